This is an optimization exercise on Yosys and OpenROAD, whose aim is small area, not a production implementation.
RTL that was checked went through simulation tests only; none was proved equivalent to the original.
Order is by start time. A run may have started before the one above it ended, and the first run may already hold edits.
Not every run is shown, and edits may drop behaviour that the tests do not exercise.
Only the layout flow was run in run 1; the RTL was not checked for function there.

<file path="run.sh">
#!/bin/bash
# synth_recipe.tcl (not shown) runs the flow's synth.tcl, then flattens the netlist and writes it again
# the make line also repeats each setting of config.mk as NAME=value (left out here)
make -C /OpenROAD-flow-scripts/flow DESIGN_CONFIG=/design/flow/config.mk WORK_HOME=/design/flow/orfs CLKGATE_MAP_FILE= SYNTH_SCRIPT=/design/flow/synth_recipe.tcl finish
</file>
<file path="config.mk">
export PLATFORM = sky130hd
export DESIGN_NAME = wrapper
export DESIGN_NICKNAME = wrapper
export VERILOG_FILES = /design/flow/design.v
export SDC_FILE = /design/flow/constraint.sdc
export NUM_CORES = 4
export LEC_CHECK = 0
export CAP_MARGIN = 20
export CORE_MARGIN = 2
export CORE_UTILIZATION = 40
export SLEW_MARGIN = 20
</file>
<file path="constraint.sdc">
create_clock -name core_clock -period 5.0 [get_ports {sck}]
set_input_delay 1.0000 -clock core_clock [delete_from_list [all_inputs] [get_ports {sck}]]
set_output_delay 1.0000 -clock core_clock [all_outputs]
set_load 0.01 [all_outputs]
</file>
<file path="design.v">
`timescale 1ns / 1ps
module adc(
    input  sck,  
    input  ws,   
    input  sd,
    input  rst,
    input  start,
    input  flag_in,
    output reg        flag_out,
    output reg [31:0] data
);
    reg [31:0] buffer;
    reg  [4:0] bit_count;
    reg  [1:0] delay;
    reg        state;
    reg        ws_d;  
    always @(posedge sck or posedge rst)begin
        if(rst)begin
            state     <=  1'b0;
            delay     <=  1'b0;
            flag_out  <=  1'b0;
            bit_count <=  5'd0;
            buffer    <= 32'b0;
            data      <= 32'b0;
            ws_d      <=  1'b0;
        end else begin
            ws_d <= ws;
            case(state)
                1'b0: begin
                    state <= start ? 1'b1 : state;
                end
                1'b1: begin
                    if(flag_out && flag_in) begin
                        flag_out  <= 1'b0;
                        bit_count <= 5'd0;
                        delay     <= 1'b0;
                    end
                    else if(!flag_out) begin
                        if(!ws) begin
                            if(!delay) begin
                                delay  <= 1'b1;
                                buffer <= 32'b0;
                            end else begin
                                if(bit_count < 5'd24) begin
                                    buffer[5'd31 - bit_count] <= sd;
                                    bit_count                 <= bit_count + 5'b1;
                                end else begin
                                    bit_count <= 5'd24;
                                end
                            end
                        end else begin
                            bit_count <= 5'd0;
                            delay     <= 1'b0;
                        end
                        if(ws && !ws_d && (bit_count >= 5'd24)) begin
                            data     <= buffer;
                            flag_out <= 1'b1;
                        end
                    end
                end
            endcase
        end
    end
endmodule
`timescale 1ns / 1ps
module mux(
    input clk,
    input rst,
    input start,
    input S_AXIS_tready,
    input [31:0] data1,
    input [31:0] data2,
    input [31:0] data3,
    input [31:0] data4,
    input [31:0] data5,
    input [31:0] data6,
    input [31:0] data7,
    input [31:0] data8,
    input flag1_in,
    input flag2_in,
    input flag3_in,
    input flag4_in,
    input flag5_in,
    input flag6_in,
    input flag7_in,
    input flag8_in,
    output reg [127:0] S_AXIS_tdata,
    output reg S_AXIS_tvalid,
    output reg S_AXIS_tlast,
    output reg flag1_out,
    output reg flag2_out,
    output reg flag3_out,
    output reg flag4_out,
    output reg flag5_out,
    output reg flag6_out,
    output reg flag7_out,
    output reg flag8_out
);
    reg [2:0] state;
    localparam S_IDLE   = 3'd0;
    localparam S_CHECK  = 3'd1;
    localparam S_TRANS1 = 3'd2;
    localparam S_TRANS2 = 3'd3;
    always @(posedge clk or posedge rst)begin
        if(rst)begin
            state <= S_IDLE;
        end else begin
            case(state)
                S_IDLE: begin
                    state <= start ? S_CHECK : S_IDLE;
                end
                S_CHECK: begin
                    state <= (S_AXIS_tready && {flag1_in, flag2_in, flag3_in, flag4_in} == 4'hf) ? S_TRANS1 : S_CHECK;
                end
                S_TRANS1: begin
                    state <= (S_AXIS_tready && {flag5_in, flag6_in, flag7_in, flag8_in} == 4'hf) ? S_TRANS2 : S_TRANS1;
                end
                S_TRANS2: begin
                    state <= S_IDLE;
                end
                default: begin
                    state <= S_IDLE;
                end
            endcase
        end
    end
    always @(posedge clk or posedge rst)begin
        if(rst)begin
            S_AXIS_tvalid <=   1'b0;
            S_AXIS_tlast  <=   1'b0;
            S_AXIS_tdata  <= 128'd0;
            {flag1_out, flag2_out, flag3_out, flag4_out, flag5_out, flag6_out, flag7_out, flag8_out} <= 8'h00;
        end else begin
            case(state)
                S_IDLE: begin
                    S_AXIS_tvalid <=   1'b0;
                    S_AXIS_tlast  <=   1'b0;
                end
                S_CHECK: begin
                    S_AXIS_tvalid <= 1'b0;
                    S_AXIS_tlast  <= 1'b0;
                    {flag1_out, flag2_out, flag3_out, flag4_out, flag5_out, flag6_out, flag7_out, flag8_out} <= 8'hff;
                end
                S_TRANS1: begin
                    S_AXIS_tdata  <= {data4, data3, data2, data1};
                    S_AXIS_tvalid <= 1'b1;
                    S_AXIS_tlast  <= 1'b0;
                    {flag1_out, flag2_out, flag3_out, flag4_out} <= 4'h0;
                end
                S_TRANS2: begin
                    S_AXIS_tdata  <= {data8, data7, data6, data5};
                    S_AXIS_tvalid <= 1'b1;
                    S_AXIS_tlast  <= 1'b1;
                    {flag5_out, flag6_out, flag7_out, flag8_out} <= 4'h0;
                end
                default: begin
                    S_AXIS_tvalid <=   1'b0;
                    S_AXIS_tlast  <=   1'b0;
                    S_AXIS_tdata  <= 128'd0;
                    {flag1_out, flag2_out, flag3_out, flag4_out, flag5_out, flag6_out, flag7_out, flag8_out} <= 8'h00;
                end
            endcase
        end
    end
endmodule
module wrapper(
  input sck,
  input ws,
  input rst,
  input start,
  input S_AXIS_tready,
  input [7:0]sd,
  output   [7:0] flag_mux_to_adc_debug,
  output   [7:0] flag_adc_to_mux_debug,
  output [127:0] S_AXIS_tdata,
  output         S_AXIS_tvalid,
  output         S_AXIS_tlast,
  output [255:0] data_debug
);
  wire [31:0] data [0:7];
  wire  [7:0] flag_adc_to_mux;
  wire  [7:0] flag_mux_to_adc;
  assign flag_mux_to_adc_debug = flag_mux_to_adc;
  assign flag_adc_to_mux_debug = flag_adc_to_mux;
  assign data_debug = {data[7], data[6], data[5], data[4], data[3], data[2], data[1], data[0]};
  genvar i;
  generate
    for (i=0; i<8; i=i+1) begin : adc_inst
      adc u_adc (
        .sck(sck),
        .ws(ws),
        .sd(sd[i]),
        .rst(rst),
        .start(start),
        .data(data[i]),
        .flag_in(flag_mux_to_adc[i]),
        .flag_out(flag_adc_to_mux[i])
      );
    end
  endgenerate
  mux m0(
    .clk(sck),
    .rst(rst),
    .start(start),
    .data1(data[0]),
    .data2(data[1]),
    .data3(data[2]),
    .data4(data[3]),
    .data5(data[4]),
    .data6(data[5]),
    .data7(data[6]),
    .data8(data[7]),
    .flag1_in(flag_adc_to_mux[0]),
    .flag2_in(flag_adc_to_mux[1]),
    .flag3_in(flag_adc_to_mux[2]),
    .flag4_in(flag_adc_to_mux[3]),
    .flag5_in(flag_adc_to_mux[4]),
    .flag6_in(flag_adc_to_mux[5]),
    .flag7_in(flag_adc_to_mux[6]),
    .flag8_in(flag_adc_to_mux[7]),
    .S_AXIS_tdata(S_AXIS_tdata),
    .S_AXIS_tvalid(S_AXIS_tvalid),
    .S_AXIS_tlast(S_AXIS_tlast),
    .S_AXIS_tready(S_AXIS_tready),
    .flag1_out(flag_mux_to_adc[0]),
    .flag2_out(flag_mux_to_adc[1]),
    .flag3_out(flag_mux_to_adc[2]),
    .flag4_out(flag_mux_to_adc[3]),
    .flag5_out(flag_mux_to_adc[4]),
    .flag6_out(flag_mux_to_adc[5]),
    .flag7_out(flag_mux_to_adc[6]),
    .flag8_out(flag_mux_to_adc[7])
);
endmodule
</file>
==> results of run 1 <==
[layer usage]
metal  global-route usage  up-vias  share of wire
li1                     -    11219              -
met2                0.391      738           0.49
met5                    0        -        0.00011
met3               0.0356      124          0.048
met4               0.0533        2          0.019
met1                0.325    12538           0.44
[sequential cells by signal, indices dropped and copies added (netlist names)]
signal	cells
adc_inst.u_adc.delay	8
m0.state	2
m0.S_AXIS_tvalid	1
m0.S_AXIS_tlast	1
adc_inst.u_adc.ws_d	1
adc_inst.u_adc.data	256
adc_inst.u_adc.state	8
adc_inst.u_adc.flag_out	8
m0.S_AXIS_tdata	128
m0.flag4_out	1
adc_inst.u_adc.bit_count	40
adc_inst.u_adc.buffer	256
m0.flag8_out	1
[how the worst max path moves through the flow]
stage            startpoint                              to  slack [ns]  cells past startpoint
6_report       m0.flag8_out        flag_mux_to_adc_debug[7]        1.84                      1
5_1_grt        m0.flag8_out        flag_mux_to_adc_debug[4]        1.66                      1
4_1_cts        m0.flag8_out        flag_mux_to_adc_debug[7]        1.70                      1
3_5_place_dp             ws       adc_inst[2].u_adc.data[9]        1.26                      5
3_3_place_gp             ws      adc_inst[4].u_adc.data[22]        1.38                      5
2_1_floorplan           rst  adc_inst[0].u_adc.bit_count[0]       -5.74                      1
[final cells by class]
cell class / count / share of cell area
Timing Repair Buffer: 451 / 0.115
Sequential cell: 711 / 0.450
Inverter: 75 / 0.00722
Clock buffer: 116 / 0.0605
Tap cell: 1050 / 0.0332
Multi-Input combinational cell: 1883 / 0.327
Clock inverter: 27 / 0.00700
[through the flow]
stage	setup slack (ns)	hold slack, ns
after floorplan	-5.74	0.447
after global placement	1.38	0.460
after detailed placement	1.26	0.469
after CTS	1.70	0.481
after global routing	1.66	0.500
final	1.84	0.474
[cells by family after synthesis]
kind of cell             count (synthesis)  synth area share
AO/OA/AOI/OAI                          895             0.184
flip-flops                             711             0.559
XOR/XNOR                                35            0.0102
multiplexers                           265            0.0934
AND/OR/NAND/NOR                        655             0.103
adder cells (fa/ha/maj)                 33            0.0130
buffers and inverters                  279            0.0377
[cells in the final DEF (no fill, tap or decap), drive strengths merged, types with 24 or more instances in the layout]
cell | synthesis | layout
clkdlybuf4s50 | 0 | 413
xnor2 | 30 | 30
o211ai | 175 | 175
nor3 | 36 | 36
clkbuf | 128 | 116
dfrtp | 711 | 711
inv | 71 | 73
a21oi | 48 | 48
o21ai | 346 | 346
nand4 | 39 | 39
nand2 | 298 | 298
buf | 76 | 38
nor2 | 53 | 53
o22ai | 32 | 32
nand3 | 74 | 74
a31oi | 24 | 24
a22oi | 129 | 129
mux2 | 259 | 259
ha | 33 | 33
==> flow_summary_export.csv, run 1 <==
group,metric,value,unit
layout,multi_input_area,12900,sq um
synth,synth_top_cell_by_area,"dfrtp_1",
synth,synth_area_leaders,"dfrtp_1 56%, mux2_2 9.0%, o21ai_0 5.4%",
route,finalWirelength,97.3,mm
setup_path,reg2reg_depth,6,
timing,period_minus_slack,3.16,ns
synth,synth.most_common_cell,"dfrtp_1",
hold_path,hp-start,"m0.S_AXIS_tdata[127]",
setup_path,r2r-start,"adc_inst[5].u_adc.bit_count[0]",
timing,slew_headroom,0.276,
cts,cts_hold_buf,0,
die,io_pins,415,
layout,fin_util,0.501,
setup_path,crit_type,"reg2out",
setup_path,path_buf_inv,1,
synth,postSynthCellCount,2873,
timing,setup_viol,0,
hold_path,worstHoldPathType,"reg2reg",
grt,grt-ovfl-total,0,
grt,antenna_found_initial,2,
timing,fmax,316,MHz
synth,synthFlopType,"dfrtp_1",
synth,synth_commonest_cells,"711 x dfrtp_1, 342 x o21ai_0, 296 x nand2_1, 256 x mux2_2, 175 x o211ai_1",
place,portBuffers,414,
grt,grt_max_degree,112,
cts,worst_skew_pair.late_latency,0.62,ns
cts,clkSinkCount,711,
layout,area_growth,24.0,%
setup_path,crit_path_start_kind,"flop",
cts,cts.path.max_buffers,3,
layout,regArea,17800,sq um
place,hpwl,70.2,mm
cts,cts_inserted_buffers,80,
setup_path,ff2ff_setup_slack,2.35,ns
timing,period_share,0.632,
synth,synth-edff-count,0,
cts,cts-resized-gates,0,
place,gp_congestion,0.895,
layout,layoutNonFillerInstCount,4313,
route,antenna_left,0,
job,maxCapViolCount,0,
timing,rsz0062_at_grt,"false",
route,wl_per_cell,22.6,um
timing,tns,0,ns
die,start_util,0.404,
die,core,78900,sq um
synth,ys_ff_latch,711,
timing,tightest_slew,1.08,ns
setup_path,cp_top_family,"flip-flops",
grt,grt_usage,0.235,
setup_path,crit_path_max_incr_delay,0.87,ns
setup_path,crit_fanout,17,
place,postPlaceCellArea,36800,sq um
synth,synth.distinct_cells,83,
layout,nNetsFinal,3248,
synth,synth-warning-count,3,
timing,fin_skew,0.0205,ns
setup_path,cp-end-kind,"output pin",
synth,netlist_area,31900,sq um
cts,cts_tree,"done",
die,die_h,286,um
route,drcViolationCount,0,
run_status,outcome,"timing/DRC/antenna clean",
synth,synth_top_cell_area_share,0.559,
route,vias_per_cell,5.71,
timing,hold_violations,0,
route,vias,24621,
place,post-place-cells,4170,
setup_path,crit_required,4.00,ns
grt,grt_pass1_vias,24593,
cts,post_cts_buffers,0,
grt,grt_pass1_wl,152,mm
cts,htreeDepth,3,
synth,synth_async_sr_flop_share,1.00,
setup_path,crit_slowest_cell,"dfrtp_1",
synth,yosysSeqAreaShare,0.559,
layout,drive_above_1_share,0.149,
setup_path,crit_chain,"clkdlybuf4s50_1",
hold_path,whs_endpoint,"m0.S_AXIS_tdata[127]",
layout,fill_cells,7030,
layout,diodes,0,
route,drt-initial-drc-count,2154,
layout,stdcell_area,39500,sq um
setup_path,r2r-end,"adc_inst[5].u_adc.buffer[24]",
die,std_cell_rows,103,
synth,avgSynthCellArea,11.1,sq um
timing,maxSlewViolCount,0,
hold_path,hold_depth,2,
die,fp.dieW,286,um
setup_path,crit_arrival,2.16,ns
cts,clk_pin_slew,0.06,ns
die,die_area,81900,sq um
route,drt-pass1-iter-count,6,
cts,cts-root-buf,"clkbuf_16",
Power of run 1 is not shown: the default activity estimate is doubtful for this run.
==> inputs of run 2 (changes only) <==
==> design.v (replaced) <==
module adc(
    input              sck,
    input              rst,
    input              ws,
    input              run,       
    input        [3:0] sd,
    input              flag_in,
    output reg         flag_out,
    output reg  [95:0] data       
);
    reg  [4:0] cnt;
    reg [95:0] sreg;
    wire full = (cnt == 5'd25);
    wire load = ws & full;
    always @(posedge sck or posedge rst) begin
        if (rst) begin
            cnt      <= 5'd0;
            flag_out <= 1'b0;
            data     <= 96'd0;
        end else begin
            if (!ws && run && !flag_out)
                cnt <= full ? cnt : cnt + 5'd1;
            else
                cnt <= 5'd0;
            flag_out <= flag_out ? !flag_in : load;
            if (load)
                data <= sreg;
        end
    end
    integer i;
    always @(posedge sck) begin
        if (!full)
            for (i = 0; i < 4; i = i + 1)
                sreg[24*i +: 24] <= {sreg[24*i +: 23], sd[i]};
    end
endmodule
module mux(
    input               clk,
    input               rst,
    input               start,
    input               S_AXIS_tready,
    input        [95:0] data_a,      
    input        [95:0] data_b,      
    input               flag_a_in,
    input               flag_b_in,
    output reg   [95:0] tdata,
    output reg          S_AXIS_tvalid,
    output reg          S_AXIS_tlast,
    output reg          flag_a_out,
    output reg          flag_b_out
);
    localparam S_IDLE   = 2'd0;
    localparam S_CHECK  = 2'd1;
    localparam S_TRANS1 = 2'd2;
    localparam S_TRANS2 = 2'd3;
    reg [1:0] state;
    always @(posedge clk or posedge rst) begin
        if (rst) begin
            state         <= S_IDLE;
            S_AXIS_tvalid <= 1'b0;
            S_AXIS_tlast  <= 1'b0;
            tdata         <= 96'd0;
            flag_a_out    <= 1'b0;
            flag_b_out    <= 1'b0;
        end else begin
            case (state)
                S_IDLE: begin
                    state         <= start ? S_CHECK : S_IDLE;
                    S_AXIS_tvalid <= 1'b0;
                    S_AXIS_tlast  <= 1'b0;
                end
                S_CHECK: begin
                    state         <= (S_AXIS_tready && flag_a_in) ? S_TRANS1 : S_CHECK;
                    S_AXIS_tvalid <= 1'b0;
                    S_AXIS_tlast  <= 1'b0;
                    flag_a_out    <= 1'b1;
                    flag_b_out    <= 1'b1;
                end
                S_TRANS1: begin
                    state         <= (S_AXIS_tready && flag_b_in) ? S_TRANS2 : S_TRANS1;
                    tdata         <= data_a;
                    S_AXIS_tvalid <= 1'b1;
                    S_AXIS_tlast  <= 1'b0;
                    flag_a_out    <= 1'b0;
                end
                S_TRANS2: begin
                    state         <= S_IDLE;
                    tdata         <= data_b;
                    S_AXIS_tvalid <= 1'b1;
                    S_AXIS_tlast  <= 1'b1;
                    flag_b_out    <= 1'b0;
                end
            endcase
        end
    end
endmodule
module wrapper(
  input sck,
  input ws,
  input rst,
  input start,
  input S_AXIS_tready,
  input [7:0]sd,
  output   [7:0] flag_mux_to_adc_debug,
  output   [7:0] flag_adc_to_mux_debug,
  output [127:0] S_AXIS_tdata,
  output         S_AXIS_tvalid,
  output         S_AXIS_tlast,
  output [255:0] data_debug
);
  reg run;
  always @(posedge sck or posedge rst)
    if (rst) run <= 1'b0;
    else if (start) run <= 1'b1;
  wire [95:0] data_a, data_b, tdata;
  wire        valid_a, valid_b, ready_a, ready_b;
  adc u_adc_a (
    .sck(sck), .rst(rst), .ws(ws), .run(run), .sd(sd[3:0]),
    .flag_in(ready_a), .flag_out(valid_a), .data(data_a)
  );
  adc u_adc_b (
    .sck(sck), .rst(rst), .ws(ws), .run(run), .sd(sd[7:4]),
    .flag_in(ready_b), .flag_out(valid_b), .data(data_b)
  );
  mux m0 (
    .clk(sck), .rst(rst), .start(start), .S_AXIS_tready(S_AXIS_tready),
    .data_a(data_a), .data_b(data_b),
    .flag_a_in(valid_a), .flag_b_in(valid_b),
    .tdata(tdata), .S_AXIS_tvalid(S_AXIS_tvalid), .S_AXIS_tlast(S_AXIS_tlast),
    .flag_a_out(ready_a), .flag_b_out(ready_b)
  );
  assign flag_mux_to_adc_debug = {{4{ready_b}}, {4{ready_a}}};
  assign flag_adc_to_mux_debug = {{4{valid_b}}, {4{valid_a}}};
  genvar i;
  generate
    for (i = 0; i < 4; i = i + 1) begin : g_out
      assign data_debug[32*i +: 32]      = {data_a[24*i +: 24], 8'h00};
      assign data_debug[32*(i+4) +: 32]  = {data_b[24*i +: 24], 8'h00};
      assign S_AXIS_tdata[32*i +: 32]    = {tdata[24*i +: 24], 8'h00};
    end
  endgenerate
endmodule
==> flow_summary_export.csv, run 2 <==
group,metric,value,unit
route,drt-initial-drc-count,586,
synth,synth_async_sr_flop_share,0.615,
route,drcViolationCount,0,
route,drt-pass1-iter-count,4,
timing,setup_viol,0,
layout,nNetsFinal,1545,
place,portBuffers,318,
synth,synthFlopType,"dfrtp_1",
layout,layout_common_cells,"318 x clkdlybuf4s50_1, 307 x dfrtp_1, 192 x edfxtp_1",
grt,antenna_found_initial,0,
timing,maxSlewViolCount,0,
place,hpwl,26.2,mm
setup_path,r2r-end,"u_adc_a.data[0]",
cts,cts_inserted_buffers,52,
setup_path,crit_path_max_incr_delay,0.73,ns
die,io_pins,415,
layout,final_common_cell,"clkdlybuf4s50_1",
setup_path,cp-end-kind,"flop",
cts,cts.path.max_buffers,3,
synth,ys_ff_latch,499,
setup_path,r2r-start,"u_adc_a.cnt[1]",
timing,period_share,0.588,
cts,post_cts_buffers,0,
synth,netlist_area,19100,sq um
route,wl_per_cell,18.8,um
setup_path,ff2ff_setup_slack,2.06,ns
setup_path,crit_chain,"inv_1 > ha_1 > nand4b_4 > or2_4 > buf_12 > mux2_4",
die,die_area,49400,sq um
setup_path,crit_fanout,51,
synth,synth_top_cell_by_area,"dfrtp_1",
route,vias,10295,
setup_path,crit_slowest_cell,"or2_4",
synth,synth-warning-count,3,
synth,avgSynthCellArea,15.8,sq um
cts,worst_skew_pair.late_latency,0.59,ns
place,preCtsSetupSlack,1.78,ns
grt,grt_pass1_vias,10349,
grt,grt_max_degree,107,
timing,hold_violations,0,
synth,synth-edff-count,192,
setup_path,cp_top_family,"simple AND/OR/NAND/NOR gates",
hold_path,whs_endpoint,"u_adc_b.sreg[54]",
cts,htreeDepth,2,
cts,clk_pin_slew,0.06,ns
timing,slew_headroom,0.329,
die,start_util,0.408,
setup_path,crit_type,"reg2reg",
route,vias_per_cell,4.73,
place,postPlaceCellArea,22500,sq um
cts,clkSinkCount,499,
timing,tns,0,ns
synth,postSynthCellCount,1205,
layout,area_growth,26.9,%
grt,grt_pass1_wl,63.9,mm
die,die_h,222,um
die,std_cell_rows,79,
setup_path,path_buf_inv,2,
cts,cts_hold_buf,0,
setup_path,crit_required,5.46,ns
layout,drive_above_1_share,0.186,
setup_path,reg2reg_depth,6,
setup_path,crit_arrival,3.39,ns
place,gp_congestion,0.752,
timing,worst_slack,2.06,ns
die,core,46800,sq um
route,antenna_left,0,
synth,yosysSeqAreaShare,0.706,
timing,fin_skew,0.0225,ns
job,maxCapViolCount,0,
cts,cts_tree,"done",
hold_path,hp-start,"u_adc_b.sreg[53]",
hold_path,worstHoldPathType,"reg2reg",
die,fp.dieW,222,um
timing,rsz0062_at_grt,"false",
synth,synth_area_leaders,"dfrtp_1 40%, edfxtp_1 30%, mux2_2 9.7%",
timing,fmax,340,MHz
grt,grt_usage,0.165,
synth,synth_commonest_cells,"307 x dfrtp_1, 192 x edfxtp_1, 164 x mux2_2, 115 x buf_4, 100 x nand2_1",
hold_path,hold_depth,0,
synth,synth.distinct_cells,28,
timing,period_minus_slack,2.94,ns
synth,synth_top_cell_area_share,0.403,
route,finalWirelength,41.0,mm
cts,cts-resized-gates,0,
grt,grt-ovfl-total,0,
layout,stdcell_area,24200,sq um
setup_path,crit_path_start_kind,"flop",
synth,synth.most_common_cell,"dfrtp_1",
timing,tightest_slew,1.01,ns
cts,cts-root-buf,"clkbuf_16",
run_status,outcome,"timing/DRC/antenna clean",
==> run 2: changes by cell type in the layout (fill, tap and decap cells not counted), moves of 95 or more <==
cell	delta
edfxtp_1	+192
nand2_1	-197
a22oi_1	-129
clkdlybuf4s50_1	-95
conb_1	+96
o211ai_1	-175
dfrtp_1	-404
o21ai_0	-246
==> run 2: how the worst max path moves through the flow <==
stage / to / slack [ns] / start / depth (start not counted)
floorplan: async pin / -0.08 / rst / 1
global placement: u_adc_a.data[80] / 1.81 / ws / 5
detailed placement: u_adc_a.data[93] / 1.78 / ws / 5
CTS: u_adc_a.data[0] / 2.03 / u_adc_a.cnt[1] / 6
global route: u_adc_a.data[0] / 1.84 / u_adc_a.cnt[1] / 6
finish: u_adc_a.data[0] / 2.06 / u_adc_a.cnt[1] / 6
==> run 2: cell families (layout without fill, tap and decap cells) <==
family          count (synthesis)  in the layout  synth area share
buf+inv                       174            442            0.0601
other cells                     1             97          0.000197
xor+xnor                        8              8           0.00368
compound gates                100            100            0.0269
flops                         499            499             0.706
mux                           292            292             0.172
simple gates                  123            123            0.0266
fa+ha+maj                       8              8           0.00525
==> run 2: layout make-up <==
cell class                 count  area (sq um)
clock buffer                  77          1490
inverter                       9          40.0
clock inverter                21           179
sequential                   499         13400
multi-input combinational    627          4860
antenna                        1          2.50
tap                          607           759
timing repair buffer         335          3410
fill                        3987         22600
==> run 2: routing by layer <==
layer	vias up	global-route usage	wire (um)
li1	4708	-	-
met1	5257	0.230	18500
met2	277	0.259	19400
met3	53	0.0424	2320
met4	0	0.0429	714
met5	-	0	0
==> run 2: metrics by stage <==
step                      instances  hold slack, ns  utilization
final                          2176           0.435        0.517
after global routing           2175           0.450        0.517
after CTS                      2173           0.436        0.516
after detailed placement       2075           0.430        0.480
after global placement         2075           0.424        0.480
after floorplan                1300           0.422            -
Power of run 2 is not shown: the default activity estimate is doubtful for this run.
==> inputs of run 3 (changes only) <==
--- a/config.mk
+++ b/config.mk
@@ -7,2 +7,3 @@
 export LEC_CHECK = 0
+export ABC_AREA = 1
 export CAP_MARGIN = 20
==> flow_summary_export.csv, run 3 <==
group,metric,value,unit
job,maxCapViolCount,0,
run_status,outcome,"timing/DRC/antenna clean",
die,start_util,0.403,
cts,cts_inserted_buffers,53,
synth,synth.most_common_cell,"nand2_1",
timing,period_minus_slack,2.68,ns
timing,tns,0,ns
synth,synth-warning-count,3,
cts,clkSinkCount,499,
timing,hold_violations,0,
place,portBuffers,318,
place,hpwl,31.0,mm
timing,fmax,373,MHz
grt,antenna_found_initial,2,
place,post-place-cells,2811,
layout,fill_cells,4569,
cts,cts-resized-gates,0,
layout,area_growth,23.7,%
setup_path,crit_required,4.00,ns
synth,synth-edff-count,192,
hold_path,worstHoldPathType,"reg2reg",
cts,htreeDepth,2,
die,die_area,52200,sq um
cts,cts_tree,"done",
synth,synthFlopType,"dfrtp_1",
setup_path,crit_type,"reg2out",
route,vias,13719,
layout,diodes,0,
timing,rsz0062_at_grt,"false",
layout,drive_above_1_share,0.0509,
synth,synth_commonest_cells,"696 x nand2_1, 307 x dfrtp_1, 206 x nand3_1, 192 x edfxtp_1, 131 x buf_4",
cts,cts_hold_buf,0,
cts,worst_skew_pair.late_latency,0.59,ns
place,gp_congestion,0.770,
grt,grt_max_degree,120,
synth,synth_top_cell_area_share,0.381,
place,preCtsSetupSlack,2.13,ns
synth,synth_top_cell_by_area,"dfrtp_1",
setup_path,crit_fanout,6,
timing,tightest_slew,1.00,ns
route,drcViolationCount,0,
setup_path,crit_arrival,1.68,ns
synth,ys_ff_latch,499,
die,core,50000,sq um
setup_path,crit_slowest_cell,"clkdlybuf4s50_1",
route,drt-pass1-iter-count,5,
layout,layout_common_cells,"696 x nand2_1, 317 x clkdlybuf4s50_1, 307 x dfrtp_1",
layout,nNetsFinal,2215,
route,finalWirelength,49.0,mm
route,wl_per_cell,16.8,um
setup_path,crit_path_start_kind,"flop",
timing,slew_headroom,0.333,
die,std_cell_rows,82,
synth,netlist_area,20100,sq um
synth,postSynthCellCount,1928,
route,antenna_left,0,
setup_path,cp_top_family,"buffers and inverters",
timing,maxSlewViolCount,0,
synth,synth_async_sr_flop_share,0.615,
setup_path,cp-end-kind,"output pin",
synth,synth_area_leaders,"dfrtp_1 38%, edfxtp_1 29%, nand2_1 13%",
grt,grt_pass1_vias,13324,
grt,grt_usage,0.187,
synth,yosysSeqAreaShare,0.667,
die,die_h,228,um
route,vias_per_cell,4.71,
synth,avgSynthCellArea,10.4,sq um
setup_path,path_buf_inv,1,
cts,post_cts_buffers,0,
die,io_pins,415,
timing,fin_skew,0.0179,ns
setup_path,crit_path_max_incr_delay,0.60,ns
grt,grt_pass1_wl,77.7,mm
layout,layoutNonFillerInstCount,2911,
die,fp.dieW,228,um
timing,period_share,0.537,
cts,cts-root-buf,"clkbuf_16",
setup_path,crit_chain,"clkdlybuf4s50_1",
layout,final_common_cell,"nand2_1",
timing,worst_slack,2.32,ns
cts,clk_pin_slew,0.06,ns
route,drt-initial-drc-count,852,
cts,cts.path.max_buffers,3,
grt,grt-ovfl-total,0,
synth,synth.distinct_cells,26,
timing,setup_viol,0,
run 3: worst paths after layout:
check                                       from                       end  slack, ns  cells past startpoint
worst max-delay path            u_adc_b.flag_out  flag_adc_to_mux_debug[7]       2.32                      1
worst min-delay path            u_adc_b.sreg[24]          u_adc_b.sreg[25]       0.45                      0
min in group asynchronous                    rst          u_adc_a.data[39]       0.98                      2
max in group asynchronous                    rst          u_adc_b.data[56]       3.01                      3
worst max register to register       m0.state[0]              m0.tdata[64]       2.35                      7
worst min register to register  u_adc_b.sreg[24]          u_adc_b.sreg[25]       0.45                      0
run 3: cell families after synthesis:
family	after synthesis	share of synthesized area
other	1	0.000186
XOR/XNOR	2	0.000870
flip-flops	499	0.667
adder cells (fa/ha/maj)	8	0.00497
buffers and inverters	336	0.0971
AO/OA/AOI/OAI	100	0.0304
AND/OR/NAND/NOR	982	0.199
run 3: final cells by class:
class,instances,area [sq um],share of cell area
sequential,499,13400,0.540
multi-input combinational,1188,5130,0.206
timing repair buffer,334,3380,0.136
clock buffer,73,1450,0.0582
tap,672,841,0.0337
inverter,118,452,0.0181
clock inverter,27,219,0.00879
run 3: metrics by stage:
step	utilization	area (sq um)	hold slack [ns]
final	0.499	24900	0.446
after global placement	0.464	23200	0.429
after floorplan	-	20500	0.427
after global routing	0.499	24900	0.456
after detailed placement	0.465	23200	0.433
after CTS	0.498	24900	0.434
run 3: routing by layer:
layer  global-route usage  vias up  part of all wire
met5                    0        -           0.00051
met4               0.0596        4             0.026
met3               0.0371       77             0.050
met2                0.308      357              0.48
met1                0.249     6744              0.44
li1                     -     6537                 -
Power of run 3 is not shown: the default activity estimate is doubtful for this run.
==> inputs of run 4 (changes only) <==
==> flow/run.sh (new file) <==
#!/bin/bash
# Standard layout with two changes: ports get the smallest buffer
# (buf_1) instead of the resizer's default pick, and clock tree synthesis
# inserts no dummy loads. Each tool's output goes to a log of its own here.
set -euo pipefail
export BUFFER_PORTS_ARGS="-buffer_cell sky130_fd_sc_hd__buf_1"
export CTS_ARGS="-sink_clustering_enable -repair_clock_nets -dont_use_dummy_load -buf_list {sky130_fd_sc_hd__clkbuf_4 sky130_fd_sc_hd__clkbuf_8}"
bash standard.sh > standard.log 2>&1
==> standard.sh (new file) <==
#!/bin/bash
# synth_recipe.tcl (not shown) runs the flow's synth.tcl, then flattens the netlist and writes it again
# the make line also repeats each setting of config.mk as NAME=value (left out here)
make -C /OpenROAD-flow-scripts/flow DESIGN_CONFIG=/design/flow/config.mk WORK_HOME=/design/flow/orfs CLKGATE_MAP_FILE= SYNTH_SCRIPT=/design/flow/synth_recipe.tcl "${@:-finish}"
--- a/config.mk
+++ b/config.mk
@@ -11,2 +11,3 @@
 export CORE_UTILIZATION = 40
+export CTS_BUF_LIST = sky130_fd_sc_hd__clkbuf_4 sky130_fd_sc_hd__clkbuf_8
 export SLEW_MARGIN = 20
removed: run.sh
==> flow_summary_export.csv, run 4 <==
group,metric,value,unit
cts,cts-resized-gates,0,
layout,final_common_cell,"nand2_1",
route,vias,13847,
synth,synth.distinct_cells,26,
synth,synth_top_cell_area_share,0.381,
route,antenna_left,0,
timing,period_share,0.520,
place,gp_congestion,0.789,
synth,synth_commonest_cells,"696 x nand2_1, 307 x dfrtp_1, 206 x nand3_1, 192 x edfxtp_1, 131 x buf_4",
route,finalWirelength,46.7,mm
timing,hold_violations,0,
cts,cts_tree,"done",
cts,htreeDepth,3,
timing,setup_viol,0,
layout,stdcell_area,22400,sq um
timing,rsz0062_at_grt,"false",
layout,drive_above_1_share,0.0522,
job,maxCapViolCount,0,
place,hpwl,29.2,mm
cts,cts_hold_buf,0,
synth,netlist_area,20100,sq um
synth,yosysSeqAreaShare,0.667,
die,die_area,52200,sq um
cts,clkSinkCount,499,
timing,fin_skew,0.0573,ns
setup_path,crit_path_start_kind,"flop",
setup_path,ff2ff_setup_slack,2.40,ns
synth,synth_top_cell_by_area,"dfrtp_1",
die,std_cell_rows,82,
hold_path,worstHoldPathType,"in2async",
grt,grt_pass1_wl,75.5,mm
grt,grt-ovfl-total,0,
setup_path,crit_arrival,2.87,ns
setup_path,cp-end-kind,"flop",
layout,layout_common_cells,"696 x nand2_1, 317 x buf_1, 307 x dfrtp_1",
route,vias_per_cell,4.78,
synth,synth-warning-count,3,
synth,ys_ff_latch,499,
layout,nNetsFinal,2246,
setup_path,r2r-start,"u_adc_b.cnt[1]",
setup_path,crit_fanout,63,
setup_path,reg2reg_depth,7,
synth,synth.most_common_cell,"nand2_1",
route,wl_per_cell,16.1,um
setup_path,critical_path.endpoint,"u_adc_b.sreg[74]",
die,start_util,0.403,
timing,maxSlewViolCount,0,
grt,grt_usage,0.182,
layout,fill_cells,4785,
timing,slew_headroom,0.314,
cts,cts.path.max_buffers,3,
cts,cts-root-buf,"clkbuf_8",
run_status,outcome,"timing/DRC/antenna clean",
die,die_h,228,um
cts,cts_inserted_buffers,85,
setup_path,crit_type,"reg2reg",
setup_path,crit_start,"u_adc_b.cnt[1]",
cts,clk_pin_slew,0.05,ns
cts,post_cts_buffers,0,
synth,synth_async_sr_flop_share,0.615,
route,drt-pass1-iter-count,5,
grt,grt_max_degree,112,
timing,period_minus_slack,2.60,ns
cts,worst_skew_pair.late_latency,0.63,ns
layout,diodes,0,
grt,antenna_found_initial,2,
timing,fmax,384,MHz
die,core,50000,sq um
setup_path,crit_required,5.27,ns
die,fp.dieW,228,um
route,drt-initial-drc-count,849,
place,portBuffers,318,
synth,synth_area_leaders,"dfrtp_1 38%, edfxtp_1 29%, nand2_1 13%",
die,io_pins,415,
timing,tightest_slew,1.03,ns
place,postPlaceCellArea,21200,sq um
grt,grt_pass1_vias,13399,
synth,avgSynthCellArea,10.4,sq um
synth,synth-edff-count,192,
layout,area_growth,11.2,%
synth,postSynthCellCount,1928,
synth,synthFlopType,"dfrtp_1",
setup_path,r2r-end,"u_adc_b.sreg[74]",
route,drcViolationCount,0,
run 4: final cells by class:
cell class	instances	area, sq um	share of cell area
timing repair buffer	333	1360	0.0609
inverter	118	454	0.0203
sequential	499	13400	0.600
multi-input combinational	1188	5130	0.229
clock buffer	85	1170	0.0522
tap	672	841	0.0375
run 4: routing by layer:
layer	track usage	routed length, um
met5	0	28
met1	0.242	20600
met3	0.0392	2780
met4	0.0741	1300
met2	0.291	22100
run 4: cells by family after synthesis:
group / count (synthesis) / share of synthesized area
AND/OR/NAND/NOR: 982 / 0.199
XOR/XNOR: 2 / 0.000870
other: 1 / 0.000186
adder cells (fa/ha/maj): 8 / 0.00497
buffers and inverters: 336 / 0.0971
flip-flops: 499 / 0.667
AO/OA/AOI/OAI: 100 / 0.0304
run 4: critical path, stage by stage (launching register included):
cell	delay, ns
dfrtp_1	0.37
inv_1	0.07
ha_1	0.18
nand2_1	0.12
nor2_4	0.05
buf_4	0.28
inv_4	0.61
buf_4	0.51
run 4: worst min path at each step:
stage	to	depth (start not counted)	from
3_5_place_dp	u_adc_a.sreg[17]	0	u_adc_a.sreg[16]
6_report	u_adc_a.data[39]	2	rst
2_1_floorplan	u_adc_a.sreg[53]	0	u_adc_a.sreg[52]
5_1_grt	u_adc_a.data[39]	2	rst
3_3_place_gp	u_adc_a.sreg[29]	0	u_adc_a.sreg[28]
4_1_cts	u_adc_a.data[39]	2	rst
run 4: through the flow:
| stage | setup slack [ns] | cells | util | hold slack, ns | setup TNS (ns) |
|---|---|---|---|---|---|
| 2_1_floorplan | -0.0850 | 2023 | - | 0.427 | -26.08 |
| 3_3_place_gp | 2.34 | 2810 | 0.425 | 0.431 | 0 |
| 3_5_place_dp | 2.26 | 2810 | 0.425 | 0.434 | 0 |
| 4_1_cts | 2.25 | 2895 | 0.448 | 0.244 | 0 |
| 5_1_grt | 2.13 | 2895 | 0.448 | 0.267 | 0 |
| 6_report | 2.40 | 2895 | 0.448 | 0.312 | 0 |
Power of run 4 is not shown: the default activity estimate is doubtful for this run.
==> inputs of run 5 (changes only) <==
==> flow/run.sh (replaced) <==
#!/bin/bash
# Standard layout with these changes: ports get the smallest buffer
# (buf_1), clock tree synthesis uses larger sink clusters and no dummy
# loads and no dummy loads.
# Each tool's output goes to a log of its own here.
set -euo pipefail
export BUFFER_PORTS_ARGS="-buffer_cell sky130_fd_sc_hd__buf_1"
export CTS_ARGS="-sink_clustering_enable -repair_clock_nets -dont_use_dummy_load -sink_clustering_size 20 -sink_clustering_max_diameter 60 -buf_list {sky130_fd_sc_hd__clkbuf_4 sky130_fd_sc_hd__clkbuf_8}"
bash standard.sh > standard.log 2>&1
--- a/config.mk
+++ b/config.mk
@@ -7,3 +7,2 @@
 export LEC_CHECK = 0
-export ABC_AREA = 1
 export CAP_MARGIN = 20
@@ -11,3 +10,2 @@
 export CORE_UTILIZATION = 40
-export CTS_BUF_LIST = sky130_fd_sc_hd__clkbuf_4 sky130_fd_sc_hd__clkbuf_8
 export SLEW_MARGIN = 20
==> flow_summary_export.csv, run 5 <==
group,metric,value,unit
cts,cts_inserted_buffers,38,
timing,fin_skew,0.0791,ns
setup_path,ff2ff_setup_slack,2.21,ns
synth,avgSynthCellArea,15.8,sq um
cts,htreeDepth,2,
run_status,outcome,"timing/DRC/antenna clean",
synth,synth_top_cell_area_share,0.403,
cts,post_cts_buffers,0,
synth,synth-warning-count,3,
setup_path,crit_slowest_cell,"or2_4",
setup_path,r2r-start,"u_adc_a.cnt[0]",
timing,period_minus_slack,2.79,ns
grt,grt_pass1_wl,60.2,mm
synth,yosysSeqAreaShare,0.706,
grt,grt_usage,0.156,
grt,antenna_found_initial,0,
setup_path,critical_path.endpoint,"u_adc_a.data[32]",
timing,rsz0062_at_grt,"false",
route,met2_length,18.8,mm
setup_path,r2r-end,"u_adc_a.data[32]",
hold_path,hp-start,"u_adc_b.sreg[53]",
synth,synthSimpleGateAreaFrac,0.0266,
synth,synth_fa_ha_area_frac,0.00525,
cts,cts_tree,"done",
setup_path,crit_chain,"ha_1 > nand4b_4 > or2_4 > buf_12 > mux2_2",
die,die_h,222,um
layout,nNetsFinal,1525,
synth,synth.distinct_cells,28,
timing,period_share,0.558,
timing,tns,0,ns
setup_path,crit_type,"reg2reg",
timing,slew_headroom,0.334,
cts,worst_skew_pair.late_latency,0.63,ns
timing,maxSlewViolCount,0,
route,drt-pass1-iter-count,4,
die,core,46800,sq um
die,std_cell_rows,79,
timing,tightest_slew,0.999,ns
synth,synth_xor_area_frac,0.00368,
layout,drive_above_1_share,0.167,
route,vias,10025,
synth,synth_compound_area_frac,0.0269,
grt,grt_max_degree,142,
layout,area_growth,10.1,%
synth,synth_top_cell_by_area,"dfrtp_1",
synth,synth_mux_area_frac,0.172,
synth,synthFlopType,"dfrtp_1",
layout,layout_common_cells,"318 x buf_1, 307 x dfrtp_1, 192 x edfxtp_1",
route,drt-initial-drc-count,561,
synth,synth_area_leaders,"dfrtp_1 40%, edfxtp_1 30%, mux2_2 9.7%",
synth,netlist_area,19100,sq um
route,antenna_left,0,
layout,final_common_cell,"buf_1",
hold_path,worstHoldPathType,"reg2reg",
cts,cts_hold_buf,0,
synth,synth-edff-count,192,
route,dr.max_layer_used,"met4",
route,finalWirelength,38.9,mm
die,start_util,0.408,
synth,postSynthCellCount,1205,
route,drcViolationCount,0,
cts,clk_pin_slew,0.11,ns
setup_path,crit_required,5.45,ns
grt,grt_pass1_vias,9749,
timing,setup_viol,0,
route,wl_met1,17.6,mm
setup_path,crit_fanout,51,
setup_path,crit_arrival,3.24,ns
setup_path,crit_start,"u_adc_a.cnt[0]",
route,wl_per_cell,18.5,um
timing,hold_violations,0,
grt,grt-ovfl-total,0,
synth,synth.most_common_cell,"dfrtp_1",
setup_path,cp_top_family,"simple AND/OR/NAND/NOR gates",
place,portBuffers,318,
setup_path,worst-path-stages,5,
cts,cts.path.max_buffers,3,
setup_path,crit_path_start_kind,"flop",
setup_path,cp-end-kind,"flop",
setup_path,crit_path_max_incr_delay,0.69,ns
route,wl_met3,1.80,mm
setup_path,path_buf_inv,1,
route,vias_per_cell,4.75,
cts,cts-resized-gates,0,
synth,synth_top_family_by_area,"multiplexers",
die,io_pins,415,
cts,cts-root-buf,"clkbuf_8",
place,hpwl,25.4,mm
setup_path,reg2reg_depth,5,
die,die_area,49400,sq um
layout,diodes,0,
timing,fmax,358,MHz
job,maxCapViolCount,0,
place,gp_congestion,0.762,
synth,ys_ff_latch,499,
die,fp.dieW,222,um
cts,clkSinkCount,499,
synth,synth_async_sr_flop_share,0.615,
synth,synth_commonest_cells,"307 x dfrtp_1, 192 x edfxtp_1, 164 x mux2_2, 115 x buf_4, 100 x nand2_1",
run 5: cell types whose count changed after synthesis, sizes merged, moves of 5 or more:
cell    change
inv       -109
nor2       -58
o21ai      +44
xor2        +5
mux2      +193
nand2     -599
o211ai     -44
mux2i      +99
buf        -67
clkbuf     +14
nand3     -201
run 5: logic make-up (layout without fill, tap and decap cells):
logic type,count (synthesis),count (layout)
DFF,499,499
muxes,292,292
buffers and inverters,174,376
and+or+nand+nor,123,123
AOI/OAI and AO/OA,100,100
adders and majority gates,8,8
xor gates and xnor gates,8,8
other,1,96
run 5: area by class of cell:
type | instances | area, sq um
repair buffers | 329 | 1350
multi-input cells | 627 | 4860
inverters | 9 | 40.0
well taps | 607 | 759
fillers | 4250 | 25800
clock buffers | 38 | 523
flip-flops and latches | 499 | 13400
run 5: through the flow:
step | hold WS (ns) | area, sq um | std cells | setup WS (ns) | utilization
after detailed placement | 0.431 | 20400 | 2070 | 2.03 | 0.437
after global routing | 0.405 | 21000 | 2109 | 2.01 | 0.449
after floorplan | 0.422 | 19400 | 1300 | -0.0850 | -
after CTS | 0.401 | 20900 | 2108 | 2.12 | 0.448
after global placement | 0.424 | 20400 | 2070 | 2.06 | 0.437
final | 0.402 | 21000 | 2109 | 2.21 | 0.449
run 5: how the worst min path moves through the flow:
stage               depth (start not counted)               end  slack (ns)
finish                                      0  u_adc_b.sreg[54]        0.40
global route                                0  u_adc_b.sreg[54]        0.40
CTS                                         2      m0.tdata[65]        0.40
detailed placement                          0  u_adc_b.sreg[49]        0.43
global placement                            0  u_adc_b.sreg[23]        0.42
floorplan                                   0  u_adc_a.sreg[30]        0.42
run 5: routing by layer:
| metal | vias to the layer above | track usage |
|---|---|---|
| met5 | - | 0 |
| met4 | 0 | 0.0469 |
| met3 | 51 | 0.0267 |
| met2 | 257 | 0.245 |
| met1 | 5126 | 0.222 |
| li1 | 4591 | - |
Power of run 5 is not shown: the default activity estimate is doubtful for this run.
==> inputs of run 6 (changes only) <==
==> design.v (replaced) <==
module adc(
    input              sck,
    input              rst,
    input              ws,
    input              run,       
    input        [3:0] sd,
    input              flag_in,
    output             flag_out,
    output reg  [95:0] data       
);
    localparam [4:0] S0      = 5'b00000;
    localparam [4:0] S_FULL  = 5'b01001;    
    localparam [4:0] S_VALID = 5'b10011;    
    reg  [4:0] st;
    reg [95:0] sreg;
    wire full  = (st == S_FULL);
    wire valid = (st == S_VALID);
    wire load  = ws & full;
    wire [4:0] step = {st[3:0], ~(st[4] ^ st[2])};
    assign flag_out = valid;
    always @(posedge sck or posedge rst) begin
        if (rst) begin
            st   <= S0;
            data <= 96'd0;
        end else begin
            if (valid)
                st <= flag_in ? S0 : S_VALID;
            else if (full)
                st <= ws ? S_VALID : S_FULL;
            else
                st <= (ws || !run) ? S0 : step;
            if (load)
                data <= sreg;
        end
    end
    integer i;
    always @(posedge sck) begin
        if (!full)
            for (i = 0; i < 4; i = i + 1)
                sreg[24*i +: 24] <= {sreg[24*i +: 23], sd[i]};
    end
endmodule
module mux(
    input               clk,
    input               rst,
    input               start,
    input               S_AXIS_tready,
    input        [95:0] data_a,      
    input        [95:0] data_b,      
    input               flag_a_in,
    input               flag_b_in,
    output reg   [95:0] tdata,
    output              S_AXIS_tvalid,
    output              S_AXIS_tlast,
    output              flag_a_out,
    output              flag_b_out,
    output              run
);
    localparam [2:0] NEVER   = 3'b000;
    localparam [2:0] IDLE    = 3'b001;
    localparam [2:0] IDLE_L  = 3'b010;
    localparam [2:0] CHECK_0 = 3'b011;
    localparam [2:0] CHECK   = 3'b100;
    localparam [2:0] T1_0    = 3'b101;
    localparam [2:0] T1      = 3'b111;
    localparam [2:0] T2      = 3'b110;
    reg [2:0] state;
    wire in_t1 = (state == T1_0) || (state == T1);
    wire in_t2 = (state == T2);
    assign run           = (state != NEVER);
    assign flag_a_out    = (state == CHECK) || (state == T1_0);
    assign flag_b_out    = state[2];
    assign S_AXIS_tvalid = (state == IDLE_L) || (state == T1) || (state == T2);
    assign S_AXIS_tlast  = (state == IDLE_L);
    always @(posedge clk or posedge rst) begin
        if (rst) begin
            state <= NEVER;
            tdata <= 96'd0;
        end else begin
            case (state)
                NEVER, IDLE, IDLE_L:
                    state <= start ? CHECK_0 : (state == NEVER ? NEVER : IDLE);
                CHECK_0, CHECK:
                    state <= (S_AXIS_tready && flag_a_in) ? T1_0 : CHECK;
                T1_0, T1:
                    state <= (S_AXIS_tready && flag_b_in) ? T2 : T1;
                default:
                    state <= IDLE_L;
            endcase
            if (in_t1)
                tdata <= data_a;
            else if (in_t2)
                tdata <= data_b;
        end
    end
endmodule
module wrapper(
  input sck,
  input ws,
  input rst,
  input start,
  input S_AXIS_tready,
  input [7:0]sd,
  output   [7:0] flag_mux_to_adc_debug,
  output   [7:0] flag_adc_to_mux_debug,
  output [127:0] S_AXIS_tdata,
  output         S_AXIS_tvalid,
  output         S_AXIS_tlast,
  output [255:0] data_debug
);
  wire [95:0] data_a, data_b, tdata;
  wire        valid_a, valid_b, ready_a, ready_b, run;
  adc u_adc_a (
    .sck(sck), .rst(rst), .ws(ws), .run(run), .sd(sd[3:0]),
    .flag_in(ready_a), .flag_out(valid_a), .data(data_a)
  );
  adc u_adc_b (
    .sck(sck), .rst(rst), .ws(ws), .run(run), .sd(sd[7:4]),
    .flag_in(ready_b), .flag_out(valid_b), .data(data_b)
  );
  mux m0 (
    .clk(sck), .rst(rst), .start(start), .S_AXIS_tready(S_AXIS_tready),
    .data_a(data_a), .data_b(data_b),
    .flag_a_in(valid_a), .flag_b_in(valid_b),
    .tdata(tdata), .S_AXIS_tvalid(S_AXIS_tvalid), .S_AXIS_tlast(S_AXIS_tlast),
    .flag_a_out(ready_a), .flag_b_out(ready_b), .run(run)
  );
  assign flag_mux_to_adc_debug = {{4{ready_b}}, {4{ready_a}}};
  assign flag_adc_to_mux_debug = {{4{valid_b}}, {4{valid_a}}};
  genvar i;
  generate
    for (i = 0; i < 4; i = i + 1) begin : g_out
      assign data_debug[32*i +: 32]      = {data_a[24*i +: 24], 8'h00};
      assign data_debug[32*(i+4) +: 32]  = {data_b[24*i +: 24], 8'h00};
      assign S_AXIS_tdata[32*i +: 32]    = {tdata[24*i +: 24], 8'h00};
    end
  endgenerate
endmodule
==> flow/run.sh (replaced) <==
#!/bin/bash
# The standard layout (standard.sh) with these changes:
#  - synthesis maps logic with an area-oriented ABC script (flow/synth.tcl);
#    flip-flops are mapped exactly as in the standard synthesis
#  - every port gets the smallest buffer, buf_1
#  - clock tree synthesis: larger sink clusters, clkbuf_4/clkbuf_8, no
#    dummy loads
#  - constant outputs share one tie cell (no tie fanout repair)
# Each tool's output goes to a log of its own in this folder.
set -euo pipefail
here=$(pwd)
export FLOW_ABC_SCRIPT=$here/flow/abc_area.script
export BUFFER_PORTS_ARGS="-buffer_cell sky130_fd_sc_hd__buf_1"
export CTS_ARGS="-sink_clustering_enable -repair_clock_nets -dont_use_dummy_load -sink_clustering_size 20 -sink_clustering_max_diameter 60 -buf_list {sky130_fd_sc_hd__clkbuf_4 sky130_fd_sc_hd__clkbuf_8}"
export SKIP_REPAIR_TIE_FANOUT=1
sed "s#SYNTH_SCRIPT=[^ ]*#SYNTH_SCRIPT=$here/flow/synth.tcl#" standard.sh > flow_standard.sh
grep -q "SYNTH_SCRIPT=$here/flow/synth.tcl" flow_standard.sh
bash flow_standard.sh > standard.log 2>&1
==> flow/abc_area.script (new file) <==
strash
dch -f
amap -m -F 4 -A 8
topo
strash
dch -f
amap -m -F 4 -A 8
topo
==> flow/synth.tcl (new file) <==
# The standard flow's synthesis script (synth_recipe.tcl) with one change: ABC maps the
# logic with an area-oriented script (flow/abc_area.script) instead of
# ORFS's speed script. Flip-flops are mapped before ABC runs, so the
# registers, their names and cell types are those of the standard synthesis.
proc synth {args} { yosys synth -nofsm -noshare {*}$args }
proc abc {args} {
  set i [lsearch -exact $args -script]
  if { $i >= 0 } {
    lset args [expr {$i + 1}] $::env(FLOW_ABC_SCRIPT)
  }
  yosys abc {*}$args
}
source $::env(SCRIPTS_DIR)/synth.tcl
# left out here: clear keep_hierarchy, flatten, clean up, hide names made inside functions, write 1_2_yosys.v
==> flow_summary_export.csv, run 6 <==
group,metric,value,unit
timing,worst_slack,1.91,ns
timing,period_minus_slack,3.09,ns
place,gp_congestion,0.781,
timing,tns,0,ns
setup_path,crit_chain,"clkinv_1 > nand3_1 > nor3_1 > buf_1",
setup_path,cp_top_family,"simple AND/OR/NAND/NOR gates",
layout,drive_above_1_share,0.0448,
grt,grt_pass1_wl,63.1,mm
place,portBuffers,318,
synth,synth_area_leaders,"dfrtp_1 43%, edfxtp_1 33%, a22o_1 9.6%",
layout,regArea,13300,sq um
timing,fmax,323,MHz
grt,grt_usage,0.180,
layout,fill_cells,3931,
grt,grt_max_degree,176,
setup_path,crit_arrival,2.09,ns
synth,avgSynthCellArea,15.3,sq um
route,vias,10869,
synth,synth_xor_area_frac,0,
layout,final_common_cell,"buf_1",
die,die_area,45600,sq um
place,preCtsSetupSlack,1.91,ns
route,drt-pass1-iter-count,5,
layout,diodes,0,
synth,synth-warning-count,2,
setup_path,crit_path_start_kind,"flop",
setup_path,crit_slowest_cell,"nor3_1",
cts,cts-root-buf,"clkbuf_8",
cts,worst_skew_pair.late_latency,0.60,ns
synth,synthSimpleGateAreaFrac,0.0260,
cts,post_cts_buffers,0,
die,start_util,0.407,
cts,clk_pin_slew,0.11,ns
grt,grt_pass1_vias,10250,
layout,multi_input_area,3380,sq um
route,wl_per_cell,20.8,um
route,antenna_left,0,
timing,tightest_slew,0.973,ns
synth,yosysSeqAreaShare,0.757,
place,hpwl,24.9,mm
grt,grt-ovfl-total,0,
die,core,43200,sq um
timing,fin_hold_ws,0.387,ns
setup_path,crit_path_max_incr_delay,0.75,ns
synth,synth_mux_area_frac,0,
die,io_pins,415,
die,die_h,214,um
layout,area_growth,10.3,%
timing,hold_violations,0,
synth,synth_async_sr_flop_share,0.611,
run_status,outcome,"timing/DRC/antenna clean",
setup_path,crit_fanout,8,
timing,fin_skew,0.0747,ns
synth,ys_ff_latch,493,
job,maxCapViolCount,0,
synth,synth_top_cell_by_area,"dfrtp_1",
cts,cts.path.max_buffers,3,
synth,netlist_area,17600,sq um
synth,synth-edff-count,192,
setup_path,path_buf_inv,2,
timing,slew_headroom,0.347,
die,fp.dieW,214,um
layout,layout_common_cells,"318 x buf_1, 300 x dfrtp_1, 192 x a22o_1, 192 x edfxtp_1, 101 x o22ai_1",
timing,setup_viol,0,
route,finalWirelength,41.4,mm
route,vias_per_cell,5.46,
timing,period_share,0.619,
synth,synth_top_cell_area_share,0.429,
timing,rsz0062_at_grt,"false",
synth,postSynthCellCount,1148,
cts,clkSinkCount,493,
synth,synth_fa_ha_area_frac,0,
route,drcViolationCount,0,
grt,antenna_found_initial,0,
cts,cts_inserted_buffers,38,
synth,synth_top_family_by_area,"compound AO/OA/AOI/OAI gates",
setup_path,crit_type,"reg2out",
route,drt-initial-drc-count,1019,
cts,cts_hold_buf,0,
synth,synth.most_common_cell,"dfrtp_1",
layout,nNetsFinal,1422,
synth,synthFlopType,"dfrtp_1",
synth,synth.distinct_cells,18,
cts,cts_tree,"done",
die,std_cell_rows,76,
hold_path,worstHoldPathType,"reg2reg",
setup_path,crit_required,4.00,ns
synth,synth_compound_area_frac,0.165,
synth,synth_commonest_cells,"301 x dfrtp_1, 192 x a22o_1, 192 x edfxtp_1, 112 x buf_4, 103 x nor2_1",
timing,maxSlewViolCount,0,
cts,htreeDepth,2,
setup_path,cp-end-kind,"output pin",
cts,cts-resized-gates,0,
[run 6: cell count changes in the layout (fill, tap and decap cells not counted), moves of 7 or more]
cell	change
a22o_1	+192
mux2_2	-164
o22ai_1	+100
mux2i_1	-99
a21oi_1	+97
conb_1	-95
nand2_1	-95
o21ai_0	-92
nor2_1	+89
mux2_4	-29
clkinv_1	+15
dfrtp_1	-7
inv_1	-7
[run 6: cell type report]
type | instances | share of cell area
clock buffers | 38 | 0.0270
inverters | 20 | 0.00517
multi-input cells | 523 | 0.174
flip-flops and latches | 493 | 0.687
well taps | 585 | 0.0378
repair buffers | 333 | 0.0689
[run 6: logic make-up (layout without fill, tap and decap cells)]
| family | Yosys count | count (layout) |
|---|---|---|
| AO/OA/AOI/OAI | 404 | 404 |
| buffers and inverters | 132 | 391 |
| flip-flops | 493 | 493 |
| other | 1 | 1 |
| AND/OR/NAND/NOR | 118 | 118 |
[run 6: final timing paths]
check	start	to	slack [ns]	depth (start not counted)
worst min register to register	u_adc_b.sreg[24]	u_adc_b.sreg[25]	0.39	0
max in group asynchronous	rst	u_adc_b.data[55]	3.26	3
worst max register to register	u_adc_a.st[2]	u_adc_a.data[29]	2.01	8
worst min-delay path	u_adc_b.sreg[24]	u_adc_b.sreg[25]	0.39	0
worst max-delay path	u_adc_b.st[3]	flag_adc_to_mux_debug[5]	1.91	4
min in group asynchronous	rst	m0.tdata[24]	0.59	2
[run 6: per-stage QoR]
step           area [sq um]  instances  utilization
3_5_place_dp          18800       1954        0.436
6_report              19400       1992        0.449
3_3_place_gp          18800       1954        0.436
5_1_grt               19400       1992        0.449
4_1_cts               19400       1992        0.449
2_1_floorplan         17600       1148            -
[run 6: worst register-to-register path, cell delays in order (launching register included)]
cell	delay (ns)
dfrtp_1	0.42
clkinv_1	0.09
nand3_1	0.08
nor3_1	0.31
inv_4	0.31
nor2_4	0.25
buf_4	0.49
buf_4	0.68
a22o_1	0.27
[run 6: metal layers]
layer  vias to the layer above  part of all wire  track usage
li1                       4801                 -            -
met1                      5630              0.47        0.274
met2                       384              0.45        0.262
met3                        54             0.070       0.0453
met4                         0             0.015       0.0359
met5                         -                 0            0
Power of run 6 is not shown: the default activity estimate is doubtful for this run.
==> inputs of run 7 (changes only) <==
--- a/flow/run.sh
+++ b/flow/run.sh
@@ -13,3 +13,3 @@
 export BUFFER_PORTS_ARGS="-buffer_cell sky130_fd_sc_hd__buf_1"
-export CTS_ARGS="-sink_clustering_enable -repair_clock_nets -dont_use_dummy_load -sink_clustering_size 20 -sink_clustering_max_diameter 60 -buf_list {sky130_fd_sc_hd__clkbuf_4 sky130_fd_sc_hd__clkbuf_8}"
+export CTS_ARGS="-sink_clustering_enable -repair_clock_nets -dont_use_dummy_load -sink_clustering_size 20 -sink_clustering_max_diameter 40 -buf_list {sky130_fd_sc_hd__clkbuf_4 sky130_fd_sc_hd__clkbuf_8}"
 export SKIP_REPAIR_TIE_FANOUT=1
--- a/config.mk
+++ b/config.mk
@@ -9,3 +9,4 @@
 export CORE_MARGIN = 2
-export CORE_UTILIZATION = 40
+export CORE_UTILIZATION = 65
+export PLACE_DENSITY = 0.75
 export SLEW_MARGIN = 20
==> flow_summary_export.csv, run 7 <==
group,metric,value,unit
run_status,outcome,"timing/DRC/antenna clean",
setup_path,crit_path_start_kind,"flop",
route,drcViolationCount,0,
timing,fin_hold_ws,0.389,ns
grt,grt_pass1_vias,10417,
synth,synth_top_cell_area_share,0.429,
die,io_pins,415,
timing,worst_slack,1.74,ns
place,preCtsSetupSlack,1.84,ns
synth,synthFlopType,"dfrtp_1",
cts,cts_inserted_buffers,46,
route,wl_per_cell,21.8,um
grt,antenna_found_initial,0,
grt,grt_pass1_wl,60.0,mm
timing,slew_headroom,0.334,
cts,htreeDepth,2,
cts,cts_hold_buf,0,
synth,yosysSeqAreaShare,0.757,
die,start_util,0.657,
timing,period_share,0.651,
layout,diodes,0,
cts,clk_pin_slew,0.11,ns
cts,clkSinkCount,493,
layout,drive_above_1_share,0.0488,
cts,cts-resized-gates,0,
die,fp.dieW,168,um
layout,area_growth,9.03,%
timing,fmax,307,MHz
die,die_h,168,um
cts,worst_skew_pair.late_latency,0.59,ns
timing,rsz0062_at_grt,"false",
layout,final_common_cell,"buf_1",
setup_path,crit_arrival,2.26,ns
synth,synth-warning-count,2,
place,hpwl,23.0,mm
route,drt-initial-drc-count,1000,
timing,period_minus_slack,3.26,ns
hold_path,worstHoldPathType,"reg2reg",
layout,stdcell_area,19100,sq um
route,drt-pass1-iter-count,5,
route,finalWirelength,38.2,mm
synth,ys_ff_latch,493,
route,vias,10988,
timing,tns,0,ns
route,antenna_left,0,
die,die_area,28400,sq um
setup_path,crit_fanout,56,
job,maxCapViolCount,0,
route,vias_per_cell,6.26,
synth,synth_top_cell_by_area,"dfrtp_1",
timing,maxSlewViolCount,0,
cts,post_cts_buffers,0,
die,std_cell_rows,60,
layout,layout_common_cells,"318 x buf_1, 300 x dfrtp_1, 192 x a22o_1, 192 x edfxtp_1, 101 x o22ai_1",
layout,nNetsFinal,1428,
synth,netlist_area,17600,sq um
cts,cts_tree,"done",
setup_path,cp-end-kind,"output pin",
grt,grt_max_degree,179,
setup_path,crit_type,"reg2out",
timing,hold_violations,0,
place,portBuffers,318,
synth,synth_area_leaders,"dfrtp_1 43%, edfxtp_1 33%, a22o_1 9.6%",
place,gp_congestion,0.782,
synth,synth.distinct_cells,18,
die,core,26700,sq um
synth,postSynthCellCount,1148,
cts,cts.path.max_buffers,3,
cts,cts-root-buf,"clkbuf_8",
grt,grt-ovfl-total,0,
synth,synth_commonest_cells,"301 x dfrtp_1, 192 x a22o_1, 192 x edfxtp_1, 112 x buf_4, 103 x nor2_1",
synth,synth-edff-count,192,
grt,grt_usage,0.269,
synth,synth_async_sr_flop_share,0.611,
setup_path,crit_required,4.00,ns
timing,setup_viol,0,
timing,fin_skew,0.0601,ns
timing,tightest_slew,0.989,ns
place,postPlaceCellArea,18500,sq um
synth,synth.most_common_cell,"dfrtp_1",
synth,avgSynthCellArea,15.3,sq um
[run 7: per-stage QoR]
step	utilization	cells
floorplan	-	1148
global placement	0.693	1708
detailed placement	0.693	1708
CTS	0.716	1754
global route	0.717	1754
finish	0.717	1754
[run 7: layout make-up]
class	count	area (sq um)
sequential	493	13300
fill	1788	7580
multi-input combinational	523	3380
timing repair buffer	331	1310
clock buffer	46	633
tap	341	427
inverter	20	103
[run 7: path summary, 6_finish.rpt]
kind | start | to | slack (ns) | cells past startpoint
max reg2reg | u_adc_b.st[1] | u_adc_b.data[91] | 1.85 | 7
max in group asynchronous | rst | u_adc_b.data[53] | 3.21 | 3
min in group asynchronous | rst | m0.tdata[35] | 0.64 | 2
min reg2reg | u_adc_b.sreg[9] | u_adc_b.sreg[10] | 0.39 | 0
max | m0.state[0] | S_AXIS_tvalid | 1.74 | 3
min | u_adc_b.sreg[9] | u_adc_b.sreg[10] | 0.39 | 0
[run 7: kinds of logic after synthesis]
kind of cell,synth area share
AOI/OAI and AO/OA,0.165
other,0.000214
and+or+nand+nor,0.0260
buffers and inverters,0.0521
DFF,0.757
[run 7: worst max-delay path, cell delays in order (launching register included)]
cell     delay, ns
dfrtp_4       0.79
buf_4         0.61
o22ai_1       0.17
buf_1         0.15
[run 7: per-layer routing]
| layer | part of all wire | vias up | global-route usage |
|---|---|---|---|
| met5 | 0 | - | 0 |
| met1 | 0.44 | 5621 | 0.412 |
| met4 | 0.020 | 0 | 0.0667 |
| met3 | 0.075 | 59 | 0.0508 |
| met2 | 0.47 | 483 | 0.411 |
| li1 | - | 4825 | - |
Power of run 7 is not shown: the default activity estimate is doubtful for this run.
==> inputs of run 8 (changes only) <==
--- a/flow/run.sh
+++ b/flow/run.sh
@@ -5,3 +5,3 @@
 #  - every port gets the smallest buffer, buf_1
-#  - clock tree synthesis: larger sink clusters, clkbuf_4/clkbuf_8, no
+#  - clock tree synthesis: larger sink clusters, clkbuf_16, no
 #    dummy loads
@@ -13,3 +13,3 @@
 export BUFFER_PORTS_ARGS="-buffer_cell sky130_fd_sc_hd__buf_1"
-export CTS_ARGS="-sink_clustering_enable -repair_clock_nets -dont_use_dummy_load -sink_clustering_size 20 -sink_clustering_max_diameter 40 -buf_list {sky130_fd_sc_hd__clkbuf_4 sky130_fd_sc_hd__clkbuf_8}"
+export CTS_ARGS="-sink_clustering_enable -repair_clock_nets -dont_use_dummy_load -sink_clustering_size 32 -sink_clustering_max_diameter 80 -buf_list {sky130_fd_sc_hd__clkbuf_16}"
 export SKIP_REPAIR_TIE_FANOUT=1
--- a/config.mk
+++ b/config.mk
@@ -9,4 +9,3 @@
 export CORE_MARGIN = 2
-export CORE_UTILIZATION = 65
-export PLACE_DENSITY = 0.75
+export CORE_UTILIZATION = 40
 export SLEW_MARGIN = 20
==> flow_summary_export.csv, run 8 <==
group,metric,value,unit
cts,cts-resized-gates,0,
synth,synth_top_cell_area_share,0.429,
synth,synth_area_leaders,"dfrtp_1 43%, edfxtp_1 33%, a22o_1 9.6%",
timing,period_minus_slack,3.02,ns
timing,maxSlewViolCount,0,
setup_path,crit_arrival,2.02,ns
layout,final_common_cell,"buf_1",
setup_path,crit_fanout,8,
place,portBuffers,318,
layout,diodes,0,
die,start_util,0.407,
synth,synth_async_sr_flop_share,0.611,
synth,synth.most_common_cell,"dfrtp_1",
grt,grt_pass1_wl,62.5,mm
place,hpwl,24.9,mm
cts,cts_tree,"done",
layout,drive_above_1_share,0.0345,
route,drt-pass1-iter-count,6,
die,die_area,45600,sq um
job,maxCapViolCount,0,
hold_path,worstHoldPathType,"reg2reg",
timing,fmax,331,MHz
place,gp_congestion,0.781,
cts,worst_skew_pair.late_latency,0.57,ns
grt,antenna_found_initial,0,
route,vias_per_cell,5.48,
route,wl_per_cell,20.7,um
synth,yosysSeqAreaShare,0.757,
synth,avgSynthCellArea,15.3,sq um
grt,grt_max_degree,176,
cts,clkSinkCount,493,
grt,grt_usage,0.176,
synth,synth-edff-count,192,
cts,cts_inserted_buffers,23,
cts,htreeDepth,1,
cts,cts.path.max_buffers,3,
setup_path,crit_required,4.00,ns
setup_path,crit_path_max_incr_delay,0.77,ns
timing,hold_violations,0,
die,io_pins,415,
route,finalWirelength,41.0,mm
timing,setup_viol,0,
die,std_cell_rows,76,
synth,synth_commonest_cells,"301 x dfrtp_1, 192 x a22o_1, 192 x edfxtp_1, 112 x buf_4, 103 x nor2_1",
grt,grt_pass1_vias,10128,
synth,synth.distinct_cells,18,
timing,period_share,0.604,
timing,tns,0,ns
synth,synth-warning-count,2,
route,drcViolationCount,0,
layout,layout_common_cells,"318 x buf_1, 300 x dfrtp_1, 192 x a22o_1, 192 x edfxtp_1, 101 x o22ai_1",
die,core,43200,sq um
setup_path,crit_type,"reg2out",
setup_path,cp-end-kind,"output pin",
synth,synth_top_cell_by_area,"dfrtp_1",
cts,cts-root-buf,"clkbuf_16",
grt,grt-ovfl-total,0,
timing,rsz0062_at_grt,"false",
layout,nNetsFinal,1407,
cts,cts_hold_buf,0,
setup_path,crit_path_start_kind,"flop",
synth,synthFlopType,"dfrtp_1",
run_status,outcome,"timing/DRC/antenna clean",
cts,clk_pin_slew,0.10,ns
die,die_h,214,um
route,antenna_left,0,
setup_path,crit_chain,"clkinv_1 > nor3_1 > buf_1",
die,fp.dieW,214,um
synth,ys_ff_latch,493,
synth,postSynthCellCount,1148,
timing,fin_skew,0.0549,ns
synth,netlist_area,17600,sq um
layout,area_growth,10.6,%
timing,slew_headroom,0.357,
timing,tightest_slew,0.965,ns
cts,post_cts_buffers,0,
route,drt-initial-drc-count,900,
route,vias,10835,
setup_path,crit_slowest_cell,"nor3_1",
## run 8: final timing paths
kind | from | to | slack [ns] | cells past startpoint
worst max-delay path | u_adc_b.st[4] | flag_adc_to_mux_debug[5] | 1.98 | 3
worst min-delay path | u_adc_b.sreg[62] | u_adc_b.sreg[63] | 0.43 | 0
worst max register to register | u_adc_a.st[2] | u_adc_a.data[32] | 2.02 | 8
worst min register to register | u_adc_b.sreg[62] | u_adc_b.sreg[63] | 0.43 | 0
max in group asynchronous | rst | u_adc_b.data[55] | 3.23 | 3
min in group asynchronous | rst | m0.tdata[24] | 0.65 | 2
## run 8: kinds of logic after synthesis
group	after synthesis	share of synthesized area
flip-flops	493	0.757
AO/OA/AOI/OAI	404	0.165
buffers and inverters	132	0.0521
AND/OR/NAND/NOR	118	0.0260
other	1	0.000214
## run 8: final cells by class
cell class	instances	area (sq um)
flip-flops and latches	493	13300
well taps	585	732
fillers	3913	23700
repair buffers	333	1340
inverters	20	100
multi-input cells	523	3380
clock buffers	23	576
## run 8: layer usage
metal | up-vias | track usage | wire length [um]
li1 | 4786 | - | -
met4 | 0 | 0.0316 | 535
met5 | - | 0 | 0
met1 | 5654 | 0.275 | 19200
met3 | 31 | 0.0274 | 2630
met2 | 364 | 0.263 | 18600
## run 8: through the flow
| step | hold slack [ns] | cells | instance area [sq um] | util | worst slack (ns) |
|---|---|---|---|---|---|
| floorplan | 0.427 | 1148 | 17600 | - | 0.00736 |
| global placement | 0.428 | 1954 | 18800 | 0.436 | 1.99 |
| detailed placement | 0.435 | 1954 | 18800 | 0.436 | 1.91 |
| CTS | 0.424 | 1977 | 19400 | 0.450 | 1.93 |
| global route | 0.423 | 1977 | 19400 | 0.450 | 1.72 |
| finish | 0.426 | 1977 | 19400 | 0.450 | 1.98 |
## run 8: critical path: cells and delay by family (launching register included)
kind	cells	cell delay, ns
DFF	1	0.40
and+or+nand+nor	1	0.77
buffers and inverters	2	0.32
Power of run 8 is not shown: the default activity estimate is doubtful for this run.
==> inputs of run 9 (changes only) <==
--- a/flow/run.sh
+++ b/flow/run.sh
@@ -5,3 +5,3 @@
 #  - every port gets the smallest buffer, buf_1
-#  - clock tree synthesis: larger sink clusters, clkbuf_16, no
+#  - clock tree synthesis: larger sink clusters, clkbuf_4/clkbuf_8, no
 #    dummy loads
@@ -13,3 +13,3 @@
 export BUFFER_PORTS_ARGS="-buffer_cell sky130_fd_sc_hd__buf_1"
-export CTS_ARGS="-sink_clustering_enable -repair_clock_nets -dont_use_dummy_load -sink_clustering_size 32 -sink_clustering_max_diameter 80 -buf_list {sky130_fd_sc_hd__clkbuf_16}"
+export CTS_ARGS="-sink_clustering_enable -repair_clock_nets -dont_use_dummy_load -sink_clustering_size 20 -sink_clustering_max_diameter 60 -buf_list {sky130_fd_sc_hd__clkbuf_4 sky130_fd_sc_hd__clkbuf_8}"
 export SKIP_REPAIR_TIE_FANOUT=1
--- a/config.mk
+++ b/config.mk
@@ -7,5 +7,5 @@
 export LEC_CHECK = 0
-export CAP_MARGIN = 20
+export CAP_MARGIN = 5
 export CORE_MARGIN = 2
 export CORE_UTILIZATION = 40
-export SLEW_MARGIN = 20
+export SLEW_MARGIN = 5
==> flow_summary_export.csv, run 9 <==
group,metric,value,unit
run_status,outcome,"timing/DRC/antenna clean",
setup_path,crit_chain,"clkinv_1 > nand3_1 > nor3_1 > buf_1",
setup_path,crit_type,"reg2out",
setup_path,crit_required,4.00,ns
synth,netlist_area,17600,sq um
timing,fmax,321,MHz
layout,area_growth,10.2,%
cts,cts_inserted_buffers,38,
cts,clkSinkCount,493,
grt,grt_usage,0.180,
setup_path,crit_fanout,8,
setup_path,ff2ff_setup_slack,2.03,ns
synth,synth.distinct_cells,18,
synth,synth-edff-count,192,
grt,grt_pass1_wl,63.1,mm
layout,drive_above_1_share,0.0448,
synth,synth_compound_area_frac,0.165,
synth,synth_fa_ha_area_frac,0,
place,portBuffers,318,
synth,synth_top_family_by_area,"compound AO/OA/AOI/OAI gates",
cts,htreeDepth,2,
cts,clk_pin_slew,0.11,ns
synth,ys_ff_latch,493,
route,drt-pass1-iter-count,6,
timing,slew_headroom,0.236,
timing,period_share,0.623,
timing,fin_hold_ws,0.387,ns
setup_path,critical_path.endpoint,"flag_adc_to_mux_debug[5]",
setup_path,cp_top_family,"simple AND/OR/NAND/NOR gates",
setup_path,crit_start,"u_adc_b.st[3]",
setup_path,cp-end-kind,"output pin",
hold_path,hp-start,"u_adc_b.sreg[24]",
layout,final_common_cell,"buf_1",
place,gp_congestion,0.781,
route,drcViolationCount,0,
layout,diodes,0,
die,core,43200,sq um
synth,postSynthCellCount,1148,
hold_path,worstHoldPathType,"reg2reg",
layout,layoutNonFillerInstCount,1992,
timing,setup_viol,0,
die,die_h,214,um
die,fp.dieW,214,um
timing,tns,0,ns
synth,synthFlopType,"dfrtp_1",
layout,fill_cells,3932,
route,finalWirelength,41.4,mm
grt,grt-ovfl-total,0,
setup_path,crit_slowest_cell,"nor3_1",
setup_path,r2r-start,"u_adc_a.st[2]",
grt,grt_max_degree,176,
synth,synthSimpleGateAreaFrac,0.0260,
route,wl_per_cell,20.8,um
cts,post_cts_buffers,0,
layout,nNetsFinal,1422,
setup_path,worst-path-stages,4,
synth,yosysSeqAreaShare,0.757,
die,io_pins,415,
layout,fin_util,0.449,
die,start_util,0.407,
synth,synth_mux_area_frac,0,
timing,maxSlewViolCount,0,
synth,synth.most_common_cell,"dfrtp_1",
route,vias_per_cell,5.45,
synth,synth_xor_area_frac,0,
synth,synth_area_leaders,"dfrtp_1 43%, edfxtp_1 33%, a22o_1 9.6%",
synth,synth_async_sr_flop_share,0.611,
timing,fin_skew,0.0740,ns
die,die_area,45600,sq um
setup_path,reg2reg_depth,8,
timing,period_minus_slack,3.11,ns
setup_path,crit_path_start_kind,"flop",
layout,layout_common_cells,"318 x buf_1, 300 x dfrtp_1, 192 x a22o_1, 192 x edfxtp_1, 101 x o22ai_1",
synth,synth_top_cell_by_area,"dfrtp_1",
cts,cts_hold_buf,0,
route,vias,10859,
timing,hold_violations,0,
synth,synth_top_cell_area_share,0.429,
grt,antenna_found_initial,0,
cts,cts_tree,"done",
cts,worst_skew_pair.late_latency,0.60,ns
synth,synth-warning-count,2,
cts,cts-resized-gates,0,
setup_path,crit_path_max_incr_delay,0.77,ns
route,drt-initial-drc-count,991,
cts,cts-root-buf,"clkbuf_8",
synth,avgSynthCellArea,15.3,sq um
place,hpwl,24.9,mm
timing,tightest_slew,1.15,ns
setup_path,crit_arrival,2.11,ns
synth,synth_commonest_cells,"301 x dfrtp_1, 192 x a22o_1, 192 x edfxtp_1, 112 x buf_4, 103 x nor2_1",
setup_path,r2r-end,"u_adc_a.data[29]",
timing,rsz0062_at_grt,"false",
setup_path,path_buf_inv,2,
route,antenna_left,0,
place,post-place-cells,1954,
grt,grt_pass1_vias,10250,
die,std_cell_rows,76,
cts,cts.path.max_buffers,3,
job,maxCapViolCount,0,
[run 9: worst reg2reg max path, stage by stage, from the launching register on]
cell,delay [ns]
dfrtp_1,0.42
clkinv_1,0.09
nand3_1,0.08
nor3_1,0.32
inv_4,0.31
nor2_4,0.23
buf_4,0.48
buf_4,0.68
a22o_1,0.27
[run 9: layout make-up]
class | instances | area [sq um] | area share
sequential | 493 | 13300 | 0.687
multi-input combinational | 523 | 3380 | 0.174
timing repair buffer | 333 | 1330 | 0.0688
tap | 585 | 732 | 0.0378
clock buffer | 38 | 523 | 0.0270
inverter | 20 | 97.6 | 0.00504
[run 9: worst min path at each step]
stage | to | slack (ns) | cells past startpoint
after detailed placement | u_adc_b.sreg[30] | 0.44 | 0
after CTS | u_adc_b.sreg[25] | 0.38 | 0
after global routing | u_adc_b.sreg[25] | 0.39 | 0
after floorplan | u_adc_a.sreg[10] | 0.43 | 0
final | u_adc_b.sreg[25] | 0.39 | 0
after global placement | u_adc_a.sreg[81] | 0.43 | 0
[run 9: per-stage QoR]
| step | setup WS (ns) | instance area (sq um) |
|---|---|---|
| final | 1.89 | 19400 |
| after global placement | 1.99 | 18800 |
| after detailed placement | 1.91 | 18800 |
| after CTS | 1.85 | 19400 |
| after floorplan | 0.00736 | 17600 |
| after global routing | 1.73 | 19400 |
[run 9: cell families (layout without fill, tap and decap cells)]
logic type | count (synthesis) | count (layout)
other cells | 1 | 1
compound gates | 404 | 404
buf+inv | 132 | 391
flops | 493 | 493
simple gates | 118 | 118
[run 9: per-layer routing]
layer / wire, um / up-vias / global-route usage
li1: - / 4801 / -
met1: 19400 / 5623 / 0.274
met2: 18600 / 383 / 0.262
met3: 2840 / 52 / 0.0453
met4: 607 / 0 / 0.0359
met5: 0 / - / 0
Power of run 9 is not shown: the default activity estimate is doubtful for this run.
==> inputs of run 10 (changes only) <==
--- a/flow/run.sh
+++ b/flow/run.sh
@@ -13,3 +13,3 @@
 export BUFFER_PORTS_ARGS="-buffer_cell sky130_fd_sc_hd__buf_1"
-export CTS_ARGS="-sink_clustering_enable -repair_clock_nets -dont_use_dummy_load -sink_clustering_size 20 -sink_clustering_max_diameter 60 -buf_list {sky130_fd_sc_hd__clkbuf_4 sky130_fd_sc_hd__clkbuf_8}"
+export CTS_ARGS="-sink_clustering_enable -repair_clock_nets -dont_use_dummy_load -sink_clustering_size 24 -sink_clustering_max_diameter 50 -buf_list {sky130_fd_sc_hd__clkbuf_8 sky130_fd_sc_hd__clkbuf_16}"
 export SKIP_REPAIR_TIE_FANOUT=1
--- a/config.mk
+++ b/config.mk
@@ -7,5 +7,6 @@
 export LEC_CHECK = 0
-export CAP_MARGIN = 5
+export CAP_MARGIN = 20
 export CORE_MARGIN = 2
-export CORE_UTILIZATION = 40
-export SLEW_MARGIN = 5
+export CORE_UTILIZATION = 55
+export PLACE_DENSITY = 0.7
+export SLEW_MARGIN = 20
==> flow_summary_export.csv, run 10 <==
group,metric,value,unit
cts,worst_skew_pair.late_latency,0.52,ns
synth,synth_top_family_by_area,"compound AO/OA/AOI/OAI gates",
job,maxCapViolCount,0,
cts,cts_hold_buf,0,
synth,synth.distinct_cells,18,
cts,post_cts_buffers,0,
setup_path,crit_slowest_cell,"dfrtp_4",
synth,synth_top_cell_by_area,"dfrtp_1",
timing,period_share,0.662,
timing,period_minus_slack,3.31,ns
synth,synth_commonest_cells,"301 x dfrtp_1, 192 x a22o_1, 192 x edfxtp_1, 112 x buf_4, 103 x nor2_1",
place,gp_congestion,0.768,
setup_path,crit_path_max_incr_delay,0.81,ns
cts,cts-root-buf,"clkbuf_16",
synth,netlist_area,17600,sq um
timing,rsz0062_at_grt,"false",
synth,postSynthCellCount,1148,
synth,synthFlopType,"dfrtp_1",
place,hpwl,23.9,mm
die,core,31500,sq um
setup_path,crit_arrival,2.31,ns
die,std_cell_rows,65,
synth,synth.most_common_cell,"dfrtp_1",
setup_path,crit_required,4.00,ns
route,vias,10960,
synth,synth_xor_area_frac,0,
timing,tns,0,ns
synth,avgSynthCellArea,15.3,sq um
route,vias_per_cell,6.06,
synth,synth-warning-count,2,
timing,slew_headroom,0.373,
setup_path,reg2reg_depth,8,
grt,antenna_found_initial,0,
grt,grt_max_degree,155,
route,drt-pass1-iter-count,5,
layout,drive_above_1_share,0.0455,
cts,clk_pin_slew,0.08,ns
setup_path,r2r-end,"u_adc_a.data[82]",
timing,hold_violations,0,
synth,ys_ff_latch,493,
route,drt-initial-drc-count,947,
layout,diodes,0,
hold_path,hold_depth,0,
layout,nNetsFinal,1423,
setup_path,ff2ff_setup_slack,1.99,ns
synth,synth_mux_area_frac,0,
setup_path,crit_chain,"buf_4 > o22ai_1 > buf_1",
timing,fmax,302,MHz
route,wl_per_cell,21.8,um
synth,synth_async_sr_flop_share,0.611,
run_status,outcome,"timing/DRC/antenna clean",
synth,synth_area_leaders,"dfrtp_1 43%, edfxtp_1 33%, a22o_1 9.6%",
cts,cts_tree,"done",
die,die_h,183,um
synth,synth_fa_ha_area_frac,0,
timing,maxSlewViolCount,0,
layout,area_growth,11.4,%
grt,grt_pass1_vias,10525,
die,fp.dieW,183,um
setup_path,crit_path_start_kind,"flop",
timing,fin_skew,0.0407,ns
route,finalWirelength,39.4,mm
layout,fill_cells,2384,
synth,synth_compound_area_frac,0.165,
cts,cts-resized-gates,0,
setup_path,path_buf_inv,2,
timing,setup_viol,0,
die,die_area,33400,sq um
place,portBuffers,318,
setup_path,cp-end-kind,"output pin",
cts,cts.path.max_buffers,3,
setup_path,cp_top_family,"flip-flops",
hold_path,hp-start,"u_adc_b.sreg[60]",
route,antenna_left,0,
hold_path,worstHoldPathType,"reg2reg",
setup_path,crit_fanout,55,
cts,clkSinkCount,493,
hold_path,whs_endpoint,"u_adc_b.sreg[61]",
timing,tightest_slew,0.938,ns
layout,final_common_cell,"buf_1",
synth,synth-edff-count,192,
cts,htreeDepth,2,
grt,grt_usage,0.236,
setup_path,r2r-start,"u_adc_a.st[2]",
grt,grt-ovfl-total,0,
die,io_pins,415,
synth,synthSimpleGateAreaFrac,0.0260,
layout,layout_common_cells,"318 x buf_1, 300 x dfrtp_1, 192 x a22o_1, 192 x edfxtp_1, 101 x o22ai_1",
route,drcViolationCount,0,
synth,synth_top_cell_area_share,0.429,
synth,yosysSeqAreaShare,0.757,
die,start_util,0.558,
grt,grt_pass1_wl,61.9,mm
cts,cts_inserted_buffers,38,
setup_path,crit_type,"reg2out",
## run 10: cell counts after synthesis
No cell type changed its count.
## run 10: cell type report
class                           instances  area [sq um]  share of cell area
Sequential cell                       493         13300               0.680
Multi-Input combinational cell        523          3380               0.173
Timing Repair Buffer                  334          1340              0.0684
Clock buffer                           38           951              0.0486
Tap cell                              402           503              0.0257
Inverter                               20           103             0.00524
## run 10: layer usage
metal	share of wire	routed length (um)	GRT usage
met5	0	0	0
met1	0.44	17400	0.364
met2	0.46	18200	0.353
met4	0.014	549	0.0435
met3	0.082	3230	0.0511
## run 10: cell families after synthesis
group	count (synthesis)
DFF	493
and+or+nand+nor	118
other	1
buffers and inverters	132
AOI/OAI and AO/OA	404
## run 10: how the worst max path moves through the flow
stage                     slack, ns               end  depth (start not counted)     startpoint
after floorplan               0.007   u_adc_b.data[0]                          7  u_adc_b.st[2]
after global placement         2.05  u_adc_a.data[91]                          6             ws
after detailed placement       1.96   u_adc_a.data[3]                          6             ws
after CTS                      1.63     S_AXIS_tvalid                          3    m0.state[0]
after global routing           1.48     S_AXIS_tvalid                          3    m0.state[0]
final                          1.69     S_AXIS_tvalid                          3    m0.state[0]
## run 10: metrics by stage
stage / hold slack [ns] / area, sq um / worst slack (ns) / instances / utilization
finish: 0.424 / 19600 / 1.69 / 1810 / 0.622
global route: 0.432 / 19600 / 1.48 / 1810 / 0.622
CTS: 0.430 / 19600 / 1.63 / 1810 / 0.622
detailed placement: 0.434 / 18600 / 1.96 / 1772 / 0.592
global placement: 0.429 / 18600 / 2.05 / 1772 / 0.592
floorplan: 0.427 / 17600 / 0.00736 / 1148 / -
Power of run 10 is not shown: the default activity estimate is doubtful for this run.
==> inputs of run 11 (changes only) <==
--- a/flow/run.sh
+++ b/flow/run.sh
@@ -13,3 +13,3 @@
 export BUFFER_PORTS_ARGS="-buffer_cell sky130_fd_sc_hd__buf_1"
-export CTS_ARGS="-sink_clustering_enable -repair_clock_nets -dont_use_dummy_load -sink_clustering_size 24 -sink_clustering_max_diameter 50 -buf_list {sky130_fd_sc_hd__clkbuf_8 sky130_fd_sc_hd__clkbuf_16}"
+export CTS_ARGS="-sink_clustering_enable -repair_clock_nets -dont_use_dummy_load -sink_clustering_size 16 -sink_clustering_max_diameter 50 -buf_list {sky130_fd_sc_hd__clkbuf_8}"
 export SKIP_REPAIR_TIE_FANOUT=1
--- a/config.mk
+++ b/config.mk
@@ -9,4 +9,3 @@
 export CORE_MARGIN = 2
-export CORE_UTILIZATION = 55
-export PLACE_DENSITY = 0.7
+export CORE_UTILIZATION = 40
 export SLEW_MARGIN = 20
==> flow_summary_export.csv, run 11 <==
group,metric,value,unit
hold_path,hold_depth,0,
synth,netlist_area,17600,sq um
die,core,43200,sq um
grt,grt_pass1_vias,10337,
synth,synth_top_cell_by_area,"dfrtp_1",
timing,fin_skew,0.0515,ns
timing,rsz0062_at_grt,"false",
die,io_pins,415,
route,finalWirelength,41.7,mm
layout,fill_cells,3928,
cts,cts_inserted_buffers,46,
timing,period_minus_slack,3.13,ns
route,wl_per_cell,20.8,um
setup_path,crit_type,"reg2out",
hold_path,hp-start,"u_adc_b.sreg[14]",
timing,setup_viol,0,
synth,synth-warning-count,2,
run_status,outcome,"timing/DRC/antenna clean",
route,drcViolationCount,0,
route,drt-pass1-iter-count,5,
layout,drive_above_1_share,0.0502,
cts,cts-resized-gates,0,
setup_path,ff2ff_setup_slack,2.00,ns
place,hpwl,24.9,mm
place,gp_congestion,0.781,
timing,maxSlewViolCount,0,
place,portBuffers,318,
job,maxCapViolCount,0,
cts,post_cts_buffers,0,
route,vias,10938,
cts,clk_pin_slew,0.10,ns
route,drt-initial-drc-count,929,
hold_path,worstHoldPathType,"reg2reg",
cts,cts_tree,"done",
cts,worst_skew_pair.late_latency,0.62,ns
die,std_cell_rows,76,
synth,synthFlopType,"dfrtp_1",
layout,diodes,0,
synth,yosysSeqAreaShare,0.757,
route,dr.max_layer_used,"met4",
timing,fmax,319,MHz
setup_path,r2r-start,"u_adc_a.st[2]",
timing,slew_headroom,0.340,
setup_path,reg2reg_depth,8,
grt,antenna_found_initial,0,
synth,avgSynthCellArea,15.3,sq um
cts,cts_hold_buf,0,
setup_path,crit_fanout,8,
timing,period_share,0.626,
timing,tightest_slew,0.982,ns
synth,synth.distinct_cells,18,
cts,cts.path.max_buffers,3,
die,start_util,0.407,
setup_path,crit_path_start_kind,"flop",
grt,grt_usage,0.180,
grt,grt_max_degree,176,
die,die_area,45600,sq um
synth,synth_area_leaders,"dfrtp_1 43%, edfxtp_1 33%, a22o_1 9.6%",
synth,ys_ff_latch,493,
synth,synth.most_common_cell,"dfrtp_1",
setup_path,crit_arrival,2.13,ns
route,wl_met3,2.54,mm
route,antenna_left,0,
route,met2_length,18.5,mm
setup_path,cp-end-kind,"output pin",
route,vias_per_cell,5.47,
cts,clkSinkCount,493,
layout,area_growth,10.9,%
cts,cts-root-buf,"clkbuf_8",
synth,synth_top_cell_area_share,0.429,
synth,synth-edff-count,192,
die,fp.dieW,214,um
die,die_h,214,um
setup_path,r2r-end,"u_adc_a.data[32]",
cts,htreeDepth,2,
grt,grt_pass1_wl,63.0,mm
hold_path,whs_endpoint,"u_adc_b.sreg[15]",
synth,postSynthCellCount,1148,
route,wl_met1,19.7,mm
grt,grt-ovfl-total,0,
layout,nNetsFinal,1430,
synth,synth_async_sr_flop_share,0.611,
setup_path,crit_required,4.00,ns
timing,hold_violations,0,
timing,tns,0,ns
synth,synth_commonest_cells,"301 x dfrtp_1, 192 x a22o_1, 192 x edfxtp_1, 112 x buf_4, 103 x nor2_1",
layout,final_common_cell,"buf_1",
layout,layout_common_cells,"318 x buf_1, 300 x dfrtp_1, 192 x a22o_1, 192 x edfxtp_1, 101 x o22ai_1",
-- run 11: cell types whose count changed in the layout (fill, tap and decap cells not counted) --
cell / previous run / this run
inv_4: 2 / 3
buf_6: 0 / 1
inv_6: 2 / 1
o21ai_1: 0 / 1
buf_4: 14 / 12
clkbuf_16: 38 / 0
o21ai_0: 5 / 4
clkbuf_8: 0 / 46
-- run 11: metrics by stage --
stage / area, sq um / instances / worst slack [ns] / utilization / hold slack [ns]
2_1_floorplan: 17600 / 1148 / 0.00736 / - / 0.427
3_3_place_gp: 18800 / 1954 / 1.99 / 0.436 / 0.428
3_5_place_dp: 18800 / 1954 / 1.91 / 0.436 / 0.435
4_1_cts: 19500 / 2000 / 1.84 / 0.451 / 0.417
5_1_grt: 19500 / 2000 / 1.72 / 0.451 / 0.431
6_report: 19500 / 2000 / 1.87 / 0.451 / 0.413
-- run 11: worst max-delay path by stage --
stage	startpoint	endpoint	cells past startpoint
after global routing	u_adc_a.st[2]	u_adc_a.st[1]	9
after CTS	u_adc_b.st[4]	flag_adc_to_mux_debug[5]	3
after floorplan	u_adc_b.st[2]	u_adc_b.data[0]	7
after detailed placement	ws	u_adc_b.data[81]	6
final	u_adc_b.st[4]	flag_adc_to_mux_debug[5]	3
after global placement	ws	u_adc_a.st[1]	7
-- run 11: logic make-up after synthesis --
group	Yosys count	synth area share
AND/OR/NAND/NOR	118	0.0260
other	1	0.000214
AO/OA/AOI/OAI	404	0.165
buffers and inverters	132	0.0521
flip-flops	493	0.757
-- run 11: layout make-up --
| class | instances | area [sq um] | area share |
|---|---|---|---|
| Multi-Input combinational cell | 523 | 3380 | 0.173 |
| Inverter | 20 | 100 | 0.00514 |
| Timing Repair Buffer | 333 | 1340 | 0.0685 |
| Sequential cell | 493 | 13300 | 0.683 |
| Tap cell | 585 | 732 | 0.0376 |
| Clock buffer | 46 | 633 | 0.0325 |
-- run 11: worst max-delay path, stage by stage (launching register included) --
cell and delay, ns:
dfrtp_1 0.40, clkinv_1 0.10, nor3_1 0.79, buf_1 0.22
-- run 11: per-layer routing --
metal,track usage,vias to the layer above
met3,0.0321,63
met1,0.276,5667
met5,0,-
met2,0.260,386
met4,0.0546,0
li1,-,4822
Power of run 11 is not shown: the default activity estimate is doubtful for this run.
==> inputs of run 12 (changes only) <==
--- a/flow/run.sh
+++ b/flow/run.sh
@@ -13,3 +13,3 @@
 export BUFFER_PORTS_ARGS="-buffer_cell sky130_fd_sc_hd__buf_1"
-export CTS_ARGS="-sink_clustering_enable -repair_clock_nets -dont_use_dummy_load -sink_clustering_size 16 -sink_clustering_max_diameter 50 -buf_list {sky130_fd_sc_hd__clkbuf_8}"
+export CTS_ARGS="-sink_clustering_enable -repair_clock_nets -dont_use_dummy_load -sink_clustering_size 10 -sink_clustering_max_diameter 40 -buf_list {sky130_fd_sc_hd__clkbuf_4}"
 export SKIP_REPAIR_TIE_FANOUT=1
==> flow_summary_export.csv, run 12 <==
group,metric,value,unit
synth,yosysSeqAreaShare,0.757,
setup_path,cp_top_family,"simple AND/OR/NAND/NOR gates",
setup_path,crit_chain,"clkinv_1 > nor3_1 > buf_1",
cts,cts_inserted_buffers,70,
die,fp.dieW,214,um
place,portBuffers,318,
synth,synth-warning-count,2,
synth,synth_commonest_cells,"301 x dfrtp_1, 192 x a22o_1, 192 x edfxtp_1, 112 x buf_4, 103 x nor2_1",
route,drcViolationCount,0,
setup_path,crit_required,4.00,ns
route,antenna_left,0,
die,core,43200,sq um
grt,grt-ovfl-total,0,
timing,rsz0062_at_grt,"false",
layout,area_growth,10.3,%
layout,regArea,13300,sq um
cts,htreeDepth,3,
hold_path,worstHoldPathType,"in2reg",
route,vias_per_cell,5.48,
cts,cts.path.max_buffers,3,
layout,final_common_cell,"buf_1",
synth,synth_async_sr_flop_share,0.611,
setup_path,crit_path_max_incr_delay,0.76,ns
grt,grt_pass1_vias,10513,
setup_path,crit_slowest_cell,"nor3_1",
timing,tns,0,ns
timing,worst_slack,1.76,ns
place,gp_congestion,0.781,
cts,cts-root-buf,"clkbuf_4",
synth,synth.most_common_cell,"dfrtp_1",
setup_path,crit_arrival,2.24,ns
timing,hold_violations,0,
synth,synth_top_cell_area_share,0.429,
grt,grt_max_degree,176,
die,std_cell_rows,76,
cts,clkSinkCount,493,
route,wl_per_cell,20.6,um
route,drt-initial-drc-count,820,
place,hpwl,24.9,mm
timing,fin_skew,0.0879,ns
grt,grt_pass1_wl,63.7,mm
setup_path,crit_path_start_kind,"flop",
cts,cts-resized-gates,0,
die,start_util,0.407,
layout,fill_cells,3960,
cts,post_cts_buffers,0,
synth,netlist_area,17600,sq um
synth,postSynthCellCount,1148,
place,preCtsSetupSlack,1.91,ns
route,vias,11094,
setup_path,crit_fanout,8,
synth,synth_top_cell_by_area,"dfrtp_1",
die,die_area,45600,sq um
timing,slew_headroom,0.355,
synth,synth.distinct_cells,18,
synth,ys_ff_latch,493,
layout,layout_common_cells,"318 x buf_1, 300 x dfrtp_1, 192 x a22o_1, 192 x edfxtp_1, 101 x o22ai_1",
cts,worst_skew_pair.late_latency,0.76,ns
die,io_pins,415,
layout,fin_util,0.449,
setup_path,cp-end-kind,"output pin",
timing,fmax,308,MHz
setup_path,path_buf_inv,2,
synth,synth-edff-count,192,
synth,avgSynthCellArea,15.3,sq um
layout,multi_input_area,3380,sq um
grt,antenna_found_initial,1,
timing,period_minus_slack,3.24,ns
run_status,outcome,"timing/DRC/antenna clean",
timing,period_share,0.649,
setup_path,crit_type,"reg2out",
layout,nNetsFinal,1454,
cts,cts_hold_buf,0,
layout,drive_above_1_share,0.0660,
grt,grt_usage,0.182,
timing,maxSlewViolCount,0,
cts,cts_tree,"done",
job,maxCapViolCount,0,
timing,setup_viol,0,
route,drt-pass1-iter-count,7,
route,finalWirelength,41.8,mm
synth,synth_area_leaders,"dfrtp_1 43%, edfxtp_1 33%, a22o_1 9.6%",
cts,clk_pin_slew,0.12,ns
synth,synthFlopType,"dfrtp_1",
timing,tightest_slew,0.967,ns
die,die_h,214,um
-- run 12: cell counts after synthesis --
Identical to the previous run, type by type.
-- run 12: worst reg2reg max path, stage by stage, from the launching register on --
cell	delay [ns]
dfrtp_1	0.40
clkinv_1	0.08
nand3_1	0.08
nor3_1	0.31
inv_4	0.31
nor2_4	0.25
buf_4	0.50
buf_4	0.68
a22o_1	0.28
-- run 12: metal layers --
layer | vias to the layer above | share of wire | GRT usage
met4 | 0 | 0.018 | 0.0536
met1 | 5700 | 0.46 | 0.273
li1 | 4903 | - | -
met3 | 61 | 0.076 | 0.0472
met5 | - | 0 | 0
met2 | 430 | 0.44 | 0.261
-- run 12: path summary, 6_finish.rpt --
path / startpoint / depth (start not counted) / slack [ns] / endpoint
min: sd[0] / 1 / 0.40 / u_adc_a.sreg[0]
min reg2reg: u_adc_b.sreg[82] / 0 / 0.41 / u_adc_b.sreg[83]
min in group asynchronous: rst / 2 / 0.44 / m0.tdata[2]
max reg2reg: u_adc_a.st[2] / 8 / 2.03 / u_adc_a.data[33]
max: u_adc_b.st[4] / 3 / 1.76 / flag_adc_to_mux_debug[5]
max in group asynchronous: rst / 3 / 3.39 / u_adc_b.data[62]
-- run 12: area by class of cell --
class                      instances  area share
sequential                       493       0.687
antenna                            1    0.000129
multi-input combinational        523       0.174
clock buffer                      70      0.0271
tap                              585      0.0378
timing repair buffer             333      0.0689
inverter                          20     0.00517
-- run 12: kinds of logic (layout without fill, tap and decap cells) --
family,count (synthesis),in the layout,share of synthesized area
AND/OR/NAND/NOR,118,118,0.0260
other,1,2,0.000214
AO/OA/AOI/OAI,404,404,0.165
flip-flops,493,493,0.757
buffers and inverters,132,423,0.0521
-- run 12: metrics by stage --
stage                     hold WS [ns]  instance area [sq um]  instances
after floorplan                  0.427                  17600       1148
after global placement           0.428                  18800       1954
after detailed placement         0.435                  18800       1954
after CTS                        0.306                  19400       2024
after global routing             0.352                  19400       2025
final                            0.397                  19400       2025
Power of run 12 is not shown: the default activity estimate is doubtful for this run.
==> inputs of run 13 (changes only) <==
--- a/flow/run.sh
+++ b/flow/run.sh
@@ -13,3 +13,3 @@
 export BUFFER_PORTS_ARGS="-buffer_cell sky130_fd_sc_hd__buf_1"
-export CTS_ARGS="-sink_clustering_enable -repair_clock_nets -dont_use_dummy_load -sink_clustering_size 10 -sink_clustering_max_diameter 40 -buf_list {sky130_fd_sc_hd__clkbuf_4}"
+export CTS_ARGS="-sink_clustering_enable -repair_clock_nets -dont_use_dummy_load -sink_clustering_size 12 -sink_clustering_max_diameter 35 -buf_list {sky130_fd_sc_hd__clkbuf_4 sky130_fd_sc_hd__clkbuf_8}"
 export SKIP_REPAIR_TIE_FANOUT=1
==> flow_summary_export.csv, run 13 <==
group,metric,value,unit
die,die_area,45600,sq um
cts,cts_tree,"done",
timing,rsz0062_at_grt,"false",
layout,layout_common_cells,"318 x buf_1, 300 x dfrtp_1, 192 x a22o_1, 192 x edfxtp_1, 101 x o22ai_1",
setup_path,crit_type,"reg2out",
hold_path,worstHoldPathType,"reg2reg",
layout,drive_above_1_share,0.0718,
synth,synth-warning-count,2,
layout,regArea,13300,sq um
cts,cts.path.max_buffers,3,
synth,synth_area_leaders,"dfrtp_1 43%, edfxtp_1 33%, a22o_1 9.6%",
grt,grt_usage,0.182,
cts,post_cts_buffers,0,
timing,period_share,0.620,
place,hpwl,24.9,mm
route,wl_per_cell,20.6,um
grt,antenna_found_initial,0,
cts,clk_pin_slew,0.07,ns
timing,period_minus_slack,3.10,ns
layout,final_common_cell,"buf_1",
setup_path,crit_required,4.00,ns
timing,fin_skew,0.0794,ns
cts,cts_inserted_buffers,79,
layout,multi_input_area,3380,sq um
timing,tns,0,ns
cts,cts-resized-gates,0,
synth,postSynthCellCount,1148,
job,maxCapViolCount,0,
synth,synthFlopType,"dfrtp_1",
synth,ys_ff_latch,493,
grt,grt_pass1_vias,10589,
die,die_h,214,um
place,portBuffers,318,
layout,nNetsFinal,1463,
cts,clkSinkCount,493,
cts,cts-root-buf,"clkbuf_8",
layout,area_growth,13.5,%
synth,netlist_area,17600,sq um
die,core,43200,sq um
timing,setup_viol,0,
route,drcViolationCount,0,
synth,synth_top_cell_area_share,0.429,
setup_path,path_buf_inv,2,
timing,maxSlewViolCount,0,
route,drt-initial-drc-count,846,
cts,cts_hold_buf,0,
synth,synth.distinct_cells,18,
timing,hold_violations,0,
route,drt-pass1-iter-count,5,
die,fp.dieW,214,um
cts,worst_skew_pair.late_latency,0.62,ns
setup_path,crit_path_start_kind,"flop",
die,io_pins,415,
setup_path,crit_path_max_incr_delay,0.77,ns
timing,fmax,322,MHz
synth,yosysSeqAreaShare,0.757,
layout,diodes,0,
grt,grt_max_degree,176,
synth,synth_async_sr_flop_share,0.611,
synth,synth.most_common_cell,"dfrtp_1",
route,vias,11090,
layout,fill_cells,3875,
synth,synth_top_cell_by_area,"dfrtp_1",
timing,tightest_slew,1.00,ns
setup_path,cp_top_family,"simple AND/OR/NAND/NOR gates",
cts,htreeDepth,3,
setup_path,crit_fanout,8,
setup_path,crit_chain,"clkinv_1 > nand3_1 > nor3_1 > buf_1",
setup_path,crit_arrival,2.10,ns
synth,avgSynthCellArea,15.3,sq um
route,antenna_left,0,
grt,grt-ovfl-total,0,
synth,synth_commonest_cells,"301 x dfrtp_1, 192 x a22o_1, 192 x edfxtp_1, 112 x buf_4, 103 x nor2_1",
die,start_util,0.407,
timing,slew_headroom,0.326,
route,finalWirelength,41.9,mm
setup_path,crit_slowest_cell,"nor3_1",
die,std_cell_rows,76,
synth,synth-edff-count,192,
run_status,outcome,"timing/DRC/antenna clean",
setup_path,cp-end-kind,"output pin",
place,gp_congestion,0.781,
route,vias_per_cell,5.45,
grt,grt_pass1_wl,64.0,mm
==> run 13: cell counts after synthesis <==
Identical to the previous run, type by type.
==> run 13: final timing paths <==
path                       cells past startpoint            start                  endpoint  slack, ns
hold reg to reg                                0  u_adc_b.sreg[7]           u_adc_b.sreg[8]       0.41
setup / recovery                               4    u_adc_b.st[3]  flag_adc_to_mux_debug[5]       1.90
max in group asynchronous                      3              rst          u_adc_a.data[62]       3.25
min in group asynchronous                      2              rst              m0.tdata[27]       0.63
hold / removal                                 0  u_adc_b.sreg[7]           u_adc_b.sreg[8]       0.41
setup reg to reg                               8    u_adc_a.st[2]           u_adc_a.data[6]       2.01
==> run 13: cell type report <==
type / instances / share of cell area
sequential: 493 / 0.667
multi-input combinational: 523 / 0.169
timing repair buffer: 333 / 0.0670
clock buffer: 79 / 0.0545
tap: 585 / 0.0367
inverter: 20 / 0.00502
==> run 13: kinds of logic after synthesis <==
logic type	Yosys count	synth area share
other cells	1	0.000214
flops	493	0.757
buf+inv	132	0.0521
compound gates	404	0.165
simple gates	118	0.0260
==> run 13: stage by stage <==
step	instances	area (sq um)	util	hold WS (ns)	worst slack [ns]
CTS	2033	19900	0.462	0.416	1.85
floorplan	1148	17600	-	0.427	0.00736
detailed placement	1954	18800	0.436	0.435	1.91
global route	2033	19900	0.462	0.420	1.72
finish	2033	19900	0.462	0.412	1.90
global placement	1954	18800	0.436	0.428	1.99
==> run 13: per-layer routing <==
metal	routed length, um	global-route usage	vias to the layer above
met5	0	0	-
met4	627	0.0527	0
met3	2920	0.0438	53
met2	18700	0.263	417
met1	19700	0.275	5728
li1	-	-	4892
Power of run 13 is not shown: the default activity estimate is doubtful for this run.
==> inputs of run 14 (changes only) <==
--- a/flow/run.sh
+++ b/flow/run.sh
@@ -13,3 +13,3 @@
 export BUFFER_PORTS_ARGS="-buffer_cell sky130_fd_sc_hd__buf_1"
-export CTS_ARGS="-sink_clustering_enable -repair_clock_nets -dont_use_dummy_load -sink_clustering_size 12 -sink_clustering_max_diameter 35 -buf_list {sky130_fd_sc_hd__clkbuf_4 sky130_fd_sc_hd__clkbuf_8}"
+export CTS_ARGS="-sink_clustering_enable -repair_clock_nets -dont_use_dummy_load -sink_clustering_size 36 -sink_clustering_max_diameter 60 -buf_list {sky130_fd_sc_hd__clkbuf_16}"
 export SKIP_REPAIR_TIE_FANOUT=1
==> flow_summary_export.csv, run 14 <==
group,metric,value,unit
run_status,outcome,"timing/DRC/antenna clean",
layout,diodes,0,
timing,tns,0,ns
timing,rsz0062_at_grt,"false",
setup_path,crit_path_start_kind,"flop",
die,start_util,0.407,
cts,cts-root-buf,"clkbuf_16",
layout,final_common_cell,"buf_1",
place,hpwl,24.9,mm
route,antenna_left,0,
timing,tightest_slew,0.979,ns
layout,drive_above_1_share,0.0421,
cts,cts_hold_buf,0,
setup_path,crit_fanout,8,
synth,synth_top_family_by_area,"compound AO/OA/AOI/OAI gates",
route,wl_per_cell,20.9,um
setup_path,crit_arrival,2.03,ns
synth,synth_commonest_cells,"301 x dfrtp_1, 192 x a22o_1, 192 x edfxtp_1, 112 x buf_4, 103 x nor2_1",
grt,grt_pass1_vias,10281,
route,drcViolationCount,0,
setup_path,crit_required,4.00,ns
synth,synth_area_leaders,"dfrtp_1 43%, edfxtp_1 33%, a22o_1 9.6%",
synth,synth_xor_area_frac,0,
timing,slew_headroom,0.343,
synth,synth-warning-count,2,
place,portBuffers,318,
timing,hold_violations,0,
synth,synth_top_cell_area_share,0.429,
setup_path,cp-end-kind,"output pin",
setup_path,ff2ff_setup_slack,2.00,ns
cts,cts-resized-gates,0,
cts,htreeDepth,2,
hold_path,worstHoldPathType,"reg2reg",
layout,stdcell_area,19700,sq um
grt,grt-ovfl-total,0,
die,io_pins,415,
cts,cts.path.max_buffers,3,
synth,synth_mux_area_frac,0,
setup_path,crit_type,"reg2out",
timing,setup_viol,0,
grt,grt_usage,0.180,
synth,synth_compound_area_frac,0.165,
die,die_h,214,um
route,finalWirelength,41.5,mm
timing,period_share,0.605,
synth,synth-edff-count,192,
cts,worst_skew_pair.late_latency,0.56,ns
die,die_area,45600,sq um
synth,synth.distinct_cells,18,
setup_path,r2r-start,"u_adc_a.st[2]",
synth,synth_top_cell_by_area,"dfrtp_1",
hold_path,hp-start,"u_adc_a.sreg[35]",
timing,maxSlewViolCount,0,
layout,area_growth,12.1,%
route,vias_per_cell,5.53,
place,postPlaceCellArea,18800,sq um
synth,ys_ff_latch,493,
cts,cts_tree,"done",
synth,synthSimpleGateAreaFrac,0.0260,
timing,period_minus_slack,3.03,ns
cts,clkSinkCount,493,
job,maxCapViolCount,0,
route,drt-pass1-iter-count,6,
synth,synth_async_sr_flop_share,0.611,
grt,antenna_found_initial,0,
layout,nNetsFinal,1418,
cts,post_cts_buffers,0,
die,core,43200,sq um
grt,grt_max_degree,176,
timing,fin_skew,0.0615,ns
die,std_cell_rows,76,
cts,clk_pin_slew,0.09,ns
die,fp.dieW,214,um
synth,yosysSeqAreaShare,0.757,
synth,synthFlopType,"dfrtp_1",
setup_path,crit_start,"u_adc_b.st[4]",
timing,fin_hold_ws,0.399,ns
synth,netlist_area,17600,sq um
synth,avgSynthCellArea,15.3,sq um
grt,grt_pass1_wl,63.0,mm
layout,layout_common_cells,"318 x buf_1, 300 x dfrtp_1, 192 x a22o_1, 192 x edfxtp_1, 101 x o22ai_1",
route,vias,10989,
synth,synth_fa_ha_area_frac,0,
place,gp_congestion,0.781,
synth,synth.most_common_cell,"dfrtp_1",
synth,postSynthCellCount,1148,
route,drt-initial-drc-count,986,
cts,cts_inserted_buffers,34,
timing,fmax,330,MHz
[run 14: kinds of logic (layout without fill, tap and decap cells)]
| kind of cell | Yosys count | in the layout |
|---|---|---|
| AOI/OAI and AO/OA | 404 | 404 |
| DFF | 493 | 493 |
| other | 1 | 1 |
| buffers and inverters | 132 | 387 |
| and+or+nand+nor | 118 | 118 |
[run 14: path summary, 6_finish.rpt]
path                            cells after the start                        to
worst min register to register                      0          u_adc_a.sreg[36]
worst max-delay path                                3  flag_adc_to_mux_debug[5]
max in group asynchronous                           3              m0.tdata[10]
worst max register to register                      8           u_adc_a.data[6]
min in group asynchronous                           2              m0.tdata[24]
worst min-delay path                                0          u_adc_a.sreg[36]
[run 14: routing by layer]
| metal | track usage | wire (um) |
|---|---|---|
| met1 | 0.275 | 19500 |
| met2 | 0.263 | 18600 |
| met3 | 0.0328 | 2540 |
| met4 | 0.0486 | 767 |
| met5 | 0 | 0 |
[run 14: critical path: stages, from the launching register on]
cell and delay (ns):
dfrtp_1 0.39, clkinv_1 0.10, nor3_1 0.79, buf_1 0.22
[run 14: cell type report]
cell class / instances / area (sq um)
clock buffer: 34 / 851
fill: 3889 / 23500
inverter: 20 / 100
multi-input combinational: 523 / 3380
sequential: 493 / 13300
tap: 585 / 732
timing repair buffer: 333 / 1340
[run 14: stage by stage]
stage | util | cells | setup slack (ns)
after global routing | 0.456 | 1988 | 1.71
after floorplan | - | 1148 | 0.00736
after global placement | 0.436 | 1954 | 1.99
after detailed placement | 0.436 | 1954 | 1.91
after CTS | 0.456 | 1988 | 1.95
final | 0.456 | 1988 | 1.97
Power of run 14 is not shown: the default activity estimate is doubtful for this run.
==> inputs of run 15 (changes only) <==
--- a/design.v
+++ b/design.v
@@ -74,21 +74,26 @@
     assign S_AXIS_tlast  = (state == IDLE_L);
+    reg [2:0] state_nx;
+    always @(*) begin
+        case (state)
+            NEVER, IDLE, IDLE_L:
+                state_nx = start ? CHECK_0 : (state == NEVER ? NEVER : IDLE);
+            CHECK_0, CHECK:
+                state_nx = (S_AXIS_tready && flag_a_in) ? T1_0 : CHECK;
+            T1_0, T1:
+                state_nx = (S_AXIS_tready && flag_b_in) ? T2 : T1;
+            default:
+                state_nx = IDLE_L;
+        endcase
+    end
+    reg keep_t;
     always @(posedge clk or posedge rst) begin
         if (rst) begin
-            state <= NEVER;
-            tdata <= 96'd0;
+            state  <= NEVER;
+            keep_t <= 1'b1;
+            tdata  <= 96'd0;
         end else begin
-            case (state)
-                NEVER, IDLE, IDLE_L:
-                    state <= start ? CHECK_0 : (state == NEVER ? NEVER : IDLE);
-                CHECK_0, CHECK:
-                    state <= (S_AXIS_tready && flag_a_in) ? T1_0 : CHECK;
-                T1_0, T1:
-                    state <= (S_AXIS_tready && flag_b_in) ? T2 : T1;
-                default:
-                    state <= IDLE_L;
-            endcase
-            if (in_t1)
-                tdata <= data_a;
-            else if (in_t2)
-                tdata <= data_b;
+            state  <= state_nx;
+            keep_t <= !(state_nx == T1_0 || state_nx == T1 || state_nx == T2);
+            tdata  <= ({96{in_t1}} & data_a) | ({96{in_t2}} & data_b) |
+                      ({96{keep_t}} & tdata);
         end
--- a/flow/run.sh
+++ b/flow/run.sh
@@ -13,3 +13,3 @@
 export BUFFER_PORTS_ARGS="-buffer_cell sky130_fd_sc_hd__buf_1"
-export CTS_ARGS="-sink_clustering_enable -repair_clock_nets -dont_use_dummy_load -sink_clustering_size 36 -sink_clustering_max_diameter 60 -buf_list {sky130_fd_sc_hd__clkbuf_16}"
+export CTS_ARGS="-sink_clustering_enable -repair_clock_nets -dont_use_dummy_load -sink_clustering_size 11 -sink_clustering_max_diameter 30 -buf_list {sky130_fd_sc_hd__clkbuf_4}"
 export SKIP_REPAIR_TIE_FANOUT=1
==> flow_summary_export.csv, run 15 <==
group,metric,value,unit
synth,synth-warning-count,2,
timing,period_share,0.631,
grt,antenna_found_initial,2,
route,antenna_left,0,
job,maxCapViolCount,0,
timing,worst_slack,1.84,ns
synth,synth_commonest_cells,"301 x dfrtp_1, 192 x a22o_1, 192 x edfxtp_1, 114 x clkinv_1, 112 x buf_4",
timing,setup_viol,0,
hold_path,hold_depth,0,
synth,yosysSeqAreaShare,0.763,
setup_path,crit_path_max_incr_delay,0.67,ns
synth,synth.distinct_cells,19,
setup_path,cp_top_family,"simple AND/OR/NAND/NOR gates",
timing,tightest_slew,1.04,ns
setup_path,crit_fanout,8,
timing,fin_hold_ws,0.373,ns
layout,area_growth,11.6,%
setup_path,ff2ff_setup_slack,1.91,ns
layout,fill_cells,3861,
synth,ys_ff_latch,494,
die,io_pins,415,
cts,cts.path.max_buffers,3,
route,vias_per_cell,5.41,
route,drt-initial-drc-count,1114,
cts,cts_tree,"done",
route,finalWirelength,40.9,mm
die,die_h,213,um
setup_path,crit_path_start_kind,"flop",
timing,tns,0,ns
grt,grt-ovfl-total,0,
cts,worst_skew_pair.late_latency,0.77,ns
hold_path,whs_endpoint,"u_adc_b.sreg[13]",
setup_path,cp-end-kind,"output pin",
cts,post_cts_buffers,0,
timing,slew_headroom,0.309,
layout,layoutNonFillerInstCount,1960,
grt,grt_pass1_vias,10344,
setup_path,crit_slowest_cell,"nor3_1",
cts,cts_hold_buf,0,
setup_path,path_buf_inv,2,
synth,postSynthCellCount,1052,
setup_path,crit_chain,"clkinv_1 > nand3_1 > nor3_1 > buf_1",
cts,clkSinkCount,494,
grt,grt_max_degree,165,
place,post-place-cells,1856,
die,std_cell_rows,76,
die,core,43100,sq um
cts,cts_inserted_buffers,100,
synth,synth.most_common_cell,"dfrtp_1",
run_status,outcome,"timing/DRC/antenna clean",
synth,netlist_area,17500,sq um
layout,layout_common_cells,"318 x buf_1, 301 x dfrtp_1, 192 x a22o_1, 192 x edfxtp_1, 109 x clkinv_1",
setup_path,crit_arrival,2.16,ns
synth,synth_area_leaders,"dfrtp_1 43%, edfxtp_1 33%, a22o_1 9.6%",
setup_path,crit_type,"reg2out",
setup_path,r2r-start,"u_adc_a.st[2]",
timing,hold_violations,0,
timing,fmax,317,MHz
route,wl_per_cell,20.9,um
synth,synth_top_cell_by_area,"dfrtp_1",
place,portBuffers,318,
synth,avgSynthCellArea,16.6,sq um
place,gp_congestion,0.774,
setup_path,crit_required,4.00,ns
grt,grt_usage,0.180,
hold_path,hp-start,"u_adc_b.sreg[12]",
timing,rsz0062_at_grt,"false",
timing,fin_skew,0.0875,ns
place,hpwl,24.5,mm
synth,synth_top_cell_area_share,0.431,
route,vias,10607,
cts,clk_pin_slew,0.09,ns
timing,maxSlewViolCount,0,
synth,synth-edff-count,192,
layout,nNetsFinal,1386,
cts,cts-resized-gates,0,
grt,grt_pass1_wl,62.5,mm
place,preCtsSetupSlack,1.91,ns
hold_path,worstHoldPathType,"reg2reg",
layout,final_common_cell,"buf_1",
synth,synthFlopType,"dfrtp_1",
die,start_util,0.406,
route,drt-pass1-iter-count,5,
timing,period_minus_slack,3.16,ns
setup_path,reg2reg_depth,8,
cts,cts-root-buf,"clkbuf_4",
layout,drive_above_1_share,0.0897,
die,fp.dieW,213,um
route,drcViolationCount,0,
setup_path,r2r-end,"u_adc_a.data[58]",
die,die_area,45400,sq um
cts,htreeDepth,3,
synth,synth_async_sr_flop_share,0.611,
[run 15: changes by cell type in the layout (fill, tap and decap cells not counted), sizes merged, moves of 2 or more]
cell    before  now
nor2       103    6
a222oi       0   96
o22ai      101    6
a21oi       97    3
clkinv      16  110
clkbuf      34  100
diode        0    4
buf        333  331
[run 15: how the worst max path moves through the flow]
stage / start / to / cells after the start
floorplan: u_adc_b.st[2] / u_adc_b.data[0] / 7
finish: u_adc_a.st[3] / flag_adc_to_mux_debug[2] / 4
global route: u_adc_a.st[3] / flag_adc_to_mux_debug[0] / 4
global placement: ws / u_adc_a.data[65] / 6
CTS: u_adc_a.st[3] / flag_adc_to_mux_debug[2] / 4
detailed placement: ws / u_adc_a.data[65] / 6
[run 15: layout make-up]
class                           count  area, sq um  share of cell area
Inverter                          114          453              0.0232
Timing Repair Buffer              331         1310              0.0671
Clock buffer                      100          751              0.0385
Antenna cell                        4         10.0            0.000514
Sequential cell                   494        13300               0.684
Multi-Input combinational cell    332         2910               0.149
Tap cell                          585          732              0.0376
[run 15: through the flow]
stage | area (sq um) | utilization
floorplan | 17500 | -
global placement | 18700 | 0.435
detailed placement | 18700 | 0.435
CTS | 19500 | 0.452
global route | 19500 | 0.452
finish | 19500 | 0.452
[run 15: kinds of logic after synthesis]
family                 count (synthesis)  share of synthesized area
flip-flops                           494                      0.763
AND/OR/NAND/NOR                       21                    0.00537
buffers and inverters                226                     0.0726
other                                  1                   0.000215
AO/OA/AOI/OAI                        310                      0.159
[run 15: metal layers]
metal,up-vias,global-route usage,part of all wire,routed length [um]
met5,-,0,0,0
met2,464,0.256,0.44,17900
met4,0,0.0617,0.022,899
met1,5393,0.266,0.46,18900
met3,74,0.0487,0.077,3140
li1,4676,-,-,-
Power of run 15 is not shown: the default activity estimate is doubtful for this run.
==> inputs of run 16 (changes only) <==
--- a/flow/run.sh
+++ b/flow/run.sh
@@ -13,3 +13,3 @@
 export BUFFER_PORTS_ARGS="-buffer_cell sky130_fd_sc_hd__buf_1"
-export CTS_ARGS="-sink_clustering_enable -repair_clock_nets -dont_use_dummy_load -sink_clustering_size 11 -sink_clustering_max_diameter 30 -buf_list {sky130_fd_sc_hd__clkbuf_4}"
+export CTS_ARGS="-sink_clustering_enable -repair_clock_nets -dont_use_dummy_load -sink_clustering_size 10 -sink_clustering_max_diameter 40 -buf_list {sky130_fd_sc_hd__clkbuf_4}"
 export SKIP_REPAIR_TIE_FANOUT=1
==> flow_summary_export.csv, run 16 <==
group,metric,value,unit
die,fp.dieW,213,um
setup_path,crit_arrival,2.14,ns
timing,rsz0062_at_grt,"false",
timing,hold_violations,0,
hold_path,worstHoldPathType,"reg2reg",
synth,synth_commonest_cells,"301 x dfrtp_1, 192 x a22o_1, 192 x edfxtp_1, 114 x clkinv_1, 112 x buf_4",
cts,post_cts_buffers,0,
grt,grt_pass1_vias,10098,
route,antenna_left,0,
cts,clk_pin_slew,0.10,ns
grt,grt_pass1_wl,62.2,mm
layout,nNetsFinal,1359,
cts,cts_hold_buf,0,
setup_path,crit_type,"reg2out",
synth,synth_area_leaders,"dfrtp_1 43%, edfxtp_1 33%, a22o_1 9.6%",
die,start_util,0.406,
layout,drive_above_1_share,0.0714,
synth,synth_top_cell_area_share,0.431,
timing,fmax,318,MHz
cts,cts.path.max_buffers,3,
synth,synth-warning-count,2,
cts,cts-resized-gates,0,
timing,fin_skew,0.0791,ns
synth,synth-edff-count,192,
place,portBuffers,318,
timing,tns,0,ns
synth,synth_async_sr_flop_share,0.611,
route,vias_per_cell,5.48,
synth,synthFlopType,"dfrtp_1",
route,drt-initial-drc-count,1141,
grt,grt_usage,0.179,
route,drt-pass1-iter-count,8,
die,std_cell_rows,76,
setup_path,cp-end-kind,"output pin",
job,maxCapViolCount,0,
layout,fill_cells,3854,
cts,cts_tree,"done",
cts,htreeDepth,3,
die,die_h,213,um
cts,cts-root-buf,"clkbuf_4",
synth,yosysSeqAreaShare,0.763,
layout,layout_common_cells,"318 x buf_1, 301 x dfrtp_1, 192 x a22o_1, 192 x edfxtp_1, 109 x clkinv_1",
timing,setup_viol,0,
timing,period_share,0.629,
grt,antenna_found_initial,1,
synth,ys_ff_latch,494,
synth,postSynthCellCount,1052,
synth,synth.most_common_cell,"dfrtp_1",
timing,period_minus_slack,3.14,ns
setup_path,crit_required,4.00,ns
die,core,43100,sq um
timing,tightest_slew,1.06,ns
die,die_area,45400,sq um
timing,maxSlewViolCount,0,
place,hpwl,24.5,mm
synth,avgSynthCellArea,16.6,sq um
route,wl_per_cell,21.2,um
layout,final_common_cell,"buf_1",
die,io_pins,415,
cts,cts_inserted_buffers,73,
place,gp_congestion,0.774,
run_status,outcome,"timing/DRC/antenna clean",
setup_path,crit_path_start_kind,"flop",
layout,area_growth,10.4,%
setup_path,crit_fanout,8,
route,finalWirelength,40.9,mm
route,vias,10570,
synth,netlist_area,17500,sq um
cts,worst_skew_pair.late_latency,0.77,ns
synth,synth.distinct_cells,19,
cts,clkSinkCount,494,
route,drcViolationCount,0,
synth,synth_top_cell_by_area,"dfrtp_1",
grt,grt_max_degree,165,
timing,slew_headroom,0.295,
grt,grt-ovfl-total,0,
-- run 16: final cells by class --
type,instances,area (sq um),share of cell area
well taps,585,732,0.0380
repair buffers,331,1310,0.0678
diodes,1,2.50,0.000130
clock buffers,73,548,0.0284
multi-input cells,332,2910,0.151
inverters,114,453,0.0235
flip-flops and latches,494,13300,0.691
-- run 16: layer usage --
layer  routed length, um  vias to the layer above  track usage
li1                    -                     4602            -
met4                 835                        0       0.0569
met2               17900                      444        0.253
met5                   0                        -            0
met1               19000                     5453        0.272
met3                3100                       71       0.0427
-- run 16: cells by family after synthesis --
group                  after synthesis  share of synthesized area
flip-flops                         494                      0.763
AND/OR/NAND/NOR                     21                    0.00537
other                                1                   0.000215
AO/OA/AOI/OAI                      310                      0.159
buffers and inverters              226                     0.0726
-- run 16: worst paths after layout --
kind                             startpoint                  endpoint  slack, ns  cells past startpoint
max                           u_adc_a.st[3]  flag_adc_to_mux_debug[2]       1.86                      4
min in group asynchronous               rst          u_adc_b.data[66]       0.43                      2
max in group asynchronous               rst               m0.tdata[4]       3.43                      3
max reg2reg                   u_adc_a.st[2]          u_adc_a.data[58]       1.88                      8
min reg2reg                u_adc_a.sreg[59]          u_adc_a.data[59]       0.41                      1
min                        u_adc_a.sreg[59]          u_adc_a.data[59]       0.41                      1
-- run 16: worst max-delay path, stage by stage, from the launching register on --
cell and delay [ns]:
dfrtp_1 0.37, clkinv_1 0.06, nand3_1 0.08, nor3_1 0.67, buf_1 0.22
-- run 16: per-stage QoR --
stage	hold WS, ns	instance area [sq um]	util	cells	setup slack (ns)
floorplan	0.427	17500	-	1052	0.00267
global placement	0.428	18700	0.435	1856	2.02
detailed placement	0.434	18700	0.435	1856	1.91
CTS	0.330	19300	0.447	1929	1.72
global route	0.357	19300	0.448	1930	1.61
finish	0.407	19300	0.448	1930	1.86
Power of run 16 is not shown: the default activity estimate is doubtful for this run.
==> inputs of run 17 (changes only) <==
--- a/config.mk
+++ b/config.mk
@@ -9,3 +9,3 @@
 export CORE_MARGIN = 2
-export CORE_UTILIZATION = 40
+export CORE_UTILIZATION = 30
 export SLEW_MARGIN = 20
==> flow_summary_export.csv, run 17 <==
group,metric,value,unit
timing,tns,0,ns
cts,cts-resized-gates,0,
route,drcViolationCount,0,
setup_path,reg2reg_depth,8,
die,io_pins,415,
synth,synth.most_common_cell,"dfrtp_1",
cts,worst_skew_pair.late_latency,0.77,ns
die,fp.dieW,245,um
setup_path,crit_start,"u_adc_a.st[2]",
layout,regArea,13300,sq um
setup_path,crit_fanout,49,
synth,avgSynthCellArea,16.6,sq um
setup_path,r2r-start,"u_adc_a.st[2]",
layout,final_common_cell,"buf_1",
route,vias_per_cell,5.06,
cts,post_cts_buffers,0,
setup_path,ff2ff_setup_slack,1.84,ns
synth,synth-edff-count,192,
die,core,57600,sq um
route,antenna_left,0,
layout,drive_above_1_share,0.0735,
setup_path,crit_arrival,3.77,ns
route,finalWirelength,43.3,mm
job,maxCapViolCount,0,
die,die_area,60200,sq um
place,portBuffers,318,
run_status,outcome,"timing/DRC/antenna clean",
place,hpwl,26.9,mm
synth,synth_async_sr_flop_share,0.611,
setup_path,cp-end-kind,"flop",
cts,cts_inserted_buffers,77,
timing,slew_headroom,0.306,
timing,setup_viol,0,
timing,period_share,0.631,
synth,synth_commonest_cells,"301 x dfrtp_1, 192 x a22o_1, 192 x edfxtp_1, 114 x clkinv_1, 112 x buf_4",
cts,htreeDepth,3,
synth,synth_top_cell_by_area,"dfrtp_1",
grt,grt_max_degree,154,
synth,synth-warning-count,2,
route,dr.max_layer_used,"met4",
cts,cts_tree,"done",
setup_path,crit_required,5.62,ns
layout,nNetsFinal,1362,
timing,maxSlewViolCount,0,
route,vias,10698,
synth,ys_ff_latch,494,
layout,multi_input_area,2910,sq um
route,wl_per_cell,20.5,um
synth,postSynthCellCount,1052,
place,preCtsSetupSlack,1.91,ns
route,wl_met1,20.2,mm
grt,grt_pass1_vias,10463,
timing,worst_slack,1.84,ns
timing,fin_skew,0.0910,ns
cts,clk_pin_slew,0.09,ns
synth,synth_top_cell_area_share,0.431,
synth,synth_area_leaders,"dfrtp_1 43%, edfxtp_1 33%, a22o_1 9.6%",
layout,area_growth,11.9,%
timing,tightest_slew,1.04,ns
hold_path,worstHoldPathType,"in2async",
layout,layout_common_cells,"318 x buf_1, 301 x dfrtp_1, 192 x a22o_1, 192 x edfxtp_1, 109 x clkinv_1",
cts,cts_hold_buf,0,
cts,clkSinkCount,494,
timing,period_minus_slack,3.16,ns
route,wl_met3,4.01,mm
setup_path,crit_type,"reg2reg",
route,met2_length,18.3,mm
synth,netlist_area,17500,sq um
timing,fmax,317,MHz
layout,fin_util,0.339,
die,start_util,0.303,
grt,grt_usage,0.143,
grt,grt-ovfl-total,0,
setup_path,r2r-end,"u_adc_a.data[63]",
cts,cts-root-buf,"clkbuf_4",
setup_path,crit_path_start_kind,"flop",
die,die_h,245,um
cts,cts.path.max_buffers,3,
die,std_cell_rows,88,
synth,synth.distinct_cells,19,
route,drt-initial-drc-count,1217,
grt,antenna_found_initial,1,
timing,hold_violations,0,
synth,yosysSeqAreaShare,0.763,
layout,fill_cells,5632,
timing,rsz0062_at_grt,"false",
grt,grt_pass1_wl,66.1,mm
route,drt-pass1-iter-count,8,
place,gp_congestion,0.803,
synth,synthFlopType,"dfrtp_1",
[run 17: stage by stage]
stage / std cells / hold WS (ns) / instance area [sq um]
floorplan: 1052 / 0.427 / 17500
global placement: 2035 / 0.429 / 19000
detailed placement: 2035 / 0.435 / 19000
CTS: 2112 / 0.236 / 19500
global route: 2113 / 0.287 / 19500
finish: 2113 / 0.331 / 19500
[run 17: per-layer routing]
layer,up-vias,track usage
met3,69,0.0348
li1,4622,-
met5,-,0
met4,0,0.0486
met2,535,0.198
met1,5472,0.215
[run 17: final cells by class]
type                    count  share of cell area
inverters                 114              0.0233
diodes                      1            0.000128
flip-flops and latches    494               0.682
well taps                 765              0.0490
repair buffers            330              0.0673
clock buffers              77              0.0296
multi-input cells         332               0.149
[run 17: worst max-delay path by stage]
stage / to / slack (ns) / depth (start not counted)
after floorplan: u_adc_b.data[0] / 0.003 / 7
after CTS: flag_adc_to_mux_debug[0] / 1.74 / 3
after detailed placement: u_adc_b.data[48] / 1.91 / 6
after global placement: u_adc_b.data[30] / 1.95 / 8
after global routing: u_adc_a.data[63] / 1.59 / 8
final: u_adc_a.data[63] / 1.84 / 8
[run 17: cells by family (layout without fill, tap and decap cells)]
group                  Yosys count  after routing  synth area share
buffers and inverters          226            521            0.0726
flip-flops                     494            494             0.763
AO/OA/AOI/OAI                  310            310             0.159
AND/OR/NAND/NOR                 21             21           0.00537
other                            1              2          0.000215
[run 17: critical path: stages, from the launching register on]
cell and delay, ns:
dfrtp_1 0.42, clkinv_1 0.09, nand3_1 0.08, nor3_1 0.46, inv_6 0.29, nor2_4 0.21, buf_4 0.50, buf_4 0.61
a22o_1 0.24
Power of run 17 is not shown: the default activity estimate is doubtful for this run.
==> inputs of run 18 (changes only) <==
--- a/config.mk
+++ b/config.mk
@@ -9,3 +9,3 @@
 export CORE_MARGIN = 2
-export CORE_UTILIZATION = 30
+export CORE_UTILIZATION = 50
 export SLEW_MARGIN = 20
==> flow_summary_export.csv, run 18 <==
group,metric,value,unit
timing,tns,0,ns
layout,area_growth,9.13,%
setup_path,r2r-start,"u_adc_b.st[1]",
synth,synth.most_common_cell,"dfrtp_1",
grt,grt_pass1_vias,10097,
job,maxCapViolCount,0,
grt,grt_pass1_wl,60.4,mm
setup_path,crit_chain,"nor3_1 > buf_1",
route,vias,10424,
cts,worst_skew_pair.late_latency,0.70,ns
synth,synth_top_cell_by_area,"dfrtp_1",
synth,yosysSeqAreaShare,0.763,
grt,antenna_found_initial,2,
route,wl_per_cell,21.6,um
place,hpwl,23.0,mm
synth,synth_async_sr_flop_share,0.611,
die,die_h,191,um
timing,fmax,330,MHz
synth,synth_area_leaders,"dfrtp_1 43%, edfxtp_1 33%, a22o_1 9.6%",
cts,cts.path.max_buffers,3,
timing,worst_slack,1.97,ns
grt,grt_max_degree,171,
layout,multi_input_area,2910,sq um
route,drt-pass1-iter-count,6,
setup_path,crit_path_start_kind,"flop",
layout,regArea,13300,sq um
setup_path,r2r-end,"u_adc_b.data[37]",
setup_path,crit_type,"reg2out",
setup_path,crit_arrival,2.03,ns
layout,fill_cells,2876,
synth,synthFlopType,"dfrtp_1",
layout,nNetsFinal,1351,
cts,cts_tree,"done",
die,start_util,0.507,
hold_path,hold_depth,0,
setup_path,crit_required,4.00,ns
route,vias_per_cell,5.81,
hold_path,hp-start,"u_adc_a.sreg[60]",
setup_path,ff2ff_setup_slack,2.15,ns
synth,postSynthCellCount,1052,
cts,clk_pin_slew,0.11,ns
place,preCtsSetupSlack,2.04,ns
run_status,outcome,"timing/DRC/antenna clean",
synth,synth.distinct_cells,19,
synth,synth_top_cell_area_share,0.431,
die,std_cell_rows,68,
timing,period_share,0.606,
setup_path,crit_path_max_incr_delay,0.70,ns
grt,grt-ovfl-total,0,
die,core,34500,sq um
setup_path,crit_fanout,8,
place,portBuffers,318,
cts,clkSinkCount,494,
route,drt-initial-drc-count,1129,
cts,post_cts_buffers,0,
timing,fin_skew,0.0888,ns
cts,cts-root-buf,"clkbuf_4",
synth,synth-edff-count,192,
grt,grt_usage,0.213,
layout,final_common_cell,"buf_1",
route,finalWirelength,38.8,mm
setup_path,crit_slowest_cell,"nor3_1",
synth,synth_commonest_cells,"301 x dfrtp_1, 192 x a22o_1, 192 x edfxtp_1, 114 x clkinv_1, 112 x buf_4",
timing,setup_viol,0,
cts,cts_hold_buf,0,
timing,period_minus_slack,3.03,ns
synth,ys_ff_latch,494,
synth,avgSynthCellArea,16.6,sq um
route,drcViolationCount,0,
layout,drive_above_1_share,0.0659,
hold_path,whs_endpoint,"u_adc_a.sreg[61]",
synth,synth-warning-count,2,
setup_path,cp-end-kind,"output pin",
layout,layout_common_cells,"318 x buf_1, 301 x dfrtp_1, 192 x a22o_1, 192 x edfxtp_1, 109 x clkinv_1",
cts,htreeDepth,3,
place,gp_congestion,0.763,
die,fp.dieW,191,um
cts,cts-resized-gates,0,
timing,tightest_slew,1.03,ns
route,antenna_left,0,
hold_path,worstHoldPathType,"reg2reg",
die,die_area,36500,sq um
timing,hold_violations,0,
timing,maxSlewViolCount,0,
setup_path,reg2reg_depth,8,
die,io_pins,415,
synth,netlist_area,17500,sq um
timing,rsz0062_at_grt,"false",
cts,cts_inserted_buffers,66,
timing,fin_hold_ws,0.409,ns
timing,slew_headroom,0.315,
==> run 18: cell type report <==
type | count | share of cell area
Tap cell | 455 | 0.0299
Multi-Input combinational cell | 332 | 0.153
Clock buffer | 66 | 0.0260
Sequential cell | 494 | 0.699
Antenna cell | 2 | 0.000263
Timing Repair Buffer | 330 | 0.0684
Inverter | 114 | 0.0238
==> run 18: critical path: cells and delay by family (launching register included) <==
family        cells  cell delay (ns)
flops             1             0.41
buf+inv           1             0.22
simple gates      1             0.70
==> run 18: layer usage <==
metal | vias up | track usage | part of all wire
met5 | - | 0 | 0
met4 | 0 | 0.0501 | 0.012
met3 | 41 | 0.0540 | 0.084
met2 | 421 | 0.304 | 0.44
met1 | 5373 | 0.330 | 0.46
li1 | 4589 | - | -
==> run 18: stage by stage <==
| step | utilization | cells | area [sq um] |
|---|---|---|---|
| floorplan | - | 1052 | 17500 |
| detailed placement | 0.538 | 1725 | 18600 |
| CTS | 0.553 | 1791 | 19000 |
| finish | 0.553 | 1793 | 19100 |
| global route | 0.553 | 1793 | 19100 |
| global placement | 0.538 | 1725 | 18600 |
==> run 18: worst max path at each step <==
| stage | startpoint | to | slack [ns] | cells after the start |
|---|---|---|---|---|
| floorplan | u_adc_b.st[2] | u_adc_b.data[0] | 0.003 | 7 |
| global placement | ws | u_adc_b.data[4] | 2.06 | 6 |
| detailed placement | ws | u_adc_b.data[30] | 2.04 | 6 |
| CTS | u_adc_a.st[2] | flag_adc_to_mux_debug[2] | 1.89 | 2 |
| global route | u_adc_a.st[2] | flag_adc_to_mux_debug[0] | 1.78 | 2 |
| finish | u_adc_a.st[2] | flag_adc_to_mux_debug[2] | 1.97 | 2 |
==> run 18: kinds of logic after synthesis <==
group                  count (synthesis)  share of synthesized area
and+or+nand+nor                       21                    0.00537
other                                  1                   0.000215
buffers and inverters                226                     0.0726
AOI/OAI and AO/OA                    310                      0.159
DFF                                  494                      0.763
Power of run 18 is not shown: the default activity estimate is doubtful for this run.
==> inputs of run 19 (changes only) <==
--- a/config.mk
+++ b/config.mk
@@ -9,3 +9,3 @@
 export CORE_MARGIN = 2
-export CORE_UTILIZATION = 50
+export CORE_UTILIZATION = 60
 export SLEW_MARGIN = 20
==> flow_summary_export.csv, run 19 <==
group,metric,value,unit
grt,grt_pass1_wl,58.5,mm
cts,worst_skew_pair.late_latency,0.71,ns
timing,tns,0,ns
cts,cts.path.max_buffers,3,
route,drt-pass1-iter-count,6,
setup_path,r2r-end,"u_adc_a.data[37]",
setup_path,crit_arrival,4.13,ns
synth,synth-warning-count,2,
synth,avgSynthCellArea,16.6,sq um
layout,regArea,13300,sq um
grt,grt_usage,0.243,
cts,cts-resized-gates,0,
setup_path,reg2reg_depth,9,
route,drcViolationCount,0,
synth,synth_compound_area_frac,0.159,
die,die_area,30500,sq um
setup_path,ff2ff_setup_slack,1.43,ns
setup_path,crit_fanout,60,
synth,synth_top_family_by_area,"compound AO/OA/AOI/OAI gates",
layout,layout_common_cells,"318 x buf_1, 301 x dfrtp_1, 192 x a22o_1, 192 x edfxtp_1, 109 x clkinv_1",
timing,fmax,280,MHz
die,std_cell_rows,62,
layout,nNetsFinal,1347,
run_status,outcome,"timing/DRC/antenna clean",
job,maxCapViolCount,0,
die,start_util,0.609,
timing,rsz0062_at_grt,"false",
timing,maxSlewViolCount,0,
setup_path,crit_start,"u_adc_a.st[2]",
grt,grt_max_degree,174,
synth,synth_xor_area_frac,0,
place,hpwl,22.6,mm
synth,synth_top_cell_by_area,"dfrtp_1",
synth,synth.distinct_cells,19,
layout,area_growth,8.29,%
synth,synth-edff-count,192,
cts,cts-root-buf,"clkbuf_4",
setup_path,crit_path_start_kind,"flop",
layout,fill_cells,2112,
die,io_pins,415,
setup_path,crit_type,"reg2reg",
synth,synth_top_cell_area_share,0.431,
layout,final_common_cell,"buf_1",
timing,period_share,0.715,
place,post-place-cells,1657,
route,vias_per_cell,6.13,
grt,grt-ovfl-total,0,
place,portBuffers,318,
cts,cts_hold_buf,0,
die,fp.dieW,175,um
setup_path,crit_top_cell,"buf_4",
route,antenna_left,0,
synth,synth.most_common_cell,"dfrtp_1",
setup_path,r2r-start,"u_adc_a.st[2]",
synth,ys_ff_latch,494,
place,gp_congestion,0.755,
layout,layoutNonFillerInstCount,1717,
synth,synth_commonest_cells,"301 x dfrtp_1, 192 x a22o_1, 192 x edfxtp_1, 114 x clkinv_1, 112 x buf_4",
synth,synthSimpleGateAreaFrac,0.00537,
timing,slew_headroom,0.278,
setup_path,crit_slowest_cell,"clkinv_2",
timing,hold_violations,0,
setup_path,critical_path.endpoint,"u_adc_a.data[37]",
die,die_h,175,um
timing,fin_skew,0.0459,ns
route,drt-initial-drc-count,1215,
setup_path,crit_path_max_incr_delay,0.81,ns
cts,clkSinkCount,494,
synth,synth_mux_area_frac,0,
synth,netlist_area,17500,sq um
timing,tightest_slew,1.08,ns
synth,synthFlopType,"dfrtp_1",
route,finalWirelength,37.6,mm
cts,clk_pin_slew,0.10,ns
setup_path,crit_chain,"clkinv_1 > nand3_1 > nor3_1 > inv_4 > nor2_4 > buf_4 > clkinv_2 > buf_4 > a22o_1",
timing,period_minus_slack,3.57,ns
setup_path,crit_required,5.56,ns
grt,antenna_found_initial,1,
route,wl_per_cell,21.9,um
cts,htreeDepth,2,
cts,cts_inserted_buffers,59,
timing,fin_hold_ws,0.421,ns
grt,grt_pass1_vias,9846,
synth,synth_fa_ha_area_frac,0,
synth,postSynthCellCount,1052,
hold_path,worstHoldPathType,"reg2reg",
route,vias,10529,
die,core,28700,sq um
setup_path,cp-end-kind,"flop",
cts,post_cts_buffers,0,
layout,multi_input_area,2910,sq um
layout,drive_above_1_share,0.0631,
synth,yosysSeqAreaShare,0.763,
hold_path,hold_depth,0,
cts,cts_tree,"done",
synth,synth_async_sr_flop_share,0.611,
timing,setup_viol,0,
synth,synth_area_leaders,"dfrtp_1 43%, edfxtp_1 33%, a22o_1 9.6%",
run 19: cell types whose count changed in the layout (fill, tap and decap cells not counted):
cell	change
buf_12	-1
buf_4	+6
buf_6	-2
clkbuf_4	-7
clkinv_2	+2
diode_2	-1
inv_4	-1
inv_6	-1
o21ai_0	-1
o21ai_1	+1
run 19: routing by layer:
layer | part of all wire | GRT usage | up-vias
met5 | 0 | 0 | -
met4 | 0.014 | 0.0597 | 0
met3 | 0.070 | 0.0379 | 50
met2 | 0.46 | 0.354 | 460
met1 | 0.46 | 0.392 | 5431
li1 | - | - | 4588
run 19: critical path: cells and delay by family, from the launching register on:
family / cells / cell delay [ns]
AND/OR/NAND/NOR: 3 / 0.57
buffers and inverters: 5 / 2.14
flip-flops: 1 / 0.42
AO/OA/AOI/OAI: 1 / 0.25
run 19: layout make-up:
class	instances	share of cell area
antenna	1	0.000132
tap	384	0.0254
timing repair buffer	333	0.0690
multi-input combinational	332	0.154
clock buffer	59	0.0234
sequential	494	0.704
inverter	114	0.0237
run 19: worst min-delay path by stage:
stage,to,startpoint
2_1_floorplan,u_adc_a.sreg[10],u_adc_a.sreg[9]
3_3_place_gp,u_adc_a.sreg[1],u_adc_a.sreg[0]
3_5_place_dp,u_adc_b.sreg[84],u_adc_b.sreg[83]
4_1_cts,u_adc_b.sreg[72],sd[7]
5_1_grt,u_adc_b.sreg[72],sd[7]
6_report,u_adc_b.sreg[20],u_adc_b.sreg[19]
run 19: cells by family (layout without fill, tap and decap cells):
logic type	Yosys count	after routing
flops	494	494
compound gates	310	310
buf+inv	226	506
simple gates	21	21
other cells	1	2
run 19: per-stage QoR:
stage | util | setup WS (ns) | instance area (sq um)
after detailed placement | 0.644 | 1.31 | 18500
after CTS | 0.659 | 1.37 | 18900
after floorplan | - | 0.00267 | 17500
final | 0.659 | 1.43 | 18900
after global routing | 0.659 | 1.14 | 18900
after global placement | 0.644 | 1.38 | 18500
Power of run 19 is not shown: the default activity estimate is doubtful for this run.
==> inputs of run 20 (changes only) <==
--- a/config.mk
+++ b/config.mk
@@ -9,3 +9,3 @@
 export CORE_MARGIN = 2
-export CORE_UTILIZATION = 60
+export CORE_UTILIZATION = 80
 export SLEW_MARGIN = 20
==> flow_summary_export.csv, run 20 <==
group,metric,value,unit
grt,grt_pass1_vias,10626,
synth,synth-edff-count,192,
synth,synth_commonest_cells,"301 x dfrtp_1, 192 x a22o_1, 192 x edfxtp_1, 114 x clkinv_1, 112 x buf_4",
timing,tns,0,ns
die,std_cell_rows,54,
cts,cts-resized-gates,0,
setup_path,r2r-start,"u_adc_a.st[2]",
synth,synthFlopType,"dfrtp_1",
die,die_area,23000,sq um
setup_path,r2r-end,"u_adc_a.data[67]",
synth,synth.distinct_cells,19,
synth,synth_area_leaders,"dfrtp_1 43%, edfxtp_1 33%, a22o_1 9.6%",
layout,layout_common_cells,"318 x buf_1, 301 x dfrtp_1, 192 x a22o_1, 192 x edfxtp_1, 109 x clkinv_1",
grt,grt-ovfl-total,0,
setup_path,cp-end-kind,"output pin",
setup_path,reg2reg_depth,8,
layout,fin_util,0.868,
timing,hold_violations,0,
synth,netlist_area,17500,sq um
synth,synth_async_sr_flop_share,0.611,
timing,fin_skew,0.0303,ns
grt,antenna_found_initial,1,
timing,fmax,324,MHz
cts,cts-root-buf,"clkbuf_4",
setup_path,ff2ff_setup_slack,1.96,ns
hold_path,worstHoldPathType,"in2async",
route,drt-initial-drc-count,1402,
timing,maxSlewViolCount,0,
setup_path,crit_slowest_cell,"nor3_1",
setup_path,crit_required,4.00,ns
cts,cts_inserted_buffers,56,
route,wl_per_cell,25.0,um
route,antenna_left,0,
cts,clkSinkCount,494,
run_status,outcome,"timing/DRC/antenna clean",
grt,grt_usage,0.348,
synth,synth_top_cell_area_share,0.431,
setup_path,crit_arrival,2.08,ns
grt,grt_max_degree,168,
layout,drive_above_1_share,0.0588,
die,io_pins,415,
job,maxCapViolCount,0,
synth,postSynthCellCount,1052,
synth,synth-warning-count,2,
place,preCtsSetupSlack,1.97,ns
synth,ys_ff_latch,494,
timing,slew_headroom,0.271,
route,vias_per_cell,6.85,
setup_path,crit_type,"reg2out",
cts,cts_tree,"done",
grt,grt_pass1_wl,60.3,mm
place,gp_congestion,0.824,
cts,cts.path.max_buffers,3,
cts,post_cts_buffers,0,
die,start_util,0.808,
synth,synth_top_cell_by_area,"dfrtp_1",
layout,nNetsFinal,1341,
setup_path,critical_path.endpoint,"flag_adc_to_mux_debug[1]",
timing,worst_slack,1.92,ns
cts,worst_skew_pair.late_latency,0.70,ns
route,finalWirelength,40.2,mm
synth,yosysSeqAreaShare,0.763,
setup_path,crit_path_start_kind,"flop",
timing,tightest_slew,1.09,ns
timing,rsz0062_at_grt,"false",
synth,avgSynthCellArea,16.6,sq um
place,portBuffers,318,
timing,period_minus_slack,3.08,ns
synth,synth.most_common_cell,"dfrtp_1",
die,die_h,152,um
cts,htreeDepth,2,
route,vias,11014,
die,core,21600,sq um
route,drt-pass1-iter-count,9,
cts,cts_hold_buf,0,
setup_path,crit_chain,"clkinv_1 > nand3_1 > nor3_1 > buf_1",
place,hpwl,24.7,mm
timing,setup_viol,0,
layout,final_common_cell,"buf_1",
cts,clk_pin_slew,0.10,ns
timing,period_share,0.617,
setup_path,crit_path_max_incr_delay,0.65,ns
route,drcViolationCount,0,
layout,area_growth,7.48,%
die,fp.dieW,152,um
setup_path,crit_fanout,8,
setup_path,crit_start,"u_adc_a.st[3]",
run 20: cell count changes in the layout (fill, tap and decap cells not counted):
cell and change:
buf_6 +2, clkbuf_4 -3, buf_12 +2, o21ai_1 -1, buf_4 -7, o21ai_0 +1
run 20: layer usage:
metal / global-route usage / up-vias / wire, um
met4: 0.155 / 0 / 1740
met2: 0.532 / 786 / 19900
li1: - / 4547 / -
met5: 0 / - / 0
met1: 0.508 / 5563 / 14500
met3: 0.0635 / 118 / 4130
run 20: cell families (layout without fill, tap and decap cells):
family / after synthesis / count (layout) / share of synthesized area
AO/OA/AOI/OAI: 310 / 310 / 0.159
AND/OR/NAND/NOR: 21 / 21 / 0.00537
flip-flops: 494 / 494 / 0.763
buffers and inverters: 226 / 500 / 0.0726
other: 1 / 2 / 0.000215
run 20: how the worst min path moves through the flow:
stage                          start          endpoint  slack [ns]  depth (start not counted)
floorplan            u_adc_a.sreg[9]  u_adc_a.sreg[10]        0.43                          0
global placement    u_adc_a.sreg[63]  u_adc_a.sreg[64]        0.43                          0
detailed placement  u_adc_b.sreg[33]  u_adc_b.sreg[34]        0.43                          0
CTS                            sd[5]  u_adc_b.sreg[24]        0.43                          1
global route                   sd[6]  u_adc_b.sreg[48]        0.43                          1
finish                           rst       m0.tdata[8]        0.43                          2
run 20: layout make-up:
cell class	count	area [sq um]
timing repair buffer	330	1320
tap	280	350
fill	961	2850
clock buffer	56	420
inverter	114	448
sequential	494	13300
antenna	1	2.50
multi-input combinational	332	2910
run 20: critical path, delay by kind of cell (launching register included):
kind / cells / cell delay, ns
flip-flops: 1 / 0.38
AND/OR/NAND/NOR: 2 / 0.73
buffers and inverters: 2 / 0.30
run 20: metrics by stage:
step	std cells	instance area, sq um	hold WS, ns
after detailed placement	1550	18300	0.434
after CTS	1606	18800	0.427
after global routing	1607	18800	0.431
final	1607	18800	0.427
after global placement	1549	18300	0.428
after floorplan	1052	17500	0.427
Power of run 20 is not shown: the default activity estimate is doubtful for this run.
==> inputs of run 21 (changes only) <==
--- a/config.mk
+++ b/config.mk
@@ -9,3 +9,4 @@
 export CORE_MARGIN = 2
-export CORE_UTILIZATION = 80
+export CORE_UTILIZATION = 75
+export PLACE_DENSITY = 0.85
 export SLEW_MARGIN = 20
==> flow_summary_export.csv, run 21 <==
group,metric,value,unit
run_status,outcome,"timing/DRC/antenna clean",
hold_path,worstHoldPathType,"reg2reg",
place,portBuffers,318,
synth,synth_area_leaders,"dfrtp_1 43%, edfxtp_1 33%, a22o_1 9.6%",
place,post-place-cells,1583,
synth,synth_top_cell_by_area,"dfrtp_1",
route,vias,10922,
layout,drive_above_1_share,0.0588,
timing,slew_headroom,0.263,
synth,avgSynthCellArea,16.6,sq um
die,die_area,24500,sq um
setup_path,crit_slowest_cell,"nor3_1",
cts,worst_skew_pair.late_latency,0.72,ns
grt,grt-ovfl-total,0,
job,maxCapViolCount,0,
setup_path,cp_top_family,"simple AND/OR/NAND/NOR gates",
die,core,22800,sq um
hold_path,hold_depth,0,
timing,tns,0,ns
hold_path,whs_endpoint,"u_adc_b.sreg[11]",
setup_path,crit_fanout,8,
synth,synth.most_common_cell,"dfrtp_1",
die,io_pins,415,
synth,synth.distinct_cells,19,
layout,layout_common_cells,"318 x buf_1, 301 x dfrtp_1, 192 x a22o_1, 192 x edfxtp_1, 109 x clkinv_1",
place,hpwl,23.9,mm
timing,fin_hold_ws,0.422,ns
synth,yosysSeqAreaShare,0.763,
timing,hold_violations,0,
route,drt-initial-drc-count,1869,
synth,netlist_area,17500,sq um
synth,postSynthCellCount,1052,
cts,cts-root-buf,"clkbuf_4",
setup_path,crit_path_max_incr_delay,0.62,ns
grt,grt_pass1_vias,10424,
synth,ys_ff_latch,494,
timing,period_share,0.604,
cts,cts.path.max_buffers,3,
cts,cts_tree,"done",
setup_path,r2r-start,"u_adc_a.st[2]",
route,drcViolationCount,0,
route,wl_per_cell,23.5,um
cts,htreeDepth,2,
timing,fmax,331,MHz
synth,synth_top_cell_area_share,0.431,
timing,fin_skew,0.0582,ns
timing,period_minus_slack,3.02,ns
place,gp_congestion,0.789,
route,vias_per_cell,6.66,
setup_path,ff2ff_setup_slack,2.03,ns
cts,cts_hold_buf,0,
setup_path,cp-end-kind,"output pin",
die,start_util,0.767,
timing,setup_viol,0,
synth,synth_commonest_cells,"301 x dfrtp_1, 192 x a22o_1, 192 x edfxtp_1, 114 x clkinv_1, 112 x buf_4",
layout,area_growth,7.72,%
synth,synth-warning-count,2,
route,antenna_left,0,
route,finalWirelength,38.6,mm
grt,grt_max_degree,180,
die,std_cell_rows,55,
setup_path,crit_chain,"clkinv_1 > nor3_1 > buf_1",
synth,synthFlopType,"dfrtp_1",
setup_path,crit_path_start_kind,"flop",
place,postPlaceCellArea,18400,sq um
synth,synth_async_sr_flop_share,0.611,
layout,final_common_cell,"buf_1",
cts,cts_inserted_buffers,55,
setup_path,path_buf_inv,2,
hold_path,hp-start,"u_adc_b.sreg[10]",
cts,clkSinkCount,494,
setup_path,crit_arrival,2.02,ns
layout,stdcell_area,18800,sq um
cts,post_cts_buffers,0,
layout,layoutNonFillerInstCount,1640,
setup_path,r2r-end,"u_adc_a.data[29]",
synth,synth-edff-count,192,
cts,cts-resized-gates,0,
die,die_h,157,um
setup_path,crit_required,4.00,ns
timing,maxSlewViolCount,0,
timing,rsz0062_at_grt,"false",
setup_path,reg2reg_depth,8,
setup_path,crit_type,"reg2out",
layout,fill_cells,1200,
layout,nNetsFinal,1341,
grt,grt_usage,0.315,
die,fp.dieW,157,um
cts,clk_pin_slew,0.10,ns
timing,tightest_slew,1.10,ns
grt,grt_pass1_wl,59.0,mm
route,drt-pass1-iter-count,7,
grt,antenna_found_initial,1,
-- run 21: logic make-up after synthesis --
family	count (synthesis)	synth area share
and+or+nand+nor	21	0.00537
AOI/OAI and AO/OA	310	0.159
DFF	494	0.763
buffers and inverters	226	0.0726
other	1	0.000215
-- run 21: how the worst max path moves through the flow --
stage / depth (start not counted) / slack [ns] / to / startpoint
final: 3 / 1.98 / flag_adc_to_mux_debug[4] / u_adc_b.st[4]
after global routing: 9 / 1.72 / u_adc_a.st[1] / u_adc_a.st[2]
after CTS: 3 / 1.93 / flag_adc_to_mux_debug[4] / u_adc_b.st[4]
after detailed placement: 6 / 1.99 / u_adc_b.data[45] / ws
after global placement: 6 / 2.00 / u_adc_b.data[47] / ws
after floorplan: 7 / 0.003 / u_adc_b.data[0] / u_adc_b.st[2]
-- run 21: through the flow --
step | setup WS, ns | util
finish | 1.98 | 0.826
global route | 1.72 | 0.826
detailed placement | 1.99 | 0.807
global placement | 2.00 | 0.807
CTS | 1.93 | 0.825
floorplan | 0.00267 | -
-- run 21: layout make-up --
class                   instances  area [sq um]  area share
diodes                          1          2.50    0.000133
well taps                     313           392      0.0208
repair buffers                331          1320      0.0703
clock buffers                  55           413      0.0219
multi-input cells             332          2910       0.155
inverters                     114           449      0.0239
flip-flops and latches        494         13300       0.708
-- run 21: metal layers --
| layer | part of all wire | track usage |
|---|---|---|
| met4 | 0.025 | 0.0992 |
| met3 | 0.094 | 0.0637 |
| met1 | 0.40 | 0.475 |
| met2 | 0.48 | 0.479 |
| met5 | 0 | 0 |
Power of run 21 is not shown: the default activity estimate is doubtful for this run.
==> inputs of run 22 (changes only) <==
--- a/config.mk
+++ b/config.mk
@@ -9,4 +9,3 @@
 export CORE_MARGIN = 2
-export CORE_UTILIZATION = 75
-export PLACE_DENSITY = 0.85
+export CORE_UTILIZATION = 70
 export SLEW_MARGIN = 20
==> flow_summary_export.csv, run 22 <==
group,metric,value,unit
setup_path,path_buf_inv,2,
timing,rsz0062_at_grt,"false",
timing,tightest_slew,1.04,ns
synth,postSynthCellCount,1052,
timing,hold_violations,0,
die,die_h,162,um
cts,cts_hold_buf,0,
setup_path,crit_path_max_incr_delay,0.67,ns
die,die_area,26200,sq um
synth,synth_async_sr_flop_share,0.611,
route,vias,10774,
grt,grt_max_degree,184,
timing,slew_headroom,0.306,
setup_path,crit_slowest_cell,"nor3_1",
synth,synth.most_common_cell,"dfrtp_1",
synth,synth_area_leaders,"dfrtp_1 43%, edfxtp_1 33%, a22o_1 9.6%",
synth,synthFlopType,"dfrtp_1",
route,finalWirelength,38.8,mm
hold_path,worstHoldPathType,"in2async",
route,antenna_left,0,
synth,synth_compound_area_frac,0.159,
layout,drive_above_1_share,0.0602,
die,std_cell_rows,57,
run_status,outcome,"timing/DRC/antenna clean",
setup_path,crit_required,4.00,ns
die,fp.dieW,162,um
setup_path,crit_fanout,8,
cts,clkSinkCount,494,
layout,final_common_cell,"buf_1",
die,start_util,0.716,
grt,grt_pass1_wl,60.1,mm
timing,maxSlewViolCount,0,
route,wl_per_cell,23.5,um
route,drt-pass1-iter-count,6,
timing,fmax,319,MHz
cts,clk_pin_slew,0.11,ns
timing,tns,0,ns
synth,synth_top_family_by_area,"compound AO/OA/AOI/OAI gates",
timing,setup_viol,0,
setup_path,cp-end-kind,"output pin",
place,gp_congestion,0.785,
cts,cts_tree,"done",
grt,antenna_found_initial,1,
cts,cts_inserted_buffers,57,
route,drcViolationCount,0,
cts,cts.path.max_buffers,3,
synth,synth.distinct_cells,19,
setup_path,crit_path_start_kind,"flop",
synth,synthSimpleGateAreaFrac,0.00537,
layout,layout_common_cells,"318 x buf_1, 301 x dfrtp_1, 192 x a22o_1, 192 x edfxtp_1, 109 x clkinv_1",
layout,area_growth,7.79,%
synth,synth_top_cell_by_area,"dfrtp_1",
synth,synth_mux_area_frac,0,
grt,grt_usage,0.297,
synth,synth_fa_ha_area_frac,0,
timing,period_share,0.627,
layout,fill_cells,1482,
synth,avgSynthCellArea,16.6,sq um
cts,cts-root-buf,"clkbuf_4",
synth,synth-warning-count,2,
cts,worst_skew_pair.late_latency,0.73,ns
job,maxCapViolCount,0,
die,io_pins,415,
synth,ys_ff_latch,494,
setup_path,crit_type,"reg2out",
timing,period_minus_slack,3.14,ns
place,portBuffers,318,
timing,fin_skew,0.0567,ns
synth,synth-edff-count,192,
grt,grt_pass1_vias,10216,
cts,cts-resized-gates,0,
synth,netlist_area,17500,sq um
layout,nNetsFinal,1343,
cts,post_cts_buffers,0,
synth,synth_xor_area_frac,0,
grt,grt-ovfl-total,0,
synth,synth_commonest_cells,"301 x dfrtp_1, 192 x a22o_1, 192 x edfxtp_1, 114 x clkinv_1, 112 x buf_4",
setup_path,cp_top_family,"simple AND/OR/NAND/NOR gates",
die,core,24400,sq um
setup_path,crit_arrival,2.14,ns
route,drt-initial-drc-count,1559,
setup_path,crit_chain,"clkinv_1 > nor3_1 > buf_1",
place,hpwl,23.9,mm
synth,yosysSeqAreaShare,0.763,
cts,htreeDepth,2,
synth,synth_top_cell_area_share,0.431,
route,vias_per_cell,6.52,
-- run 22: final timing paths --
| path | cells past startpoint | end | slack (ns) | startpoint |
|---|---|---|---|---|
| setup / recovery | 3 | flag_adc_to_mux_debug[6] | 1.86 | u_adc_b.st[4] |
| hold / removal | 2 | u_adc_b.data[8] | 0.42 | rst |
| setup reg to reg | 8 | u_adc_a.data[55] | 1.90 | u_adc_a.st[2] |
| hold reg to reg | 0 | u_adc_a.sreg[78] | 0.44 | u_adc_a.sreg[77] |
| max in group asynchronous | 3 | m0.tdata[56] | 3.45 | rst |
| min in group core_clock | 1 | u_adc_a.sreg[24] | 0.44 | sd[1] |
-- run 22: kinds of logic (layout without fill, tap and decap cells) --
kind of cell | count (synthesis) | in the layout
compound gates | 310 | 310
buf+inv | 226 | 502
flops | 494 | 494
other cells | 1 | 2
simple gates | 21 | 21
-- run 22: final cells by class --
type	count	area, sq um	share of cell area
Inverter	114	448	0.0238
Clock buffer	57	428	0.0227
Antenna cell	1	2.50	0.000133
Timing Repair Buffer	331	1310	0.0694
Multi-Input combinational cell	332	2910	0.155
Sequential cell	494	13300	0.708
Tap cell	324	405	0.0215
-- run 22: metal layers --
layer | GRT usage | up-vias | share of wire
met5 | 0 | - | 0
met4 | 0.0889 | 0 | 0.026
met3 | 0.0569 | 61 | 0.082
met2 | 0.470 | 563 | 0.50
met1 | 0.433 | 5606 | 0.39
li1 | - | 4544 | -
-- run 22: stage by stage --
step / cells / worst slack [ns] / area (sq um) / utilization / hold WS (ns)
2_1_floorplan: 1052 / 0.00267 / 17500 / - / 0.427
3_3_place_gp: 1595 / 1.93 / 18400 / 0.754 / 0.429
3_5_place_dp: 1595 / 1.90 / 18400 / 0.754 / 0.434
4_1_cts: 1652 / 1.85 / 18800 / 0.772 / 0.395
5_1_grt: 1653 / 1.65 / 18800 / 0.772 / 0.415
6_report: 1653 / 1.86 / 18800 / 0.772 / 0.422
Power of run 22 is not shown: the default activity estimate is doubtful for this run.
==> inputs of run 23 (changes only) <==
--- a/flow/run.sh
+++ b/flow/run.sh
@@ -13,3 +13,3 @@
 export BUFFER_PORTS_ARGS="-buffer_cell sky130_fd_sc_hd__buf_1"
-export CTS_ARGS="-sink_clustering_enable -repair_clock_nets -dont_use_dummy_load -sink_clustering_size 10 -sink_clustering_max_diameter 40 -buf_list {sky130_fd_sc_hd__clkbuf_4}"
+export CTS_ARGS="-sink_clustering_enable -repair_clock_nets -dont_use_dummy_load -sink_clustering_size 20 -sink_clustering_max_diameter 40 -buf_list {sky130_fd_sc_hd__clkbuf_8}"
 export SKIP_REPAIR_TIE_FANOUT=1
==> flow_summary_export.csv, run 23 <==
group,metric,value,unit
run_status,outcome,"timing/DRC/antenna clean",
timing,fmax,321,MHz
synth,synth_async_sr_flop_share,0.611,
setup_path,reg2reg_depth,8,
setup_path,crit_type,"reg2reg",
setup_path,crit_path_start_kind,"flop",
setup_path,cp-end-kind,"flop",
route,antenna_left,0,
grt,grt_usage,0.295,
timing,maxSlewViolCount,0,
place,post-place-cells,1595,
grt,antenna_found_initial,0,
hold_path,worstHoldPathType,"reg2reg",
timing,tns,0,ns
synth,yosysSeqAreaShare,0.763,
die,fp.dieW,162,um
layout,layout_common_cells,"318 x buf_1, 301 x dfrtp_1, 192 x a22o_1, 192 x edfxtp_1, 109 x clkinv_1",
setup_path,critical_path.endpoint,"u_adc_b.data[82]",
timing,period_share,0.623,
timing,slew_headroom,0.302,
synth,synth_commonest_cells,"301 x dfrtp_1, 192 x a22o_1, 192 x edfxtp_1, 114 x clkinv_1, 112 x buf_4",
synth,synth_top_cell_by_area,"dfrtp_1",
setup_path,r2r-start,"u_adc_b.st[2]",
route,drt-pass1-iter-count,8,
cts,htreeDepth,2,
synth,synth_top_cell_area_share,0.431,
setup_path,crit_chain,"clkinv_1 > nand3_1 > nor3_1 > inv_4 > nor2_4 > clkinv_2 > buf_4 > a22o_1",
setup_path,crit_path_max_incr_delay,0.61,ns
route,vias_per_cell,6.51,
job,maxCapViolCount,0,
synth,synth.distinct_cells,19,
layout,regArea,13300,sq um
layout,layoutNonFillerInstCount,1640,
setup_path,crit_arrival,3.52,ns
layout,diodes,0,
die,start_util,0.716,
cts,cts.path.max_buffers,3,
cts,cts-resized-gates,0,
grt,grt_pass1_vias,10196,
cts,cts_hold_buf,0,
route,wl_per_cell,23.5,um
setup_path,crit_fanout,53,
cts,clkSinkCount,494,
die,core,24400,sq um
place,gp_congestion,0.785,
layout,multi_input_area,2910,sq um
cts,clk_pin_slew,0.10,ns
synth,avgSynthCellArea,16.6,sq um
synth,synth_area_leaders,"dfrtp_1 43%, edfxtp_1 33%, a22o_1 9.6%",
route,drt-initial-drc-count,1301,
layout,fill_cells,1454,
place,hpwl,23.9,mm
synth,netlist_area,17500,sq um
route,finalWirelength,38.6,mm
cts,worst_skew_pair.late_latency,0.58,ns
die,die_area,26200,sq um
layout,drive_above_1_share,0.0517,
setup_path,ff2ff_setup_slack,1.89,ns
timing,setup_viol,0,
setup_path,crit_slowest_cell,"clkinv_2",
route,vias,10672,
cts,post_cts_buffers,0,
timing,hold_violations,0,
grt,grt-ovfl-total,0,
setup_path,crit_start,"u_adc_b.st[2]",
synth,postSynthCellCount,1052,
synth,synthFlopType,"dfrtp_1",
die,std_cell_rows,57,
setup_path,r2r-end,"u_adc_b.data[82]",
synth,synth.most_common_cell,"dfrtp_1",
grt,grt_pass1_wl,59.7,mm
grt,grt_max_degree,184,
timing,tightest_slew,1.05,ns
cts,cts_inserted_buffers,45,
layout,final_common_cell,"buf_1",
timing,rsz0062_at_grt,"false",
cts,cts_tree,"done",
synth,synth-edff-count,192,
die,die_h,162,um
layout,area_growth,8.87,%
cts,cts-root-buf,"clkbuf_8",
timing,fin_skew,0.0540,ns
place,portBuffers,318,
layout,nNetsFinal,1331,
die,io_pins,415,
route,drcViolationCount,0,
setup_path,crit_required,5.41,ns
synth,ys_ff_latch,494,
timing,period_minus_slack,3.11,ns
timing,fin_hold_ws,0.408,ns
synth,synth-warning-count,2,
-- run 23: cell counts after synthesis --
Identical to the previous run, type by type.
-- run 23: cell families (layout without fill, tap and decap cells) --
logic type | count (synthesis) | count (layout) | share of synthesized area
simple gates | 21 | 21 | 0.00537
other cells | 1 | 1 | 0.000215
buf+inv | 226 | 490 | 0.0726
compound gates | 310 | 310 | 0.159
flops | 494 | 494 | 0.763
-- run 23: how the worst min path moves through the flow --
stage	to	cells past startpoint	slack [ns]	start
2_1_floorplan	u_adc_a.sreg[10]	0	0.43	u_adc_a.sreg[9]
3_3_place_gp	u_adc_b.sreg[15]	0	0.43	u_adc_b.sreg[14]
3_5_place_dp	u_adc_b.sreg[41]	0	0.43	u_adc_b.sreg[40]
4_1_cts	u_adc_a.sreg[5]	0	0.40	u_adc_a.sreg[4]
5_1_grt	u_adc_a.sreg[3]	0	0.40	u_adc_a.sreg[2]
6_report	u_adc_a.sreg[5]	0	0.41	u_adc_a.sreg[4]
-- run 23: worst max-delay path: cells and delay by family, from the launching register on --
kind / cells / cell delay, ns
buf+inv: 4 / 1.59
flops: 1 / 0.41
compound gates: 1 / 0.28
simple gates: 3 / 0.64
-- run 23: metal layers --
layer / global-route usage / wire [um]
met5: 0 / 0
met4: 0.0909 / 1190
met3: 0.0541 / 3010
met2: 0.468 / 19100
met1: 0.431 / 15300
-- run 23: per-stage QoR --
| step | instance area, sq um | util | setup WS [ns] |
|---|---|---|---|
| after floorplan | 17500 | - | 0.00267 |
| after global routing | 19000 | 0.780 | 1.65 |
| after CTS | 19000 | 0.780 | 1.89 |
| after global placement | 18400 | 0.754 | 1.93 |
| after detailed placement | 18400 | 0.754 | 1.90 |
| final | 19000 | 0.780 | 1.89 |
-- run 23: area by class of cell --
| cell class | count | share of cell area |
|---|---|---|
| Tap cell | 324 | 0.0213 |
| Sequential cell | 494 | 0.701 |
| Clock buffer | 45 | 0.0326 |
| Timing Repair Buffer | 331 | 0.0687 |
| Multi-Input combinational cell | 332 | 0.153 |
| Inverter | 114 | 0.0236 |
Power of run 23 is not shown: the default activity estimate is doubtful for this run.
==> inputs of run 24 (changes only) <==
--- a/flow/run.sh
+++ b/flow/run.sh
@@ -13,3 +13,3 @@
 export BUFFER_PORTS_ARGS="-buffer_cell sky130_fd_sc_hd__buf_1"
-export CTS_ARGS="-sink_clustering_enable -repair_clock_nets -dont_use_dummy_load -sink_clustering_size 20 -sink_clustering_max_diameter 40 -buf_list {sky130_fd_sc_hd__clkbuf_8}"
+export CTS_ARGS="-sink_clustering_enable -repair_clock_nets -dont_use_dummy_load -sink_clustering_size 10 -sink_clustering_max_diameter 25 -buf_list {sky130_fd_sc_hd__clkbuf_4}"
 export SKIP_REPAIR_TIE_FANOUT=1
==> flow_summary_export.csv, run 24 <==
group,metric,value,unit
grt,grt_pass1_vias,10692,
hold_path,worstHoldPathType,"reg2reg",
timing,period_share,0.617,
setup_path,crit_arrival,2.09,ns
timing,tns,0,ns
synth,postSynthCellCount,1052,
cts,cts-root-buf,"clkbuf_4",
cts,cts_hold_buf,0,
die,die_area,26200,sq um
timing,hold_violations,0,
die,fp.dieW,162,um
synth,synth_top_cell_area_share,0.431,
route,drcViolationCount,0,
route,drt-initial-drc-count,1420,
timing,slew_headroom,0.300,
synth,avgSynthCellArea,16.6,sq um
setup_path,crit_type,"reg2out",
place,gp_congestion,0.785,
grt,grt_pass1_wl,60.8,mm
cts,cts_inserted_buffers,98,
timing,fin_skew,0.108,ns
layout,fill_cells,1462,
timing,tightest_slew,1.05,ns
die,std_cell_rows,57,
die,start_util,0.716,
route,antenna_left,0,
timing,period_minus_slack,3.09,ns
grt,gr-usage-met2,0.472,
die,io_pins,415,
job,maxCapViolCount,0,
die,die_h,162,um
grt,grt_usage,0.300,
layout,layout_common_cells,"318 x buf_1, 301 x dfrtp_1, 192 x a22o_1, 192 x edfxtp_1, 109 x clkinv_1",
synth,synth_async_sr_flop_share,0.611,
cts,cts_tree,"done",
route,vias_per_cell,6.46,
synth,synth_top_cell_by_area,"dfrtp_1",
synth,synth_commonest_cells,"301 x dfrtp_1, 192 x a22o_1, 192 x edfxtp_1, 114 x clkinv_1, 112 x buf_4",
layout,final_common_cell,"buf_1",
grt,grt_max_degree,184,
grt,antenna_found_initial,1,
setup_path,cp-end-kind,"output pin",
run_status,outcome,"timing/DRC/antenna clean",
route,finalWirelength,39.1,mm
grt,use_met1,0.427,
layout,nNetsFinal,1384,
grt,grt_use_met3,0.0718,
setup_path,crit_required,4.00,ns
cts,htreeDepth,3,
synth,synth.distinct_cells,19,
place,hpwl,23.9,mm
layout,drive_above_1_share,0.0884,
synth,ys_ff_latch,494,
synth,synthFlopType,"dfrtp_1",
setup_path,crit_path_start_kind,"flop",
setup_path,crit_fanout,8,
grt,grt-ovfl-total,0,
route,vias,10941,
synth,synth-edff-count,192,
cts,post_cts_buffers,0,
synth,synth-warning-count,2,
synth,synth.most_common_cell,"dfrtp_1",
place,portBuffers,318,
timing,setup_viol,0,
cts,clkSinkCount,494,
synth,yosysSeqAreaShare,0.763,
route,drt-pass1-iter-count,6,
timing,maxSlewViolCount,0,
timing,fmax,324,MHz
cts,cts.path.max_buffers,3,
cts,worst_skew_pair.late_latency,0.70,ns
cts,clk_pin_slew,0.08,ns
grt,grt-busiest-layer,"met2",
synth,netlist_area,17500,sq um
layout,area_growth,9.55,%
die,core,24400,sq um
synth,synth_area_leaders,"dfrtp_1 43%, edfxtp_1 33%, a22o_1 9.6%",
cts,cts-resized-gates,0,
route,wl_per_cell,23.1,um
timing,rsz0062_at_grt,"false",
## run 24: cell count changes in the layout (fill, tap and decap cells not counted)
cell,before,now
clkbuf_4,0,98
diode_2,0,1
clkbuf_8,45,0
## run 24: worst paths after layout
path | slack (ns) | endpoint | cells after the start | startpoint
worst min register to register | 0.40 | u_adc_a.data[36] | 1 | u_adc_a.sreg[36]
max in group asynchronous | 3.40 | m0.tdata[84] | 3 | rst
worst max register to register | 1.92 | u_adc_a.data[53] | 8 | u_adc_a.st[2]
worst max-delay path | 1.91 | flag_adc_to_mux_debug[6] | 3 | u_adc_b.st[4]
min in group asynchronous | 0.51 | u_adc_b.data[8] | 2 | rst
worst min-delay path | 0.40 | u_adc_a.data[36] | 1 | u_adc_a.sreg[36]
## run 24: layout make-up
class	count	area (sq um)	share of cell area
flip-flops and latches	494	13300	0.696
multi-input cells	332	2910	0.152
inverters	114	448	0.0234
repair buffers	331	1310	0.0683
diodes	1	2.50	0.000131
clock buffers	98	736	0.0384
well taps	324	405	0.0212
## run 24: kinds of logic (layout without fill, tap and decap cells)
group                  Yosys count  count (layout)  synth area share
AO/OA/AOI/OAI                  310             310             0.159
buffers and inverters          226             543            0.0726
flip-flops                     494             494             0.763
other                            1               2          0.000215
AND/OR/NAND/NOR                 21              21           0.00537
## run 24: critical path, cell delays in order (launching register included)
cell      delay, ns
dfrtp_1        0.39
clkinv_1       0.12
nor3_1         0.69
buf_1          0.22
## run 24: through the flow
step / area, sq um / hold WS [ns] / setup WS (ns) / util / cells
final: 19100 / 0.398 / 1.91 / 0.785 / 1694
after detailed placement: 18400 / 0.434 / 1.90 / 0.754 / 1595
after floorplan: 17500 / 0.427 / 0.00267 / - / 1052
after global placement: 18400 / 0.429 / 1.93 / 0.754 / 1595
after CTS: 19100 / 0.389 / 1.88 / 0.784 / 1693
after global routing: 19100 / 0.401 / 1.69 / 0.785 / 1694
## run 24: layer usage
layer | vias up | wire length (um)
met5 | - | 0
met4 | 0 | 846
met3 | 51 | 3300
met2 | 562 | 19500
met1 | 5683 | 15400
li1 | 4645 | -
Power of run 24 is not shown: the default activity estimate is doubtful for this run.
==> inputs of run 25 (changes only) <==
--- a/flow/run.sh
+++ b/flow/run.sh
@@ -5,3 +5,3 @@
 #  - every port gets the smallest buffer, buf_1
-#  - clock tree synthesis: larger sink clusters, clkbuf_4/clkbuf_8, no
+#  - clock tree synthesis: larger sink clusters, clkbuf_4, no
 #    dummy loads
@@ -13,3 +13,3 @@
 export BUFFER_PORTS_ARGS="-buffer_cell sky130_fd_sc_hd__buf_1"
-export CTS_ARGS="-sink_clustering_enable -repair_clock_nets -dont_use_dummy_load -sink_clustering_size 10 -sink_clustering_max_diameter 25 -buf_list {sky130_fd_sc_hd__clkbuf_4}"
+export CTS_ARGS="-sink_clustering_enable -repair_clock_nets -dont_use_dummy_load -sink_clustering_size 10 -sink_clustering_max_diameter 40 -buf_list {sky130_fd_sc_hd__clkbuf_4}"
 export SKIP_REPAIR_TIE_FANOUT=1
--- a/config.mk
+++ b/config.mk
@@ -10,2 +10,3 @@
 export CORE_UTILIZATION = 70
+export GPL_TIMING_DRIVEN = 0
 export SLEW_MARGIN = 20
==> flow_summary_export.csv, run 25 <==
group,metric,value,unit
synth,synth_top_cell_area_share,0.431,
die,std_cell_rows,57,
timing,slew_headroom,0.314,
die,core,24400,sq um
route,vias,11245,
grt,grt_max_degree,134,
setup_path,crit_path_start_kind,"flop",
synth,synth.most_common_cell,"dfrtp_1",
layout,layout_common_cells,"318 x buf_1, 301 x dfrtp_1, 192 x a22o_1, 192 x edfxtp_1, 112 x buf_4",
route,wl_per_cell,22.8,um
route,vias_per_cell,6.34,
setup_path,crit_required,5.56,ns
grt,grt_pass1_wl,62.2,mm
place,portBuffers,318,
synth,synth_async_sr_flop_share,0.611,
layout,final_common_cell,"buf_1",
timing,period_share,0.681,
grt,grt_usage,0.305,
cts,cts_inserted_buffers,56,
layout,layoutNonFillerInstCount,1773,
layout,drive_above_1_share,0.138,
synth,synthFlopType,"dfrtp_1",
synth,synth-edff-count,192,
synth,synth_area_leaders,"dfrtp_1 43%, edfxtp_1 33%, a22o_1 9.6%",
timing,period_minus_slack,3.40,ns
die,start_util,0.716,
route,finalWirelength,40.5,mm
cts,cts_tree,"done",
synth,synth_top_cell_by_area,"dfrtp_1",
synth,postSynthCellCount,1052,
place,post-place-cells,1716,
setup_path,cp-end-kind,"flop",
route,drt-initial-drc-count,1674,
synth,netlist_area,17500,sq um
layout,nNetsFinal,1463,
setup_path,crit_arrival,3.97,ns
die,die_h,162,um
synth,synth_commonest_cells,"301 x dfrtp_1, 192 x a22o_1, 192 x edfxtp_1, 114 x clkinv_1, 112 x buf_4",
timing,setup_viol,0,
die,die_area,26200,sq um
synth,ys_ff_latch,494,
job,maxCapViolCount,0,
grt,grt_pass1_vias,10750,
cts,worst_skew_pair.late_latency,0.71,ns
synth,yosysSeqAreaShare,0.763,
place,gp_congestion,0.764,
route,drt-pass1-iter-count,6,
route,antenna_left,0,
timing,maxSlewViolCount,0,
die,fp.dieW,162,um
timing,tightest_slew,1.02,ns
timing,fmax,294,MHz
layout,area_growth,14.9,%
synth,synth-warning-count,2,
cts,post_cts_buffers,0,
cts,htreeDepth,2,
setup_path,crit_fanout,51,
run_status,outcome,"timing/DRC/antenna clean",
timing,fin_skew,0.0639,ns
route,drcViolationCount,0,
cts,clk_pin_slew,0.11,ns
grt,grt-ovfl-total,0,
cts,cts-resized-gates,0,
timing,hold_violations,0,
die,io_pins,415,
setup_path,crit_type,"reg2reg",
cts,cts.path.max_buffers,3,
cts,clkSinkCount,494,
place,hpwl,26.6,mm
grt,antenna_found_initial,1,
timing,rsz0062_at_grt,"false",
synth,synth.distinct_cells,19,
hold_path,worstHoldPathType,"in2async",
synth,avgSynthCellArea,16.6,sq um
cts,cts_hold_buf,0,
cts,cts-root-buf,"clkbuf_4",
[run 25: layer usage]
| metal | global-route usage | share of wire | routed length, um | up-vias |
|---|---|---|---|---|
| met3 | 0.0559 | 0.093 | 3760 | 75 |
| li1 | - | - | - | 4802 |
| met5 | 0 | 0 | 0 | - |
| met1 | 0.447 | 0.38 | 15500 | 5705 |
| met4 | 0.0957 | 0.028 | 1120 | 0 |
| met2 | 0.482 | 0.50 | 20100 | 663 |
[run 25: kinds of logic after synthesis]
family,synth area share
AOI/OAI and AO/OA,0.159
buffers and inverters,0.0726
DFF,0.763
and+or+nand+nor,0.00537
other,0.000215
[run 25: area by class of cell]
cell class,count,area [sq um]
flip-flops and latches,494,13300
fillers,1322,4310
multi-input cells,332,2910
repair buffers,340,1710
plain buffers,112,841
inverters,114,460
clock buffers,56,420
well taps,324,405
diodes,1,2.50
[run 25: critical path, cell delays in order (launching register included)]
cell and delay [ns]:
dfrtp_1 0.40, clkinv_1 0.08, nand3_1 0.07, nor3_1 0.38, clkinv_4 0.53, nor2_4 0.51, buf_16 0.23, buf_16 0.17
clkinv_4 0.32, buf_16 0.34, a22o_1 0.23
[run 25: worst paths after layout]
kind | from | end | slack, ns | cells after the start
setup / recovery | u_adc_a.st[2] | u_adc_a.data[29] | 1.60 | 10
hold / removal | rst | m0.tdata[48] | 0.27 | 2
setup reg to reg | u_adc_a.st[2] | u_adc_a.data[29] | 1.60 | 10
hold reg to reg | u_adc_a.sreg[40] | u_adc_a.sreg[41] | 0.43 | 0
max in group asynchronous | rst | u_adc_a.data[4] | 3.78 | 3
min in group core_clock | u_adc_a.sreg[40] | u_adc_a.sreg[41] | 0.43 | 0
[run 25: metrics by stage]
| step | setup slack [ns] | util | hold WS, ns | setup TNS [ns] | cell area [sq um] |
|---|---|---|---|---|---|
| 2_1_floorplan | 0.00267 | - | 0.427 | 0 | 17500 |
| 3_3_place_gp | -2.70 | 0.783 | 0.429 | -1009.31 | 19100 |
| 3_5_place_dp | 1.55 | 0.806 | 0.434 | 0 | 19700 |
| 4_1_cts | 1.55 | 0.823 | 0.231 | 0 | 20100 |
| 5_1_grt | 1.42 | 0.823 | 0.231 | 0 | 20100 |
| 6_report | 1.60 | 0.823 | 0.274 | 0 | 20100 |
Power of run 25 is not shown: the default activity estimate is doubtful for this run.
==> inputs of run 26 (changes only) <==
--- a/config.mk
+++ b/config.mk
@@ -10,2 +10,3 @@
 export CORE_UTILIZATION = 70
+export GPL_ROUTABILITY_DRIVEN = 0
 export GPL_TIMING_DRIVEN = 0
==> flow_summary_export.csv, run 26 <==
group,metric,value,unit
run_status,outcome,"timing/DRC/antenna clean",
layout,nNetsFinal,1463,
place,portBuffers,318,
synth,synth.most_common_cell,"dfrtp_1",
cts,cts_hold_buf,0,
synth,synth_area_leaders,"dfrtp_1 43%, edfxtp_1 33%, a22o_1 9.6%",
route,vias,11245,
cts,worst_skew_pair.late_latency,0.71,ns
layout,drive_above_1_share,0.138,
setup_path,crit_required,5.56,ns
place,post-place-cells,1716,
layout,area_growth,14.9,%
setup_path,crit_path_start_kind,"flop",
timing,maxSlewViolCount,0,
route,antenna_left,0,
synth,yosysSeqAreaShare,0.763,
grt,grt_use_met3,0.0559,
layout,final_common_cell,"buf_1",
route,vias_per_cell,6.34,
synth,postSynthCellCount,1052,
synth,ys_ff_latch,494,
setup_path,crit_arrival,3.97,ns
die,std_cell_rows,57,
grt,use_met1,0.447,
synth,synth.distinct_cells,19,
timing,fin_skew,0.0639,ns
cts,clk_pin_slew,0.11,ns
die,fp.dieW,162,um
timing,tightest_slew,1.02,ns
cts,cts-root-buf,"clkbuf_4",
setup_path,crit_fanout,51,
grt,grt_usage,0.305,
timing,rsz0062_at_grt,"false",
cts,post_cts_buffers,0,
synth,synth_commonest_cells,"301 x dfrtp_1, 192 x a22o_1, 192 x edfxtp_1, 114 x clkinv_1, 112 x buf_4",
synth,synth_top_cell_by_area,"dfrtp_1",
cts,cts-resized-gates,0,
timing,fin_hold_ws,0.274,ns
timing,fmax,294,MHz
synth,synth-edff-count,192,
timing,setup_viol,0,
cts,cts_inserted_buffers,56,
die,core,24400,sq um
grt,grt-busiest-layer,"met2",
die,io_pins,415,
hold_path,worstHoldPathType,"in2async",
grt,grt_pass1_wl,62.2,mm
cts,cts_tree,"done",
grt,antenna_found_initial,1,
timing,slew_headroom,0.314,
layout,layout_common_cells,"318 x buf_1, 301 x dfrtp_1, 192 x a22o_1, 192 x edfxtp_1, 112 x buf_4",
grt,grt_pass1_vias,10750,
grt,grt_max_degree,134,
cts,htreeDepth,2,
synth,synth_top_cell_area_share,0.431,
cts,cts.path.max_buffers,3,
setup_path,cp-end-kind,"flop",
route,wl_per_cell,22.8,um
synth,synth_async_sr_flop_share,0.611,
die,die_area,26200,sq um
timing,period_minus_slack,3.40,ns
die,start_util,0.716,
setup_path,crit_type,"reg2reg",
route,drt-pass1-iter-count,6,
grt,gr-usage-met2,0.482,
route,drt-initial-drc-count,1674,
synth,synth-warning-count,2,
synth,avgSynthCellArea,16.6,sq um
timing,hold_violations,0,
grt,grt-ovfl-total,0,
layout,layoutNonFillerInstCount,1773,
die,die_h,162,um
timing,period_share,0.681,
synth,netlist_area,17500,sq um
route,finalWirelength,40.5,mm
place,hpwl,26.6,mm
route,drcViolationCount,0,
synth,synthFlopType,"dfrtp_1",
job,maxCapViolCount,0,
cts,clkSinkCount,494,
-- run 26: critical path, stage by stage (launching register included) --
cell	delay [ns]
dfrtp_1	0.40
clkinv_1	0.08
nand3_1	0.07
nor3_1	0.38
clkinv_4	0.53
nor2_4	0.51
buf_16	0.23
buf_16	0.17
clkinv_4	0.32
buf_16	0.34
a22o_1	0.23
-- run 26: worst paths after layout --
check,startpoint,to,slack [ns],depth (start not counted)
worst max-delay path,u_adc_a.st[2],u_adc_a.data[29],1.60,10
worst min-delay path,rst,m0.tdata[48],0.27,2
worst max register to register,u_adc_a.st[2],u_adc_a.data[29],1.60,10
worst min register to register,u_adc_a.sreg[40],u_adc_a.sreg[41],0.43,0
max in group asynchronous,rst,u_adc_a.data[4],3.78,3
min in group core_clock,u_adc_a.sreg[40],u_adc_a.sreg[41],0.43,0
-- run 26: cells by family after synthesis --
| family | after synthesis | share of synthesized area |
|---|---|---|
| AND/OR/NAND/NOR | 21 | 0.00537 |
| other | 1 | 0.000215 |
| buffers and inverters | 226 | 0.0726 |
| flip-flops | 494 | 0.763 |
| AO/OA/AOI/OAI | 310 | 0.159 |
-- run 26: layout make-up --
cell class,instances,area [sq um]
Buffer,112,841
Timing Repair Buffer,340,1710
Multi-Input combinational cell,332,2910
Fill cell,1322,4310
Clock buffer,56,420
Tap cell,324,405
Inverter,114,460
Sequential cell,494,13300
Antenna cell,1,2.50
-- run 26: metal layers --
layer	wire length, um	vias to the layer above	share of wire
met5	0	-	0
met4	1120	0	0.028
met3	3760	75	0.093
met2	20100	663	0.50
met1	15500	5705	0.38
li1	-	4802	-
-- run 26: stage by stage --
step / TNS, ns / area (sq um) / util / setup slack [ns]
finish: 0 / 20100 / 0.823 / 1.60
global route: 0 / 20100 / 0.823 / 1.42
CTS: 0 / 20100 / 0.823 / 1.55
detailed placement: 0 / 19700 / 0.806 / 1.55
global placement: -1009.31 / 19100 / 0.783 / -2.70
floorplan: 0 / 17500 / - / 0.00267
Power of run 26 is not shown: the default activity estimate is doubtful for this run.

==> afterwards: timing with drivers on the ports <==
No port has a modelled driver above. Below, the same layouts with a new extraction and two added sets of constraints. Step 1 sets driving cells, clkbuf_16 on the clock port and buf_2 on the other inputs (assumed; they add their load-dependent delay and slew). Step 2 also shifts input and output timing later by t, the mid clock arrival at the registers, as if the neighbouring blocks saw the same clock. Three values: no drivers, after step 1, after step 2; two values: the first two.
| run | shift t [ns] | setup slack, ns | worst setup path after step 2 | slew at the worst register clock pin (ns) | worst slew at a driven data input, ns |
|---|---|---|---|---|---|
| run 1 | 0.669 | 1.840 / 1.778 / 1.329 | input to register | 0.06 / 0.06 | 0.10 |
| run 2 | 0.630 | 2.061 / 2.061 / 1.750 | input to register | 0.06 / 0.06 | 0.07 |
| run 3 | 0.647 | 2.316 / 2.255 / 2.347 | register to register | 0.06 / 0.06 | 0.08 |
| run 4 | 0.662 | 2.399 / 2.399 / 2.305 | input to register | 0.06 / 0.06 | 0.07 |
| run 5 | 0.632 | 2.208 / 2.208 / 2.158 | input to register | 0.12 / 0.12 | 0.05 |
| run 6 | 0.621 | 1.906 / 1.860 / 1.885 | input to register | 0.12 / 0.12 | 0.04 |
| run 7 | 0.603 | 1.744 / 1.699 / 1.725 | input to register | 0.11 / 0.11 | 0.03 |
| run 8 | 0.599 | 1.979 / 1.929 / 1.882 | input to register | 0.12 / 0.12 | 0.04 |
| run 9 | 0.617 | 1.886 / 1.841 / 1.897 | input to register | 0.12 / 0.12 | 0.04 |
| run 10 | 0.551 | 1.688 / 1.639 / 1.918 | input to register | 0.09 / 0.09 | 0.04 |
| run 11 | 0.645 | 1.870 / 1.825 / 1.879 | input to register | 0.10 / 0.10 | 0.04 |
| run 12 | 0.763 | 1.757 / 1.712 / 1.872 | input to register | 0.12 / 0.12 | 0.04 |
| run 13 | 0.631 | 1.898 / 1.854 / 1.861 | input to register | 0.08 / 0.08 | 0.04 |
| run 14 | 0.584 | 1.974 / 1.924 / 1.860 | input to register | 0.12 / 0.12 | 0.04 |
| run 15 | 0.783 | 1.844 / 1.798 / 1.879 | input to register | 0.11 / 0.11 | 0.04 |
| run 16 | 0.768 | 1.857 / 1.810 / 1.874 | input to register | 0.11 / 0.11 | 0.04 |
| run 17 | 0.784 | 1.844 / 1.819 / 1.844 | register to register | 0.11 / 0.11 | 0.04 |
| run 18 | 0.709 | 1.970 / 1.923 / 2.020 | input to register | 0.11 / 0.11 | 0.03 |
| run 19 | 0.749 | 1.427 / 1.427 / 1.362 | input to register | 0.11 / 0.11 | 0.04 |
| run 20 | 0.724 | 1.916 / 1.873 / 1.949 | input to register | 0.11 / 0.11 | 0.03 |
| run 21 | 0.732 | 1.982 / 1.939 / 1.952 | input to register | 0.11 / 0.11 | 0.04 |
| run 22 | 0.750 | 1.863 / 1.818 / 1.886 | input to register | 0.11 / 0.11 | 0.04 |
| run 23 | 0.597 | 1.886 / 1.886 / 1.867 | input to register | 0.11 / 0.11 | 0.03 |
| run 24 | 0.700 | 1.914 / 1.868 / 1.912 | input to register | 0.09 / 0.09 | 0.04 |
| run 25 | 0.728 | 1.596 / 1.596 / 1.596 | register to register | 0.11 / 0.11 | 0.04 |
| run 26 | 0.728 | 1.596 / 1.596 / 1.596 | register to register | 0.11 / 0.11 | 0.04 |
After both steps every run listed still meets setup and hold. The setup slack of run 1, which loses most, moves by -0.062 ns with the drivers and by -0.511 ns with both steps.
